Background: an optimization exercise with open tools, aiming at small area. Do not read the settings as production practice.
At most, simulation tests tie the RTL to the original design; equivalence was not proved.
The runs stand in the order in which they began. Some may have run side by side, so a run need not build on the results above it, and the first need not be the original design.
Not every run is shown, and edits may drop behaviour that the tests do not exercise.
No functional check of the RTL was part of runs 4, 6 to 10, 14 and 19.
In runs 17 to 21 the design's own scripts or RTL, not TritonCTS, make the clock network.
The clock port is modelled as an ideal driver, which makes a skipped or thinned clock tree look cheaper than it is; a real chip needs a root buffer or a tree.
Power is estimated from default activity; no workload was simulated.

<file path="design/flow/config.mk">
export PLATFORM = sky130hd
export DESIGN_NAME = midside_axis_wrapper
export DESIGN_NICKNAME = midside_axis_wrapper
export VERILOG_FILES = /design/flow/design.v
export SDC_FILE = /design/flow/constraint.sdc
export NUM_CORES = 4
export LEC_CHECK = 0
export CAP_MARGIN = 20
export CORE_MARGIN = 2
export CORE_UTILIZATION = 40
export SLEW_MARGIN = 20
</file>
<file path="design/flow/design.v">
`timescale 1ns / 1ps
module mid_side_core (
    input  wire               clk,
    input  wire               ce,       
    input  wire               enable,   
    input  wire signed [15:0] L,
    input  wire signed [15:0] R,
    output wire signed [15:0] mid,
    output wire signed [15:0] side
);
    wire signed [23:0] L_ext = {{8{L[15]}}, L};
    wire signed [23:0] R_ext = {{8{R[15]}}, R};
    wire signed [23:0] sum_lr  = L_ext + R_ext;
    wire signed [23:0] diff_lr = L_ext - R_ext;
    wire signed [23:0] mid_24  = sum_lr  >>> 1;
    wire signed [23:0] side_24 = diff_lr >>> 1;
    wire signed [15:0] mid_calc  = mid_24[15:0];
    wire signed [15:0] side_calc = side_24[15:0];
    reg signed [15:0] mid_reg;
    reg signed [15:0] side_reg;
    always @(posedge clk) begin
        if (ce) begin
            if (enable) begin
                mid_reg  <= mid_calc;
                side_reg <= side_calc;
            end else begin
                mid_reg  <= L;
                side_reg <= R;
            end
        end
    end
    assign mid  = mid_reg;
    assign side = side_reg;
endmodule
`timescale 1ns / 1ps
module mid_side_inverse (
    input  wire               clk,
    input  wire               ce,       
    input  wire               enable,   
    input  wire signed [15:0] mid,
    input  wire signed [15:0] side,
    output wire signed [15:0] L,
    output wire signed [15:0] R
);
    wire signed [23:0] mid_ext  = {{8{mid[15]}},  mid};
    wire signed [23:0] side_ext = {{8{side[15]}}, side};
    wire signed [23:0] L_24 = mid_ext + side_ext;
    wire signed [23:0] R_24 = mid_ext - side_ext;
    localparam signed [23:0] MAX_16 = 24'sh007FFF;  
    localparam signed [23:0] MIN_16 = 24'shFF8000;  
    wire signed [15:0] L_sat;
    wire signed [15:0] R_sat;
    assign L_sat = (L_24 > MAX_16) ? 16'sh7FFF :
                   (L_24 < MIN_16) ? 16'sh8000 :
                   L_24[15:0];
    assign R_sat = (R_24 > MAX_16) ? 16'sh7FFF :
                   (R_24 < MIN_16) ? 16'sh8000 :
                   R_24[15:0];
    reg signed [15:0] L_reg;
    reg signed [15:0] R_reg;
    always @(posedge clk) begin
        if (ce) begin
            if (enable) begin
                L_reg <= L_sat;
                R_reg <= R_sat;
            end else begin
                L_reg <= mid;
                R_reg <= side;
            end
        end
    end
    assign L = L_reg;
    assign R = R_reg;
endmodule
`timescale 1ns / 1ps
module midside_axis_wrapper #
(
    parameter integer C_S_AXI_DATA_WIDTH = 32,
    parameter integer C_S_AXI_ADDR_WIDTH = 4,
    parameter integer C_AXIS_DATA_WIDTH  = 32
)
(
    input  wire aclk,
    input  wire aresetn,
    input  wire [C_S_AXI_ADDR_WIDTH-1:0]  s_axi_awaddr,
    input  wire [2:0]                     s_axi_awprot,
    input  wire                           s_axi_awvalid,
    output wire                           s_axi_awready,
    input  wire [C_S_AXI_DATA_WIDTH-1:0]  s_axi_wdata,
    input  wire [(C_S_AXI_DATA_WIDTH/8)-1:0] s_axi_wstrb,
    input  wire                           s_axi_wvalid,
    output wire                           s_axi_wready,
    output wire [1:0]                     s_axi_bresp,
    output wire                           s_axi_bvalid,
    input  wire                           s_axi_bready,
    input  wire [C_S_AXI_ADDR_WIDTH-1:0]  s_axi_araddr,
    input  wire [2:0]                     s_axi_arprot,
    input  wire                           s_axi_arvalid,
    output wire                           s_axi_arready,
    output wire [C_S_AXI_DATA_WIDTH-1:0]  s_axi_rdata,
    output wire [1:0]                     s_axi_rresp,
    output wire                           s_axi_rvalid,
    input  wire                           s_axi_rready,
    input  wire [C_AXIS_DATA_WIDTH-1:0] s_axis_tdata,
    input  wire                         s_axis_tvalid,
    output wire                         s_axis_tready,
    input  wire                         s_axis_tlast,
    output wire [C_AXIS_DATA_WIDTH-1:0] m_axis_tdata,
    output wire                         m_axis_tvalid,
    input  wire                         m_axis_tready,
    output wire                         m_axis_tlast
);
    reg [C_S_AXI_DATA_WIDTH-1:0] slv_reg0;
    reg [C_S_AXI_DATA_WIDTH-1:0] slv_reg1;  
    reg axi_awready, axi_wready;
    reg axi_bvalid;
    reg axi_arready;
    reg axi_rvalid;
    reg [C_S_AXI_DATA_WIDTH-1:0] axi_rdata;
    assign s_axi_awready = axi_awready;
    assign s_axi_wready  = axi_wready;
    assign s_axi_bresp   = 2'b00;
    assign s_axi_bvalid  = axi_bvalid;
    assign s_axi_arready = axi_arready;
    assign s_axi_rdata   = axi_rdata;
    assign s_axi_rresp   = 2'b00;
    assign s_axi_rvalid  = axi_rvalid;
    wire slv_reg_wren = axi_awready && s_axi_awvalid &&
                        axi_wready  && s_axi_wvalid;
    always @(posedge aclk) begin
        if (!aresetn) begin
            axi_awready <= 1'b0;
            axi_wready  <= 1'b0;
        end else begin
            axi_awready <= (~axi_awready && s_axi_awvalid && s_axi_wvalid);
            axi_wready  <= (~axi_wready  && s_axi_wvalid  && s_axi_awvalid);
        end
    end
    always @(posedge aclk) begin
        if (!aresetn) begin
            slv_reg0 <= 32'd0;
            slv_reg1 <= 32'd0;
        end else if (slv_reg_wren) begin
            case (s_axi_awaddr[C_S_AXI_ADDR_WIDTH-1:2])
                2'h0: slv_reg0 <= s_axi_wdata;
                2'h1: slv_reg1 <= s_axi_wdata;
                default: ;
            endcase
        end
    end
    always @(posedge aclk) begin
        if (!aresetn)
            axi_bvalid <= 1'b0;
        else if (slv_reg_wren && ~axi_bvalid)
            axi_bvalid <= 1'b1;
        else if (s_axi_bready)
            axi_bvalid <= 1'b0;
    end
    always @(posedge aclk) begin
        if (!aresetn) begin
            axi_arready <= 1'b0;
            axi_rvalid  <= 1'b0;
        end else begin
            axi_arready <= (~axi_arready && s_axi_arvalid);
            axi_rvalid  <= (axi_arready && s_axi_arvalid) ? 1'b1 :
                           (axi_rvalid  && s_axi_rready) ? 1'b0 : axi_rvalid;
        end
    end
    always @(posedge aclk) begin
        if (!aresetn)
            axi_rdata <= 32'd0;
        else if (axi_arready && s_axi_arvalid) begin
            case (s_axi_araddr[C_S_AXI_ADDR_WIDTH-1:2])
                2'h0: axi_rdata <= slv_reg0;
                2'h1: axi_rdata <= slv_reg1;
                default: axi_rdata <= 32'd0;
            endcase
        end
    end
    wire core_enable    = slv_reg0[0];
    wire inverse_enable = slv_reg0[1];
    wire signed [15:0] axis_L = s_axis_tdata[31:16];
    wire signed [15:0] axis_R = s_axis_tdata[15:0];
    reg [1:0] valid_pipe;
    reg [1:0] last_pipe;
    wire pipeline_ce = m_axis_tready || !valid_pipe[1];
    assign s_axis_tready = pipeline_ce;
    always @(posedge aclk) begin
        if (!aresetn) begin
            valid_pipe <= 2'b00;
            last_pipe  <= 2'b00;
        end else if (pipeline_ce) begin
            valid_pipe[0] <= s_axis_tvalid;
            last_pipe[0]  <= s_axis_tlast;
            valid_pipe[1] <= valid_pipe[0];
            last_pipe[1]  <= last_pipe[0];
        end
    end
    wire signed [15:0] mid_sig, side_sig;
    wire signed [15:0] out_L, out_R;
    mid_side_core u_ms_encode (
        .clk    (aclk),
        .ce     (pipeline_ce),
        .enable (core_enable),
        .L      (axis_L),
        .R      (axis_R),
        .mid    (mid_sig),
        .side   (side_sig)
    );
    mid_side_inverse u_ms_decode (
        .clk    (aclk),
        .ce     (pipeline_ce),
        .enable (inverse_enable),
        .mid    (mid_sig),
        .side   (side_sig),
        .L      (out_L),
        .R      (out_R)
    );
    assign m_axis_tdata  = {out_L, out_R};
    assign m_axis_tvalid = valid_pipe[1];
    assign m_axis_tlast  = last_pipe[1];
endmodule
</file>
<file path="design/flow/constraint.sdc">
create_clock -name core_clock -period 5.0 [get_ports {aclk}]
set_input_delay 1.0000 -clock core_clock [delete_from_list [all_inputs] [get_ports {aclk}]]
set_output_delay 1.0000 -clock core_clock [all_outputs]
set_load 0.01 [all_outputs]
</file>
<file path="design/flow/run.sh">
#!/bin/bash
# synth_recipe.tcl (not shown) runs the flow's synth.tcl, then flattens the netlist and writes it again
# the make line also repeats each setting of config.mk as NAME=value (left out here)
make -C /OpenROAD-flow-scripts/flow DESIGN_CONFIG=/design/flow/config.mk WORK_HOME=/design/flow/orfs CLKGATE_MAP_FILE= SYNTH_SCRIPT=/design/flow/synth_recipe.tcl finish
</file>
==> results.ini, run 1 <==
[critical_path]
slowest_stage=a2111oi_0
cp_cell_sequence=clkdlybuf4s50_1, inv_1, ha_1, and3_1, nand2_1, and2_1, a21oi_1, o221ai_1, a2111oi_0, nor3_1, o31ai_1
endpoint=u_ms_encode.side_reg[13]$_DFFE_PP_
rr_worst_depth=10
cp.arrival_ns=4.24
r2r_start=u_ms_encode.side_reg[0]$_DFFE_PP_
critPathKind=primary input to flop
cp-startpoint=s_axis_tdata[7]
max_stage_delay_ns=0.83
cp_max_fo=9
ff2ff_setup_slack_ns=1.36
startpoint_type=primary input
r2r-end=u_ms_decode.R_reg[13]$_DFFE_PP_
cp.required_ns=5.27
endpoint_kind=flop

[layout]
layout_commonest_cell=nand2_1
reg.largest.list=axi_rdata: 32 flops, slv_reg0: 32 flops, slv_reg1: 32 flops
fill_cells=2399
multi_input_area_um2=5780
nets=1444
most-common-layout-cells=nand2_1, clkdlybuf4s50_1, dfxtp_1, nor2_1, inv_1
drive_above_1_share_pct=8.09
utilization_pct=49.4
final-seq-area_um2=4030
area_growth_pct=22.3

[yosys]
synth_ff_type=dfxtp_1
synth_edf_count=64
synth_top_area_share_pct=20.2
syn_area_per_cell_um2=8.78
seq_area_frac_synth_pct=38.7
syn-instance-count=1184
mappedNetlistArea_um2=10400
yosys_warnings=3
synth_cell_types=73
postSynth.asyncResetShare_pct=0
ys_ff_latch=169
synth_largest_area_cell=dfxtp_1
synth.area.top_cells=dfxtp_1, edfxtp_1, ha_1, nand2_1, a21boi_0

[grt]
antenna_found_initial=2
grt_pass1_wl_um=41800
track_usage_pct=19.4
grt_pass1_vias=8024
grt_overflow_total=0
grt_max_degree=65

[placed_design]
dp_hpwl_um=18700
pre_cts_ws_ns=0.670
place.gp.congestion=0.884
io_buffers=149

[floorplan]
io_pins=168
coreArea_um2=25800
fp.dieArea_um2=27300
start_util_pct=40.3
die_h_um=165
dieWidth_um=165
fp-row-count=59

[timing]
slew_violations=0
fin_skew_ns=0.0158
min_period_ns=3.97
fin_setup_tns_ns=0
relSlewSlack_pct=38.4
fmax_mhz=252
setup_violations=0
hold_violations=0
setup_ws_ns=1.03
finalCritPeriodShare_pct=79.4
max_slew.worst_pin.slew_ns=0.901
rsz0062_at_grt=no

[min_path]
worstHoldStart=axi_arready$_SDFF_PN0_
hold_path_class=flop to flop

[clock_network]
clock_latency_ns=0.44
tritoncts=yes
post_cts_buffers=0
clk_path_buf_depth=2
path_clk_slew_ns=0.08
ctsHoldBuffers=0
numCtsBuffers=17
cts-root-buf=clkbuf_16
cts-resized-gates=0
htreeDepth=4
cts.sinks=169

[pwr]
power.density_nw_per_um2=291
peakVddDrop_uv=193
p_leak_nw=4.78
power.total_w=0.00370

[routing]
vias=8522
drt_first_pass_iters=5
postRouteAntennaNets=0
wl_um=26200
drcViolationCount=0
vias_per_cell=5.21
drtIter0Drc=511
wl_per_cell_um=16.0

[job]
maxCapViolCount=0

[outcome]
status=finished clean

[routing by layer]
layer  track usage (%)  share of wire (%)  wire length [um]
met1              25.7                 46             12100
met3              5.57                6.4              1680
met5                 0                  0                 0
met4              4.98                1.4               369
met2              31.0                 46             12000
[power by group]
part	total (W)	internal (W)	leakage, nW	switching (W)
Combinational	0.000807	0.000360	2.96	0.000447
Clock	0.00139	0.000697	0.304	0.000693
Sequential	0.00150	0.00147	1.52	0.0000248
Total	0.00370	0.00253	4.78	0.00117
[cell families after synthesis]
logic type / after synthesis / share of synthesized area (%)
other: 1 / 0.0361
adders and majority gates: 71 / 8.75
DFF: 169 / 38.7
buffers and inverters: 154 / 5.95
muxes: 40 / 4.31
AOI/OAI and AO/OA: 328 / 21.8
xor gates and xnor gates: 48 / 4.04
and+or+nand+nor: 373 / 16.4
[cells in the mapped netlist (all sizes together), types with 21 or more instances]
| library cell | instances |
|---|---|
| a21boi | 68 |
| nand2 | 166 |
| o22ai | 21 |
| dfxtp | 105 |
| mux2 | 35 |
| edfxtp | 64 |
| a21oi | 60 |
| xnor2 | 36 |
| o21ai | 42 |
| nor2 | 78 |
| ha | 63 |
| inv | 71 |
| clkbuf | 65 |
| nor3 | 28 |
| a22oi | 34 |
| nor2b | 43 |
[layout make-up]
class | count | share of cell area, %
Timing Repair Buffer | 162 | 12.5
Clock inverter | 15 | 1.64
Multi-Input combinational cell | 864 | 45.5
Clock buffer | 17 | 3.35
Inverter | 71 | 2.10
Antenna cell | 2 | 0.0394
Sequential cell | 169 | 31.7
Tap cell | 335 | 3.30
[worst min-delay path by stage]
stage	end	slack, ns	cells after the start
after global placement	axi_arready$_SDFF_PN0_	0.42	1
after CTS	axi_arready$_SDFF_PN0_	0.45	1
final	axi_arready$_SDFF_PN0_	0.44	1
after global routing	axi_arready$_SDFF_PN0_	0.47	1
after floorplan	valid_pipe[1]$_SDFFE_PN0P_	0.43	2
after detailed placement	axi_arready$_SDFF_PN0_	0.43	1
[worst max-delay path: cells and delay by family]
kind                       cells  cell delay, ns
AOI/OAI and AO/OA              4            1.56
buffers and inverters          2            0.61
and+or+nand+nor                4            0.61
adders and majority gates      1            0.46
[stage by stage]
stage | hold WS [ns] | area [um2] | cells
global route | 0.474 | 12700 | 1634
CTS | 0.446 | 12700 | 1633
finish | 0.441 | 12700 | 1635
detailed placement | 0.431 | 12100 | 1601
floorplan | 0.434 | 10400 | 1187
global placement | 0.422 | 12100 | 1601
==> run 2: changes to the inputs <==
==> design/flow/design.v (replaced) <==
`timescale 1ns / 1ps
module mid_side_core (
    input  wire        clk,
    input  wire        ce,
    input  wire        enable,
    input  wire [15:0] L,
    input  wire [15:0] R,
    output reg  [15:0] L_q,
    output reg  [15:0] R_q,
    output reg         enc_q
);
    always @(posedge clk) begin
        if (ce) begin
            L_q   <= L;
            R_q   <= R;
            enc_q <= enable;
        end
    end
endmodule
`timescale 1ns / 1ps
module mid_side_inverse (
    input  wire        clk,
    input  wire        ce,
    input  wire        enc,
    input  wire        dec,
    input  wire [15:0] L,
    input  wire [15:0] R,
    output reg  [15:0] L_out,
    output reg  [15:0] R_out
);
    wire [16:0] L_ext = {L[15], L};
    wire [16:0] R_ext = {R[15], R};
    wire        p     = L[0] ^ R[0];
    wire [16:0] addend = (enc & dec) ? {17{p}} : R_ext;
    wire [16:0] sum    = L_ext + addend;
    wire [16:0] diff   = L_ext - R_ext;
    function [15:0] sat16(input [16:0] x);
        sat16 = (x[16] == x[15]) ? x[15:0] : {x[16], {15{~x[16]}}};
    endfunction
    wire [15:0] L_n = ~dec ? (enc ? sum[16:1]  : L) : sat16(sum);
    wire [15:0] R_n = ~dec ? (enc ? diff[16:1] : R) : (enc ? R : sat16(diff));
    always @(posedge clk) begin
        if (ce) begin
            L_out <= L_n;
            R_out <= R_n;
        end
    end
endmodule
`timescale 1ns / 1ps
module midside_axis_wrapper #
(
    parameter integer C_S_AXI_DATA_WIDTH = 32,
    parameter integer C_S_AXI_ADDR_WIDTH = 4,
    parameter integer C_AXIS_DATA_WIDTH  = 32
)
(
    input  wire aclk,
    input  wire aresetn,
    input  wire [C_S_AXI_ADDR_WIDTH-1:0]  s_axi_awaddr,
    input  wire [2:0]                     s_axi_awprot,
    input  wire                           s_axi_awvalid,
    output wire                           s_axi_awready,
    input  wire [C_S_AXI_DATA_WIDTH-1:0]  s_axi_wdata,
    input  wire [(C_S_AXI_DATA_WIDTH/8)-1:0] s_axi_wstrb,
    input  wire                           s_axi_wvalid,
    output wire                           s_axi_wready,
    output wire [1:0]                     s_axi_bresp,
    output wire                           s_axi_bvalid,
    input  wire                           s_axi_bready,
    input  wire [C_S_AXI_ADDR_WIDTH-1:0]  s_axi_araddr,
    input  wire [2:0]                     s_axi_arprot,
    input  wire                           s_axi_arvalid,
    output wire                           s_axi_arready,
    output wire [C_S_AXI_DATA_WIDTH-1:0]  s_axi_rdata,
    output wire [1:0]                     s_axi_rresp,
    output wire                           s_axi_rvalid,
    input  wire                           s_axi_rready,
    input  wire [C_AXIS_DATA_WIDTH-1:0] s_axis_tdata,
    input  wire                         s_axis_tvalid,
    output wire                         s_axis_tready,
    input  wire                         s_axis_tlast,
    output wire [C_AXIS_DATA_WIDTH-1:0] m_axis_tdata,
    output wire                         m_axis_tvalid,
    input  wire                         m_axis_tready,
    output wire                         m_axis_tlast
);
    reg [31:0] slv_reg0;      
    reg [31:0] slv_reg1;      
    reg        zero0, zero1;  
    reg        axi_awready;   
    reg        axi_bvalid;
    reg        axi_arready;
    reg        axi_rvalid;
    reg [31:0] axi_rdata;
    assign s_axi_awready = axi_awready;
    assign s_axi_wready  = axi_awready;
    assign s_axi_bresp   = 2'b00;
    assign s_axi_bvalid  = axi_bvalid;
    assign s_axi_arready = axi_arready;
    assign s_axi_rdata   = axi_rdata;
    assign s_axi_rresp   = 2'b00;
    assign s_axi_rvalid  = axi_rvalid;
    wire wren = axi_awready & s_axi_awvalid & s_axi_wvalid;
    wire we0  = wren & (s_axi_awaddr[3:2] == 2'd0);
    wire we1  = wren & (s_axi_awaddr[3:2] == 2'd1);
    wire rden = axi_arready & s_axi_arvalid;
    always @(posedge aclk) begin
        axi_awready <= aresetn & ~axi_awready & s_axi_awvalid & s_axi_wvalid;
        axi_bvalid  <= aresetn & (axi_bvalid ? ~s_axi_bready : wren);
        axi_arready <= aresetn & ~axi_arready & s_axi_arvalid;
        axi_rvalid  <= aresetn & (rden | (axi_rvalid & ~s_axi_rready));
        zero0       <= ~aresetn | (zero0 & ~we0);
        zero1       <= ~aresetn | (zero1 & ~we1);
    end
    always @(posedge aclk) begin
        if (we0) slv_reg0 <= s_axi_wdata;
        if (we1) slv_reg1 <= s_axi_wdata;
    end
    wire rsel0 = (s_axi_araddr[3:2] == 2'd0) & ~zero0;
    wire rsel1 = (s_axi_araddr[3:2] == 2'd1) & ~zero1;
    always @(posedge aclk)
        if (rden)
            axi_rdata <= ({32{rsel0}} & slv_reg0) | ({32{rsel1}} & slv_reg1);
    wire enc = slv_reg0[0] & ~zero0;
    wire dec = slv_reg0[1] & ~zero0;
    reg v1, v2, l1, l2;
    wire ce = m_axis_tready | ~v2;
    assign s_axis_tready = ce;
    always @(posedge aclk) begin
        v1 <= aresetn & (ce ? s_axis_tvalid : v1);
        v2 <= aresetn & (ce ? v1 : v2);
        if (ce) begin
            l1 <= s_axis_tlast;
            l2 <= l1;
        end
    end
    wire [15:0] st1_L, st1_R;
    wire        st1_enc;
    wire [15:0] out_L, out_R;
    mid_side_core u_stage1 (
        .clk    (aclk),
        .ce     (ce),
        .enable (enc),
        .L      (s_axis_tdata[31:16]),
        .R      (s_axis_tdata[15:0]),
        .L_q    (st1_L),
        .R_q    (st1_R),
        .enc_q  (st1_enc)
    );
    mid_side_inverse u_stage2 (
        .clk    (aclk),
        .ce     (ce),
        .enc    (st1_enc),
        .dec    (dec),
        .L      (st1_L),
        .R      (st1_R),
        .L_out  (out_L),
        .R_out  (out_R)
    );
    assign m_axis_tdata  = {out_L, out_R};
    assign m_axis_tvalid = v2;
    assign m_axis_tlast  = l2;
endmodule
==> run 2 against run 1 <==
Compared with the run above:
- sequential power up 11%
- wire length down 26%
- clock power about the same
- maximum frequency down 10%
- register-to-register slack worse by 0.79 ns
- setup slack worse by 0.46 ns
- area after synthesis down 20%
- power up 0.58%
- clock-buffer cell count unchanged
- die area down 19%
==> results.ini, run 2 <==
[outcome]
status=finished clean

[yosys]
syn-instance-count=638  ; -46%
syn_area_per_cell_um2=13.1  ; +49%
yosys-top-cells-count=edfxtp_1, a21oi_1, nand2_1, ha_1, a22o_1
synth_ff_type=edfxtp_1
postSynth.asyncResetShare_pct=0  ; unchanged
synth_edf_count=163  ; +150%
synth_largest_area_cell=edfxtp_1
synth.area.top_cells=edfxtp_1, ha_1, a22o_1, a21o_1, a21oi_1
yosys_warnings=3  ; unchanged
synthMostInstantiatedCell=edfxtp_1
synth_cell_types=65  ; -11%
ys_ff_latch=171  ; +1.2%
seq_area_frac_synth_pct=60.7  ; +22 points
mappedNetlistArea_um2=8330  ; -20%
synth_top_area_share_pct=58.8  ; +39 points

[clock_network]
numCtsBuffers=17  ; unchanged
clock_latency_ns=0.44  ; about the same
path_clk_slew_ns=0.07  ; about the same
cts.sinks=171  ; +1.2%
cts-resized-gates=0  ; unchanged
tritoncts=yes
cts-root-buf=clkbuf_16
clk_path_buf_depth=2  ; unchanged
post_cts_buffers=0  ; unchanged
htreeDepth=4  ; unchanged
ctsHoldBuffers=0  ; unchanged

[routing]
wl_um=19500  ; -26%
wl_per_cell_um=18.1  ; +13%
vias_per_cell=5.33  ; +2.2%
drt_first_pass_iters=5  ; unchanged
postRouteAntennaNets=0  ; unchanged
drcViolationCount=0  ; unchanged
drtIter0Drc=371  ; -27%
vias=5726  ; -33%

[grt]
grt_pass1_wl_um=30400  ; -27%
grt_pass1_vias=5871  ; -27%
grt_overflow_total=0  ; unchanged
track_usage_pct=18.0  ; -1.4 points
grt_max_degree=68  ; +4.6%
antenna_found_initial=0  ; -2

[placed_design]
dpl_cell_area_um2=10100  ; -17%
dp_hpwl_um=13700  ; -27%
place.gp.congestion=0.873  ; -1.3%
io_buffers=149  ; unchanged

[timing]
hold_ws_ns=0.447  ; +0.00587 ns
fin_skew_ns=0.0141  ; -0.00163 ns
max_slew.worst_pin.slew_ns=0.869  ; -0.0323 ns
min_period_ns=4.43  ; +0.455 ns
setup_violations=0  ; unchanged
slew_violations=0  ; unchanged
relSlewSlack_pct=41.8  ; +3.5 points
finalCritPeriodShare_pct=88.6  ; +9.1 points
fmax_mhz=226  ; -10%
rsz0062_at_grt=no
fin_setup_tns_ns=0  ; unchanged
hold_violations=0  ; unchanged

[floorplan]
io_pins=168  ; unchanged
dieWidth_um=148  ; -10%
fp-row-count=52  ; -12%
fp.dieArea_um2=22000  ; -19%
coreArea_um2=20400  ; -21%
die_h_um=148  ; -10%
start_util_pct=40.9  ; +0.54 points

[job]
maxCapViolCount=0  ; unchanged

[critical_path]
cp.arrival_ns=4.59  ; +0.35 ns
endpoint_kind=flop
cp.required_ns=5.16  ; -0.11 ns
startpoint_type=flop
cp_max_fo=17  ; +8
critPathKind=flop to flop

[layout]
area_growth_pct=28.9
layout_commonest_cell=edfxtp_1
nets=921  ; -36%
stdcell_area_um2=10700  ; -16%
utilization_pct=52.7  ; +3.3 points
reg.largest.list=axi_rdata: 32 flops, slv_reg0: 32 flops, slv_reg1: 32 flops
drive_above_1_share_pct=7.96  ; -0.13 points
most-common-layout-cells=edfxtp_1, clkdlybuf4s50_1, a21oi_1, nand2_1, ha_1

[min_path]
hold_path_class=flop to flop

[pwr]
p_leak_nw=3.97  ; -17%
power.total_w=0.00372  ; +0.58%
power.density_nw_per_um2=346  ; +19%
peakVddDrop_uv=219  ; +13%

## run 2: cell count changes in the layout (fill, tap and decap cells not counted), sizes merged, moves of 20 or more
cell	previous run	this run
nor2b	43	7
a21boi	68	1
inv	79	38
a21o	11	31
mux2	35	1
dfxtp	105	8
nor2	78	24
a22oi	34	7
a22o	0	32
ha	63	36
edfxtp	64	163
nand2	166	39
## run 2: layout make-up
class,count,area [um2]
diodes,1,2.50
clock buffers,17,425
clock inverters,15,224
fillers,1713,9630
inverters,31,116
multi-input cells,410,3000
flip-flops and latches,171,5050
well taps,270,338
repair buffers,160,1570
## run 2: per-layer routing
layer,vias up,routed length [um],track usage (%)
met4,0,429,6.81
met2,214,9190,29.5
li1,2767,-,-
met5,-,0,0
met1,2716,8140,21.9
met3,29,1710,6.53
## run 2: logic make-up after synthesis
logic type | share of synthesized area (%)
AOI/OAI and AO/OA | 18.5
xor gates and xnor gates | 2.84
adders and majority gates | 5.89
buffers and inverters | 3.68
DFF | 60.7
muxes | 1.34
other | 0.0450
and+or+nand+nor | 6.99
## run 2: worst paths after layout
| kind | depth (start not counted) | slack [ns] | to | startpoint |
|---|---|---|---|---|
| max | 16 | 0.57 | u_stage2.L_out[3]$_DFFE_PN_ | u_stage1.R_q[0]$_DFFE_PN_ |
| min | 0 | 0.45 | l2$_DFFE_PN_ | l1$_DFFE_PN_ |
| max reg2reg | 16 | 0.57 | u_stage2.L_out[3]$_DFFE_PN_ | u_stage1.R_q[0]$_DFFE_PN_ |
| min reg2reg | 0 | 0.45 | l2$_DFFE_PN_ | l1$_DFFE_PN_ |
## run 2: stage by stage
stage,setup slack (ns),cells
3_3_place_gp,0.718,1042
2_1_floorplan,0.888,641
4_1_cts,0.640,1074
3_5_place_dp,0.673,1042
5_1_grt,0.351,1074
6_report,0.572,1075
## run 2: report_power, final
part / internal, W / switching [W] / leakage, nW
combinational: 0.000302 / 0.000366 / 2.05
sequential: 0.00163 / 0.0000354 / 1.61
clock: 0.000701 / 0.000680 / 0.309
## run 2: critical path: stages, from the launching register on
cell	delay, ns
edfxtp_1	0.45
ha_1	0.33
nor2_1	0.05
buf_4	0.19
a21o_1	0.17
ha_1	0.36
a21o_1	0.21
a311oi_1	0.36
o21a_1	0.25
o21a_1	0.19
o21bai_1	0.12
a21o_1	0.22
xnor2_1	0.13
ha_1	0.65
nor2_4	0.17
a211oi_1	0.24
a21oi_1	0.07
==> run 3: changes to the inputs <==
--- a/design/flow/design.v
+++ b/design/flow/design.v
@@ -36,12 +36,22 @@
     wire [16:0] diff   = L_ext - R_ext;
-    function [15:0] sat16(input [16:0] x);
-        sat16 = (x[16] == x[15]) ? x[15:0] : {x[16], {15{~x[16]}}};
-    endfunction
-    wire [15:0] L_n = ~dec ? (enc ? sum[16:1]  : L) : sat16(sum);
-    wire [15:0] R_n = ~dec ? (enc ? diff[16:1] : R) : (enc ? R : sat16(diff));
+    wire        ovl  = sum[16]  ^ sum[15];
+    wire        ovr  = diff[16] ^ diff[15];
+    wire [15:0] satl = {sum[16],  {15{~sum[16]}}};
+    wire [15:0] satr = {diff[16], {15{~diff[16]}}};
+    wire hold  = ~ce;
+    wire l_pas = ce & ~dec & ~enc;
+    wire l_shf = ce & ~dec &  enc;
+    wire l_sum = ce &  dec & ~ovl;
+    wire l_sat = ce &  dec &  ovl;
+    wire r_pas = ce & (dec == enc);
+    wire r_shf = ce & ~dec &  enc;
+    wire r_dif = ce &  dec & ~enc & ~ovr;
+    wire r_sat = ce &  dec & ~enc &  ovr;
     always @(posedge clk) begin
-        if (ce) begin
-            L_out <= L_n;
-            R_out <= R_n;
-        end
+        L_out <= ({16{hold}}  & L_out)      | ({16{l_pas}} & L) |
+                 ({16{l_shf}} & sum[16:1])  | ({16{l_sum}} & sum[15:0]) |
+                 ({16{l_sat}} & satl);
+        R_out <= ({16{hold}}  & R_out)      | ({16{r_pas}} & R) |
+                 ({16{r_shf}} & diff[16:1]) | ({16{r_dif}} & diff[15:0]) |
+                 ({16{r_sat}} & satr);
     end
@@ -121,4 +131,5 @@
     always @(posedge aclk)
-        if (rden)
-            axi_rdata <= ({32{rsel0}} & slv_reg0) | ({32{rsel1}} & slv_reg1);
+        axi_rdata <= ({32{~rden}} & axi_rdata) |
+                     ({32{rden & rsel0}} & slv_reg0) |
+                     ({32{rden & rsel1}} & slv_reg1);
     wire enc = slv_reg0[0] & ~zero0;
==> design/flow/flow/run.sh (new file) <==
#!/bin/bash
set -euo pipefail
bash standard.sh \
  "BUFFER_PORTS_ARGS=-buffer_cell sky130_fd_sc_hd__buf_1" \
  "CTS_ARGS=-sink_clustering_enable -repair_clock_nets -dont_use_dummy_load -buf_list sky130_fd_sc_hd__clkbuf_4 sky130_fd_sc_hd__clkbuf_8" \
  finish > flow_make.log 2>&1
==> design/flow/standard.sh (new file) <==
#!/bin/bash
# synth_recipe.tcl (not shown) runs the flow's synth.tcl, then flattens the netlist and writes it again
# the make line also repeats each setting of config.mk as NAME=value (left out here)
make -C /OpenROAD-flow-scripts/flow DESIGN_CONFIG=/design/flow/config.mk WORK_HOME=/design/flow/orfs CLKGATE_MAP_FILE= SYNTH_SCRIPT=/design/flow/synth_recipe.tcl "${@:-finish}"
removed: design/flow/run.sh
==> run 3 against run 2 <==
Compared with the run above:
- the flow now stops in 4_1_cts
- area after synthesis down 5.8%
- synthesized cell count up 7.1%
==> results.ini, run 3 <==
[outcome]
status=did not finish
haltStage=4_1_cts
error=[ERROR STA-0564] clock_tree_synthesis positional arguments not supported.

[yosys]
postSynth.asyncResetShare_pct=0  ; unchanged
muxShareOfSynthArea_pct=1.71  ; +0.37 points
mappedNetlistArea_um2=7850  ; -5.8%
seq_area_frac_synth_pct=56.3  ; -4.5 points
ys_ff_latch=171  ; unchanged
synthMostInstantiatedCell=edfxtp_1
synth_cell_types=69  ; +6.2%
synth_largest_area_cell=edfxtp_1
synth_xor_area_share_pct=2.34  ; -0.50 points
yosys_warnings=3  ; unchanged
synth_top_family_by_area=compound AO/OA/AOI/OAI gates
syn_area_per_cell_um2=11.5  ; -12%
yosys-top-cells-count=edfxtp_1, dfxtp_1, inv_1, o21ai_0, nor2_1
synth.area.top_cells=edfxtp_1, dfxtp_1, ha_1, a222oi_1, o21ai_0
syn-instance-count=683  ; +7.1%
synth_ff_type=edfxtp_1
synth_compound_area_share_pct=19.2  ; +0.73 points
synth_top_area_share_pct=37.9  ; -21 points
yosys.area_share.simple_pct=8.66  ; +1.7 points
synth_edf_count=99  ; -39%
synthAdderAreaFrac_pct=6.79  ; +0.90 points

[placed_design]
dp_hpwl_um=13400  ; -2.5%
dpl_cell_area_um2=8730  ; -13%
place.gp.congestion=0.855  ; -2.0%
io_buffers=149  ; unchanged
pre_cts_ws_ns=1.03  ; +0.359 ns

[floorplan]
fp-row-count=51  ; -1.9%
start_util_pct=40.6  ; -0.30 points
io_pins=168  ; unchanged
die_h_um=144  ; -2.8%
dieWidth_um=144  ; -2.8%

run 3: cell count changes after synthesis, moves of 20 or more:
| cell | before | now |
|---|---|---|
| a21o_1 | 30 | 10 |
| a222oi_1 | 0 | 32 |
| a22o_1 | 32 | 1 |
| dfxtp_1 | 8 | 72 |
| edfxtp_1 | 163 | 99 |
| inv_1 | 31 | 57 |
| o21ai_0 | 24 | 45 |
run 3: power by group through the flow:
stage	Combinational (W)	Clock, W	Sequential (W)
2_1_floorplan	0.000372	0	0.00162
3_3_place_gp	0.000523	0	0.00161
3_5_place_dp	0.000524	0	0.00161
run 3: worst max path at each step:
stage	startpoint	to	slack (ns)	cells past startpoint
floorplan	s_axi_wvalid	slv_reg1[0]$_DFFE_PP_	0.98	2
global placement	zero0$_DFF_P_	u_stage2.L_out[4]$_DFF_P_	1.10	16
detailed placement	zero0$_DFF_P_	u_stage2.L_out[4]$_DFF_P_	1.03	16
run 3: logic make-up after synthesis:
logic type | after synthesis
adder cells (fa/ha/maj) | 43
AND/OR/NAND/NOR | 137
flip-flops | 171
buffers and inverters | 96
AO/OA/AOI/OAI | 201
other | 1
multiplexers | 13
XOR/XNOR | 21
run 3: through the flow:
step / cells / hold slack, ns / total power (W) / util [%]
2_1_floorplan: 686 / 0.400 / 0.00199 / -
3_3_place_gp: 1078 / 0.403 / 0.00214 / 45.2
3_5_place_dp: 1078 / 0.419 / 0.00214 / 45.2
==> run 4: changes to the inputs <==
--- a/design/flow/design.v
+++ b/design/flow/design.v
@@ -34,4 +34,16 @@
     wire [16:0] addend = (enc & dec) ? {17{p}} : R_ext;
-    wire [16:0] sum    = L_ext + addend;
-    wire [16:0] diff   = L_ext - R_ext;
+    wire [16:0] sum, diff;
+    wire [17:0] cs, cd;
+    wire [16:0] nR = ~R_ext;
+    assign cs[0] = 1'b0;
+    assign cd[0] = 1'b1;
+    genvar i;
+    generate
+        for (i = 0; i < 17; i = i + 1) begin : g_add
+            assign sum[i]   = L_ext[i] ^ addend[i] ^ cs[i];
+            assign cs[i+1]  = (L_ext[i] & addend[i]) | (cs[i] & (L_ext[i] ^ addend[i]));
+            assign diff[i]  = L_ext[i] ^ nR[i] ^ cd[i];
+            assign cd[i+1]  = (L_ext[i] & nR[i]) | (cd[i] & (L_ext[i] ^ nR[i]));
+        end
+    endgenerate
     wire        ovl  = sum[16]  ^ sum[15];
==> design/flow/flow/run.sh (replaced) <==
#!/bin/bash
set -euo pipefail
bash standard.sh \
  "BUFFER_PORTS_ARGS=-buffer_cell sky130_fd_sc_hd__buf_1" \
  "CTS_ARGS=-sink_clustering_enable -repair_clock_nets -dont_use_dummy_load -buf_list {sky130_fd_sc_hd__clkbuf_4 sky130_fd_sc_hd__clkbuf_8}" \
  finish > flow_make.log 2>&1
==> run 4 against run 3 <==
Compared with the run above:
- the layout now fails its checks (setup timing)
- synthesized cell count fell by 25%
- area after synthesis shrank 11%
==> results.ini, run 4 <==
[outcome]
status=complete, but fails checks
violations=setup timing

[layout]
drive_above_1_share_pct=23.1
fill_cells=1547
stdcell_area_um2=8520
layout_commonest_cell=buf_1
most-common-layout-cells=buf_1, edfxtp_1, dfxtp_1, inv_1, buf_4
reg.largest.list=axi_rdata: 32 flops, slv_reg0: 32 flops, slv_reg1: 32 flops
final-seq-area_um2=4410
stdcell_count=918
area_growth_pct=22.2
antennaDiodeCount=0
multi_input_area_um2=2430
nets=820

[yosys]
postSynth.asyncResetShare_pct=0  ; unchanged
synth_ff_type=edfxtp_1
yosys_warnings=3  ; unchanged
ys_ff_latch=171  ; unchanged
synth_largest_area_cell=edfxtp_1
synthMostInstantiatedCell=edfxtp_1
synth_top_area_share_pct=42.6  ; +4.8 points
seq_area_frac_synth_pct=63.3  ; +7.1 points
synth.area.top_cells=edfxtp_1, dfxtp_1, fa_1, a222oi_1, inv_1
synth_edf_count=99  ; unchanged
syn-instance-count=515  ; -25%
yosys-top-cells-count=edfxtp_1, dfxtp_1, inv_1, a222oi_1, fa_1
mappedNetlistArea_um2=6970  ; -11%
synth_cell_types=46  ; -33%
syn_area_per_cell_um2=13.5  ; +18%

[routing]
postRouteAntennaNets=0
vias_per_cell=5.29
vias=4852
drt_first_pass_iters=5
wl_per_cell_um=18.7
drcViolationCount=0
drtIter0Drc=398
wl_um=17100

[floorplan]
dieWidth_um=136  ; -5.6%
die_h_um=136  ; -5.6%
io_pins=168  ; unchanged
fp-row-count=48  ; -5.9%
coreArea_um2=17200
fp.dieArea_um2=18500
start_util_pct=40.6  ; about the same

[critical_path]
endpoint=u_stage2.L_out[10]$_DFF_P_
r2r-end=u_stage2.L_out[10]$_DFF_P_
rr_worst_depth=25
ff2ff_setup_slack_ns=-2.38
startpoint_type=flop
endpoint_kind=flop
cp-startpoint=u_stage1.R_q[0]$_DFFE_PN_
cp.arrival_ns=7.75
cp_max_fo=7
cp.required_ns=5.37
critPathKind=flop to flop
r2r_start=u_stage1.R_q[0]$_DFFE_PN_

[clock_network]
clk_path_buf_depth=2
cts.sinks=171
numCtsBuffers=17
tritoncts=yes
path_clk_slew_ns=0.07
cts-root-buf=clkbuf_8
htreeDepth=4
clock_latency_ns=0.45

[grt]
grt_overflow_total=0
antenna_found_initial=0
grt_pass1_vias=5136
grt_pass1_wl_um=26900
track_usage_pct=19.3
grt_max_degree=38

[timing]
min_period_ns=7.38
hold_violations=0
setup_ws_ns=-2.38
rsz0062_at_grt=yes
max_slew.worst_pin.slew_ns=0.750
fmax_mhz=135
setup_violations=32
fin_skew_ns=0.0337
fin_setup_tns_ns=-62.51
finalCritPeriodShare_pct=148
slew_violations=0
relSlewSlack_pct=49.6

[placed_design]
io_buffers=149  ; unchanged
dp_hpwl_um=11600  ; -14%
place.gp.congestion=0.794  ; -7.2%
dpl_cell_area_um2=8040  ; -8.0%
place_inst=891  ; -17%

[pwr]
power.density_nw_per_um2=324
peakVddDrop_uv=198
p_leak_nw=3.28
power.total_w=0.00276

[min_path]
hold_path_class=flop to flop

[job]
maxCapViolCount=0

-- run 4: logic make-up (layout without fill, tap and decap cells) --
logic type | Yosys count | in the layout | share of synthesized area [%]
compound gates | 104 | 104 | 11.4
flops | 171 | 171 | 63.3
mux | 15 | 15 | 2.37
xor+xnor | 2 | 2 | 0.251
buf+inv | 98 | 273 | 6.14
other cells | 1 | 4 | 0.0538
fa+ha+maj | 41 | 41 | 10.3
simple gates | 83 | 83 | 6.17
-- run 4: stage by stage --
stage | setup slack, ns | hold slack [ns] | util (%)
finish | -2.38 | 0.437 | 49.6
global route | -2.57 | 0.446 | 49.6
CTS | -2.39 | 0.446 | 49.2
detailed placement | -2.58 | 0.427 | 46.8
global placement | -2.47 | 0.403 | 46.8
floorplan | -2.61 | 0.400 | -
-- run 4: repair_timing --
item                       4_1_cts  5_1_grt
gates resized for setup         36       15
hold buffers                     0        0
cloned                           2        0
setup endpoints to repair       32       32
pin swaps                       32       12
setup buffers                    6        3
-- run 4: how the worst min path moves through the flow --
stage / from / to / slack [ns] / cells past startpoint
finish: l1$_DFFE_PN_ / l2$_DFFE_PN_ / 0.44 / 0
global route: l1$_DFFE_PN_ / l2$_DFFE_PN_ / 0.45 / 0
CTS: l1$_DFFE_PN_ / l2$_DFFE_PN_ / 0.45 / 0
detailed placement: l1$_DFFE_PN_ / l2$_DFFE_PN_ / 0.43 / 0
global placement: l1$_DFFE_PN_ / l2$_DFFE_PN_ / 0.40 / 0
floorplan: l1$_DFFE_PN_ / l2$_DFFE_PN_ / 0.40 / 0
-- run 4: routing by layer --
| layer | vias up | GRT usage (%) | part of all wire, % |
|---|---|---|---|
| met1 | 2417 | 22.4 | 40 |
| met2 | 188 | 33.1 | 50 |
| met5 | - | 0 | 0 |
| met3 | 15 | 7.53 | 9.0 |
| li1 | 2232 | - | - |
| met4 | 0 | 5.61 | 1.4 |
-- run 4: area by class of cell --
class	instances	share of cell area, %
sequential	171	51.8
clock buffer	17	2.75
tap	225	3.30
multi-input combinational	249	28.5
inverter	64	2.85
timing repair buffer	192	10.7
-- run 4: critical path, stage by stage, from the launching register on --
cell	delay, ns
edfxtp_1	0.44
ha_4	0.30
nand2b_4	0.12
o21ai_2	0.05
ha_2	0.18
fa_2	0.40
fa_2	0.38
fa_2	0.38
fa_2	0.40
fa_2	0.35
fa_2	0.36
fa_2	0.36
fa_2	0.35
fa_2	0.36
fa_2	0.35
fa_2	0.34
fa_2	0.35
fa_2	0.36
inv_2	0.06
fa_2	0.20
fa_2	0.46
xnor2_2	0.17
nor3_2	0.22
buf_4	0.21
nand2_1	0.08
nand3_1	0.09
-- run 4: power breakdown --
part | switching [W] | internal [W] | leakage [nW]
Sequential | 0.0000414 | 0.00154 | 1.54
Clock | 0.000424 | 0.000301 | 0.122
Combinational | 0.000232 | 0.000218 | 1.62
==> run 5: changes to the inputs <==
--- a/design/flow/design.v
+++ b/design/flow/design.v
@@ -34,16 +34,4 @@
     wire [16:0] addend = (enc & dec) ? {17{p}} : R_ext;
-    wire [16:0] sum, diff;
-    wire [17:0] cs, cd;
-    wire [16:0] nR = ~R_ext;
-    assign cs[0] = 1'b0;
-    assign cd[0] = 1'b1;
-    genvar i;
-    generate
-        for (i = 0; i < 17; i = i + 1) begin : g_add
-            assign sum[i]   = L_ext[i] ^ addend[i] ^ cs[i];
-            assign cs[i+1]  = (L_ext[i] & addend[i]) | (cs[i] & (L_ext[i] ^ addend[i]));
-            assign diff[i]  = L_ext[i] ^ nR[i] ^ cd[i];
-            assign cd[i+1]  = (L_ext[i] & nR[i]) | (cd[i] & (L_ext[i] ^ nR[i]));
-        end
-    endgenerate
+    wire [16:0] sum    = L_ext + addend;
+    wire [16:0] diff   = L_ext - R_ext;
     wire        ovl  = sum[16]  ^ sum[15];
==> run 5 against run 4 <==
Compared with the run above:
- the run now finishes clean
- clock skew increased by 0.0075 ns
- clock power hardly changed
- maximum frequency grew 85%
- synthesized cell count up 33%
- first-iteration DRC count increased by 4.8%
- via count up 21%
- global-route usage fell by 1.0 points
- sequential power barely moved
- largest power group unchanged
- highest routed layer is now met5
==> results.ini, run 5 <==
[clock_network]
tritoncts=yes
path_clk_slew_ns=0.08  ; about the same
numCtsBuffers=17  ; unchanged
ctsHoldBuffers=0  ; unchanged
clk_path_buf_depth=2  ; unchanged
post_cts_buffers=0  ; -6
htreeDepth=4  ; unchanged
cts-resized-gates=0  ; -100%
cts-root-buf=clkbuf_8
cts.sinks=171  ; unchanged
clock_latency_ns=0.48  ; +0.03 ns

[routing]
vias=5867  ; +21%
postRouteAntennaNets=0  ; unchanged
vias_per_cell=5.35  ; +1.3%
wl_um=18700  ; +9.1%
drt_first_pass_iters=5  ; unchanged
drcViolationCount=0  ; unchanged
wl_per_cell_um=17.1  ; -8.6%
drtIter0Drc=417  ; +4.8%

[layout]
most-common-layout-cells=buf_1, edfxtp_1, dfxtp_1, inv_1, o21ai_0
drive_above_1_share_pct=6.02  ; -17 points
area_growth_pct=14.3
reg.largest.list=axi_rdata: 32 flops, slv_reg0: 32 flops, slv_reg1: 32 flops
nets=959  ; +17%
stdcell_area_um2=8970  ; +5.3%
layout_commonest_cell=buf_1
stdcell_count=1096  ; +19%

[placed_design]
dpl_cell_area_um2=8730  ; +8.7%
dp_hpwl_um=13400  ; +16%
io_buffers=149  ; unchanged
pre_cts_ws_ns=1.03  ; +3.61 ns
place_inst=1078  ; +21%
place.gp.congestion=0.855  ; +7.7%

[yosys]
synth_largest_area_cell=edfxtp_1
postSynth.asyncResetShare_pct=0  ; unchanged
muxShareOfSynthArea_pct=1.71  ; -0.66 points
synth_cell_types=69  ; +50%
mappedNetlistArea_um2=7850  ; +13%
yosys-top-cells-count=edfxtp_1, dfxtp_1, inv_1, o21ai_0, nor2_1
syn_area_per_cell_um2=11.5  ; -15%
seq_area_frac_synth_pct=56.3  ; -7.1 points
synthAdderAreaFrac_pct=6.79  ; -3.5 points
ys_ff_latch=171  ; unchanged
synthMostInstantiatedCell=edfxtp_1
yosys_warnings=3  ; unchanged
synth_compound_area_share_pct=19.2  ; +7.8 points
yosys.area_share.simple_pct=8.66  ; +2.5 points
synth_xor_area_share_pct=2.34  ; +2.1 points
synth_ff_type=edfxtp_1
synth_edf_count=99  ; unchanged
synth_top_family_by_area=compound AO/OA/AOI/OAI gates
syn-instance-count=683  ; +33%
synth.area.top_cells=edfxtp_1, dfxtp_1, ha_1, a222oi_1, o21ai_0
synth_top_area_share_pct=37.9  ; -4.8 points

[critical_path]
critPathKind=flop to flop
slowest_stage=o41a_1
cp_num_buf_inv=2  ; unchanged
critPathTopFamily=compound AO/OA/AOI/OAI gates
max_stage_delay_ns=0.59  ; +0.13 ns
cp.required_ns=5.33  ; -0.04 ns
cp_max_fo=16  ; +9
endpoint_kind=flop
cp_cell_sequence=inv_1, nand2_1, inv_1, ha_1, nand2_1, o21ai_0, ha_1, fa_1, a21oi_1, nor2_1, o31ai_2, nor3_1, o41a_1, a21oi_1, a221oi_1, a21o_1
ff2ff_setup_slack_ns=1.00  ; +3.38 ns
cp.arrival_ns=4.33  ; -3.42 ns
startpoint_type=flop

[floorplan]
fp-row-count=51  ; +6.3%
start_util_pct=40.6  ; about the same
fp.dieArea_um2=20800  ; +12%
coreArea_um2=19300  ; +13%
io_pins=168  ; unchanged
dieWidth_um=144  ; +5.9%
die_h_um=144  ; +5.9%

[timing]
hold_violations=0  ; unchanged
slew_violations=0  ; unchanged
fin_setup_tns_ns=0  ; +62.51 ns
rsz0062_at_grt=no
min_period_ns=4.00  ; -3.38 ns
setup_ws_ns=1.00  ; +3.38 ns
hold_ws_ns=0.433  ; -0.00325 ns
finalCritPeriodShare_pct=80.0  ; -68 points
fin_skew_ns=0.0412  ; +0.00753 ns
relSlewSlack_pct=25.9  ; -24 points
fmax_mhz=250  ; +85%
max_slew.worst_pin.slew_ns=1.11  ; +0.357 ns
setup_violations=0  ; -100%

[grt]
grt_max_degree=57  ; +50%
antenna_found_initial=2  ; +2
grt_overflow_total=0  ; unchanged
grt_pass1_vias=5561  ; +8.3%
track_usage_pct=18.2  ; -1.0 points
grt_pass1_wl_um=28900  ; +7.2%

[outcome]
status=finished clean

[min_path]
hold_path_class=flop to flop

[pwr]
p_leak_nw=3.51  ; +7.1%
power.density_nw_per_um2=316  ; -2.6%
peakVddDrop_uv=183  ; -7.5%

[job]
maxCapViolCount=0  ; unchanged

run 5: cell types whose count changed after synthesis, sizes merged, moves of 14 or more:
cell   change
a21oi     +27
a311o     +14
fa        -28
ha        +30
nor2      +24
o21ai     +14
run 5: cell families after synthesis:
| family | after synthesis |
|---|---|
| compound gates | 201 |
| flops | 171 |
| simple gates | 137 |
| buf+inv | 96 |
| fa+ha+maj | 43 |
| xor+xnor | 21 |
| mux | 13 |
| other cells | 1 |
run 5: layer usage:
layer / vias up / global-route usage (%) / part of all wire (%)
li1: 2895 / - / -
met1: 2775 / 20.9 / 42
met2: 173 / 31.9 / 49
met3: 22 / 6.99 / 7.7
met4: 2 / 4.95 / 1.2
met5: - / 0 / 0.070
run 5: final cells by class:
type,count,area [um2]
diodes,1,2.50
clock buffers,17,234
fillers,1847,10400
inverters,57,214
multi-input cells,419,3090
flip-flops and latches,171,4410
well taps,265,332
repair buffers,166,687
run 5: metrics by stage:
step	total power (W)	utilization, %
final	0.00283	46.4
after global routing	0.00298	46.4
after CTS	0.00286	46.4
after detailed placement	0.00214	45.2
after global placement	0.00214	45.2
after floorplan	0.00199	-
run 5: path summary, 6_finish.rpt:
check / start / end / cells after the start
setup / recovery: zero0$_DFF_P_ / u_stage2.L_out[5]$_DFF_P_ / 16
hold / removal: l1$_DFFE_PN_ / l2$_DFFE_PN_ / 0
setup reg to reg: zero0$_DFF_P_ / u_stage2.L_out[5]$_DFF_P_ / 16
hold reg to reg: l1$_DFFE_PN_ / l2$_DFFE_PN_ / 0
run 5: power by group:
part / internal (W) / leakage (nW) / switching, W / total (W)
sequential: 0.00154 / 1.54 / 0.0000366 / 0.00158
clock: 0.000300 / 0.122 / 0.000422 / 0.000722
combinational: 0.000220 / 1.86 / 0.000308 / 0.000528
total: 0.00206 / 3.51 / 0.000766 / 0.00283
==> run 6: changes to the inputs <==
--- a/design/flow/design.v
+++ b/design/flow/design.v
@@ -1,3 +1,22 @@
 `timescale 1ns / 1ps
-module mid_side_core (
+module ms_carry #(parameter integer K = 9) (
+    input  wire [15:0] L,
+    input  wire [15:0] R,
+    output wire        c_sum,    
+    output wire        c_diff    
+);
+    wire [K:0] cs, cd;
+    assign cs[0] = 1'b0;
+    assign cd[0] = 1'b1;
+    genvar i;
+    generate
+        for (i = 0; i < K; i = i + 1) begin : g_c
+            assign cs[i+1] = (L[i] & R[i])  | (cs[i] & (L[i] | R[i]));
+            assign cd[i+1] = (L[i] & ~R[i]) | (cd[i] & (L[i] | ~R[i]));
+        end
+    endgenerate
+    assign c_sum  = cs[K];
+    assign c_diff = cd[K];
+endmodule
+module mid_side_core #(parameter integer K = 9) (
     input  wire        clk,
@@ -9,4 +28,8 @@
     output reg  [15:0] R_q,
-    output reg         enc_q
-);
+    output reg         enc_q,
+    output reg         cs_q,
+    output reg         cd_q
+);
+    wire c_sum, c_diff;
+    ms_carry #(.K(K)) u_carry (.L(L), .R(R), .c_sum(c_sum), .c_diff(c_diff));
     always @(posedge clk) begin
@@ -16,2 +39,4 @@
             enc_q <= enable;
+            cs_q  <= c_sum;
+            cd_q  <= c_diff;
         end
@@ -20,3 +45,3 @@
 `timescale 1ns / 1ps
-module mid_side_inverse (
+module mid_side_inverse #(parameter integer K = 9) (
     input  wire        clk,
@@ -27,2 +52,4 @@
     input  wire [15:0] R,
+    input  wire        cs_k,
+    input  wire        cd_k,
     output reg  [15:0] L_out,
@@ -33,5 +60,26 @@
     wire        p     = L[0] ^ R[0];
-    wire [16:0] addend = (enc & dec) ? {17{p}} : R_ext;
-    wire [16:0] sum    = L_ext + addend;
-    wire [16:0] diff   = L_ext - R_ext;
+    wire        pe     = p & enc & dec;
+    wire        use_r  = ~(enc & dec) & (enc | dec);
+    wire [16:0] addend = ({17{use_r}} & R_ext) | {17{pe}};
+    wire [16:0] nR     = ~R_ext;
+    wire        cl_k   = (use_r & cs_k) | (pe & (|L[K-1:0]));
+    wire [16:0] sum, diff;
+    wire [17:0] cs, cd;
+    genvar i;
+    generate
+        for (i = 0; i < 17; i = i + 1) begin : g_add
+            if (i == 0) begin : g_c0
+                assign cs[0] = 1'b0;
+                assign cd[0] = 1'b1;
+            end else if (i == K) begin : g_ck
+                assign cs[K] = cl_k;
+                assign cd[K] = cd_k;
+            end else begin : g_cr
+                assign cs[i] = (L_ext[i-1] & addend[i-1]) | (cs[i-1] & (L_ext[i-1] ^ addend[i-1]));
+                assign cd[i] = (L_ext[i-1] & nR[i-1])     | (cd[i-1] & (L_ext[i-1] ^ nR[i-1]));
+            end
+            assign sum[i]  = L_ext[i] ^ addend[i] ^ cs[i];
+            assign diff[i] = L_ext[i] ^ nR[i]     ^ cd[i];
+        end
+    endgenerate
     wire        ovl  = sum[16]  ^ sum[15];
@@ -41,5 +89,4 @@
     wire hold  = ~ce;
-    wire l_pas = ce & ~dec & ~enc;
     wire l_shf = ce & ~dec &  enc;
-    wire l_sum = ce &  dec & ~ovl;
+    wire l_sum = ce & ~(~dec & enc) & ~ovl;
     wire l_sat = ce &  dec &  ovl;
@@ -50,3 +97,3 @@
     always @(posedge clk) begin
-        L_out <= ({16{hold}}  & L_out)      | ({16{l_pas}} & L) |
+        L_out <= ({16{hold}}  & L_out)      |
                  ({16{l_shf}} & sum[16:1])  | ({16{l_sum}} & sum[15:0]) |
@@ -148,3 +195,3 @@
     wire [15:0] st1_L, st1_R;
-    wire        st1_enc;
+    wire        st1_enc, st1_cs, st1_cd;
     wire [15:0] out_L, out_R;
@@ -158,3 +205,5 @@
         .R_q    (st1_R),
-        .enc_q  (st1_enc)
+        .enc_q  (st1_enc),
+        .cs_q   (st1_cs),
+        .cd_q   (st1_cd)
     );
@@ -167,2 +216,4 @@
         .R      (st1_R),
+        .cs_k   (st1_cs),
+        .cd_k   (st1_cd),
         .L_out  (out_L),
==> run 6 against run 5 <==
Compared with the run above:
- clock skew increased by 0.0011 ns
- clock power about the same
- final cell count decreased by 15%
- setup slack got worse by 0.78 ns
- synthesized cell count decreased by 22%
- sequential share of layout area increased by 4.6 points
==> results.ini, run 6 <==
[outcome]
status=finished clean

[layout]
stdcell_area_um2=8310  ; -7.3%
layout_commonest_cell=buf_1
most-common-layout-cells=buf_1, edfxtp_1, dfxtp_1, inv_1, nand2_1
fill_cells=1589  ; -14%
nets=827  ; -14%
utilization_pct=48.2  ; +1.9 points
reg.largest.list=axi_rdata: 32 flops, slv_reg0: 32 flops, slv_reg1: 32 flops
drive_above_1_share_pct=9.97  ; +3.9 points
stdcell_count=928  ; -15%
area_growth_pct=18.3
final-seq-area_um2=4470  ; +1.4%
multi_input_area_um2=2260  ; -27%

[timing]
hold_violations=0  ; unchanged
setup_violations=0  ; unchanged
fin_skew_ns=0.0423  ; +0.00107 ns
setup_ws_ns=0.219  ; -0.781 ns
slew_violations=0  ; unchanged
finalCritPeriodShare_pct=95.6  ; +16 points
fmax_mhz=209  ; -16%
max_slew.worst_pin.slew_ns=0.597  ; -0.511 ns
min_period_ns=4.78  ; +0.781 ns
relSlewSlack_pct=60.2  ; +34 points

[floorplan]
io_pins=168  ; unchanged
fp.dieArea_um2=18600  ; -10%
start_util_pct=40.8  ; +0.18 points
dieWidth_um=137  ; -5.2%
fp-row-count=48  ; -5.9%
die_h_um=137  ; -5.2%
coreArea_um2=17200  ; -11%

[placed_design]
place_inst=908  ; -16%
dp_hpwl_um=11400  ; -15%
place.gp.congestion=0.867  ; +1.4%
io_buffers=149  ; unchanged
pre_cts_ws_ns=-0.363  ; -1.39 ns
dpl_cell_area_um2=7990  ; -8.5%

[routing]
vias_per_cell=5.25  ; -1.9%
vias=4874  ; -17%
drt_first_pass_iters=7  ; +2
drcViolationCount=0  ; unchanged
wl_um=16300  ; -13%
postRouteAntennaNets=0  ; unchanged
wl_per_cell_um=17.6  ; +3.0%
drtIter0Drc=403  ; -3.4%

[yosys]
synth_top_family_by_area=compound AO/OA/AOI/OAI gates
muxShareOfSynthArea_pct=0.142  ; -1.6 points
yosys.area_share.simple_pct=7.85  ; -0.80 points
syn-instance-count=532  ; -22%
synthMostInstantiatedCell=edfxtp_1
synth_cell_types=51  ; -26%
yosys-top-cells-count=edfxtp_1, dfxtp_1, inv_1, nand2_1, a222oi_1
mappedNetlistArea_um2=7030  ; -10%
ys_ff_latch=173  ; +1.2%
synthAdderAreaFrac_pct=9.40  ; +2.6 points
synth_top_area_share_pct=43.2  ; +5.3 points
synth_largest_area_cell=edfxtp_1
seq_area_frac_synth_pct=63.7  ; +7.4 points
synth_edf_count=101  ; +2.0%
syn_area_per_cell_um2=13.2  ; +15%
yosys_warnings=3  ; unchanged
postSynth.asyncResetShare_pct=0  ; unchanged
synth_xor_area_share_pct=0.873  ; -1.5 points
synth_compound_area_share_pct=12.4  ; -6.9 points
synth.area.top_cells=edfxtp_1, dfxtp_1, fa_1, a222oi_1, inv_1
synth_ff_type=edfxtp_1

[min_path]
hold_depth=0  ; unchanged
hold_path_class=flop to flop
holdPathEnd=l2$_DFFE_PN_
worstHoldStart=l1$_DFFE_PN_

[critical_path]
ff2ff_setup_slack_ns=0.22  ; -0.78 ns
r2r_start=u_stage1.L_q[7]$_DFFE_PN_
cp.arrival_ns=5.08  ; +0.75 ns
r2r-end=u_stage2.L_out[12]$_DFF_P_
cp_max_fo=12  ; -4
critPathKind=flop to flop
cp.required_ns=5.30  ; -0.03 ns
startpoint_type=flop
rr_worst_depth=16  ; unchanged
endpoint_kind=flop

[grt]
antenna_found_initial=1  ; -1
grt_overflow_total=0  ; unchanged
grt_max_degree=51  ; -11%
grt_pass1_wl_um=25100  ; -13%
track_usage_pct=17.8  ; -0.45 points
grt_pass1_vias=4862  ; -13%

[clock_network]
tritoncts=yes
htreeDepth=4  ; unchanged
numCtsBuffers=17  ; unchanged
cts.sinks=173  ; +1.2%
clock_latency_ns=0.46  ; -0.02 ns
cts-root-buf=clkbuf_8
clk_path_buf_depth=2  ; unchanged
path_clk_slew_ns=0.07  ; about the same

[job]
maxCapViolCount=0  ; unchanged

[pwr]
power.density_nw_per_um2=322  ; +2.0%
p_leak_nw=3.26  ; -7.2%
peakVddDrop_uv=179  ; -1.9%

-- run 6: kinds of logic after synthesis --
kind of cell               count (synthesis)
AOI/OAI and AO/OA                        108
and+or+nand+nor                          108
DFF                                      173
adders and majority gates                 37
other                                      1
buffers and inverters                     97
xor gates and xnor gates                   7
muxes                                      1
-- run 6: metal layers --
metal,vias up,wire [um],track usage [%]
met3,16,964,4.70
met4,0,323,6.77
met5,-,0,0
met1,2410,6790,21.9
met2,156,8230,30.0
li1,2292,-,-
-- run 6: power by group --
group	internal, W	switching (W)
logic	0.000148	0.000192
registers	0.00157	0.0000411
clock network	0.000301	0.000419
total	0.00202	0.000652
-- run 6: metrics by stage --
step	total power, W	hold slack (ns)	TNS (ns)
floorplan	0.00183	0.400	0
global placement	0.00196	0.406	-1.73
detailed placement	0.00197	0.427	-3.92
CTS	0.00270	0.445	0
global route	0.00281	0.453	-0.00188
finish	0.00268	0.437	0
-- run 6: timing repair --
action	4_1_cts	5_1_grt
hold buffers	0	0
pin swaps	0	4
resized for setup	2	8
setup endpoints to repair	12	15
buffers inserted	0	2
-- run 6: critical path, stage by stage, from the launching register on --
cell      delay (ns)
edfxtp_1        0.41
nor4_2          0.38
a31oi_1         0.14
a21o_1          0.18
fa_1            0.41
fa_1            0.41
fa_1            0.39
fa_1            0.39
fa_1            0.38
inv_1           0.09
fa_1            0.19
fa_2            0.49
xnor2_4         0.19
nor3_4          0.07
buf_12          0.16
a221oi_1        0.25
nand2_1         0.10
-- run 6: cell type report --
class	count	share of cell area [%]
Sequential cell	173	53.8
Inverter	66	2.99
Tap cell	225	3.39
Clock buffer	17	2.81
Antenna cell	1	0.0301
Timing Repair Buffer	181	9.77
Multi-Input combinational cell	265	27.2
-- run 6: worst max path at each step --
stage | start | to | slack [ns] | cells past startpoint
4_1_cts | slv_reg0[1]$_DFFE_PP_ | u_stage2.L_out[13]$_DFF_P_ | 0.11 | 17
3_3_place_gp | slv_reg0[1]$_DFFE_PP_ | u_stage2.L_out[13]$_DFF_P_ | -0.16 | 17
3_5_place_dp | slv_reg0[1]$_DFFE_PP_ | u_stage2.L_out[13]$_DFF_P_ | -0.36 | 17
6_report | u_stage1.L_q[7]$_DFFE_PN_ | u_stage2.L_out[12]$_DFF_P_ | 0.22 | 16
2_1_floorplan | slv_reg0[1]$_DFFE_PP_ | u_stage2.L_out[10]$_DFF_P_ | 0.005 | 20
5_1_grt | slv_reg0[1]$_DFFE_PP_ | u_stage2.L_out[0]$_DFF_P_ | -0.002 | 18
==> run 7: changes to the inputs <==
--- a/design/flow/config.mk
+++ b/design/flow/config.mk
@@ -10,2 +10,3 @@
 export CORE_UTILIZATION = 40
+export GPL_TIMING_DRIVEN = 0
 export SLEW_MARGIN = 20
==> run 7 against run 6 <==
Compared with the run above:
- wire length is 3.0% higher
- area after synthesis stayed put
- maximum frequency is 1.6% lower
- power is 0.94% higher
- final cell count is 1.3% higher
- worst hold slack worse by 0.014 ns
- setup slack worse by 0.079 ns
- largest power group unchanged
- still clean
- largest cell class unchanged
==> results.ini, run 7 <==
[yosys]
synth_largest_area_cell=edfxtp_1
synth_top_area_share_pct=43.2  ; unchanged
synthAdderAreaFrac_pct=9.40  ; unchanged
syn-instance-count=532  ; unchanged
yosys.area_share.simple_pct=7.85  ; unchanged
yosys-top-cells-count=edfxtp_1, dfxtp_1, inv_1, nand2_1, a222oi_1
synth_compound_area_share_pct=12.4  ; unchanged
synth.area.top_cells=edfxtp_1, dfxtp_1, fa_1, a222oi_1, inv_1
synth_edf_count=101  ; unchanged
syn_area_per_cell_um2=13.2  ; unchanged
mappedNetlistArea_um2=7030  ; unchanged
muxShareOfSynthArea_pct=0.142  ; unchanged
synth_ff_type=edfxtp_1
synth_xor_area_share_pct=0.873  ; unchanged
yosys_warnings=3  ; unchanged
synth_cell_types=51  ; unchanged
ys_ff_latch=173  ; unchanged
seq_area_frac_synth_pct=63.7  ; unchanged
synth_top_family_by_area=compound AO/OA/AOI/OAI gates
postSynth.asyncResetShare_pct=0  ; unchanged
synthMostInstantiatedCell=edfxtp_1

[clock_network]
cts.sinks=173  ; unchanged
clock_latency_ns=0.46  ; about the same
numCtsBuffers=17  ; unchanged
tritoncts=yes
ctsHoldBuffers=0  ; unchanged
htreeDepth=4  ; unchanged
cts-root-buf=clkbuf_8
path_clk_slew_ns=0.08  ; about the same
clk_path_buf_depth=2  ; unchanged

[timing]
setup_violations=0  ; unchanged
finalCritPeriodShare_pct=97.2  ; +1.6 points
slew_violations=0  ; unchanged
min_period_ns=4.86  ; +0.0786 ns
fmax_mhz=206  ; -1.6%
hold_violations=0  ; unchanged
max_slew.worst_pin.slew_ns=0.776  ; +0.179 ns
relSlewSlack_pct=48.2  ; -12 points
fin_skew_ns=0.0359  ; -0.00634 ns

[grt]
grt_pass1_wl_um=25600  ; +2.2%
grt_overflow_total=0  ; unchanged
grt_max_degree=47  ; -7.8%
track_usage_pct=18.2  ; +0.39 points
antenna_found_initial=0  ; -1
grt_pass1_vias=4989  ; +2.6%

[routing]
wl_um=16800  ; +3.0%
postRouteAntennaNets=0  ; unchanged
drcViolationCount=0  ; unchanged
vias_per_cell=5.31  ; +1.1%
drtIter0Drc=397  ; -1.5%
wl_per_cell_um=17.9  ; +1.7%
drt_first_pass_iters=5  ; -2
vias=4992  ; +2.4%

[critical_path]
max_stage_delay_ns=0.46  ; -0.03 ns
endpoint=u_stage2.L_out[10]$_DFF_P_
ff2ff_setup_slack_ns=0.14  ; -0.08 ns
slowest_stage=fa_2
critPathKind=flop to flop
rr_worst_depth=18  ; +2
cp.arrival_ns=5.19  ; +0.11 ns
endpoint_kind=flop
cp_max_fo=7  ; -5
cp_cell_sequence=ha_1, nand3b_1, buf_4, a31oi_1, a21o_1, fa_2, fa_2, fa_2, fa_2, fa_1, inv_1, fa_2, fa_2, xnor2_2, nor3_4, clkbuf_8, a221oi_1, nand2_1
cp-startpoint=u_stage1.R_q[0]$_DFFE_PN_
r2r_start=u_stage1.R_q[0]$_DFFE_PN_
crit_top_cell=fa_2
startpoint_type=flop
cp.required_ns=5.33  ; +0.03 ns
r2r-end=u_stage2.L_out[10]$_DFF_P_

[layout]
layout_commonest_cell=buf_1
fill_cells=1602  ; +0.82%
antennaDiodeCount=0  ; -1
reg.largest.list=axi_rdata: 32 flops, slv_reg0: 32 flops, slv_reg1: 32 flops
area_growth_pct=19.8
most-common-layout-cells=buf_1, edfxtp_1, dfxtp_1, inv_1, nand2_1
stdcell_area_um2=8420  ; +1.2%
drive_above_1_share_pct=11.9  ; +1.9 points
multi_input_area_um2=2320  ; +2.7%
nets=840  ; +1.6%
stdcell_count=940  ; +1.3%
final-seq-area_um2=4470  ; unchanged

[placed_design]
dp_hpwl_um=12300  ; +7.1%
dpl_cell_area_um2=7950  ; -0.50%
place_inst=916  ; +0.88%
io_buffers=149  ; unchanged
place.gp.congestion=0.880  ; +1.5%

[floorplan]
die_h_um=137  ; unchanged
dieWidth_um=137  ; unchanged
io_pins=168  ; unchanged
start_util_pct=40.8  ; unchanged
fp.dieArea_um2=18600  ; unchanged
fp-row-count=48  ; unchanged
coreArea_um2=17200  ; unchanged

[job]
maxCapViolCount=0  ; unchanged

[pwr]
swShare_pct=24.8  ; +0.47 points
peakVddDrop_uv=163  ; -9.0%
pwr-share-seq_pct=60.1  ; -0.3 points
p_switching_w=0.000671  ; +2.9%
p_leak_nw=3.30  ; +1.2%
comb_power_share_pct=13.1  ; +0.4 points
power.density_nw_per_um2=321  ; -0.29%
power_frac_clock_pct=26.8  ; about the same
internal_power_w=0.00203  ; +0.31%

[min_path]
hold_path_class=flop to flop

[outcome]
status=finished clean

## run 7: cell types whose count changed in the layout (fill, tap and decap cells not counted), sizes merged
| cell | delta |
|---|---|
| clkbuf | +14 |
| buf | -1 |
| diode | -1 |
## run 7: worst min path at each step
stage / start / end / slack, ns / cells past startpoint
finish: l1$_DFFE_PN_ / l2$_DFFE_PN_ / 0.42 / 0
global route: slv_reg0[25]$_DFFE_PP_ / axi_rdata[25]$_DFF_P_ / 0.43 / 2
CTS: l1$_DFFE_PN_ / l2$_DFFE_PN_ / 0.43 / 0
detailed placement: l1$_DFFE_PN_ / l2$_DFFE_PN_ / 0.41 / 0
global placement: l1$_DFFE_PN_ / l2$_DFFE_PN_ / 0.41 / 0
floorplan: l1$_DFFE_PN_ / l2$_DFFE_PN_ / 0.40 / 0
## run 7: power groups by stage
stage,logic [W],registers (W),clock network (W)
detailed placement,0.000312,0.00165,0
floorplan,0.000172,0.00166,0
CTS,0.000327,0.00162,0.000754
global placement,0.000303,0.00165,0
global route,0.000393,0.00163,0.000805
finish,0.000354,0.00162,0.000724
## run 7: layer usage
layer | vias to the layer above | routed length (um) | track usage, %
met5 | - | 0 | 0
met2 | 182 | 8200 | 29.5
met1 | 2449 | 7160 | 23.2
li1 | 2322 | - | -
met3 | 39 | 908 | 4.11
met4 | 0 | 523 | 8.45
## run 7: layout make-up
type	instances	share of cell area (%)
buffer	30	2.11
inverter	66	2.99
multi-input combinational	265	27.6
clock buffer	17	2.78
tap	225	3.34
timing repair buffer	164	8.03
sequential	173	53.2
## run 7: timing repair
item	4_1_cts	5_1_grt
cloned	0	1
gates resized for setup	18	20
setup buffers	3	4
pin swaps	2	7
endpoints found under the setup margin	16	15
## run 7: logic make-up after synthesis
| kind of cell | Yosys count |
|---|---|
| xor+xnor | 7 |
| mux | 1 |
| compound gates | 108 |
| fa+ha+maj | 37 |
| simple gates | 108 |
| flops | 173 |
| buf+inv | 97 |
| other cells | 1 |
## run 7: metrics by stage
step | TNS (ns) | total power, W | worst slack [ns] | util, % | hold WS [ns]
2_1_floorplan | 0 | 0.00183 | 0.00521 | - | 0.400
3_3_place_gp | -49.05 | 0.00195 | -0.743 | 45.7 | 0.406
3_5_place_dp | -11.00 | 0.00196 | -0.799 | 46.1 | 0.411
4_1_cts | 0 | 0.00270 | 0.00199 | 48.0 | 0.426
5_1_grt | -0.0454 | 0.00283 | -0.0202 | 48.8 | 0.434
6_report | 0 | 0.00270 | 0.140 | 48.8 | 0.423
## run 7: critical path: cells and delay by family, from the launching register on
kind            cells  cell delay (ns)
buf+inv             3             0.44
fa+ha+maj           8             2.83
simple gates        3             0.34
flops               1             0.39
compound gates      3             0.50
xor+xnor            1             0.25
==> run 8: changes to the inputs <==
--- a/design/flow/config.mk
+++ b/design/flow/config.mk
@@ -7,6 +7,6 @@
 export LEC_CHECK = 0
-export CAP_MARGIN = 20
+export CAP_MARGIN = 0
 export CORE_MARGIN = 2
-export CORE_UTILIZATION = 40
+export CORE_UTILIZATION = 60
 export GPL_TIMING_DRIVEN = 0
-export SLEW_MARGIN = 20
+export SLEW_MARGIN = 0
==> run 8 against run 7 <==
Compared with the run above:
- setup slack got worse by 0.031 ns
- synthesized cell count unchanged
- global-route usage increased by 6.5 points
==> results.ini, run 8 <==
[min_path]
hold_path_class=flop to flop
hold_depth=0  ; unchanged

[routing]
drcViolationCount=0  ; unchanged
wl_um=15400  ; -8.2%
vias_per_cell=5.84  ; +9.9%
drt_first_pass_iters=6  ; +1
wl_per_cell_um=17.9  ; +0.44%
vias=5015  ; +0.46%
postRouteAntennaNets=0  ; unchanged
drtIter0Drc=463  ; +17%

[critical_path]
critPathTopFamily=adder cells
cp_num_buf_inv=3  ; unchanged
cp_cell_sequence=ha_4, nand3b_1, buf_4, a31oi_1, a21o_1, fa_2, fa_2, fa_2, fa_2, fa_1, inv_1, fa_2, fa_2, xnor2_4, nor3_4, buf_4, a221oi_2, nand2_1
crit_cells=18  ; unchanged
cp.required_ns=5.31  ; -0.02 ns
rr_worst_depth=18  ; unchanged
max_stage_delay_ns=0.51  ; +0.05 ns
cp.arrival_ns=5.20  ; about the same
crit_top_cell=fa_2
startpoint_type=flop
critPathKind=flop to flop
endpoint_kind=flop
slowest_stage=fa_2
cp_max_fo=5  ; -2

[timing]
fin_skew_ns=0.0278  ; -0.00810 ns
fmax_mhz=204  ; -0.62%
rsz0062_at_grt=yes
setup_violations=0  ; unchanged
finalCritPeriodShare_pct=97.8  ; +0.61 points
setup_ws_ns=0.110  ; -0.0306 ns
max_slew.worst_pin.slew_ns=0.722  ; -0.0534 ns
relSlewSlack_pct=51.4  ; +3.2 points
hold_violations=0  ; unchanged
min_period_ns=4.89  ; +0.0306 ns
fin_setup_tns_ns=0  ; unchanged
slew_violations=0  ; unchanged

[pwr]
power.total_w=0.00266  ; -1.5%
peakVddDrop_uv=267  ; +64%
p_leak_nw=3.29  ; -0.38%
power.density_nw_per_um2=320  ; -0.17%

[yosys]
seq_area_frac_synth_pct=63.7  ; unchanged
synthMostInstantiatedCell=edfxtp_1
syn_area_per_cell_um2=13.2  ; unchanged
synth_edf_count=101  ; unchanged
synth_top_area_share_pct=43.2  ; unchanged
ys_ff_latch=173  ; unchanged
syn-instance-count=532  ; unchanged
synth_largest_area_cell=edfxtp_1
postSynth.asyncResetShare_pct=0  ; unchanged
yosys_warnings=3  ; unchanged
synth.area.top_cells=edfxtp_1, dfxtp_1, fa_1, a222oi_1, inv_1
yosys-top-cells-count=edfxtp_1, dfxtp_1, inv_1, nand2_1, a222oi_1
mappedNetlistArea_um2=7030  ; unchanged
synth_ff_type=edfxtp_1
synth_cell_types=51  ; unchanged

[floorplan]
dieWidth_um=112  ; -18%
fp-row-count=39  ; -19%
coreArea_um2=11400  ; -34%
io_pins=168  ; unchanged
start_util_pct=61.5  ; +21 points
fp.dieArea_um2=12600  ; -32%
die_h_um=112  ; -18%

[layout]
most-common-layout-cells=buf_1, edfxtp_1, dfxtp_1, inv_1, nand2_1
antennaDiodeCount=0  ; unchanged
drive_above_1_share_pct=11.3  ; -0.58 points
nets=841  ; +0.12%
utilization_pct=72.7  ; +24 points
stdcell_count=859  ; -8.6%
area_growth_pct=18.2
reg.largest.list=axi_rdata: 32 flops, slv_reg0: 32 flops, slv_reg1: 32 flops
layout_commonest_cell=buf_1

[placed_design]
pre_cts_ws_ns=-0.803  ; -0.00367 ns
place.gp.congestion=0.866  ; -1.5%
io_buffers=149  ; unchanged
dp_hpwl_um=11400  ; -6.8%
place_inst=833  ; -9.1%

[grt]
antenna_found_initial=0  ; unchanged
grt_pass1_vias=5187  ; +4.0%
grt_pass1_wl_um=24100  ; -6.0%
track_usage_pct=24.7  ; +6.5 points
grt_max_degree=47  ; unchanged
grt_overflow_total=0  ; unchanged

[clock_network]
cts.sinks=173  ; unchanged
path_clk_slew_ns=0.07  ; about the same
clk_path_buf_depth=2  ; unchanged
clock_latency_ns=0.45  ; about the same
cts-root-buf=clkbuf_8
htreeDepth=4  ; unchanged
numCtsBuffers=17  ; unchanged
tritoncts=yes
ctsHoldBuffers=0  ; unchanged

[outcome]
status=finished clean

[job]
maxCapViolCount=0  ; unchanged

## run 8: cell counts after synthesis
Identical to the previous run, type by type.
## run 8: final timing paths
kind                                           startpoint                        end  slack (ns)
worst min register to register               l1$_DFFE_PN_               l2$_DFFE_PN_        0.43
worst max-delay path            u_stage1.R_q[0]$_DFFE_PN_  u_stage2.L_out[0]$_DFF_P_        0.11
worst min-delay path                         l1$_DFFE_PN_               l2$_DFFE_PN_        0.43
worst max register to register  u_stage1.R_q[0]$_DFFE_PN_  u_stage2.L_out[0]$_DFF_P_        0.11
## run 8: cell families (layout without fill, tap and decap cells)
group / Yosys count / after routing / share of synthesized area, %
buffers and inverters: 97 / 278 / 5.63
muxes: 1 / 1 / 0.142
and+or+nand+nor: 108 / 108 / 7.85
AOI/OAI and AO/OA: 108 / 108 / 12.4
other: 1 / 4 / 0.0534
DFF: 173 / 173 / 63.7
xor gates and xnor gates: 7 / 7 / 0.873
adders and majority gates: 37 / 37 / 9.40
## run 8: cell type report
class	count	area (um2)
plain buffers	30	171
flip-flops and latches	173	4470
repair buffers	165	699
clock buffers	17	234
fillers	854	3110
well taps	143	179
inverters	66	251
multi-input cells	265	2300
## run 8: stage by stage
| step | hold WS [ns] | area [um2] |
|---|---|---|
| 2_1_floorplan | 0.400 | 7040 |
| 3_3_place_gp | 0.403 | 7780 |
| 3_5_place_dp | 0.420 | 7860 |
| 4_1_cts | 0.435 | 8190 |
| 5_1_grt | 0.442 | 8310 |
| 6_report | 0.431 | 8310 |
## run 8: power breakdown
| group | total (W) | switching (W) | internal, W |
|---|---|---|---|
| clock network | 0.000701 | 0.000400 | 0.000300 |
| logic | 0.000344 | 0.000196 | 0.000148 |
| registers | 0.00162 | 0.0000415 | 0.00157 |
## run 8: repair_timing
| action | 4_1_cts | 5_1_grt |
|---|---|---|
| endpoints found under the setup margin | 16 | 14 |
| pin swaps | 2 | 8 |
| buffers inserted | 5 | 4 |
| gates cloned | 1 | 0 |
| gates resized for setup | 17 | 16 |
## run 8: layer usage
| metal | vias up | GRT usage (%) | routed length [um] |
|---|---|---|---|
| met1 | 2420 | 27.3 | 5640 |
| met4 | 0 | 14.0 | 598 |
| met2 | 213 | 41.5 | 7950 |
| met5 | - | 0 | 0 |
| met3 | 56 | 8.91 | 1230 |
| li1 | 2326 | - | - |
==> run 9: changes to the inputs <==
==> design/flow/flow/run.sh (replaced) <==
#!/bin/bash
set -euo pipefail
bash standard.sh \
  "BUFFER_PORTS_ARGS=-buffer_cell sky130_fd_sc_hd__buf_1" \
  "CTS_ARGS=-sink_clustering_enable -repair_clock_nets -dont_use_dummy_load -sink_clustering_size 50 -sink_clustering_max_diameter 120 -buf_list {sky130_fd_sc_hd__clkbuf_4 sky130_fd_sc_hd__clkbuf_8}" \
  finish > flow_make.log 2>&1
--- a/design/flow/config.mk
+++ b/design/flow/config.mk
@@ -7,6 +7,5 @@
 export LEC_CHECK = 0
-export CAP_MARGIN = 0
+export CAP_MARGIN = 20
 export CORE_MARGIN = 2
-export CORE_UTILIZATION = 60
-export GPL_TIMING_DRIVEN = 0
-export SLEW_MARGIN = 0
+export CORE_UTILIZATION = 40
+export SLEW_MARGIN = 20
==> run 9 against run 8 <==
Compared with the run above:
- still clean
- register-to-register slack better by 0.11 ns
- combinational power fell by 1%
- utilization decreased by 25 points
- worst hold slack gained 0.0055 ns
- critical path type unchanged
==> results.ini, run 9 <==
[outcome]
status=finished clean

[timing]
relSlewSlack_pct=60.2  ; +8.8 points
max_slew.worst_pin.slew_ns=0.597  ; -0.125 ns
fin_skew_ns=0.0423  ; +0.0144 ns
setup_ws_ns=0.219  ; +0.109 ns
fmax_mhz=209  ; +2.3%
finalCritPeriodShare_pct=95.6  ; -2.2 points
slew_violations=0  ; unchanged
min_period_ns=4.78  ; -0.109 ns
hold_violations=0  ; unchanged
setup_violations=0  ; unchanged

[clock_network]
clock_latency_ns=0.46  ; about the same
cts.sinks=173  ; unchanged
tritoncts=yes
path_clk_slew_ns=0.07  ; about the same
clk_path_buf_depth=2  ; unchanged
htreeDepth=4  ; unchanged
ctsHoldBuffers=0  ; unchanged
numCtsBuffers=17  ; unchanged
cts-root-buf=clkbuf_8

[yosys]
synth_xor_area_share_pct=0.873  ; unchanged
muxShareOfSynthArea_pct=0.142  ; unchanged
yosys_warnings=3  ; unchanged
postSynth.asyncResetShare_pct=0  ; unchanged
synth_largest_area_cell=edfxtp_1
synth_edf_count=101  ; unchanged
synthMostInstantiatedCell=edfxtp_1
synth_compound_area_share_pct=12.4  ; unchanged
synth_top_area_share_pct=43.2  ; unchanged
ys_ff_latch=173  ; unchanged
yosys-top-cells-count=edfxtp_1, dfxtp_1, inv_1, nand2_1, a222oi_1
yosys.area_share.simple_pct=7.85  ; unchanged
synth.area.top_cells=edfxtp_1, dfxtp_1, fa_1, a222oi_1, inv_1
synth_ff_type=edfxtp_1
mappedNetlistArea_um2=7030  ; unchanged
synthAdderAreaFrac_pct=9.40  ; unchanged
syn-instance-count=532  ; unchanged
syn_area_per_cell_um2=13.2  ; unchanged
synth_cell_types=51  ; unchanged
synth_top_family_by_area=compound AO/OA/AOI/OAI gates
seq_area_frac_synth_pct=63.7  ; unchanged

[pwr]
peakVddDrop_uv=179  ; -33%
p_leak_nw=3.26  ; -0.82%
internal_power_w=0.00202  ; about the same
power_frac_clock_pct=26.9  ; +0.6 points
swShare_pct=24.4  ; +0.41 points
p_switching_w=0.000652  ; +2.3%
comb_power_share_pct=12.7  ; -0.2 points
pwr-share-seq_pct=60.4  ; -0.3 points
power.density_nw_per_um2=322  ; +0.47%

[placed_design]
io_buffers=149  ; unchanged
place_inst=908  ; +9.0%
place.gp.congestion=0.867  ; about the same
pre_cts_ws_ns=-0.363  ; +0.441 ns
dpl_cell_area_um2=7990  ; +1.7%
dp_hpwl_um=11400  ; +0.11%

[routing]
drt_first_pass_iters=7  ; +1
postRouteAntennaNets=0  ; unchanged
vias=4874  ; -2.8%
wl_per_cell_um=17.6  ; -2.1%
drcViolationCount=0  ; unchanged
drtIter0Drc=403  ; -13%
vias_per_cell=5.25  ; -10%
wl_um=16300  ; +5.7%

[critical_path]
cp.arrival_ns=5.08  ; -0.12 ns
ff2ff_setup_slack_ns=0.22  ; +0.11 ns
cp.required_ns=5.30  ; about the same
endpoint=u_stage2.L_out[12]$_DFF_P_
rr_worst_depth=16  ; -2
critPathKind=flop to flop
startpoint_type=flop
endpoint_kind=flop
r2r-end=u_stage2.L_out[12]$_DFF_P_
cp_max_fo=12  ; +7
r2r_start=u_stage1.L_q[7]$_DFFE_PN_
cp-startpoint=u_stage1.L_q[7]$_DFFE_PN_

[floorplan]
die_h_um=137  ; +22%
dieWidth_um=137  ; +22%
start_util_pct=40.8  ; -21 points
io_pins=168  ; unchanged
fp-row-count=48  ; +23%
coreArea_um2=17200  ; +51%
fp.dieArea_um2=18600  ; +48%

[grt]
track_usage_pct=17.8  ; -6.9 points
grt_pass1_vias=4862  ; -6.3%
grt_overflow_total=0  ; unchanged
grt_max_degree=51  ; +8.5%
antenna_found_initial=1  ; +1
grt_pass1_wl_um=25100  ; +4.1%

[layout]
reg.largest.list=axi_rdata: 32 flops, slv_reg0: 32 flops, slv_reg1: 32 flops
multi_input_area_um2=2260  ; -1.6%
drive_above_1_share_pct=9.97  ; -1.3 points
area_growth_pct=18.3  ; about the same
fill_cells=1589  ; +86%
most-common-layout-cells=buf_1, edfxtp_1, dfxtp_1, inv_1, nand2_1
nets=827  ; -1.7%
stdcell_count=928  ; +8.0%
final-seq-area_um2=4470  ; unchanged
stdcell_area_um2=8310  ; about the same
layout_commonest_cell=buf_1
utilization_pct=48.2  ; -25 points

[min_path]
hold_path_class=flop to flop

[job]
maxCapViolCount=0  ; unchanged

-- run 9: changes by cell type in the layout (fill, tap and decap cells not counted), sizes merged --
cell    previous run  this run
buf              182       181
clkbuf            30        17
diode              0         1
-- run 9: final cells by class --
class,count,area share (%)
Sequential cell,173,53.8
Multi-Input combinational cell,265,27.2
Inverter,66,2.99
Antenna cell,1,0.0301
Clock buffer,17,2.81
Tap cell,225,3.39
Timing Repair Buffer,181,9.77
-- run 9: metal layers --
metal / GRT usage [%] / share of wire [%] / vias up
met5: 0 / 0 / -
met2: 30.0 / 50 / 156
met4: 6.77 / 2.0 / 0
li1: - / - / 2292
met1: 21.9 / 42 / 2410
met3: 4.70 / 5.9 / 16
-- run 9: per-stage QoR --
step                setup TNS, ns  total power [W]  hold slack, ns
finish                          0          0.00268           0.437
global route             -0.00188          0.00281           0.453
CTS                             0          0.00270           0.445
detailed placement          -3.92          0.00197           0.427
global placement            -1.73          0.00196           0.406
floorplan                       0          0.00183           0.400
-- run 9: worst max-delay path, cell delays in order, from the launching register on --
cell and delay [ns]:
edfxtp_1 0.41, nor4_2 0.38, a31oi_1 0.14, a21o_1 0.18
fa_1 0.41, fa_1 0.41, fa_1 0.39, fa_1 0.39
fa_1 0.38, inv_1 0.09, fa_1 0.19, fa_2 0.49
xnor2_4 0.19, nor3_4 0.07, buf_12 0.16, a221oi_1 0.25
nand2_1 0.10
-- run 9: timing repair --
item | in CTS | in global routing
buffers inserted | 0 | 2
endpoints found under the hold margin | 0 | 0
setup endpoints to repair | 12 | 15
gates resized for setup | 2 | 8
pin swaps | 0 | 4
-- run 9: how the worst min path moves through the flow --
stage,startpoint,to,slack (ns),cells past startpoint
floorplan,l1$_DFFE_PN_,l2$_DFFE_PN_,0.40,0
finish,l1$_DFFE_PN_,l2$_DFFE_PN_,0.44,0
global route,l1$_DFFE_PN_,l2$_DFFE_PN_,0.45,0
global placement,l1$_DFFE_PN_,l2$_DFFE_PN_,0.41,0
detailed placement,l1$_DFFE_PN_,l2$_DFFE_PN_,0.43,0
CTS,l1$_DFFE_PN_,l2$_DFFE_PN_,0.44,0
-- run 9: power groups by stage --
stage	Clock [W]	Combinational, W	Sequential, W
2_1_floorplan	0	0.000172	0.00166
3_3_place_gp	0	0.000311	0.00164
3_5_place_dp	0	0.000321	0.00165
4_1_cts	0.000756	0.000324	0.00162
5_1_grt	0.000811	0.000380	0.00162
6_report	0.000720	0.000340	0.00162
-- run 9: cell families after synthesis --
kind of cell | count (synthesis)
flip-flops | 173
other | 1
adder cells (fa/ha/maj) | 37
buffers and inverters | 97
AND/OR/NAND/NOR | 108
AO/OA/AOI/OAI | 108
XOR/XNOR | 7
multiplexers | 1
==> run 10: changes to the inputs <==
--- a/design/flow/design.v
+++ b/design/flow/design.v
@@ -5,2 +5,3 @@
     output wire        c_sum,    
+    output wire        c_dec,    
     output wire        c_diff    
@@ -18,2 +19,3 @@
     assign c_sum  = cs[K];
+    assign c_dec  = (L[0] ^ R[0]) & (|L[K-1:0]);
     assign c_diff = cd[K];
@@ -29,7 +31,8 @@
     output reg         enc_q,
-    output reg         cs_q,
+    output reg         cl0_q,    
+    output reg         cl1_q,    
     output reg         cd_q
 );
-    wire c_sum, c_diff;
-    ms_carry #(.K(K)) u_carry (.L(L), .R(R), .c_sum(c_sum), .c_diff(c_diff));
+    wire c_sum, c_dec, c_diff;
+    ms_carry #(.K(K)) u_carry (.L(L), .R(R), .c_sum(c_sum), .c_dec(c_dec), .c_diff(c_diff));
     always @(posedge clk) begin
@@ -39,3 +42,4 @@
             enc_q <= enable;
-            cs_q  <= c_sum;
+            cl0_q <= enable & c_sum;
+            cl1_q <= enable ? c_dec : c_sum;
             cd_q  <= c_diff;
@@ -52,3 +56,4 @@
     input  wire [15:0] R,
-    input  wire        cs_k,
+    input  wire        cl0_k,
+    input  wire        cl1_k,
     input  wire        cd_k,
@@ -64,3 +69,3 @@
     wire [16:0] nR     = ~R_ext;
-    wire        cl_k   = (use_r & cs_k) | (pe & (|L[K-1:0]));
+    wire        cl_k   = dec ? cl1_k : cl0_k;
     wire [16:0] sum, diff;
@@ -84,6 +89,6 @@
     endgenerate
-    wire        ovl  = sum[16]  ^ sum[15];
-    wire        ovr  = diff[16] ^ diff[15];
-    wire [15:0] satl = {sum[16],  {15{~sum[16]}}};
-    wire [15:0] satr = {diff[16], {15{~diff[16]}}};
+    wire        ovl  = (L[15] ~^ addend[15]) & (cs[15] ^ L[15]);
+    wire        ovr  = (L[15] ~^ nR[15])     & (cd[15] ^ L[15]);
+    wire [15:0] satl = {L[15], {15{~L[15]}}};
+    wire [15:0] satr = {L[15], {15{~L[15]}}};
     wire hold  = ~ce;
@@ -195,3 +200,3 @@
     wire [15:0] st1_L, st1_R;
-    wire        st1_enc, st1_cs, st1_cd;
+    wire        st1_enc, st1_cl0, st1_cl1, st1_cd;
     wire [15:0] out_L, out_R;
@@ -206,3 +211,4 @@
         .enc_q  (st1_enc),
-        .cs_q   (st1_cs),
+        .cl0_q  (st1_cl0),
+        .cl1_q  (st1_cl1),
         .cd_q   (st1_cd)
@@ -216,3 +222,4 @@
         .R      (st1_R),
-        .cs_k   (st1_cs),
+        .cl0_k  (st1_cl0),
+        .cl1_k  (st1_cl1),
         .cd_k   (st1_cd),
==> design/flow/flow/run.sh (replaced) <==
#!/bin/bash
set -euo pipefail
bash standard.sh \
  "BUFFER_PORTS_ARGS=-buffer_cell sky130_fd_sc_hd__buf_1" \
  "CTS_ARGS=-sink_clustering_enable -repair_clock_nets -dont_use_dummy_load -buf_list {sky130_fd_sc_hd__clkbuf_4 sky130_fd_sc_hd__clkbuf_8}" \
  finish > flow_make.log 2>&1
==> run 10 against run 9 <==
Compared with the run above:
- final cell count up 1.8%
- critical path type unchanged
- register-to-register slack better by 0.04 ns
- power down 1.0%
- largest power group unchanged
- global-route usage down 0.46 points
- largest cell class unchanged
==> results.ini, run 10 <==
[clock_network]
numCtsBuffers=17  ; unchanged
clock_latency_ns=0.45  ; about the same
tritoncts=yes
htreeDepth=4  ; unchanged
clk_path_buf_depth=2  ; unchanged
path_clk_slew_ns=0.08  ; about the same
ctsHoldBuffers=0  ; unchanged
cts.sinks=174  ; +0.58%
cts-root-buf=clkbuf_8

[critical_path]
ff2ff_setup_slack_ns=0.26  ; +0.04 ns
cp.required_ns=5.30  ; about the same
critPathTopFamily=adder cells
max_stage_delay_ns=0.41  ; -0.08 ns
slowest_stage=fa_1
cp.arrival_ns=5.04  ; -0.04 ns
crit_top_cell=fa_1
cp_num_buf_inv=3  ; +1
critPathKind=flop to flop
startpoint_type=flop
cp_cell_sequence=nor2b_4, inv_4, ha_1, buf_4, o21ai_0, ha_1, fa_1, fa_1, fa_1, fa_1, fa_1, fa_1, inv_1, fa_1, xor2_1, xnor2_1, o221ai_1
cp_max_fo=17  ; +5
endpoint_kind=flop

[yosys]
seq_area_frac_synth_pct=62.0  ; -1.7 points
ys_ff_latch=174  ; +0.58%
mappedNetlistArea_um2=7260  ; +3.4%
yosys_warnings=3  ; unchanged
synth_ff_type=edfxtp_1
syn-instance-count=565  ; +6.2%
yosys-top-cells-count=edfxtp_1, dfxtp_1, inv_1, nand2_1, a222oi_1
synth_largest_area_cell=edfxtp_1
synth_top_area_share_pct=42.2  ; -0.99 points
synthMostInstantiatedCell=edfxtp_1
synth_cell_types=57  ; +12%
syn_area_per_cell_um2=12.9  ; -2.7%
synth_edf_count=102  ; +0.99%
synth.area.top_cells=edfxtp_1, dfxtp_1, fa_1, a222oi_1, inv_1
postSynth.asyncResetShare_pct=0  ; unchanged

[routing]
drtIter0Drc=358  ; -11%
vias_per_cell=5.25  ; about the same
wl_um=16300  ; -0.28%
vias=4961  ; +1.8%
wl_per_cell_um=17.2  ; -2.1%
postRouteAntennaNets=0  ; unchanged
drcViolationCount=0  ; unchanged
drt_first_pass_iters=6  ; -1

[floorplan]
dieWidth_um=139  ; +1.6%
fp.dieArea_um2=19300  ; +3.3%
start_util_pct=40.6  ; -0.19 points
fp-row-count=49  ; +2.1%
coreArea_um2=17900  ; +3.9%
die_h_um=139  ; +1.6%
io_pins=168  ; unchanged

[grt]
use_met2_pct=30.4  ; +0.38 points
track_usage_pct=17.3  ; -0.46 points
grt_use_met3_pct=6.63  ; +1.9 points
grt_pass1_wl_um=26400  ; +5.4%
antenna_found_initial=0  ; -1
grt_pass1_vias=5290  ; +8.8%
met1_usage_pct=19.6  ; -2.3 points
grt_overflow_total=0  ; unchanged
grt_max_degree=50  ; -2.0%
busiest_layer=met2

[layout]
multi_input_area_um2=2350  ; +3.9%
utilization_pct=46.4  ; -1.8 points
nets=845  ; +2.2%
fill_cells=1680  ; +5.7%
reg.largest.list=axi_rdata: 32 flops, slv_reg0: 32 flops, slv_reg1: 32 flops
antennaDiodeCount=0  ; -1
final-seq-area_um2=4500  ; +0.67%
layout_commonest_cell=buf_1
drive_above_1_share_pct=6.98  ; -3.0 points
most-common-layout-cells=buf_1, edfxtp_1, dfxtp_1, inv_1, nand2_1
area_growth_pct=14.4

[job]
maxCapViolCount=0  ; unchanged

[timing]
min_period_ns=4.74  ; -0.0438 ns
setup_violations=0  ; unchanged
fmax_mhz=211  ; +0.92%
fin_skew_ns=0.0373  ; -0.00504 ns
rsz0062_at_grt=no
max_slew.worst_pin.slew_ns=0.784  ; +0.188 ns
fin_setup_tns_ns=0  ; unchanged
hold_violations=0  ; unchanged
relSlewSlack_pct=47.4  ; -13 points
hold_ws_ns=0.440  ; +0.00307 ns
finalCritPeriodShare_pct=94.7  ; -0.88 points
slew_violations=0  ; unchanged

[pwr]
power.density_nw_per_um2=319  ; -0.95%
peakVddDrop_uv=168  ; -6.1%
p_leak_nw=3.27  ; +0.13%

[placed_design]
dp_hpwl_um=11800  ; +2.8%
io_buffers=149  ; unchanged
place.gp.congestion=0.814  ; -6.1%

[min_path]
hold_path_class=flop to flop

[outcome]
status=finished clean

[run 10: kinds of logic after synthesis]
group	count (synthesis)	synth area share, %
mux	1	0.138
flops	174	62.0
buf+inv	103	6.24
fa+ha+maj	36	9.06
compound gates	110	12.3
simple gates	135	9.56
other cells	1	0.0516
xor+xnor	5	0.603
[run 10: repair_timing]
item | CTS | global route
setup buffers | 0 | 0
setup endpoints to repair | 0 | 5
resized for setup | 0 | 1
[run 10: metrics by stage]
step,total power (W),area (um2),instances,worst slack [ns]
6_report,0.00265,8310,945,0.263
5_1_grt,0.00278,8310,945,0.0487
4_1_cts,0.00268,8300,945,0.229
3_5_place_dp,0.00196,8070,928,0.248
3_3_place_gp,0.00195,8070,928,0.315
2_1_floorplan,0.00184,7270,568,0.446
[run 10: metal layers]
layer | share of wire [%] | wire length, um | up-vias
li1 | - | - | 2361
met1 | 40 | 6490 | 2426
met2 | 51 | 8280 | 155
met3 | 7.6 | 1240 | 19
met4 | 1.5 | 242 | 0
met5 | 0 | 0 | -
[run 10: path summary, 6_finish.rpt]
path | start | end | cells past startpoint
worst max-delay path | zero0$_DFF_P_ | u_stage2.L_out[7]$_DFF_P_ | 17
worst min-delay path | l1$_DFFE_PN_ | l2$_DFFE_PN_ | 0
worst max register to register | zero0$_DFF_P_ | u_stage2.L_out[7]$_DFF_P_ | 17
worst min register to register | l1$_DFFE_PN_ | l2$_DFFE_PN_ | 0
[run 10: where the power goes]
group | internal (W) | switching (W)
registers | 0.00158 | 0.0000418
logic | 0.000122 | 0.000178
clock network | 0.000300 | 0.000425
total | 0.00200 | 0.000644
[run 10: layout make-up]
type                    count  area share (%)
flip-flops and latches    174            54.2
multi-input cells         291            28.3
repair buffers            162            7.91
well taps                 229            3.45
inverters                  72            3.31
clock buffers              17            2.82
==> run 11: changes to the inputs <==
--- a/design/flow/design.v
+++ b/design/flow/design.v
@@ -49,2 +49,39 @@
 `timescale 1ns / 1ps
+module ms_fa (
+    input  wire a,
+    input  wire b,
+    input  wire ci,
+    output wire s,
+    output wire co
+);
+    assign s  = a ^ b ^ ci;
+    assign co = (a & b) | (ci & (a ^ b));
+endmodule
+module ms_addend (
+    input  wire use_r,
+    input  wire r,
+    input  wire ones,
+    output wire a
+);
+    assign a = (use_r & r) | ones;
+endmodule
+module ms_lsel (
+    input  wire hold, input wire q,
+    input  wire shf,  input wire s_hi,
+    input  wire sum,  input wire s_lo,
+    input  wire satc,
+    output wire d
+);
+    assign d = (hold & q) | (shf & s_hi) | (sum & s_lo) | satc;
+endmodule
+module ms_rsel (
+    input  wire hold, input wire q,
+    input  wire pas,  input wire r,
+    input  wire shf,  input wire d_hi,
+    input  wire dif,  input wire d_lo,
+    input  wire satc,
+    output wire d
+);
+    assign d = (hold & q) | (pas & r) | (shf & d_hi) | (dif & d_lo) | satc;
+endmodule
 module mid_side_inverse #(parameter integer K = 9) (
@@ -62,48 +99,59 @@
 );
-    wire [16:0] L_ext = {L[15], L};
-    wire [16:0] R_ext = {R[15], R};
-    wire        p     = L[0] ^ R[0];
+    wire        p      = L[0] ^ R[0];
     wire        pe     = p & enc & dec;
     wire        use_r  = ~(enc & dec) & (enc | dec);
-    wire [16:0] addend = ({17{use_r}} & R_ext) | {17{pe}};
-    wire [16:0] nR     = ~R_ext;
-    wire        cl_k   = dec ? cl1_k : cl0_k;
-    wire [16:0] sum, diff;
-    wire [17:0] cs, cd;
+    wire [15:0] addend;
+    wire [15:0] nR     = ~R;
+    wire [15:0] cs, cd;
+    wire [15:0] sum, diff;
+    wire        cs16, cd16;
+    assign sum[0]  = L[0] ^ addend[0];
+    assign cs[1]   = L[0] & addend[0];
+    assign diff[0] = L[0] ^ R[0];
+    assign cd[1]   = L[0] | nR[0];
+    assign cs[K]   = dec ? cl1_k : cl0_k;
+    assign cd[K]   = cd_k;
     genvar i;
     generate
-        for (i = 0; i < 17; i = i + 1) begin : g_add
-            if (i == 0) begin : g_c0
-                assign cs[0] = 1'b0;
-                assign cd[0] = 1'b1;
-            end else if (i == K) begin : g_ck
-                assign cs[K] = cl_k;
-                assign cd[K] = cd_k;
-            end else begin : g_cr
-                assign cs[i] = (L_ext[i-1] & addend[i-1]) | (cs[i-1] & (L_ext[i-1] ^ addend[i-1]));
-                assign cd[i] = (L_ext[i-1] & nR[i-1])     | (cd[i-1] & (L_ext[i-1] ^ nR[i-1]));
+        for (i = 0; i < 16; i = i + 1) begin : g_opd
+            ms_addend u_a (.use_r(use_r), .r(R[i]), .ones(pe), .a(addend[i]));
+        end
+        for (i = 1; i < 16; i = i + 1) begin : g_add
+            wire cso, cdo;
+            ms_fa u_fs (.a(L[i]), .b(addend[i]), .ci(cs[i]), .s(sum[i]),  .co(cso));
+            ms_fa u_fd (.a(L[i]), .b(nR[i]),     .ci(cd[i]), .s(diff[i]), .co(cdo));
+            if (i + 1 < 16 && i + 1 != K) begin : g_c
+                assign cs[i+1] = cso;
+                assign cd[i+1] = cdo;
             end
-            assign sum[i]  = L_ext[i] ^ addend[i] ^ cs[i];
-            assign diff[i] = L_ext[i] ^ nR[i]     ^ cd[i];
-        end
-    endgenerate
-    wire        ovl  = (L[15] ~^ addend[15]) & (cs[15] ^ L[15]);
-    wire        ovr  = (L[15] ~^ nR[15])     & (cd[15] ^ L[15]);
-    wire [15:0] satl = {L[15], {15{~L[15]}}};
-    wire [15:0] satr = {L[15], {15{~L[15]}}};
+        end
+    endgenerate
+    wire sum16  = (L[15] & addend[15]) | ((L[15] | addend[15]) & sum[15]);
+    wire diff16 = (L[15] & nR[15])     | ((L[15] | nR[15])     & diff[15]);
+    wire ovl = (L[15] ~^ addend[15]) & (cs[15] ^ L[15]);
+    wire ovr = (L[15] ~^ nR[15])     & (cd[15] ^ L[15]);
     wire hold  = ~ce;
-    wire l_shf = ce & ~dec &  enc;
+    wire l_shf = ce & ~dec & enc;
     wire l_sum = ce & ~(~dec & enc) & ~ovl;
-    wire l_sat = ce &  dec &  ovl;
+    wire l_sat = ce & dec & ovl;
     wire r_pas = ce & (dec == enc);
-    wire r_shf = ce & ~dec &  enc;
-    wire r_dif = ce &  dec & ~enc & ~ovr;
-    wire r_sat = ce &  dec & ~enc &  ovr;
+    wire r_shf = ce & ~dec & enc;
+    wire r_dif = ce & dec & ~enc & ~ovr;
+    wire r_sat = ce & dec & ~enc & ovr;
+    wire [16:0] sum_x  = {sum16, sum};
+    wire [16:0] diff_x = {diff16, diff};
+    wire [15:0] l_d, r_d;
+    generate
+        for (i = 0; i < 16; i = i + 1) begin : g_out
+            ms_lsel u_l (.hold(hold), .q(L_out[i]), .shf(l_shf), .s_hi(sum_x[i+1]),
+                         .sum(l_sum), .s_lo(sum[i]),
+                         .satc(l_sat & (i == 15 ? L[15] : ~L[15])), .d(l_d[i]));
+            ms_rsel u_r (.hold(hold), .q(R_out[i]), .pas(r_pas), .r(R[i]),
+                         .shf(r_shf), .d_hi(diff_x[i+1]), .dif(r_dif), .d_lo(diff[i]),
+                         .satc(r_sat & (i == 15 ? L[15] : ~L[15])), .d(r_d[i]));
+        end
+    endgenerate
     always @(posedge clk) begin
-        L_out <= ({16{hold}}  & L_out)      |
-                 ({16{l_shf}} & sum[16:1])  | ({16{l_sum}} & sum[15:0]) |
-                 ({16{l_sat}} & satl);
-        R_out <= ({16{hold}}  & R_out)      | ({16{r_pas}} & R) |
-                 ({16{r_shf}} & diff[16:1]) | ({16{r_dif}} & diff[15:0]) |
-                 ({16{r_sat}} & satr);
+        L_out <= l_d;
+        R_out <= r_d;
     end
@@ -182,6 +230,13 @@
     wire rsel1 = (s_axi_araddr[3:2] == 2'd1) & ~zero1;
+    wire [31:0] rdata_d;
+    genvar gi;
+    generate
+        for (gi = 0; gi < 32; gi = gi + 1) begin : g_rd
+            ms_rdbit u_rd (.hold(~rden), .q(axi_rdata[gi]),
+                           .s0(rden & rsel0), .r0(slv_reg0[gi]),
+                           .s1(rden & rsel1), .r1(slv_reg1[gi]), .d(rdata_d[gi]));
+        end
+    endgenerate
     always @(posedge aclk)
-        axi_rdata <= ({32{~rden}} & axi_rdata) |
-                     ({32{rden & rsel0}} & slv_reg0) |
-                     ({32{rden & rsel1}} & slv_reg1);
+        axi_rdata <= rdata_d;
     wire enc = slv_reg0[0] & ~zero0;
@@ -232 +287,9 @@
 endmodule
+module ms_rdbit (
+    input  wire hold, input wire q,
+    input  wire s0,   input wire r0,
+    input  wire s1,   input wire r1,
+    output wire d
+);
+    assign d = (hold & q) | (s0 & r0) | (s1 & r1);
+endmodule
==> design/flow/flow/run.sh (replaced) <==
#!/bin/bash
set -euo pipefail
bash standard.sh \
  "BUFFER_PORTS_ARGS=-buffer_cell sky130_fd_sc_hd__buf_1" \
  "CTS_ARGS=-sink_clustering_enable -repair_clock_nets -dont_use_dummy_load -sink_clustering_size 30 -sink_clustering_max_diameter 100 -buf_list {sky130_fd_sc_hd__clkbuf_16}" \
  finish > flow_make.log 2>&1
--- a/design/flow/config.mk
+++ b/design/flow/config.mk
@@ -11 +11,2 @@
 export SLEW_MARGIN = 20
+export SYNTH_HIERARCHICAL = 1
==> run 11 against run 10 <==
Compared with the run above:
- sequential power about the same
- sequential share of layout area down 1.0 points
- wire length down 5.1%
- largest power group unchanged
- utilization up 2.7 points
==> results.ini, run 11 <==
[outcome]
status=finished clean

[critical_path]
startpoint_type=flop
critPathKind=flop to flop
cp-startpoint=u_stage1.R_q[0]$_DFFE_PP_
cp.required_ns=5.29  ; about the same
endpoint_kind=flop
max_stage_delay_ns=0.48  ; +0.07 ns
r2r-end=u_stage2.L_out[8]$_DFF_P_
crit_top_cell=fa_1
cp_max_fo=5  ; -12
cp_cell_sequence=ha_1, inv_1, and3_2, a21o_1, ha_1, fa_1, fa_1, fa_1, fa_2, fa_2, fa_2, fa_1, fa_1, a22oi_1, nand2_1
slowest_stage=fa_1
r2r_start=u_stage1.R_q[0]$_DFFE_PP_
ff2ff_setup_slack_ns=0.16  ; -0.10 ns
rr_worst_depth=15  ; -2
cp.arrival_ns=5.13  ; +0.09 ns

[routing]
postRouteAntennaNets=0  ; unchanged
drcViolationCount=0  ; unchanged
drt_first_pass_iters=6  ; unchanged
vias_per_cell=5.28  ; +0.48%
wl_um=15400  ; -5.1%
vias=4795  ; -3.3%
drtIter0Drc=325  ; -9.2%
wl_per_cell_um=17.0  ; -1.4%

[timing]
setup_violations=0  ; unchanged
slew_violations=0  ; unchanged
fin_setup_tns_ns=0  ; unchanged
finalCritPeriodShare_pct=96.8  ; +2.0 points
relSlewSlack_pct=27.4  ; -20 points
fmax_mhz=207  ; -2.1%
hold_violations=0  ; unchanged
rsz0062_at_grt=no
max_slew.worst_pin.slew_ns=1.09  ; +0.305 ns
hold_ws_ns=0.432  ; -0.00800 ns
min_period_ns=4.84  ; +0.102 ns
fin_skew_ns=0.0242  ; -0.0131 ns

[floorplan]
io_pins=168  ; unchanged
fp.dieArea_um2=18700  ; -3.0%
die_h_um=137  ; -1.5%
start_util_pct=40.8  ; +0.27 points
coreArea_um2=17200  ; -3.7%
dieWidth_um=137  ; -1.5%
fp-row-count=48  ; -2.0%

[clock_network]
htreeDepth=4  ; unchanged
cts-root-buf=clkbuf_16
ctsHoldBuffers=0  ; unchanged
clock_latency_ns=0.43  ; -0.02 ns
tritoncts=yes
cts-resized-gates=0  ; unchanged
clk_path_buf_depth=2  ; unchanged
post_cts_buffers=0  ; unchanged
path_clk_slew_ns=0.06  ; -0.02 ns
numCtsBuffers=17  ; unchanged
cts.sinks=174  ; unchanged

[grt]
track_usage_pct=17.2  ; -0.12 points
antenna_found_initial=0  ; unchanged
grt_max_degree=35  ; -30%
grt_overflow_total=0  ; unchanged
grt_pass1_vias=4896  ; -7.4%
grt_pass1_wl_um=24400  ; -7.8%

[layout]
drive_above_1_share_pct=8.63  ; +1.6 points
multi_input_area_um2=2320  ; -1.4%
most-common-layout-cells=buf_1, edfxtp_1, dfxtp_1, inv_1, a222oi_1
antennaDiodeCount=0  ; unchanged
final-seq-area_um2=4500  ; unchanged
fill_cells=1553  ; -7.6%
nets=817  ; -3.3%
reg.largest.list=axi_rdata: 32 flops, slv_reg0: 32 flops, slv_reg1: 32 flops
area_growth_pct=20.3
layout_commonest_cell=buf_1

[yosys]
ys_ff_latch=174  ; unchanged
yosys_warnings=9  ; +6
synth_ff_type=edfxtp_1
synth_cell_types=46  ; -19%
syn_area_per_cell_um2=14.0  ; +8.7%
seq_area_frac_synth_pct=64.0  ; +2.0 points
postSynth.asyncResetShare_pct=0  ; unchanged
synth.area.top_cells=edfxtp_1, dfxtp_1, fa_1, a222oi_1, inv_1
mappedNetlistArea_um2=7040  ; -3.1%
synth_top_area_share_pct=43.5  ; +1.3 points
syn-instance-count=504  ; -11%
yosys-top-cells-count=edfxtp_1, dfxtp_1, inv_1, a222oi_1, nand2_1
synth_edf_count=102  ; unchanged
synth_largest_area_cell=edfxtp_1
synthMostInstantiatedCell=edfxtp_1

[pwr]
pwr-share-seq_pct=55.0  ; -6.3 points
power_frac_clock_pct=35.1  ; +7.7 points
power.density_nw_per_um2=350  ; +9.9%
swShare_pct=22.5  ; -1.8 points
p_leak_nw=3.55  ; +8.8%
peakVddDrop_uv=245  ; +46%
internal_power_w=0.00230  ; +15%
power.total_w=0.00297  ; +12%
p_switching_w=0.000668  ; +3.7%
comb_power_share_pct=9.9  ; -1.4 points

[min_path]
holdPathEnd=l2$_DFFE_PN_
hold_path_class=flop to flop
hold_depth=0  ; unchanged
worstHoldStart=l1$_DFFE_PN_

[placed_design]
io_buffers=149  ; unchanged
dp_hpwl_um=11200  ; -4.7%
place.gp.congestion=0.815  ; about the same

[job]
maxCapViolCount=0  ; unchanged

==> run 11: cell count changes after synthesis, sizes merged, moves of 14 or more <==
cell / previous run / this run
a21o: 0 / 18
a22oi: 6 / 20
buf: 22 / 5
a222oi: 31 / 48
a21oi: 14 / 33
nand3: 16 / 1
nor3: 17 / 1
nand2: 59 / 39
==> run 11: kinds of logic after synthesis <==
family / Yosys count / synth area share [%]
buffers and inverters: 74 / 4.21
AO/OA/AOI/OAI: 139 / 15.2
adder cells (fa/ha/maj): 41 / 10.4
XOR/XNOR: 2 / 0.249
other: 1 / 0.0533
multiplexers: 4 / 0.657
flip-flops: 174 / 64.0
AND/OR/NAND/NOR: 69 / 5.15
==> run 11: final cells by class <==
cell class | instances | area share, %
Clock buffer | 17 | 5.02
Inverter | 69 | 3.06
Multi-Input combinational cell | 259 | 27.4
Sequential cell | 174 | 53.2
Tap cell | 225 | 3.32
Timing Repair Buffer | 165 | 8.02
==> run 11: worst max path at each step <==
stage | end | slack (ns) | depth (start not counted)
floorplan | u_stage2.L_out[8]$_DFF_P_ | 0.11 | 16
global placement | u_stage2.L_out[8]$_DFF_P_ | 0.10 | 16
detailed placement | u_stage2.L_out[8]$_DFF_P_ | 0.05 | 15
CTS | u_stage2.L_out[8]$_DFF_P_ | 0.03 | 15
global route | u_stage2.L_out[8]$_DFF_P_ | 0.007 | 15
finish | u_stage2.L_out[8]$_DFF_P_ | 0.16 | 15
==> run 11: power by group through the flow <==
stage | Combinational (W) | Clock, W | Sequential [W]
6_report | 0.000293 | 0.00104 | 0.00163
5_1_grt | 0.000331 | 0.00112 | 0.00164
4_1_cts | 0.000293 | 0.00107 | 0.00163
3_5_place_dp | 0.000290 | 0 | 0.00166
3_3_place_gp | 0.000281 | 0 | 0.00166
2_1_floorplan | 0.000153 | 0 | 0.00167
==> run 11: through the flow <==
stage / worst slack, ns / std cells / utilization [%] / area, um2
4_1_cts: 0.0318 / 909 / 49.0 / 8450
5_1_grt: 0.00650 / 909 / 49.1 / 8470
6_report: 0.161 / 909 / 49.1 / 8470
3_5_place_dp: 0.0507 / 892 / 46.5 / 8020
2_1_floorplan: 0.108 / 507 / - / 7060
3_3_place_gp: 0.101 / 892 / 46.5 / 8020
==> run 11: per-module statistics from Yosys, one instance, submodules excluded, a selection <==
module,flops+latches,area (um2),cells inside
ms_addend,0,7.51,1
ms_rsel,0,18.8,3
ms_rdbit,0,13.8,2
midside_axis_wrapper,106,3000,137
ms_lsel,0,16.3,3
mid_side_inverse,32,957,83
ms_fa,0,20.0,1
==> run 11: critical path, delay by kind of cell (launching register included) <==
kind / cells / cell delay [ns]
adders and majority gates: 10 / 3.59
DFF: 1 / 0.41
AOI/OAI and AO/OA: 2 / 0.36
and+or+nand+nor: 2 / 0.31
buffers and inverters: 1 / 0.04
==> run 11: layer usage <==
metal	part of all wire (%)	track usage, %	wire [um]	vias up
li1	-	-	-	2265
met2	50	29.2	7680	176
met4	2.0	7.23	307	0
met3	8.2	6.48	1270	27
met5	0	0	0	-
met1	40	19.5	6170	2327
==> run 12: changes to the inputs <==
==> design/flow/flow/run.sh (replaced) <==
#!/bin/bash
set -euo pipefail
bash standard.sh \
  "BUFFER_PORTS_ARGS=-buffer_cell sky130_fd_sc_hd__buf_1" \
  "CTS_ARGS=-sink_clustering_enable -repair_clock_nets -dont_use_dummy_load -buf_list {sky130_fd_sc_hd__clkbuf_4 sky130_fd_sc_hd__clkbuf_8}" \
  finish > flow_make.log 2>&1
==> run 12 against run 11 <==
Compared with the run above:
- clock skew is 0.0040 ns higher
- area after synthesis stayed put
- flip-flop and latch count unchanged
- sequential share of layout area is 1.2 points higher
- first-iteration DRC count rose by 20%
- clock power fell by 32%
==> results.ini, run 12 <==
[outcome]
status=finished clean

[grt]
antenna_found_initial=0  ; unchanged
grt_pass1_wl_um=24200  ; -0.73%
grt_pass1_vias=4865  ; -0.63%
grt_max_degree=35  ; unchanged
track_usage_pct=17.1  ; -0.11 points
grt_overflow_total=0  ; unchanged

[yosys]
synthMostInstantiatedCell=edfxtp_1
synth_edf_count=102  ; unchanged
synth.area.top_cells=edfxtp_1, dfxtp_1, fa_1, a222oi_1, inv_1
seq_area_frac_synth_pct=64.0  ; unchanged
synth_compound_area_share_pct=15.2  ; unchanged
mappedNetlistArea_um2=7040  ; unchanged
synth_top_family_by_area=compound AO/OA/AOI/OAI gates
synth_cell_types=46  ; unchanged
syn-instance-count=504  ; unchanged
synth_largest_area_cell=edfxtp_1
yosys-top-cells-count=edfxtp_1, dfxtp_1, inv_1, a222oi_1, nand2_1
muxShareOfSynthArea_pct=0.658  ; unchanged
synth_top_area_share_pct=43.5  ; unchanged
yosys.area_share.simple_pct=5.15  ; unchanged
postSynth.asyncResetShare_pct=0  ; unchanged
ys_ff_latch=174  ; unchanged
syn_area_per_cell_um2=14.0  ; unchanged
synth_ff_type=edfxtp_1
synthAdderAreaFrac_pct=10.4  ; unchanged
yosys_warnings=9  ; unchanged
synth_xor_area_share_pct=0.249  ; unchanged

[layout]
reg.largest.list=axi_rdata: 32 flops, slv_reg0: 32 flops, slv_reg1: 32 flops
area_growth_pct=17.6
layout_commonest_cell=buf_1
nets=817  ; unchanged
antennaDiodeCount=0  ; unchanged
most-common-layout-cells=buf_1, edfxtp_1, dfxtp_1, inv_1, a222oi_1
fill_cells=1571  ; +1.2%
drive_above_1_share_pct=8.48  ; -0.15 points

[timing]
hold_violations=0  ; unchanged
fin_skew_ns=0.0283  ; +0.00405 ns
setup_ws_ns=0.149  ; -0.0115 ns
max_slew.worst_pin.slew_ns=1.15  ; +0.0651 ns
fmax_mhz=206  ; -0.24%
slew_violations=0  ; unchanged
setup_violations=0  ; unchanged
relSlewSlack_pct=22.7  ; -4.6 points
hold_ws_ns=0.436  ; +0.00417 ns
rsz0062_at_grt=yes
min_period_ns=4.85  ; +0.0115 ns
finalCritPeriodShare_pct=97.0  ; +0.23 points

[placed_design]
pre_cts_ws_ns=0.0507  ; unchanged
dp_hpwl_um=11200  ; unchanged
io_buffers=149  ; unchanged
place.gp.congestion=0.815  ; unchanged

[clock_network]
path_clk_slew_ns=0.08  ; +0.02 ns
tritoncts=yes
post_cts_buffers=0  ; unchanged
cts-root-buf=clkbuf_8
clk_path_buf_depth=2  ; unchanged
ctsHoldBuffers=0  ; unchanged
cts-resized-gates=0  ; unchanged
cts.sinks=174  ; unchanged
numCtsBuffers=17  ; unchanged
htreeDepth=4  ; unchanged
clock_latency_ns=0.45  ; +0.02 ns

[critical_path]
cp_max_fo=5  ; unchanged
cp.required_ns=5.31  ; +0.02 ns
critPathTopFamily=adder cells
startpoint_type=flop
cp_cell_sequence=ha_1, inv_1, and3_2, a21o_1, ha_1, fa_1, fa_1, fa_1, fa_2, fa_2, fa_2, fa_1, fa_1, a22oi_1, nand2_1
critPathKind=flop to flop
max_stage_delay_ns=0.48  ; about the same
crit_top_cell=fa_1
cp_num_buf_inv=1  ; unchanged
cp.arrival_ns=5.16  ; +0.03 ns
slowest_stage=fa_1
endpoint_kind=flop

[pwr]
peakVddDrop_uv=223  ; -9.3%
p_leak_nw=3.47  ; -2.4%
power.density_nw_per_um2=318  ; -9.2%

[routing]
vias_per_cell=5.30  ; +0.42%
drt_first_pass_iters=5  ; -1
drtIter0Drc=390  ; +20%
wl_um=15400  ; -0.14%
postRouteAntennaNets=0  ; unchanged
drcViolationCount=0  ; unchanged
wl_per_cell_um=16.9  ; -0.14%
vias=4815  ; +0.42%

[floorplan]
coreArea_um2=17200  ; unchanged
start_util_pct=40.8  ; unchanged
dieWidth_um=137  ; unchanged
fp-row-count=48  ; unchanged
die_h_um=137  ; unchanged
io_pins=168  ; unchanged
fp.dieArea_um2=18700  ; unchanged

[min_path]
hold_path_class=flop to flop

[job]
maxCapViolCount=0  ; unchanged

## run 12: worst paths after layout
| check | from | end | slack, ns | depth (start not counted) |
|---|---|---|---|---|
| setup / recovery | u_stage1.R_q[0]$_DFFE_PP_ | u_stage2.L_out[8]$_DFF_P_ | 0.15 | 15 |
| hold / removal | l1$_DFFE_PN_ | l2$_DFFE_PN_ | 0.44 | 0 |
| setup reg to reg | u_stage1.R_q[0]$_DFFE_PP_ | u_stage2.L_out[8]$_DFF_P_ | 0.15 | 15 |
| hold reg to reg | l1$_DFFE_PN_ | l2$_DFFE_PN_ | 0.44 | 0 |
## run 12: power breakdown
group | switching, W | internal (W)
clock | 0.000411 | 0.000300
sequential | 0.0000440 | 0.00158
combinational | 0.000172 | 0.000123
## run 12: cells by family (layout without fill, tap and decap cells)
family / count (synthesis) / in the layout
buffers and inverters: 74 / 251
flip-flops: 174 / 174
AND/OR/NAND/NOR: 69 / 69
other: 1 / 4
XOR/XNOR: 2 / 2
adder cells (fa/ha/maj): 41 / 41
AO/OA/AOI/OAI: 139 / 139
multiplexers: 4 / 4
## run 12: through the flow
| step | TNS [ns] | power [W] | area [um2] | utilization [%] | cells |
|---|---|---|---|---|---|
| floorplan | 0 | 0.00183 | 7060 | - | 507 |
| global placement | 0 | 0.00194 | 8020 | 46.5 | 892 |
| detailed placement | 0 | 0.00195 | 8020 | 46.5 | 892 |
| CTS | 0 | 0.00267 | 8260 | 47.9 | 909 |
| global route | -0.00503 | 0.00275 | 8280 | 48.0 | 909 |
| finish | 0 | 0.00263 | 8280 | 48.0 | 909 |
## run 12: final cells by class
| cell class | count | area (um2) | area share [%] |
|---|---|---|---|
| sequential | 174 | 4500 | 54.4 |
| multi-input combinational | 259 | 2310 | 28.0 |
| timing repair buffer | 165 | 683 | 8.25 |
| tap | 225 | 282 | 3.40 |
| inverter | 69 | 259 | 3.13 |
| clock buffer | 17 | 234 | 2.83 |
## run 12: modules after synthesis, one instance, submodules excluded, a selection
module | cells | flip-flops and latches
midside_axis_wrapper | 137 | 106
ms_rdbit | 2 | 0
ms_rsel | 3 | 0
mid_side_inverse | 83 | 32
ms_fa | 1 | 0
ms_lsel | 3 | 0
ms_addend | 1 | 0
mid_side_core | 38 | 36
## run 12: layer usage
metal  global-route usage, %  vias up  part of all wire (%)
met4                    7.12        0                   2.1
met2                    29.1      181                    49
met1                    19.2     2344                    40
met3                    6.59       27                   9.0
met5                       0        -                     0
li1                        -     2263                     -
## run 12: worst register-to-register path: cells and delay by family (launching register included)
kind / cells / cell delay (ns)
AOI/OAI and AO/OA: 2 / 0.36
and+or+nand+nor: 2 / 0.31
adders and majority gates: 10 / 3.58
buffers and inverters: 1 / 0.05
DFF: 1 / 0.42
==> run 13: changes to the inputs <==
==> design/flow/flow/run.sh (replaced) <==
#!/bin/bash
set -euo pipefail
here=$(pwd)
bash standard.sh \
  "BUFFER_PORTS_ARGS=-buffer_cell sky130_fd_sc_hd__buf_1" \
  "CTS_ARGS=-sink_clustering_enable -repair_clock_nets -dont_use_dummy_load -buf_list {sky130_fd_sc_hd__clkbuf_4 sky130_fd_sc_hd__clkbuf_8}" \
  "POST_CTS_TCL=$here/flow/post_cts.tcl" \
  finish > flow_make.log 2>&1
==> design/flow/flow/post_cts.tcl (new file) <==
# After CTS's own timing repair: give back drive strength that the timing
# does not need (cells are only resized down; placement stays legal).
log_cmd repair_timing -recover_power 100 -setup_margin 0.05
==> run 13 against run 12 <==
Compared with the run above:
- area after synthesis is the same
- non-clock buffer count grew 3
- sequential share of layout area shrank 0.23 points
- largest power group unchanged
- worst hold slack is essentially flat
- wire length grew 0.65%
- highest routed layer unchanged
- clock-buffer cell count is the same
- clock power is essentially flat
- clock skew grew 0.00099 ns
==> results.ini, run 13 <==
[critical_path]
cp_max_fo=5  ; unchanged
ff2ff_setup_slack_ns=0.18  ; +0.03 ns
critPathKind=flop to flop
cp.required_ns=5.31  ; about the same
r2r-end=u_stage2.L_out[8]$_DFF_P_
r2r_start=u_stage1.R_q[0]$_DFFE_PP_
rr_worst_depth=15  ; unchanged
endpoint_kind=flop
startpoint_type=flop
cp.arrival_ns=5.13  ; -0.03 ns

[grt]
grt_pass1_vias=4870  ; +0.10%
grt_max_degree=35  ; unchanged
grt_pass1_wl_um=24200  ; about the same
grt_overflow_total=0  ; unchanged
antenna_found_initial=0  ; unchanged
track_usage_pct=17.1  ; about the same

[routing]
vias_per_cell=5.28  ; -0.41%
drt_first_pass_iters=7  ; +2
wl_um=15500  ; +0.65%
vias=4811  ; -0.083%
wl_per_cell_um=17.0  ; +0.32%
drcViolationCount=0  ; unchanged
postRouteAntennaNets=0  ; unchanged
drtIter0Drc=370  ; -5.1%

[yosys]
syn-instance-count=504  ; unchanged
synth_top_area_share_pct=43.5  ; unchanged
synth_cell_types=46  ; unchanged
synthMostInstantiatedCell=edfxtp_1
yosys_warnings=9  ; unchanged
postSynth.asyncResetShare_pct=0  ; unchanged
ys_ff_latch=174  ; unchanged
syn_area_per_cell_um2=14.0  ; unchanged
synth_ff_type=edfxtp_1
mappedNetlistArea_um2=7040  ; unchanged
synth_largest_area_cell=edfxtp_1
synth.area.top_cells=edfxtp_1, dfxtp_1, fa_1, a222oi_1, inv_1
yosys-top-cells-count=edfxtp_1, dfxtp_1, inv_1, a222oi_1, nand2_1
seq_area_frac_synth_pct=64.0  ; unchanged
synth_edf_count=102  ; unchanged

[floorplan]
start_util_pct=40.8  ; unchanged
coreArea_um2=17200  ; unchanged
dieWidth_um=137  ; unchanged
fp-row-count=48  ; unchanged
fp.dieArea_um2=18700  ; unchanged
die_h_um=137  ; unchanged
io_pins=168  ; unchanged

[layout]
area_growth_pct=18.1
antennaDiodeCount=0  ; unchanged
drive_above_1_share_pct=8.30  ; -0.18 points
fill_cells=1570  ; -0.064%
multi_input_area_um2=2310  ; -0.16%
most-common-layout-cells=buf_1, edfxtp_1, dfxtp_1, inv_1, a222oi_1
nets=820  ; +0.37%
reg.largest.list=axi_rdata: 32 flops, slv_reg0: 32 flops, slv_reg1: 32 flops
layout_commonest_cell=buf_1
final-seq-area_um2=4500  ; unchanged
stdcell_area_um2=8310  ; +0.42%

[clock_network]
cts.sinks=174  ; unchanged
path_clk_slew_ns=0.08  ; about the same
clock_latency_ns=0.45  ; about the same
tritoncts=yes

[job]
maxCapViolCount=0  ; unchanged

[pwr]
power.density_nw_per_um2=317  ; -0.50%
p_leak_nw=3.47  ; about the same
internal_power_w=0.00201  ; about the same
swShare_pct=23.7  ; -0.055 points
pwr-share-seq_pct=61.9  ; about the same
p_switching_w=0.000625  ; -0.31%
power_frac_clock_pct=27.0  ; about the same
comb_power_share_pct=11.2  ; about the same
peakVddDrop_uv=223  ; about the same

[placed_design]
dp_hpwl_um=11200  ; unchanged
io_buffers=149  ; unchanged
place.gp.congestion=0.815  ; unchanged
dpl_cell_area_um2=8020  ; unchanged

[timing]
min_period_ns=4.82  ; -0.0278 ns
max_slew.worst_pin.slew_ns=1.14  ; -0.0105 ns
finalCritPeriodShare_pct=96.5  ; -0.56 points
rsz0062_at_grt=no
hold_violations=0  ; unchanged
relSlewSlack_pct=23.4  ; +0.70 points
fin_setup_tns_ns=0  ; unchanged
setup_violations=0  ; unchanged
fin_skew_ns=0.0292  ; +0.000989 ns
fmax_mhz=207  ; +0.58%
slew_violations=0  ; unchanged

[outcome]
status=finished clean

[min_path]
hold_path_class=flop to flop
holdPathEnd=l2$_DFFE_PN_
hold_depth=0  ; unchanged
worstHoldStart=l1$_DFFE_PN_

run 13: layer usage:
layer	GRT usage, %	up-vias	routed length, um
met1	19.3	2325	6150
met5	0	-	0
met2	29.1	190	7630
li1	-	2268	-
met4	7.00	0	318
met3	6.56	28	1400
run 13: per-module statistics from Yosys (local to each module, per instance), excerpt:
module	times used	cells	area, um2	flip-flops and latches
mid_side_core	1	38	1100	36
mid_side_inverse	1	83	957	32
midside_axis_wrapper	1	137	3000	106
ms_addend	16	1	7.51	0
ms_fa	30	1	20.0	0
ms_lsel	16	3	16.3	0
ms_rdbit	32	2	13.8	0
ms_rsel	16	3	18.8	0
run 13: critical path, cell delays in order (launching register included):
cell and delay, ns:
edfxtp_1 0.42, ha_1 0.29, inv_1 0.04, and3_2 0.24, a21o_1 0.17, ha_1 0.19
fa_1 0.40, fa_2 0.35, fa_1 0.40, fa_2 0.36, fa_2 0.35, fa_2 0.34
fa_1 0.38, fa_1 0.48, a22oi_1 0.21, nand2_1 0.07
run 13: cell families (layout without fill, tap and decap cells):
kind of cell | count (synthesis) | count (layout) | share of synthesized area (%)
fa+ha+maj | 41 | 41 | 10.4
compound gates | 139 | 139 | 15.2
simple gates | 69 | 69 | 5.15
xor+xnor | 2 | 2 | 0.249
buf+inv | 74 | 254 | 4.21
mux | 4 | 4 | 0.657
other cells | 1 | 4 | 0.0533
flops | 174 | 174 | 64.0
run 13: layout make-up:
cell class	instances	area share, %
inverter	69	3.12
timing repair buffer	168	8.69
clock buffer	17	2.81
tap	225	3.39
sequential	174	54.2
multi-input combinational	259	27.8
run 13: through the flow:
step | instances | utilization (%) | hold slack, ns | setup WS [ns] | total power [W]
floorplan | 507 | - | 0.400 | 0.108 | 0.00183
global placement | 892 | 46.5 | 0.405 | 0.101 | 0.00194
detailed placement | 892 | 46.5 | 0.419 | 0.0507 | 0.00195
global route | 912 | 48.2 | 0.451 | 0.0296 | 0.00275
finish | 912 | 48.2 | 0.436 | 0.177 | 0.00263
run 13: power groups by stage:
stage / clock, W / sequential [W] / combinational [W]
after floorplan: 0 / 0.00167 / 0.000153
after global placement: 0 / 0.00166 / 0.000281
after detailed placement: 0 / 0.00166 / 0.000290
after global routing: 0.000786 / 0.00164 / 0.000330
final: 0.000710 / 0.00163 / 0.000294
run 13: how the worst max path moves through the flow:
stage	start	to	slack, ns	cells after the start
3_5_place_dp	u_stage1.R_q[0]$_DFFE_PP_	u_stage2.L_out[8]$_DFF_P_	0.05	15
6_report	u_stage1.R_q[0]$_DFFE_PP_	u_stage2.L_out[8]$_DFF_P_	0.18	15
2_1_floorplan	slv_reg0[1]$_DFFE_PP_	u_stage2.L_out[8]$_DFF_P_	0.11	16
3_3_place_gp	slv_reg0[1]$_DFFE_PP_	u_stage2.L_out[8]$_DFF_P_	0.10	16
5_1_grt	u_stage1.R_q[0]$_DFFE_PP_	u_stage2.L_out[8]$_DFF_P_	0.03	15
==> run 14: changes to the inputs <==
--- a/design/flow/design.v
+++ b/design/flow/design.v
@@ -1,3 +1,3 @@
 `timescale 1ns / 1ps
-module ms_carry #(parameter integer K = 9) (
+module ms_carry #(parameter integer K = 8) (
     input  wire [15:0] L,
@@ -22,3 +22,3 @@
 endmodule
-module mid_side_core #(parameter integer K = 9) (
+module mid_side_core #(parameter integer K = 8) (
     input  wire        clk,
@@ -86,3 +86,3 @@
 endmodule
-module mid_side_inverse #(parameter integer K = 9) (
+module mid_side_inverse #(parameter integer K = 8) (
     input  wire        clk,
==> run 14 against run 13 <==
Compared with the run above:
- still clean
- flip-flop and latch count did not move
- synthesized cell count increased by 0.60%
- clock-buffer cell count did not move
- critical path depth stayed put
- maximum frequency up 1.0%
- critical endpoint is now u_stage2.L_out[15]$_DFF_P_
- largest power group unchanged
==> results.ini, run 14 <==
[outcome]
status=finished clean

[grt]
grt_overflow_total=0  ; unchanged
grt_max_degree=36  ; +2.9%
track_usage_pct=17.3  ; +0.14 points
antenna_found_initial=0  ; unchanged
grt_pass1_vias=4805  ; -1.3%
grt_pass1_wl_um=24600  ; +1.4%

[timing]
slew_violations=0  ; unchanged
setup_violations=0  ; unchanged
fin_skew_ns=0.0247  ; -0.00452 ns
min_period_ns=4.77  ; -0.0482 ns
max_slew.worst_pin.slew_ns=1.07  ; -0.0786 ns
relSlewSlack_pct=29.0  ; +5.5 points
finalCritPeriodShare_pct=95.5  ; -0.96 points
hold_ws_ns=0.438  ; +0.00142 ns
hold_violations=0  ; unchanged
rsz0062_at_grt=no
fmax_mhz=209  ; +1.0%

[routing]
postRouteAntennaNets=0  ; unchanged
wl_um=15600  ; +0.65%
drt_first_pass_iters=8  ; +1
drtIter0Drc=379  ; +2.4%
wl_per_cell_um=17.0  ; -0.22%
drcViolationCount=0  ; unchanged
vias=4787  ; -0.50%
vias_per_cell=5.20  ; -1.4%

[floorplan]
coreArea_um2=17300  ; +0.35%
fp-row-count=48  ; unchanged
die_h_um=137  ; +0.25%
dieWidth_um=137  ; +0.25%
io_pins=168  ; unchanged
fp.dieArea_um2=18800  ; +0.50%
start_util_pct=40.9  ; +0.068 points

[yosys]
synth_top_area_share_pct=43.3  ; -0.22 points
yosys-top-cells-count=edfxtp_1, dfxtp_1, inv_1, a222oi_1, nand2_1
synth.area.top_cells=edfxtp_1, dfxtp_1, fa_1, a222oi_1, inv_1
syn_area_per_cell_um2=14.0  ; about the same
mappedNetlistArea_um2=7080  ; +0.52%
seq_area_frac_synth_pct=63.6  ; -0.33 points
ys_ff_latch=174  ; unchanged
yosys_warnings=9  ; unchanged
syn-instance-count=507  ; +0.60%
postSynth.asyncResetShare_pct=0  ; unchanged
synth_cell_types=49  ; +6.5%
synth_largest_area_cell=edfxtp_1
synth_edf_count=102  ; unchanged
synth_ff_type=edfxtp_1
synthMostInstantiatedCell=edfxtp_1

[critical_path]
cp_max_fo=3  ; -2
cp_cell_sequence=ha_1, inv_1, and3_1, a21o_1, fa_2, fa_2, fa_1, fa_1, fa_1, fa_2, fa_2, fa_1, buf_4, a22oi_1, nand2_1
max_stage_delay_ns=0.49  ; about the same
startpoint_type=flop
endpoint_kind=flop
cp.required_ns=5.31  ; about the same
cp.arrival_ns=5.08  ; -0.05 ns
critPathKind=flop to flop
slowest_stage=fa_1

[pwr]
power.total_w=0.00265  ; +0.74%
power.density_nw_per_um2=316  ; -0.21%
p_leak_nw=3.50  ; +1.1%
peakVddDrop_uv=164  ; -26%

[placed_design]
dp_hpwl_um=10900  ; -2.6%
io_buffers=149  ; unchanged
place.gp.congestion=0.808  ; -0.86%

[layout]
nets=828  ; +0.98%
layout_commonest_cell=buf_1
area_growth_pct=18.6
antennaDiodeCount=0  ; unchanged
reg.largest.list=axi_rdata: 32 flops, slv_reg0: 32 flops, slv_reg1: 32 flops
most-common-layout-cells=buf_1, edfxtp_1, dfxtp_1, inv_1, a222oi_1
drive_above_1_share_pct=8.35  ; +0.048 points

[job]
maxCapViolCount=0  ; unchanged

[clock_network]
cts.sinks=174  ; unchanged
tritoncts=yes
clock_latency_ns=0.45  ; about the same
path_clk_slew_ns=0.07  ; about the same

[min_path]
hold_path_class=flop to flop

run 14: changes by cell type in the layout (fill, tap and decap cells not counted), sizes merged, moves of 2 or more:
cell | previous run | this run
o22ai | 4 | 1
o21a | 1 | 3
a211oi | 4 | 2
nand4b | 1 | 3
a22oi | 20 | 16
buf | 157 | 162
nand2b | 4 | 6
inv | 69 | 65
run 14: area by class of cell:
type	instances	area, um2
sequential	174	4500
fill	1579	8910
inverter	65	244
timing repair buffer	173	779
clock buffer	17	234
tap	225	282
multi-input combinational	266	2350
run 14: final timing paths:
kind	startpoint	cells after the start	endpoint	slack (ns)
worst max-delay path	u_stage1.R_q[0]$_DFFE_PP_	15	u_stage2.L_out[15]$_DFF_P_	0.23
worst min-delay path	l1$_DFFE_PN_	0	l2$_DFFE_PN_	0.44
worst max register to register	u_stage1.R_q[0]$_DFFE_PP_	15	u_stage2.L_out[15]$_DFF_P_	0.23
worst min register to register	l1$_DFFE_PN_	0	l2$_DFFE_PN_	0.44
run 14: cells by family (layout without fill, tap and decap cells):
kind of cell	count (synthesis)	count (layout)	synth area share (%)
DFF	174	174	63.6
AOI/OAI and AO/OA	135	135	14.8
and+or+nand+nor	79	79	6.06
buffers and inverters	70	255	3.98
adders and majority gates	42	42	10.6
muxes	4	4	0.654
xor gates and xnor gates	2	2	0.248
other	1	4	0.0530
run 14: metal layers:
layer | share of wire [%] | up-vias | GRT usage (%)
li1 | - | 2289 | -
met1 | 40 | 2308 | 19.8
met2 | 51 | 175 | 30.2
met3 | 7.7 | 15 | 5.67
met4 | 1.2 | 0 | 6.01
met5 | 0 | - | 0
run 14: critical path, delay by kind of cell, from the launching register on:
kind                     cells  cell delay [ns]
AO/OA/AOI/OAI                2             0.33
adder cells (fa/ha/maj)      9             3.45
buffers and inverters        2             0.21
flip-flops                   1             0.39
AND/OR/NAND/NOR              2             0.27
run 14: modules after synthesis, one instance, submodules excluded, a selection:
module / flip-flops and latches / cells inside
mid_side_core: 36 / 38
mid_side_inverse: 32 / 83
midside_axis_wrapper: 106 / 137
ms_addend: 0 / 1
ms_fa: 0 / 1
ms_lsel: 0 / 3
ms_rdbit: 0 / 2
ms_rsel: 0 / 3
run 14: report_power, final:
part / internal (W) / total, W / switching, W
sequential: 0.00158 / 0.00163 / 0.0000434
clock: 0.000301 / 0.000721 / 0.000420
combinational: 0.000131 / 0.000303 / 0.000172
run 14: stage by stage:
stage / setup TNS (ns) / area [um2] / utilization (%) / instances / setup slack, ns
after floorplan: 0 / 7100 / - / 510 / 0.0117
after global placement: 0 / 8080 / 46.7 / 895 / 0.0358
after detailed placement: -0.0177 / 8080 / 46.7 / 895 / -0.0177
after global routing: 0 / 8390 / 48.5 / 920 / 0.0339
final: 0 / 8390 / 48.5 / 920 / 0.225
==> run 15: changes to the inputs <==
--- a/design/flow/design.v
+++ b/design/flow/design.v
@@ -1,3 +1,3 @@
 `timescale 1ns / 1ps
-module ms_carry #(parameter integer K = 8) (
+module ms_carry #(parameter integer K = 9) (
     input  wire [15:0] L,
@@ -22,3 +22,3 @@
 endmodule
-module mid_side_core #(parameter integer K = 8) (
+module mid_side_core #(parameter integer K = 9) (
     input  wire        clk,
@@ -86,3 +86,3 @@
 endmodule
-module mid_side_inverse #(parameter integer K = 8) (
+module mid_side_inverse #(parameter integer K = 9) (
     input  wire        clk,
==> design/flow/flow/run.sh (replaced) <==
#!/bin/bash
set -euo pipefail
bash standard.sh \
  "BUFFER_PORTS_ARGS=-buffer_cell sky130_fd_sc_hd__buf_1" \
  "CTS_ARGS=-sink_clustering_enable -repair_clock_nets -dont_use_dummy_load -buf_list {sky130_fd_sc_hd__clkbuf_4 sky130_fd_sc_hd__clkbuf_8}" \
  finish > flow_make.log 2>&1
--- a/design/flow/config.mk
+++ b/design/flow/config.mk
@@ -9,3 +9,3 @@
 export CORE_MARGIN = 2
-export CORE_UTILIZATION = 40
+export CORE_UTILIZATION = 70
 export SLEW_MARGIN = 20
removed: design/flow/flow/post_cts.tcl
==> run 15 against run 14 <==
Compared with the run above:
- still clean on timing, DRC and antenna
- wire length down 4.4%
- area after synthesis down 0.51%
- sequential power about the same
- non-clock buffer count down 8
- design area down 2.7%
- critical path type unchanged
- highest routed layer unchanged
==> results.ini, run 15 <==
[yosys]
seq_area_frac_synth_pct=64.0  ; +0.33 points
yosys_warnings=9  ; unchanged
ys_ff_latch=174  ; unchanged
synth_ff_type=edfxtp_1
synth_top_area_share_pct=43.5  ; +0.22 points
synth_edf_count=102  ; unchanged
syn_area_per_cell_um2=14.0  ; about the same
yosys-top-cells-count=edfxtp_1, dfxtp_1, inv_1, a222oi_1, nand2_1
postSynth.asyncResetShare_pct=0  ; unchanged
syn-instance-count=504  ; -0.59%
mappedNetlistArea_um2=7040  ; -0.51%
synth_largest_area_cell=edfxtp_1
synthMostInstantiatedCell=edfxtp_1
synth.area.top_cells=edfxtp_1, dfxtp_1, fa_1, a222oi_1, inv_1
synth_cell_types=46  ; -6.1%

[layout]
area_growth_pct=15.9
stdcell_count=817  ; -11%
nets=817  ; -1.3%
most-common-layout-cells=buf_1, edfxtp_1, dfxtp_1, inv_1, a222oi_1
reg.largest.list=axi_rdata: 32 flops, slv_reg0: 32 flops, slv_reg1: 32 flops
antennaDiodeCount=0  ; unchanged
utilization_pct=83.5  ; +35 points
layout_commonest_cell=buf_1
drive_above_1_share_pct=8.48  ; +0.13 points

[timing]
slew_violations=0  ; unchanged
max_slew.worst_pin.slew_ns=0.968  ; -0.0977 ns
hold_ws_ns=0.432  ; -0.00525 ns
fin_skew_ns=0.0268  ; +0.00211 ns
setup_violations=0  ; unchanged
finalCritPeriodShare_pct=97.3  ; +1.8 points
min_period_ns=4.86  ; +0.0881 ns
hold_violations=0  ; unchanged
fmax_mhz=206  ; -1.8%
rsz0062_at_grt=no
fin_setup_tns_ns=0  ; unchanged
relSlewSlack_pct=35.1  ; +6.1 points
setup_ws_ns=0.137  ; -0.0881 ns

[critical_path]
cp.arrival_ns=5.20  ; +0.12 ns
ff2ff_setup_slack_ns=0.14  ; -0.09 ns
critPathKind=flop to flop
endpoint_kind=flop
cp.required_ns=5.33  ; +0.02 ns
cp_max_fo=11  ; +8
startpoint_type=flop

[placed_design]
place_inst=798  ; -11%
io_buffers=149  ; unchanged
place.gp.congestion=0.906  ; +12%
dp_hpwl_um=10200  ; -6.9%
pre_cts_ws_ns=0.0823  ; +0.100 ns

[floorplan]
die_h_um=104  ; -24%
fp.dieArea_um2=10900  ; -42%
dieWidth_um=104  ; -24%
start_util_pct=72.0  ; +31 points
io_pins=168  ; unchanged
coreArea_um2=9770  ; -43%
fp-row-count=36  ; -25%

[min_path]
hold_path_class=flop to flop

[routing]
drcViolationCount=0  ; unchanged
wl_um=14900  ; -4.4%
wl_per_cell_um=18.3  ; +7.7%
drtIter0Drc=565  ; +49%
postRouteAntennaNets=0  ; unchanged
drt_first_pass_iters=5  ; -3
vias_per_cell=6.06  ; +17%
vias=4953  ; +3.5%

[pwr]
power.density_nw_per_um2=322  ; +2.0%
p_leak_nw=3.46  ; -1.2%
peakVddDrop_uv=382  ; +130%

[grt]
track_usage_pct=28.7  ; +11 points
grt_max_degree=42  ; +17%
grt_pass1_vias=4974  ; +3.5%
grt_overflow_total=0  ; unchanged
antenna_found_initial=0  ; unchanged
grt_pass1_wl_um=23900  ; -2.8%

[clock_network]
numCtsBuffers=17
htreeDepth=4
clock_latency_ns=0.46  ; about the same
clk_path_buf_depth=2
cts.sinks=174  ; unchanged
path_clk_slew_ns=0.08  ; about the same
cts-root-buf=clkbuf_8
tritoncts=yes

[job]
maxCapViolCount=0  ; unchanged

[outcome]
status=finished clean

==> run 15: cell types whose count changed in the layout (fill, tap and decap cells not counted), moves of 3 or more <==
cell,before,now
clkbuf_1,7,0
inv_1,64,67
buf_12,3,0
buf_1,144,149
nand4b_1,3,0
clkbuf_2,4,0
a22oi_1,16,20
==> run 15: kinds of logic after synthesis <==
logic type | synth area share, %
flops | 64.0
other cells | 0.0533
fa+ha+maj | 10.4
simple gates | 5.15
xor+xnor | 0.249
buf+inv | 4.21
mux | 0.657
compound gates | 15.2
==> run 15: area by class of cell <==
class                           instances  area, um2
Sequential cell                       174       4500
Multi-Input combinational cell        259       2310
Fill cell                             573       1610
Timing Repair Buffer                  165        683
Inverter                               69        259
Clock buffer                           17        234
Tap cell                              133        166
==> run 15: final timing paths <==
kind                            cells after the start                          to                      start
worst max-delay path                               15  u_stage2.L_out[15]$_DFF_P_  u_stage1.R_q[0]$_DFFE_PP_
worst min-delay path                                0                l2$_DFFE_PN_               l1$_DFFE_PN_
worst max register to register                     15  u_stage2.L_out[15]$_DFF_P_  u_stage1.R_q[0]$_DFFE_PP_
worst min register to register                      0                l2$_DFFE_PN_               l1$_DFFE_PN_
==> run 15: routing by layer <==
layer  global-route usage (%)  part of all wire [%]
met5                        0                     0
met1                     33.1                    36
met2                     48.9                    52
met3                     8.77                   8.6
met4                     13.7                   2.8
==> run 15: per-stage QoR <==
stage               total power, W  area, um2
floorplan                  0.00183       7060
global placement           0.00193       7890
detailed placement         0.00195       7890
CTS                        0.00264       8130
global route               0.00274       8160
finish                     0.00263       8160
==> run 15: what timing repair did <==
item                       4_1_cts  5_1_grt
gates resized for setup          0        6
setup endpoints to repair        0       16
buffers inserted                 0        2
hold buffers                     0        0
==> run 15: Yosys stat by module, one instance, submodules excluded, a selection <==
module | cell area [um2] | cells | flip-flops and latches | copies in the design
midside_axis_wrapper | 3000 | 137 | 106 | 1
ms_fa | 20.0 | 1 | 0 | 30
ms_rdbit | 13.8 | 2 | 0 | 32
ms_rsel | 18.8 | 3 | 0 | 16
ms_lsel | 16.3 | 3 | 0 | 16
mid_side_core | 1100 | 38 | 36 | 1
mid_side_inverse | 957 | 83 | 32 | 1
ms_addend | 7.51 | 1 | 0 | 16
==> run 15: power by group <==
group	total, W	switching (W)	leakage, nW	internal, W
Clock	0.000705	0.000406	0.122	0.000300
Sequential	0.00163	0.0000445	1.57	0.00158
Combinational	0.000296	0.000172	1.77	0.000124
==> run 15: critical path: stages, from the launching register on <==
cell and delay, ns:
edfxtp_1 0.43, ha_1 0.29, inv_1 0.04, and3_1 0.21, buf_4 0.19, a21o_1 0.18
fa_1 0.42, fa_1 0.43, fa_1 0.41, fa_1 0.43, fa_1 0.42, fa_2 0.42
fa_1 0.49, a21o_1 0.17, a22oi_1 0.14, nand2_1 0.06
==> run 16: changes to the inputs <==
--- a/design/flow/config.mk
+++ b/design/flow/config.mk
@@ -9,3 +9,3 @@
 export CORE_MARGIN = 2
-export CORE_UTILIZATION = 70
+export CORE_UTILIZATION = 60
 export SLEW_MARGIN = 20
==> run 16 against run 15 <==
Compared with the run above:
- clock skew decreased by 0.013 ns
- still clean on timing, DRC and antenna
- area after synthesis unchanged
- worst hold slack worse by 0.0095 ns
- sequential share of layout area about the same
- via count down 5.0%
- critical path depth is 1 higher
- sequential power hardly changed
- clock-buffer cell count unchanged
- largest power group unchanged
- first-iteration DRC count fell by 26%
==> results.ini, run 16 <==
[outcome]
status=finished clean

[pwr]
p_leak_nw=3.46  ; -0.13%
pwr-share-seq_pct=62.1  ; +0.2 points
peakVddDrop_uv=282  ; -26%
power_frac_clock_pct=26.8  ; about the same
swShare_pct=23.3  ; -0.37 points
comb_power_share_pct=11.1  ; -0.2 points
power.density_nw_per_um2=321  ; -0.49%
internal_power_w=0.00201  ; about the same
p_switching_w=0.000610  ; -2.0%

[critical_path]
cp.arrival_ns=5.13  ; -0.07 ns
endpoint_kind=flop
slowest_stage=fa_2
cp_cell_sequence=nor2b_4, inv_1, ha_1, inv_2, a21o_1, ha_1, fa_1, fa_1, fa_2, fa_1, fa_1, fa_1, fa_2, fa_2, a22oi_1, nand2_1
max_stage_delay_ns=0.46  ; -0.03 ns
critPathKind=flop to flop
critPathTopFamily=adder cells
cp_num_buf_inv=2  ; unchanged
cp_max_fo=6  ; -5
startpoint_type=flop
cp.required_ns=5.31  ; -0.02 ns
crit_top_cell=fa_1

[yosys]
synth_edf_count=102  ; unchanged
synth_cell_types=46  ; unchanged
syn_area_per_cell_um2=14.0  ; unchanged
yosys-top-cells-count=edfxtp_1, dfxtp_1, inv_1, a222oi_1, nand2_1
yosys_warnings=9  ; unchanged
seq_area_frac_synth_pct=64.0  ; unchanged
mappedNetlistArea_um2=7040  ; unchanged
synthMostInstantiatedCell=edfxtp_1
ys_ff_latch=174  ; unchanged
synth_largest_area_cell=edfxtp_1
synth.area.top_cells=edfxtp_1, dfxtp_1, fa_1, a222oi_1, inv_1
synth_top_area_share_pct=43.5  ; unchanged
postSynth.asyncResetShare_pct=0  ; unchanged
synth_ff_type=edfxtp_1
syn-instance-count=504  ; unchanged

[clock_network]
post_cts_buffers=0  ; unchanged
cts-root-buf=clkbuf_8
path_clk_slew_ns=0.07  ; about the same
numCtsBuffers=17  ; unchanged
clock_latency_ns=0.43  ; -0.03 ns
clk_path_buf_depth=2  ; unchanged
cts.sinks=174  ; unchanged
htreeDepth=4  ; unchanged
tritoncts=yes
ctsHoldBuffers=0  ; unchanged
cts-resized-gates=2  ; +2

[timing]
min_period_ns=4.82  ; -0.0477 ns
fin_setup_tns_ns=0  ; unchanged
relSlewSlack_pct=29.6  ; -5.5 points
fin_skew_ns=0.0135  ; -0.0133 ns
hold_violations=0  ; unchanged
setup_violations=0  ; unchanged
fmax_mhz=208  ; +0.99%
finalCritPeriodShare_pct=96.3  ; -0.95 points
slew_violations=0  ; unchanged
max_slew.worst_pin.slew_ns=1.05  ; +0.0848 ns

[layout]
nets=815  ; -0.24%
area_growth_pct=15.9  ; about the same
layout_commonest_cell=buf_1
utilization_pct=71.5  ; -12 points
reg.largest.list=axi_rdata: 32 flops, slv_reg0: 32 flops, slv_reg1: 32 flops
antennaDiodeCount=0  ; unchanged
stdcell_area_um2=8160  ; about the same
drive_above_1_share_pct=8.36  ; -0.12 points
stdcell_count=825  ; +0.98%
most-common-layout-cells=buf_1, edfxtp_1, dfxtp_1, inv_1, a222oi_1

[routing]
postRouteAntennaNets=0  ; unchanged
vias=4706  ; -5.0%
drtIter0Drc=418  ; -26%
vias_per_cell=5.70  ; -5.9%
wl_um=14000  ; -6.2%
wl_per_cell_um=17.0  ; -7.1%
drt_first_pass_iters=6  ; +1
drcViolationCount=0  ; unchanged

[placed_design]
place.gp.congestion=0.889  ; -1.9%
dpl_cell_area_um2=7910  ; +0.16%
place_inst=808  ; +1.3%
io_buffers=149  ; unchanged
dp_hpwl_um=9960  ; -2.0%

[grt]
grt_overflow_total=0  ; unchanged
antenna_found_initial=0  ; unchanged
grt_pass1_vias=4684  ; -5.8%
track_usage_pct=22.7  ; -6.0 points
grt_max_degree=37  ; -12%
grt_pass1_wl_um=22300  ; -6.4%

[floorplan]
coreArea_um2=11400  ; +17%
fp-row-count=39  ; +8.3%
io_pins=168  ; unchanged
fp.dieArea_um2=12600  ; +16%
dieWidth_um=112  ; +7.7%
start_util_pct=61.7  ; -10 points
die_h_um=112  ; +7.7%

[min_path]
hold_path_class=flop to flop

[job]
maxCapViolCount=0  ; unchanged

[run 16: kinds of logic (layout without fill, tap and decap cells)]
logic type / after synthesis / count (layout) / share of synthesized area (%)
xor+xnor: 2 / 2 / 0.249
flops: 174 / 174 / 64.0
mux: 4 / 4 / 0.657
buf+inv: 74 / 249 / 4.21
compound gates: 139 / 139 / 15.2
fa+ha+maj: 41 / 41 / 10.4
simple gates: 69 / 69 / 5.15
other cells: 1 / 4 / 0.0533
[run 16: area by class of cell]
class	count	area [um2]
flip-flops and latches	174	4500
fillers	866	3260
multi-input cells	259	2320
repair buffers	163	664
inverters	69	259
clock buffers	17	234
well taps	143	179
[run 16: modules after synthesis (local to each module, per instance), excerpt]
module,cells,area [um2]
ms_rsel,3,18.8
ms_addend,1,7.51
ms_fa,1,20.0
midside_axis_wrapper,137,3000
ms_lsel,3,16.3
mid_side_core,38,1100
mid_side_inverse,83,957
ms_rdbit,2,13.8
[run 16: worst reg2reg max path, delay by kind of cell, from the launching register on]
family | cells | cell delay (ns)
adder cells (fa/ha/maj) | 10 | 3.61
AO/OA/AOI/OAI | 2 | 0.37
flip-flops | 1 | 0.35
AND/OR/NAND/NOR | 2 | 0.22
buffers and inverters | 2 | 0.14
[run 16: path summary, 6_finish.rpt]
kind,endpoint,from,cells after the start,slack [ns]
worst max register to register,u_stage2.L_out[8]$_DFF_P_,slv_reg0[1]$_DFFE_PP_,16,0.18
worst max-delay path,u_stage2.L_out[8]$_DFF_P_,slv_reg0[1]$_DFFE_PP_,16,0.18
worst min-delay path,l2$_DFFE_PN_,l1$_DFFE_PN_,0,0.42
worst min register to register,l2$_DFFE_PN_,l1$_DFFE_PN_,0,0.42
[run 16: metrics by stage]
| step | worst slack (ns) | total power (W) | hold slack (ns) |
|---|---|---|---|
| after floorplan | 0.108 | 0.00183 | 0.400 |
| after detailed placement | -0.0270 | 0.00194 | 0.407 |
| after CTS | 0.00237 | 0.00264 | 0.423 |
| final | 0.185 | 0.00262 | 0.423 |
| after global placement | 0.0585 | 0.00193 | 0.404 |
| after global routing | -0.00354 | 0.00273 | 0.432 |
[run 16: per-layer routing]
metal  wire [um]  vias up  GRT usage [%]
li1            -     2257              -
met1        5480     2254           26.9
met2        7330      181           39.5
met3        1010       14           6.86
met4         174        0           8.29
met5           0        -              0
[run 16: power by group through the flow]
| stage | Sequential (W) | Clock, W | Combinational, W |
|---|---|---|---|
| detailed placement | 0.00166 | 0 | 0.000285 |
| floorplan | 0.00167 | 0 | 0.000153 |
| global placement | 0.00165 | 0 | 0.000276 |
| CTS | 0.00163 | 0.000723 | 0.000288 |
| global route | 0.00163 | 0.000773 | 0.000323 |
| finish | 0.00162 | 0.000701 | 0.000292 |
==> run 17: changes to the inputs <==
==> design/flow/flow/run.sh (replaced) <==
#!/bin/bash
set -euo pipefail
here=$(pwd)
bash standard.sh \
  "BUFFER_PORTS_ARGS=-buffer_cell sky130_fd_sc_hd__buf_1" \
  "PRE_CTS_TCL=$here/flow/pre_cts.tcl" \
  finish > flow_make.log 2>&1
==> design/flow/flow/manual_cts.tcl (new file) <==
# Manual two-level clock tree, used in place of TritonCTS.
# The registers are split into NLEAF groups by position (k-means); each group
# gets one leaf clock buffer at its centre, and one root buffer at the centre
# of the leaves is the only cell the clock port drives.  Every register sees
# the same two buffers between it and the port.
proc mcts_build { nleaf leaf_cell root_cell } {
  set block [ord::get_db_block]
  set db [ord::get_db]
  set clk_net [$block findNet aclk]
  set sinks {}
  foreach it [$clk_net getITerms] {
    lappend sinks $it
  }
  set pts {}
  foreach it $sinks {
    set b [[$it getInst] getBBox]
    lappend pts [list [expr {([$b xMin] + [$b xMax]) / 2.0}] [expr {([$b yMin] + [$b yMax]) / 2.0}]]
  }
  set n [llength $pts]
  # k-means, seeded with points spread along the sorted order
  set order [lsort -real -index 0 $pts]
  set cent {}
  for {set k 0} {$k < $nleaf} {incr k} {
    lappend cent [lindex $order [expr {int(($k + 0.5) * $n / $nleaf)}]]
  }
  for {set iter 0} {$iter < 50} {incr iter} {
    set asg {}
    foreach p $pts {
      set best 0; set bd 1e30
      for {set k 0} {$k < $nleaf} {incr k} {
        set c [lindex $cent $k]
        set d [expr {abs([lindex $p 0] - [lindex $c 0]) + abs([lindex $p 1] - [lindex $c 1])}]
        if {$d < $bd} { set bd $d; set best $k }
      }
      lappend asg $best
    }
    set newc {}
    for {set k 0} {$k < $nleaf} {incr k} {
      set sx 0; set sy 0; set cnt 0
      foreach p $pts a $asg {
        if {$a == $k} { set sx [expr {$sx + [lindex $p 0]}]; set sy [expr {$sy + [lindex $p 1]}]; incr cnt }
      }
      if {$cnt > 0} { lappend newc [list [expr {$sx / $cnt}] [expr {$sy / $cnt}]] } else { lappend newc [lindex $cent $k] }
    }
    set cent $newc
  }
  set lm [$db findMaster $leaf_cell]
  set rm [$db findMaster $root_cell]
  # root
  set root [odb::dbInst_create $block $rm "mcts_root"]
  set rootnet [odb::dbNet_create $block "mcts_root_net"]
  $rootnet setSigType CLOCK
  set sx 0; set sy 0
  foreach c $cent { set sx [expr {$sx + [lindex $c 0]}]; set sy [expr {$sy + [lindex $c 1]}] }
  $root setLocation [expr {int($sx / $nleaf)}] [expr {int($sy / $nleaf)}]
  $root setPlacementStatus PLACED
  # leaves
  set leafnets {}
  for {set k 0} {$k < $nleaf} {incr k} {
    set c [lindex $cent $k]
    if {[lsearch -exact $asg $k] < 0} { lappend leafnets {}; continue }
    set li [odb::dbInst_create $block $lm "mcts_leaf_$k"]
    $li setLocation [expr {int([lindex $c 0])}] [expr {int([lindex $c 1])}]
    $li setPlacementStatus PLACED
    set ln [odb::dbNet_create $block "mcts_leaf_net_$k"]
    $ln setSigType CLOCK
    [$li findITerm A] connect $rootnet
    [$li findITerm X] connect $ln
    lappend leafnets $ln
  }
  foreach it $sinks a $asg {
    $it disconnect
    $it connect [lindex $leafnets $a]
  }
  [$root findITerm A] connect $clk_net
  [$root findITerm X] connect $rootnet
  set cnts {}
  foreach ln $leafnets { if {$ln ne {}} { lappend cnts [expr {[llength [$ln getITerms]] - 1}] } }
  puts "mcts: $n sinks, $nleaf leaves of $leaf_cell, root $root_cell, leaf loads: $cnts"
}
==> design/flow/flow/pre_cts.tcl (new file) <==
# Replaces TritonCTS with a two-level tree (manual_cts.tcl): 13 leaf
# clkbuf_8, each at the centre of a group of registers, all driven by one
# root clkbuf_8 on the clock port.  cts.tcl's own legalisation and timing
# repair then run as usual.
source [file join [file dirname [info script]] manual_cts.tcl]
mcts_build 13 sky130_fd_sc_hd__clkbuf_8 sky130_fd_sc_hd__clkbuf_8
set_propagated_clock [all_clocks]
proc clock_tree_synthesis { args } {
  puts "clock_tree_synthesis skipped: the clock tree was built by pre_cts.tcl"
}
==> run 17 against run 16 <==
Compared with the run above:
- still clean on timing, DRC and antenna
- global-route usage decreased by 1.6 points
- final cell count decreased by 0.24%
- critical path type unchanged
- setup slack got worse by 0.017 ns
- critical path depth decreased by 1
- clock power decreased by 7.8%
- via count decreased by 0.74%
- synthesized cell count unchanged
- register-to-register slack got worse by 0.02 ns
- largest cell class unchanged
- flip-flop and latch count unchanged
- combinational power about the same
- clock skew increased by 0.022 ns
- critical endpoint unchanged
- maximum frequency decreased by 0.36%
==> results.ini, run 17 <==
[outcome]
status=finished clean

[yosys]
ys_ff_latch=174  ; unchanged
synth_largest_area_cell=edfxtp_1
synth_cell_types=46  ; unchanged
synth_ff_type=edfxtp_1
synth_edf_count=102  ; unchanged
synth.area.top_cells=edfxtp_1, dfxtp_1, fa_1, a222oi_1, inv_1
yosys_warnings=9  ; unchanged
synthMostInstantiatedCell=edfxtp_1
postSynth.asyncResetShare_pct=0  ; unchanged
seq_area_frac_synth_pct=64.0  ; unchanged
synth_top_area_share_pct=43.5  ; unchanged
syn-instance-count=504  ; unchanged
yosys-top-cells-count=edfxtp_1, dfxtp_1, inv_1, a222oi_1, nand2_1
syn_area_per_cell_um2=14.0  ; unchanged
mappedNetlistArea_um2=7040  ; unchanged

[layout]
layout_commonest_cell=buf_1
area_growth_pct=15.6
antennaDiodeCount=0  ; unchanged
nets=813  ; -0.25%
most-common-layout-cells=buf_1, edfxtp_1, dfxtp_1, inv_1, a222oi_1
reg.largest.list=axi_rdata: 32 flops, slv_reg0: 32 flops, slv_reg1: 32 flops
fill_cells=879  ; +1.5%
drive_above_1_share_pct=8.38  ; +0.025 points
stdcell_count=823  ; -0.24%

[clock_network]
path_clk_slew_ns=0.08  ; about the same
clock_latency_ns=0.47  ; +0.04 ns
ctsHoldBuffers=0  ; unchanged

[critical_path]
rr_worst_depth=15  ; -1
cp-startpoint=u_stage1.R_q[0]$_DFFE_PP_
cp_max_fo=3  ; -3
endpoint=u_stage2.L_out[8]$_DFF_P_
critPathKind=flop to flop
endpoint_kind=flop
cp.arrival_ns=5.17  ; +0.04 ns
ff2ff_setup_slack_ns=0.17  ; -0.02 ns
r2r_start=u_stage1.R_q[0]$_DFFE_PP_
cp.required_ns=5.34  ; +0.03 ns
r2r-end=u_stage2.L_out[8]$_DFF_P_
startpoint_type=flop

[timing]
slew_violations=0  ; unchanged
rsz0062_at_grt=no
setup_ws_ns=0.167  ; -0.0175 ns
fmax_mhz=207  ; -0.36%
setup_violations=0  ; unchanged
min_period_ns=4.83  ; +0.0175 ns
max_slew.worst_pin.slew_ns=1.06  ; +0.0115 ns
relSlewSlack_pct=28.8  ; -0.77 points
finalCritPeriodShare_pct=96.7  ; +0.35 points
hold_violations=0  ; unchanged
fin_skew_ns=0.0354  ; +0.0219 ns

[floorplan]
fp-row-count=39  ; unchanged
die_h_um=112  ; unchanged
fp.dieArea_um2=12600  ; unchanged
io_pins=168  ; unchanged
dieWidth_um=112  ; unchanged
start_util_pct=61.7  ; unchanged
coreArea_um2=11400  ; unchanged

[routing]
wl_met2_um=7150  ; -2.4%
postRouteAntennaNets=0  ; unchanged
wl_met3_um=1040  ; +3.0%
drt_first_pass_iters=5  ; -1
wl_um=13900  ; -0.66%
drtIter0Drc=372  ; -11%
drcViolationCount=0  ; unchanged
vias=4671  ; -0.74%
vias_per_cell=5.68  ; -0.50%
wl_per_cell_um=16.9  ; -0.42%
dr.max_layer_used=met4
met1Wirelength_um=5460  ; -0.35%

[min_path]
worstHoldStart=l1$_DFFE_PN_
hold_path_class=flop to flop

[grt]
grt_max_degree=37  ; unchanged
track_usage_pct=21.1  ; -1.6 points
antenna_found_initial=0  ; unchanged
grt_pass1_wl_um=22000  ; -1.5%
grt_pass1_vias=4650  ; -0.73%
grt_overflow_total=0  ; unchanged

[pwr]
p_leak_nw=3.44  ; -0.50%
power.density_nw_per_um2=315  ; -1.8%
peakVddDrop_uv=281  ; -0.50%

[placed_design]
place.gp.congestion=0.889  ; unchanged
pre_cts_ws_ns=-0.0270  ; unchanged
io_buffers=149  ; unchanged
dp_hpwl_um=9960  ; unchanged
place_inst=808  ; unchanged

[job]
maxCapViolCount=0  ; unchanged

## run 17: cell counts after synthesis
Identical to the previous run, type by type.
## run 17: per-layer routing
metal	GRT usage (%)	vias up
met5	0	-
met3	4.81	21
met2	38.8	143
met4	3.90	0
met1	25.9	2255
li1	-	2252
## run 17: final cells by class
class                      instances  area, um2  area share, %
timing repair buffer             164        672           8.26
inverter                          69        259           3.18
sequential                       174       4500           55.4
buffer                            14        193           2.37
multi-input combinational        259       2330           28.6
tap                              143        179           2.20
## run 17: where the power goes
group,internal [W],total (W),switching [W]
sequential,0.00158,0.00162,0.0000412
combinational,0.000125,0.000293,0.000168
clock,0.000249,0.000646,0.000397
## run 17: Yosys stat by module (local to each module, per instance), excerpt
module	flip-flops and latches	area, um2
mid_side_core	36	1100
mid_side_inverse	32	957
midside_axis_wrapper	106	3000
ms_addend	0	7.51
ms_fa	0	20.0
ms_lsel	0	16.3
ms_rdbit	0	13.8
ms_rsel	0	18.8
## run 17: stage by stage
step	total power (W)	hold slack, ns	area, um2	utilization [%]	TNS (ns)
after global placement	0.00193	0.404	7910	69.2	0
after CTS	0.00258	0.413	8100	70.9	0
final	0.00256	0.415	8140	71.3	0
after floorplan	0.00183	0.400	7060	-	0
after global routing	0.00267	0.420	8140	71.3	0
after detailed placement	0.00194	0.407	7910	69.2	-0.0270
## run 17: critical path, cell delays in order (launching register included)
cell and delay, ns:
edfxtp_1 0.42, ha_1 0.29, inv_1 0.05, and3_1 0.20, a21o_1 0.16, ha_1 0.18, fa_1 0.37, fa_1 0.39
fa_2 0.37, fa_1 0.39, fa_1 0.39, fa_1 0.40, fa_2 0.38, fa_2 0.50, a22oi_2 0.17, nand2_1 0.06
## run 17: logic make-up after synthesis
logic type                 synth area share (%)
buffers and inverters                      4.21
DFF                                        64.0
and+or+nand+nor                            5.15
AOI/OAI and AO/OA                          15.2
other                                    0.0533
xor gates and xnor gates                  0.249
adders and majority gates                  10.4
muxes                                     0.657
## run 17: worst min-delay path by stage
stage	to	slack [ns]	depth (start not counted)
global route	l2$_DFFE_PN_	0.42	0
floorplan	l2$_DFFE_PN_	0.40	0
detailed placement	l2$_DFFE_PN_	0.41	0
global placement	l2$_DFFE_PN_	0.40	0
CTS	l2$_DFFE_PN_	0.41	0
finish	l2$_DFFE_PN_	0.42	0
## run 17: repair_timing
item                                   CTS  global route
setup endpoints to repair                2            14
pin swaps                                0             2
resized for setup                        1             9
setup buffers                            0             1
endpoints found under the hold margin    0             0
==> run 18: changes to the inputs <==
--- a/design/flow/design.v
+++ b/design/flow/design.v
@@ -86,2 +86,33 @@
 endmodule
+module ms_mode (
+    input  wire ce, input wire enc, input wire dec,
+    input  wire L0, input wire R0,
+    output wire hold, output wire use_r, output wire ones
+);
+    assign hold  = ~ce;
+    assign use_r = enc ^ dec;
+    assign ones  = enc & dec & (L0 ^ R0);
+endmodule
+module ms_outsel (
+    input  wire ce, input wire enc, input wire dec,
+    input  wire L15, input wire a15, input wire nr15,
+    input  wire cs15, input wire cd15,
+    output wire l_shf, output wire l_sum, output wire l_sat_lo, output wire l_sat_hi,
+    output wire r_pas, output wire r_shf, output wire r_dif,
+    output wire r_sat_lo, output wire r_sat_hi
+);
+    wire ovl = (L15 ~^ a15)  & (cs15 ^ L15);
+    wire ovr = (L15 ~^ nr15) & (cd15 ^ L15);
+    wire l_sat = ce & dec & ovl;
+    wire r_sat = ce & dec & ~enc & ovr;
+    assign l_shf    = ce & ~dec & enc;
+    assign l_sum    = ce & ~(~dec & enc) & ~ovl;
+    assign l_sat_lo = l_sat & ~L15;
+    assign l_sat_hi = l_sat & L15;
+    assign r_pas    = ce & (dec == enc);
+    assign r_shf    = ce & ~dec & enc;
+    assign r_dif    = ce & dec & ~enc & ~ovr;
+    assign r_sat_lo = r_sat & ~L15;
+    assign r_sat_hi = r_sat & L15;
+endmodule
 module mid_side_inverse #(parameter integer K = 9) (
@@ -99,5 +130,5 @@
 );
-    wire        p      = L[0] ^ R[0];
-    wire        pe     = p & enc & dec;
-    wire        use_r  = ~(enc & dec) & (enc | dec);
+    wire        hold, use_r, pe;
+    ms_mode u_mode (.ce(ce), .enc(enc), .dec(dec), .L0(L[0]), .R0(R[0]),
+                    .hold(hold), .use_r(use_r), .ones(pe));
     wire [15:0] addend;
@@ -130,12 +161,8 @@
     wire diff16 = (L[15] & nR[15])     | ((L[15] | nR[15])     & diff[15]);
-    wire ovl = (L[15] ~^ addend[15]) & (cs[15] ^ L[15]);
-    wire ovr = (L[15] ~^ nR[15])     & (cd[15] ^ L[15]);
-    wire hold  = ~ce;
-    wire l_shf = ce & ~dec & enc;
-    wire l_sum = ce & ~(~dec & enc) & ~ovl;
-    wire l_sat = ce & dec & ovl;
-    wire r_pas = ce & (dec == enc);
-    wire r_shf = ce & ~dec & enc;
-    wire r_dif = ce & dec & ~enc & ~ovr;
-    wire r_sat = ce & dec & ~enc & ovr;
+    wire l_shf, l_sum, l_sat_lo, l_sat_hi, r_pas, r_shf, r_dif, r_sat_lo, r_sat_hi;
+    ms_outsel u_sel (.ce(ce), .enc(enc), .dec(dec), .L15(L[15]), .a15(addend[15]),
+                     .nr15(nR[15]), .cs15(cs[15]), .cd15(cd[15]),
+                     .l_shf(l_shf), .l_sum(l_sum), .l_sat_lo(l_sat_lo), .l_sat_hi(l_sat_hi),
+                     .r_pas(r_pas), .r_shf(r_shf), .r_dif(r_dif),
+                     .r_sat_lo(r_sat_lo), .r_sat_hi(r_sat_hi));
     wire [16:0] sum_x  = {sum16, sum};
@@ -147,6 +174,6 @@
                          .sum(l_sum), .s_lo(sum[i]),
-                         .satc(l_sat & (i == 15 ? L[15] : ~L[15])), .d(l_d[i]));
+                         .satc(i == 15 ? l_sat_hi : l_sat_lo), .d(l_d[i]));
             ms_rsel u_r (.hold(hold), .q(R_out[i]), .pas(r_pas), .r(R[i]),
                          .shf(r_shf), .d_hi(diff_x[i+1]), .dif(r_dif), .d_lo(diff[i]),
-                         .satc(r_sat & (i == 15 ? L[15] : ~L[15])), .d(r_d[i]));
+                         .satc(i == 15 ? r_sat_hi : r_sat_lo), .d(r_d[i]));
         end
==> run 18 against run 17 <==
Compared with the run above:
- still clean
- first-iteration DRC count decreased by 0.54%
- clock skew is 0.012 ns lower
- final cell count is 1.5% lower
- synthesized cell count down 1.6%
- worst hold slack improved by 0.025 ns
- sequential share of layout area up 0.57 points
- critical path type unchanged
- critical endpoint is now u_stage2.L_out[15]$_DFF_P_
- largest power group unchanged
==> results.ini, run 18 <==
[placed_design]
dp_hpwl_um=9640  ; -3.3%
place_inst=797  ; -1.4%
io_buffers=149  ; unchanged
place.gp.congestion=0.925  ; +4.1%

[layout]
area_growth_pct=14.8
utilization_pct=70.5  ; -0.72 points
reg.largest.list=axi_rdata: 32 flops, slv_reg0: 32 flops, slv_reg1: 32 flops
drive_above_1_share_pct=7.63  ; -0.75 points
layout_commonest_cell=buf_1
antennaDiodeCount=0  ; unchanged
stdcell_count=811  ; -1.5%
most-common-layout-cells=buf_1, edfxtp_1, dfxtp_1, inv_1, a222oi_1
nets=798  ; -1.8%

[critical_path]
cp.arrival_ns=5.14  ; -0.03 ns
cp_max_fo=8  ; +5
ff2ff_setup_slack_ns=0.19  ; +0.02 ns
startpoint_type=flop
r2r_start=slv_reg0[1]$_DFFE_PP_
endpoint_kind=flop
rr_worst_depth=14  ; -1
critPathKind=flop to flop
r2r-end=u_stage2.L_out[15]$_DFF_P_
cp.required_ns=5.33  ; about the same

[yosys]
ys_ff_latch=174  ; unchanged
postSynth.asyncResetShare_pct=0  ; unchanged
synth_cell_types=47  ; +2.2%
syn-instance-count=496  ; -1.6%
synth_largest_area_cell=edfxtp_1
seq_area_frac_synth_pct=64.2  ; +0.22 points
synth_edf_count=102  ; unchanged
synth_ff_type=edfxtp_1
yosys-top-cells-count=edfxtp_1, dfxtp_1, inv_1, a222oi_1, nand2_1
synth.area.top_cells=edfxtp_1, dfxtp_1, fa_1, a222oi_1, inv_1
syn_area_per_cell_um2=14.1  ; +1.3%
synthMostInstantiatedCell=edfxtp_1
mappedNetlistArea_um2=7020  ; -0.34%
yosys_warnings=9  ; unchanged
synth_top_area_share_pct=43.7  ; +0.15 points

[timing]
rsz0062_at_grt=no
slew_violations=0  ; unchanged
hold_violations=0  ; unchanged
fin_setup_tns_ns=0  ; unchanged
min_period_ns=4.81  ; -0.0227 ns
fmax_mhz=208  ; +0.47%
max_slew.worst_pin.slew_ns=1.04  ; -0.0255 ns
relSlewSlack_pct=30.8  ; +2.0 points
fin_skew_ns=0.0233  ; -0.0121 ns
setup_violations=0  ; unchanged
finalCritPeriodShare_pct=96.2  ; -0.45 points

[grt]
grt_overflow_total=0  ; unchanged
track_usage_pct=21.0  ; -0.15 points
antenna_found_initial=0  ; unchanged
grt_max_degree=47  ; +27%
grt_pass1_wl_um=22000  ; about the same
grt_pass1_vias=4659  ; +0.19%

[min_path]
worstHoldStart=l1$_DFFE_PN_
hold_path_class=flop to flop
hold_depth=0  ; unchanged
holdPathEnd=l2$_DFFE_PN_

[job]
maxCapViolCount=0  ; unchanged

[floorplan]
coreArea_um2=11400  ; unchanged
die_h_um=112  ; -0.16%
dieWidth_um=112  ; -0.16%
io_pins=168  ; unchanged
start_util_pct=61.5  ; -0.21 points
fp-row-count=39  ; unchanged
fp.dieArea_um2=12600  ; -0.33%

[pwr]
peakVddDrop_uv=305  ; +8.7%
power.density_nw_per_um2=317  ; +0.48%
p_leak_nw=3.38  ; -1.8%

[routing]
drcViolationCount=0  ; unchanged
postRouteAntennaNets=0  ; unchanged
wl_per_cell_um=16.7  ; -1.4%
vias_per_cell=5.70  ; +0.37%
drtIter0Drc=370  ; -0.54%
wl_um=13500  ; -2.8%
vias=4620  ; -1.1%
drt_first_pass_iters=6  ; +1

[clock_network]
cts-resized-gates=0  ; -1
clock_latency_ns=0.45  ; -0.02 ns
ctsHoldBuffers=0  ; unchanged
path_clk_slew_ns=0.08  ; about the same
post_cts_buffers=0  ; unchanged

[outcome]
status=finished clean

-- run 18: Yosys stat by module, one instance, submodules excluded, excerpt --
module / cell area, um2 / flops+latches
ms_lsel: 16.3 / 0
mid_side_inverse: 766 / 32
midside_axis_wrapper: 3000 / 106
ms_rdbit: 13.8 / 0
ms_addend: 7.51 / 0
ms_fa: 20.0 / 0
ms_outsel: 136 / 0
mid_side_core: 1100 / 36
-- run 18: worst max path at each step --
stage                                      end  cells after the start  slack (ns)                   from
global route         u_stage2.L_out[8]$_DFF_P_                     14        0.03  slv_reg0[1]$_DFFE_PP_
CTS                  u_stage2.L_out[8]$_DFF_P_                     15        0.04  slv_reg0[1]$_DFFE_PP_
detailed placement   u_stage2.L_out[8]$_DFF_P_                     15        0.01  slv_reg0[1]$_DFFE_PP_
floorplan            u_stage2.L_out[0]$_DFF_P_                     13        0.15  slv_reg0[1]$_DFFE_PP_
finish              u_stage2.L_out[15]$_DFF_P_                     14        0.19  slv_reg0[1]$_DFFE_PP_
global placement     u_stage2.L_out[8]$_DFF_P_                     15        0.16  slv_reg0[1]$_DFFE_PP_
-- run 18: kinds of logic after synthesis --
| logic type | after synthesis | share of synthesized area [%] |
|---|---|---|
| adder cells (fa/ha/maj) | 40 | 10.3 |
| AND/OR/NAND/NOR | 72 | 5.78 |
| flip-flops | 174 | 64.2 |
| AO/OA/AOI/OAI | 136 | 15.0 |
| other | 1 | 0.0534 |
| buffers and inverters | 68 | 3.96 |
| multiplexers | 4 | 0.660 |
| XOR/XNOR | 1 | 0.125 |
-- run 18: final cells by class --
type	instances	area, um2
sequential	174	4500
fill	830	3360
multi-input combinational	257	2300
timing repair buffer	161	649
inverter	62	233
buffer	14	193
tap	143	179
-- run 18: worst max-delay path: stages (launching register included) --
cell and delay [ns]:
edfxtp_1 0.38, nor2b_2 0.18, ha_1 0.32, buf_4 0.18
a21o_1 0.20, fa_1 0.41, fa_1 0.41, fa_1 0.40
fa_1 0.40, fa_1 0.40, fa_2 0.37, fa_1 0.49
maj3_1 0.36, a22oi_1 0.14, nand2_1 0.07
-- run 18: layer usage --
| metal | wire length, um | track usage (%) | part of all wire [%] | vias up |
|---|---|---|---|---|
| li1 | - | - | - | 2220 |
| met1 | 5310 | 25.8 | 39 | 2207 |
| met4 | 270 | 3.98 | 2.0 | 0 |
| met2 | 6930 | 38.8 | 51 | 171 |
| met3 | 997 | 4.21 | 7.4 | 22 |
| met5 | 0 | 0 | 0 | - |
-- run 18: metrics by stage --
stage                     setup WS (ns)  total power (W)  hold WS, ns  instance area [um2]
final                             0.190          0.00255        0.440                 8050
after global routing             0.0262          0.00266        0.446                 8050
after CTS                        0.0364          0.00257        0.437                 8030
after detailed placement         0.0139          0.00194        0.417                 7840
after global placement            0.157          0.00192        0.401                 7840
after floorplan                   0.150          0.00182        0.400                 7030
-- run 18: report_power, final --
group | switching [W] | total (W) | internal, W
clock | 0.000395 | 0.000644 | 0.000249
combinational | 0.000162 | 0.000281 | 0.000120
sequential | 0.0000419 | 0.00162 | 0.00158
total | 0.000598 | 0.00255 | 0.00195
==> run 19: changes to the inputs <==
--- a/design/flow/design.v
+++ b/design/flow/design.v
@@ -4,4 +4,5 @@
     input  wire [15:0] R,
-    output wire        c_sum,    
-    output wire        c_dec,    
+    input  wire        enc,      
+    output wire        cl0,      
+    output wire        cl1,      
     output wire        c_diff    
@@ -18,4 +19,6 @@
     endgenerate
-    assign c_sum  = cs[K];
-    assign c_dec  = (L[0] ^ R[0]) & (|L[K-1:0]);
+    wire   c_sum  = cs[K];
+    wire   c_dec  = (L[0] ^ R[0]) & (|L[K-1:0]);
+    assign cl0    = enc & c_sum;
+    assign cl1    = enc ? c_dec : c_sum;
     assign c_diff = cd[K];
@@ -35,4 +38,4 @@
 );
-    wire c_sum, c_dec, c_diff;
-    ms_carry #(.K(K)) u_carry (.L(L), .R(R), .c_sum(c_sum), .c_dec(c_dec), .c_diff(c_diff));
+    wire cl0, cl1, c_diff;
+    ms_carry #(.K(K)) u_carry (.L(L), .R(R), .enc(enable), .cl0(cl0), .cl1(cl1), .c_diff(c_diff));
     always @(posedge clk) begin
@@ -42,4 +45,4 @@
             enc_q <= enable;
-            cl0_q <= enable & c_sum;
-            cl1_q <= enable ? c_dec : c_sum;
+            cl0_q <= cl0;
+            cl1_q <= cl1;
             cd_q  <= c_diff;
==> design/flow/flow/pre_cts.tcl (replaced) <==
# Replaces TritonCTS with a two-level tree (manual_cts.tcl): 12 leaf
# clkbuf_8, each at the centre of a group of registers, all driven by one
# root clkbuf_8 on the clock port.  cts.tcl's own legalisation and timing
# repair then run as usual.
source [file join [file dirname [info script]] manual_cts.tcl]
mcts_build 12 sky130_fd_sc_hd__clkbuf_8 sky130_fd_sc_hd__clkbuf_8
set_propagated_clock [all_clocks]
proc clock_tree_synthesis { args } {
  puts "clock_tree_synthesis skipped: the clock tree was built by pre_cts.tcl"
}
==> run 19 against run 18 <==
Compared with the run above:
- still clean
- utilization about the same
- clock power down 4.5%
- setup slack worse by 0.0037 ns
==> results.ini, run 19 <==
[outcome]
status=finished clean

[grt]
busiest_layer=met2
grt_pass1_vias=4852  ; +4.1%
use_met2_pct=40.4  ; +1.5 points
track_usage_pct=21.9  ; +0.90 points
grt_pass1_wl_um=22800  ; +3.7%
grt_overflow_total=0  ; unchanged
met1_usage_pct=26.3  ; +0.47 points
antenna_found_initial=0  ; unchanged
grt_use_met3_pct=4.64  ; +0.43 points
grt_max_degree=47  ; unchanged

[timing]
fmax_mhz=208  ; about the same
hold_violations=0  ; unchanged
setup_violations=0  ; unchanged
slew_violations=0  ; unchanged
rsz0062_at_grt=no
relSlewSlack_pct=28.1  ; -2.6 points
fin_skew_ns=0.0292  ; +0.00590 ns
finalCritPeriodShare_pct=96.3  ; about the same
min_period_ns=4.81  ; +0.00372 ns
max_slew.worst_pin.slew_ns=1.08  ; +0.0392 ns
fin_setup_tns_ns=0  ; unchanged

[critical_path]
slowest_stage=fa_1
cp_max_fo=4  ; -4
cp.arrival_ns=5.11  ; -0.03 ns
endpoint_kind=flop
cp.required_ns=5.30  ; -0.03 ns
max_stage_delay_ns=0.52  ; +0.03 ns
cp_cell_sequence=nor2b_2, ha_1, and2_1, a21o_1, ha_1, fa_1, fa_1, fa_1, fa_2, fa_2, fa_2, fa_2, fa_1, a22oi_1, nand2_1
startpoint_type=flop
critPathKind=flop to flop

[routing]
postRouteAntennaNets=0  ; unchanged
vias_per_cell=5.76  ; +1.1%
wl_um=13900  ; +2.5%
vias=4681  ; +1.3%
wl_per_cell_um=17.0  ; +2.3%
drt_first_pass_iters=6  ; unchanged
drcViolationCount=0  ; unchanged
drtIter0Drc=391  ; +5.7%

[floorplan]
coreArea_um2=11400  ; unchanged
die_h_um=112  ; about the same
fp.dieArea_um2=12600  ; -0.12%
fp-row-count=39  ; unchanged
dieWidth_um=112  ; about the same
io_pins=168  ; unchanged
start_util_pct=61.4  ; -0.077 points

[pwr]
pwr-share-seq_pct=64.3  ; +0.6 points
peakVddDrop_uv=294  ; -3.5%
comb_power_share_pct=11.3  ; +0.3 points
power.density_nw_per_um2=314  ; -0.88%
p_switching_w=0.000589  ; -1.6%
internal_power_w=0.00194  ; -0.76%
p_leak_nw=3.36  ; -0.49%
swShare_pct=23.3  ; -0.14 points
power_frac_clock_pct=24.4  ; -0.8 points

[layout]
stdcell_count=813  ; +0.25%
drive_above_1_share_pct=7.46  ; -0.17 points
antennaDiodeCount=0  ; unchanged
reg.largest.list=axi_rdata: 32 flops, slv_reg0: 32 flops, slv_reg1: 32 flops
area_growth_pct=14.9  ; about the same
most-common-layout-cells=buf_1, edfxtp_1, dfxtp_1, inv_1, a222oi_1
nets=800  ; +0.25%
layout_commonest_cell=buf_1

[yosys]
postSynth.asyncResetShare_pct=0  ; unchanged
yosys_warnings=9  ; unchanged
syn-instance-count=499  ; +0.60%
syn_area_per_cell_um2=14.0  ; -0.73%
yosys-top-cells-count=edfxtp_1, dfxtp_1, inv_1, a222oi_1, nand2_1
synth_largest_area_cell=edfxtp_1
mappedNetlistArea_um2=7010  ; -0.12%
synth_cell_types=46  ; -2.1%
synthMostInstantiatedCell=edfxtp_1
synth_ff_type=edfxtp_1
synth.area.top_cells=edfxtp_1, dfxtp_1, fa_1, a222oi_1, inv_1
seq_area_frac_synth_pct=64.3  ; +0.080 points
synth_edf_count=102  ; unchanged
ys_ff_latch=174  ; unchanged
synth_top_area_share_pct=43.7  ; +0.055 points

[placed_design]
dp_hpwl_um=9920  ; +2.9%
place.gp.congestion=0.913  ; -1.2%
io_buffers=149  ; unchanged
place_inst=799  ; +0.25%

[clock_network]
path_clk_slew_ns=0.09  ; about the same
clock_latency_ns=0.44  ; about the same

[min_path]
hold_path_class=flop to flop

[job]
maxCapViolCount=0  ; unchanged

run 19: cell count changes after synthesis, moves of 2 or more:
cell     delta
a21oi_1     +3
o22ai_1     +3
a22oi_1     -2
maj3_2      -2
nand2_1     +2
run 19: kinds of logic (layout without fill, tap and decap cells):
kind of cell    after synthesis  in the layout  share of synthesized area [%]
buf+inv                      68            236                           3.96
simple gates                 74             74                           5.89
xor+xnor                      1              1                          0.125
mux                           4              4                          0.607
fa+ha+maj                    38             38                           9.94
other cells                   1              4                         0.0535
flops                       174            174                           64.3
compound gates              139            139                           15.1
run 19: metal layers:
layer  wire [um]  vias up
met3        1010       23
met4         322        0
met5           0        -
met2        7400      151
li1            -     2228
met1        5120     2279
run 19: worst paths after layout:
check                   startpoint                        end  slack, ns  cells past startpoint
min reg2reg           l1$_DFFE_PN_               l2$_DFFE_PN_       0.44                      0
max reg2reg  slv_reg0[1]$_DFFE_PP_  u_stage2.L_out[7]$_DFF_P_       0.19                     15
min                   l1$_DFFE_PN_               l2$_DFFE_PN_       0.44                      0
max          slv_reg0[1]$_DFFE_PP_  u_stage2.L_out[7]$_DFF_P_       0.19                     15
run 19: Yosys stat by module, one instance, submodules excluded, a selection:
| module | cell area, um2 | cells | flops+latches | copies in the design |
|---|---|---|---|---|
| mid_side_core | 1080 | 36 | 36 | 1 |
| mid_side_inverse | 766 | 55 | 32 | 1 |
| midside_axis_wrapper | 3000 | 137 | 106 | 1 |
| ms_addend | 7.51 | 1 | 0 | 16 |
| ms_fa | 20.0 | 1 | 0 | 30 |
| ms_lsel | 16.3 | 3 | 0 | 16 |
| ms_mode | 31.3 | 4 | 0 | 1 |
| ms_outsel | 136 | 16 | 0 | 1 |
| ms_rdbit | 13.8 | 2 | 0 | 32 |
| ms_rsel | 18.8 | 3 | 0 | 16 |
run 19: stage by stage:
stage	setup slack (ns)	area (um2)	util (%)	hold WS (ns)	total power (W)
after floorplan	0.150	7020	-	0.400	0.00182
after global placement	0.147	7840	68.6	0.403	0.00192
after detailed placement	0.0899	7840	68.6	0.422	0.00194
after CTS	0.0632	8020	70.2	0.440	0.00254
after global routing	0.00986	8050	70.5	0.458	0.00264
final	0.186	8050	70.5	0.439	0.00253
run 19: power groups by stage:
| stage | clock (W) | combinational (W) | sequential (W) |
|---|---|---|---|
| floorplan | 0 | 0.000148 | 0.00167 |
| global placement | 0 | 0.000266 | 0.00165 |
| detailed placement | 0 | 0.000278 | 0.00166 |
| CTS | 0.000637 | 0.000280 | 0.00162 |
| global route | 0.000689 | 0.000320 | 0.00163 |
| finish | 0.000615 | 0.000285 | 0.00162 |
run 19: layout make-up:
| cell class | count | area (um2) |
|---|---|---|
| Sequential cell | 174 | 4500 |
| Fill cell | 862 | 3370 |
| Multi-Input combinational cell | 260 | 2290 |
| Timing Repair Buffer | 161 | 662 |
| Inverter | 62 | 233 |
| Buffer | 13 | 179 |
| Tap cell | 143 | 179 |
run 19: timing repair:
item	CTS	global route
hold buffers	0	0
setup buffers	0	1
gates resized for setup	0	9
endpoints found under the setup margin	0	5
run 19: worst max-delay path, delay by kind of cell (launching register included):
kind | cells | cell delay, ns
simple gates | 3 | 0.46
fa+ha+maj | 10 | 3.51
compound gates | 2 | 0.33
flops | 1 | 0.39
==> run 20: changes to the inputs <==
--- a/design/flow/design.v
+++ b/design/flow/design.v
@@ -4,5 +4,4 @@
     input  wire [15:0] R,
-    input  wire        enc,      
-    output wire        cl0,      
-    output wire        cl1,      
+    output wire        c_sum,    
+    output wire        c_dec,    
     output wire        c_diff    
@@ -19,6 +18,4 @@
     endgenerate
-    wire   c_sum  = cs[K];
-    wire   c_dec  = (L[0] ^ R[0]) & (|L[K-1:0]);
-    assign cl0    = enc & c_sum;
-    assign cl1    = enc ? c_dec : c_sum;
+    assign c_sum  = cs[K];
+    assign c_dec  = (L[0] ^ R[0]) & (|L[K-1:0]);
     assign c_diff = cd[K];
@@ -38,4 +35,4 @@
 );
-    wire cl0, cl1, c_diff;
-    ms_carry #(.K(K)) u_carry (.L(L), .R(R), .enc(enable), .cl0(cl0), .cl1(cl1), .c_diff(c_diff));
+    wire c_sum, c_dec, c_diff;
+    ms_carry #(.K(K)) u_carry (.L(L), .R(R), .c_sum(c_sum), .c_dec(c_dec), .c_diff(c_diff));
     always @(posedge clk) begin
@@ -45,4 +42,4 @@
             enc_q <= enable;
-            cl0_q <= cl0;
-            cl1_q <= cl1;
+            cl0_q <= enable & c_sum;
+            cl1_q <= enable ? c_dec : c_sum;
             cd_q  <= c_diff;
==> run 20 against run 19 <==
Compared with the run above:
- wire length fell by 3.1%
- register-to-register slack is essentially flat
- first-iteration DRC count rose by 0.26%
- power barely moved
- design area is 0.11% lower
- critical endpoint is now u_stage2.L_out[15]$_DFF_P_
- largest power group unchanged
==> results.ini, run 20 <==
[layout]
final-seq-area_um2=4500  ; unchanged
stdcell_area_um2=8040  ; -0.11%
nets=797  ; -0.38%
reg.largest.list=axi_rdata: 32 flops, slv_reg0: 32 flops, slv_reg1: 32 flops
most-common-layout-cells=buf_1, edfxtp_1, dfxtp_1, inv_1, a222oi_1
area_growth_pct=14.6
layout_commonest_cell=buf_1
antennaDiodeCount=0  ; unchanged
drive_above_1_share_pct=7.50  ; +0.034 points
fill_cells=827  ; -4.1%
utilization_pct=70.4  ; -0.077 points
multi_input_area_um2=2300  ; +0.16%

[routing]
drtIter0Drc=392  ; +0.26%
drt_first_pass_iters=5  ; -1
postRouteAntennaNets=0  ; unchanged
drcViolationCount=0  ; unchanged
wl_per_cell_um=16.6  ; -2.7%
vias=4565  ; -2.5%
vias_per_cell=5.64  ; -2.1%
wl_um=13400  ; -3.1%

[timing]
rsz0062_at_grt=no
fin_setup_tns_ns=0  ; unchanged
fmax_mhz=208  ; about the same
relSlewSlack_pct=31.4  ; +3.3 points
setup_ws_ns=0.182  ; -0.00436 ns
fin_skew_ns=0.0262  ; -0.00298 ns
hold_violations=0  ; unchanged
setup_violations=0  ; unchanged
finalCritPeriodShare_pct=96.4  ; about the same
min_period_ns=4.82  ; +0.00436 ns
slew_violations=0  ; unchanged
max_slew.worst_pin.slew_ns=1.03  ; -0.0490 ns

[yosys]
yosys-top-cells-count=edfxtp_1, dfxtp_1, inv_1, a222oi_1, nand2_1
synth_cell_types=47  ; +2.2%
ys_ff_latch=174  ; unchanged
synthMostInstantiatedCell=edfxtp_1
synth_largest_area_cell=edfxtp_1
syn-instance-count=496  ; -0.60%
synth_ff_type=edfxtp_1
seq_area_frac_synth_pct=64.2  ; -0.080 points
yosys_warnings=9  ; unchanged
synth.area.top_cells=edfxtp_1, dfxtp_1, fa_1, a222oi_1, inv_1
mappedNetlistArea_um2=7020  ; +0.12%
synth_top_area_share_pct=43.7  ; -0.055 points
syn_area_per_cell_um2=14.1  ; +0.73%
postSynth.asyncResetShare_pct=0  ; unchanged
synth_edf_count=102  ; unchanged

[floorplan]
dieWidth_um=112  ; about the same
io_pins=168  ; unchanged
fp-row-count=39  ; unchanged
coreArea_um2=11400  ; unchanged
fp.dieArea_um2=12600  ; +0.12%
die_h_um=112  ; about the same
start_util_pct=61.5  ; +0.077 points

[pwr]
power.total_w=0.00252  ; about the same
peakVddDrop_uv=275  ; -6.4%
p_leak_nw=3.37  ; +0.28%
pwr-share-seq_pct=64.3  ; about the same
swShare_pct=23.4  ; +0.039 points
comb_power_share_pct=11.1  ; -0.2 points
internal_power_w=0.00193  ; about the same
power.density_nw_per_um2=314  ; about the same
p_switching_w=0.000590  ; +0.13%
power_frac_clock_pct=24.5  ; about the same

[grt]
met1_usage_pct=26.0  ; -0.31 points
use_met2_pct=37.7  ; -2.7 points
busiest_layer=met2
grt_use_met3_pct=4.10  ; -0.54 points
grt_max_degree=47  ; unchanged
grt_pass1_vias=4623  ; -4.7%
antenna_found_initial=0  ; unchanged
grt_overflow_total=0  ; unchanged
grt_pass1_wl_um=21700  ; -4.8%
track_usage_pct=20.7  ; -1.2 points

[min_path]
hold_path_class=flop to flop
worstHoldStart=slv_reg0[10]$_DFFE_PP_

[critical_path]
cp.arrival_ns=5.14  ; +0.03 ns
startpoint_type=flop
cp_max_fo=8  ; +4
critPathKind=flop to flop
r2r_start=slv_reg0[1]$_DFFE_PP_
cp-startpoint=slv_reg0[1]$_DFFE_PP_
cp.required_ns=5.32  ; +0.02 ns
endpoint_kind=flop

[outcome]
status=finished clean

[clock_network]
path_clk_slew_ns=0.10  ; about the same
clock_latency_ns=0.43  ; about the same

[job]
maxCapViolCount=0  ; unchanged

[placed_design]
io_buffers=149  ; unchanged
place.gp.congestion=0.925  ; +1.3%
dpl_cell_area_um2=7840  ; about the same
pre_cts_ws_ns=0.0139  ; -0.0760 ns
dp_hpwl_um=9640  ; -2.8%

==> run 20: changes by cell type after synthesis, moves of 2 or more <==
cell,previous run,this run
a22oi_1,18,20
nand2_1,40,38
a21oi_1,36,33
maj3_2,1,3
o22ai_1,6,3
==> run 20: timing repair <==
item / CTS / global route
setup buffers: 0 / 0
hold buffers: 0 / 0
gates resized for setup: 0 / 8
setup endpoints to repair: 0 / 3
==> run 20: power groups by stage <==
stage | Combinational (W) | Sequential, W | Clock [W]
3_3_place_gp | 0.000267 | 0.00165 | 0
2_1_floorplan | 0.000149 | 0.00167 | 0
3_5_place_dp | 0.000278 | 0.00166 | 0
6_report | 0.000281 | 0.00162 | 0.000619
5_1_grt | 0.000314 | 0.00163 | 0.000682
4_1_cts | 0.000279 | 0.00162 | 0.000641
==> run 20: modules after synthesis, one instance, submodules excluded, excerpt <==
module,cells inside,cell area [um2]
ms_fa,1,20.0
ms_rdbit,2,13.8
ms_outsel,16,136
mid_side_inverse,55,766
ms_rsel,3,18.8
midside_axis_wrapper,137,3000
ms_lsel,3,16.3
ms_mode,4,31.3
mid_side_core,38,1100
ms_addend,1,7.51
==> run 20: cell type report <==
class	instances	share of cell area (%)
multi-input combinational	257	28.6
timing repair buffer	161	8.08
tap	143	2.23
buffer	13	2.23
sequential	174	56.0
inverter	62	2.89
==> run 20: logic make-up after synthesis <==
kind of cell / synth area share, %
DFF: 64.2
and+or+nand+nor: 5.78
xor gates and xnor gates: 0.125
muxes: 0.660
other: 0.0534
adders and majority gates: 10.3
buffers and inverters: 3.96
AOI/OAI and AO/OA: 15.0
==> run 20: worst paths after layout <==
check	endpoint	slack [ns]	cells past startpoint
hold / removal	axi_rdata[10]$_DFF_P_	0.44	2
hold reg to reg	axi_rdata[10]$_DFF_P_	0.44	2
setup / recovery	u_stage2.L_out[15]$_DFF_P_	0.18	14
setup reg to reg	u_stage2.L_out[15]$_DFF_P_	0.18	14
==> run 20: metrics by stage <==
stage,cells,hold WS (ns)
6_report,810,0.442
4_1_cts,810,0.449
3_5_place_dp,797,0.417
2_1_floorplan,499,0.400
5_1_grt,810,0.457
3_3_place_gp,797,0.401
==> run 20: metal layers <==
metal,vias up,part of all wire (%)
met3,20,6.8
met4,0,1.6
met2,146,51
met1,2180,40
met5,-,0
li1,2219,-
==> run 20: critical path, cell delays in order, from the launching register on <==
cell      delay [ns]
edfxtp_1        0.38
nor2b_2         0.18
ha_1            0.32
buf_4           0.18
a21o_1          0.20
fa_1            0.41
fa_1            0.41
fa_1            0.40
fa_1            0.40
fa_1            0.40
fa_2            0.37
fa_1            0.49
maj3_1          0.36
a22oi_1         0.14
nand2_1         0.07
==> run 21: changes to the inputs <==
==> design/flow/flow/pre_cts.tcl (replaced) <==
# Replaces TritonCTS with a two-level tree (manual_cts.tcl): 11 leaf
# clkbuf_8, each at the centre of a group of registers, all driven by one
# root clkbuf_8 on the clock port.  cts.tcl's own legalisation and timing
# repair then run as usual.
source [file join [file dirname [info script]] manual_cts.tcl]
mcts_build 11 sky130_fd_sc_hd__clkbuf_8 sky130_fd_sc_hd__clkbuf_8
set_propagated_clock [all_clocks]
proc clock_tree_synthesis { args } {
  puts "clock_tree_synthesis skipped: the clock tree was built by pre_cts.tcl"
}
--- a/design/flow/config.mk
+++ b/design/flow/config.mk
@@ -9,3 +9,3 @@
 export CORE_MARGIN = 2
-export CORE_UTILIZATION = 60
+export CORE_UTILIZATION = 70
 export SLEW_MARGIN = 20
==> run 21 against run 20 <==
Compared with the run above:
- still clean
- die area fell by 14%
- first-iteration DRC count rose by 22%
- combinational power rose by 2%
- register-to-register slack got worse by 0.04 ns
- flip-flop and latch count did not move
- area after synthesis did not move
- sequential power barely moved
- sequential share of layout area rose by 0.052 points
- largest power group unchanged
- highest routed layer unchanged
==> results.ini, run 21 <==
[critical_path]
max_stage_delay_ns=0.49  ; about the same
cp_cell_sequence=nor2b_4, ha_2, buf_4, a21o_1, fa_1, fa_1, fa_1, fa_2, fa_1, fa_2, fa_1, maj3_1, a22oi_1, nand2_1
critPathKind=flop to flop
ff2ff_setup_slack_ns=0.14  ; -0.04 ns
cp_num_buf_inv=1  ; unchanged
endpoint_kind=flop
slowest_stage=fa_1
cp.arrival_ns=5.18  ; +0.04 ns
crit_cells=14  ; unchanged
cp_max_fo=11  ; +3
critPathTopFamily=adder cells
crit_top_cell=fa_1
startpoint_type=flop
rr_worst_depth=14  ; unchanged
cp.required_ns=5.32  ; about the same

[floorplan]
dieWidth_um=104  ; -7.2%
coreArea_um2=9770  ; -14%
fp-row-count=36  ; -7.7%
die_h_um=104  ; -7.2%
fp.dieArea_um2=10800  ; -14%
start_util_pct=71.8  ; +10 points
io_pins=168  ; unchanged

[layout]
area_growth_pct=14.5  ; about the same
layout_commonest_cell=buf_1
reg.largest.list=axi_rdata: 32 flops, slv_reg0: 32 flops, slv_reg1: 32 flops
utilization_pct=82.2  ; +12 points
nets=799  ; +0.25%
drive_above_1_share_pct=7.92  ; +0.43 points
antennaDiodeCount=0  ; unchanged
most-common-layout-cells=buf_1, edfxtp_1, dfxtp_1, inv_1, a222oi_1
fill_cells=591  ; -29%
stdcell_area_um2=8030  ; about the same

[yosys]
mappedNetlistArea_um2=7020  ; unchanged
seq_area_frac_synth_pct=64.2  ; unchanged
synth.area.top_cells=edfxtp_1, dfxtp_1, fa_1, a222oi_1, inv_1
yosys-top-cells-count=edfxtp_1, dfxtp_1, inv_1, a222oi_1, nand2_1
synth_largest_area_cell=edfxtp_1
syn-instance-count=496  ; unchanged
synth_top_area_share_pct=43.7  ; unchanged
yosys_warnings=9  ; unchanged
syn_area_per_cell_um2=14.1  ; unchanged
ys_ff_latch=174  ; unchanged
postSynth.asyncResetShare_pct=0  ; unchanged
synthMostInstantiatedCell=edfxtp_1
synth_cell_types=47  ; unchanged
synth_edf_count=102  ; unchanged
synth_ff_type=edfxtp_1

[pwr]
p_switching_w=0.000580  ; -1.7%
comb_power_share_pct=11.5  ; +0.4 points
p_leak_nw=3.38  ; +0.22%
power_frac_clock_pct=23.5  ; -1.0 points
power.density_nw_per_um2=311  ; -0.88%
internal_power_w=0.00192  ; -0.75%
pwr-share-seq_pct=65.0  ; +0.7 points
peakVddDrop_uv=257  ; -6.6%
swShare_pct=23.2  ; -0.17 points

[placed_design]
io_buffers=149  ; unchanged
pre_cts_ws_ns=0.0432  ; +0.0293 ns
dp_hpwl_um=10400  ; +7.6%
place.gp.congestion=0.860  ; -7.0%
dpl_cell_area_um2=7830  ; about the same

[min_path]
hold_depth=0  ; -2
hold_path_class=flop to flop

[routing]
drcViolationCount=0  ; unchanged
postRouteAntennaNets=0  ; unchanged
wl_per_cell_um=17.8  ; +7.5%
vias=4730  ; +3.6%
wl_um=14300  ; +6.4%
drt_first_pass_iters=8  ; +3
vias_per_cell=5.90  ; +4.6%
drtIter0Drc=479  ; +22%

[clock_network]
path_clk_slew_ns=0.10  ; about the same
ctsHoldBuffers=0  ; unchanged
clock_latency_ns=0.43  ; about the same

[timing]
setup_violations=0  ; unchanged
hold_violations=0  ; unchanged
max_slew.worst_pin.slew_ns=1.06  ; +0.0311 ns
setup_ws_ns=0.141  ; -0.0408 ns
fin_skew_ns=0.0387  ; +0.0125 ns
finalCritPeriodShare_pct=97.2  ; +0.82 points
relSlewSlack_pct=29.3  ; -2.1 points
min_period_ns=4.86  ; +0.0408 ns
fmax_mhz=206  ; -0.84%
slew_violations=0  ; unchanged
fin_setup_tns_ns=0  ; unchanged

[grt]
grt_pass1_wl_um=22800  ; +5.2%
grt_max_degree=40  ; -15%
antenna_found_initial=0  ; unchanged
grt_overflow_total=0  ; unchanged
grt_pass1_vias=4783  ; +3.5%
track_usage_pct=26.0  ; +5.3 points

[outcome]
status=finished clean

[job]
maxCapViolCount=0  ; unchanged

## run 21: cell counts after synthesis
No cell type changed its count.
## run 21: area by class of cell
| cell class | count | area [um2] | area share, % |
|---|---|---|---|
| Buffer | 12 | 165 | 2.06 |
| Sequential cell | 174 | 4500 | 56.1 |
| Tap cell | 133 | 166 | 2.07 |
| Timing Repair Buffer | 164 | 672 | 8.36 |
| Multi-Input combinational cell | 257 | 2290 | 28.5 |
| Inverter | 62 | 233 | 2.90 |
## run 21: cells by family (layout without fill, tap and decap cells)
kind of cell               after synthesis  after routing  synth area share [%]
and+or+nand+nor                         72             72                  5.78
AOI/OAI and AO/OA                      136            136                  15.0
buffers and inverters                   68            238                  3.96
adders and majority gates               40             40                  10.3
xor gates and xnor gates                 1              1                 0.125
muxes                                    4              4                 0.660
other                                    1              4                0.0534
DFF                                    174            174                  64.2
## run 21: path summary, 6_finish.rpt
path | startpoint | endpoint
setup / recovery | slv_reg0[1]$_DFFE_PP_ | u_stage2.L_out[15]$_DFF_P_
hold / removal | l1$_DFFE_PN_ | l2$_DFFE_PN_
setup reg to reg | slv_reg0[1]$_DFFE_PP_ | u_stage2.L_out[15]$_DFF_P_
hold reg to reg | l1$_DFFE_PN_ | l2$_DFFE_PN_
## run 21: layer usage
layer / wire length [um] / vias to the layer above / track usage, % / share of wire (%)
met1: 5150 / 2282 / 31.2 / 36
met5: 0 / - / 0 / 0
met3: 1020 / 29 / 4.26 / 7.1
met4: 387 / 0 / 6.37 / 2.7
li1: - / 2226 / - / -
met2: 7730 / 193 / 48.8 / 54
## run 21: Yosys stat by module, one instance, submodules excluded, excerpt
module                cells  times used  area, um2  flip-flops and latches
mid_side_core            38           1       1100                      36
ms_outsel                16           1        136                       0
ms_rdbit                  2          32       13.8                       0
ms_rsel                   3          16       18.8                       0
ms_lsel                   3          16       16.3                       0
midside_axis_wrapper    137           1       3000                     106
ms_mode                   4           1       31.3                       0
ms_fa                     1          30       20.0                       0
mid_side_inverse         55           1        766                      32
ms_addend                 1          16       7.51                       0
## run 21: per-stage QoR
stage / total power, W / cells / hold slack, ns
after CTS: 0.00251 / 801 / 0.423
after detailed placement: 0.00194 / 789 / 0.410
final: 0.00250 / 802 / 0.425
after floorplan: 0.00182 / 499 / 0.400
after global placement: 0.00192 / 789 / 0.401
after global routing: 0.00260 / 802 / 0.440
## run 21: repair_timing
item                                    CTS  global route
buffers inserted                          0             1
gates resized for setup                   2             7
pin swaps                                 0             1
endpoints found under the setup margin    1             6
gates cloned                              0             0
## run 21: worst reg2reg max path: stages (launching register included)
cell and delay [ns]:
edfxtp_1 0.42, nor2b_4 0.16, ha_2 0.32, buf_4 0.20, a21o_1 0.20, fa_1 0.43, fa_1 0.39, fa_1 0.41
fa_2 0.37, fa_1 0.40, fa_2 0.38, fa_1 0.49, maj3_1 0.38, a22oi_1 0.14, nand2_1 0.07
## run 21: power by group through the flow
stage	Combinational [W]	Sequential, W	Clock, W
after floorplan	0.000149	0.00167	0
after global placement	0.000265	0.00165	0
after detailed placement	0.000279	0.00166	0
after CTS	0.000282	0.00163	0.000600
after global routing	0.000317	0.00163	0.000650
final	0.000287	0.00163	0.000587

-- port drivers added, routing unchanged --
How much do the figures lean on ideal ports? The routed layouts below were timed once more, with nothing changed but the port constraints. Step 1 assumes that a clkbuf_16 drives the clock port and a buf_2 every other input. Step 2 times the ports against the registers' clock, not the clock port: input delays grow and output delays shrink by t, the midpoint of the rising clock arrivals with the driver on. a / b / c = ideal / step 1 / step 2; a / b = the first two.
run | t, ns | slack for setup (ns) | worst setup path after step 2 | worst data-port slew with drivers (ns)
run 1 | 0.482 | 1.028 / 1.054 / 0.572 | input to register | 0.08
run 2 | 0.476 | 0.572 / 0.572 / 0.572 | register to register | 0.06
run 4 | 0.473 | -2.383 / -2.383 / -2.383 | register to register | 0.06
run 5 | 0.490 | 1.000 / 1.000 / 1.000 | register to register | 0.06
run 6 | 0.476 | 0.219 / 0.219 / 0.219 | register to register | 0.08
run 7 | 0.477 | 0.140 / 0.140 / 0.140 | register to register | 0.06
run 8 | 0.468 | 0.110 / 0.110 / 0.110 | register to register | 0.06
run 9 | 0.476 | 0.219 / 0.219 / 0.219 | register to register | 0.08
run 10 | 0.479 | 0.263 / 0.263 / 0.263 | register to register | 0.06
run 11 | 0.452 | 0.161 / 0.161 / 0.161 | register to register | 0.07
run 12 | 0.471 | 0.149 / 0.149 / 0.149 | register to register | 0.07
run 13 | 0.470 | 0.177 / 0.177 / 0.177 | register to register | 0.07
run 14 | 0.468 | 0.225 / 0.225 / 0.225 | register to register | 0.08
run 15 | 0.478 | 0.137 / 0.137 / 0.137 | register to register | 0.06
run 16 | 0.463 | 0.185 / 0.185 / 0.185 | register to register | 0.05
run 17 | 0.488 | 0.167 / 0.167 / 0.167 | register to register | 0.05
run 18 | 0.473 | 0.190 / 0.190 / 0.190 | register to register | 0.05
run 19 | 0.457 | 0.186 / 0.186 / 0.186 | register to register | 0.06
run 20 | 0.454 | 0.182 / 0.182 / 0.182 | register to register | 0.05
run 21 | 0.445 | 0.141 / 0.141 / 0.141 | register to register | 0.05
For run 1, which loses most, drivers alone change the setup slack by +0.026 ns; drivers and shift together by -0.456 ns.
